This design comes from an exercise in tuning for small area, a short achievable clock period and few clock cycles per item on the open sky130 flow, not from production work.
At most, simulation tests tie the RTL to the original design; equivalence was not proved.
Order is by start time. A run may have started before the one above it ended, and the first run may already hold edits.
Not every run is shown, and edits may drop behaviour that the tests do not exercise.
The RTL of runs 3, 4, 11 and 12 was laid out without a check of its function.
In runs 17 to 27 the design's own scripts or RTL, not TritonCTS, make the clock network.
The clock port is modelled as an ideal driver, which makes a skipped or thinned clock tree look cheaper than it is; a real chip needs a root buffer or a tree.

==> design/flow/design.v <==
module pe #(
    parameter BITWIDTH = 4,
    parameter OUTWIDTH = 2*BITWIDTH
    ) (
    input                           clk,
    input                           compute_en,
    input                           reset,
    input                           load_weights,
    input        [BITWIDTH -1:0]    in_data,     
    input        [BITWIDTH -1:0]    in_weight,   
    output logic [BITWIDTH -1:0]    out_data,    
    output logic [BITWIDTH -1:0]    out_weight,  
    output logic [OUTWIDTH -1:0]    out_result   
);
logic res_res ;
always @(posedge clk) begin
    if (reset) begin
        out_data    <= 0;
        out_weight  <= 0;
        out_result  <= 0;
        res_res     <= 0;
    end 
    else 
    begin
        if (load_weights) 
        begin
            out_data    <= 0;
            out_weight  <= 0;
            out_result  <= 0;
        end else if (compute_en) begin
            out_data    <= in_data;
            out_weight  <= in_weight;
            out_result  <= out_result + (in_data * in_weight);
        end
    end
end
endmodule
module heichips25_systolicArray #(
    parameter BITWIDTH = 4,
    parameter OUTWIDTH = 2*BITWIDTH
)(
    input                           clk,             
    input                           reset,           
    input        [BITWIDTH -1:0]    data_in,         
    input                           load_weights,    
    input                           load_inputs,     
    input                           store_outputs,     
    output logic [OUTWIDTH -1:0]    results,    
    output logic                    valid_out        
);
    reg [BITWIDTH -1:0] weights     [0:3][0:6];     
    reg [BITWIDTH -1:0] inputs      [0:3][0:6];      
    reg [BITWIDTH -1:0] pe_inputs   [0:3][0:3];   
    reg [BITWIDTH -1:0] pe_weights  [0:3][0:3];  
    reg [OUTWIDTH -1:0] accum       [0:3][0:3];       
    reg [3:0]   load_counter;           
    reg         compute_en;                   
    reg [3:0]   cp;          
    reg [3:0]   out;          
    reg [2:0]   cp2;          
    always @(posedge clk) begin
        if (reset) begin
            for (int i=0; i<4; i++) begin
                for (int j=0; j<7; j++) begin
                    weights[i][j]   <= 0;
                    inputs[i][j]    <= 0;
                end                
            end
            load_counter            <= 0;
            compute_en              <= 0;
            cp                      <= 0;
            cp2                     <= 0;
            valid_out               <= 0;
            results                 <= 0;
        end
        else begin
            valid_out               <= 0;   
            if (load_weights) begin
                case (load_counter)
                    0: weights[0][0] <= data_in;
                    1: weights[1][1] <= data_in;
                    2: weights[2][2] <= data_in;
                    3: weights[3][3] <= data_in;
                    4: weights[0][1] <= data_in;
                    5: weights[1][2] <= data_in;
                    6: weights[2][3] <= data_in;
                    7: weights[3][4] <= data_in;
                    8: weights[0][2] <= data_in;
                    9: weights[1][3] <= data_in;
                    10:weights[2][4] <= data_in;
                    11:weights[3][5] <= data_in;
                    12:weights[0][3] <= data_in;
                    13:weights[1][4] <= data_in;
                    14:weights[2][5] <= data_in;
                    15:weights[3][6] <= data_in;
                    default: weights[0][0] <= data_in;
                endcase
                load_counter <= load_counter + 1;
            end
            else if (load_inputs) begin
                case (load_counter)
                    0: inputs[0][0] <= data_in;
                    1: inputs[0][1] <= data_in;
                    2: inputs[0][2] <= data_in;
                    3: inputs[0][3] <= data_in;
                    4: inputs[1][1] <= data_in;
                    5: inputs[1][2] <= data_in;
                    6: inputs[1][3] <= data_in;
                    7: inputs[1][4] <= data_in;
                    8: inputs[2][2] <= data_in;
                    9: inputs[2][3] <= data_in;
                    10:inputs[2][4] <= data_in;
                    11:inputs[2][5] <= data_in;
                    12:inputs[3][3] <= data_in;
                    13:inputs[3][4] <= data_in;
                    14:inputs[3][5] <= data_in;
                    15:inputs[3][6] <= data_in;
                    default: inputs[0][0] <= data_in;
                endcase
                load_counter        <= load_counter + 1;
                if (load_counter == 15) begin
                    compute_en      <= 1;
                    load_counter    <= 0;
                end
            end
            else if (compute_en) begin
                if (cp == 6) begin
                    if (cp2 == 3) begin 
                        compute_en  <= 0;
                        valid_out   <= 1;
                        cp          <= 0;
                        cp2         <= 0;
                        out         <= 0;
                    end else begin
                        cp2         <= cp2 + 1 ;
                        compute_en  <= 1;
                        valid_out   <= 0;
                        cp          <= cp ;
                    end
                end
                else begin
                    cp              <= cp + 1;
                end
            end 
            else if (store_outputs) begin
                results             <= accum[out[3:2]][out[1:0]];
                out                 <= out + 1;
            end else
            begin
                load_counter        <= 0;
                out                 <= 0;
            end    
        end
    end
    genvar i, j;
    generate
        for (i=0; i<4; i++) begin : row
            for (j=0; j<4; j++) begin : col
                pe processing_element (
                    .clk            (clk),
                    .compute_en     (compute_en),
                    .load_weights   (load_weights),
                    .reset          (reset),
                    .in_data        (((j == 0)) ?   inputs[i][cp]   : pe_inputs[i][j-1] ),
                    .in_weight      ((i == 0)   ?   weights[j][cp]  : pe_weights[i-1][j]),
                    .out_data       (pe_inputs[i][j]),
                    .out_weight     (pe_weights[i][j]),
                    .out_result     (accum[i][j]) 
                );
            end
        end
    endgenerate 
endmodule
==> design/flow/run.sh <==
#!/bin/bash
# synth_recipe.tcl (not shown) runs the flow's synth.tcl, then flattens the netlist and writes it again
# the make line also repeats each setting of config.mk as NAME=value (left out here)
make -C /OpenROAD-flow-scripts/flow DESIGN_CONFIG=/design/flow/config.mk WORK_HOME=/design/flow/orfs CLKGATE_MAP_FILE= SYNTH_SCRIPT=/design/flow/synth_recipe.tcl finish
==> design/flow/config.mk <==
export PLATFORM = sky130hd
export DESIGN_NAME = heichips25_systolicArray
export DESIGN_NICKNAME = heichips25_systolicArray
export VERILOG_FILES = /design/flow/design.v
export SDC_FILE = /design/flow/constraint.sdc
export NUM_CORES = 4
export LEC_CHECK = 0
export CAP_MARGIN = 20
export CORE_MARGIN = 2
export CORE_UTILIZATION = 40
export SLEW_MARGIN = 20
==> design/flow/constraint.sdc <==
create_clock -name core_clock -period 6.5 [get_ports {clk}]
set_input_delay 1.3000 -clock core_clock [delete_from_list [all_inputs] [get_ports {clk}]]
set_output_delay 1.3000 -clock core_clock [all_outputs]
set_load 0.01 [all_outputs]
==> results of run 1 <==
[worst max-delay path by stage]
stage	cells past startpoint	to	slack, ps
floorplan	23	row[1].col[0].processing_element.out_result[7]	970
global placement	21	row[1].col[0].processing_element.out_result[7]	690
detailed placement	21	row[1].col[0].processing_element.out_result[7]	670
CTS	21	row[1].col[0].processing_element.out_result[7]	620
global route	21	row[1].col[0].processing_element.out_result[7]	160
finish	21	row[1].col[0].processing_element.out_result[7]	520
[sequential cells by signal, indices dropped and copies added, names as in the netlist]
| name | flops |
|---|---|
| compute_en | 1 |
| row.col.processing_element.out_result | 128 |
| row.col.processing_element.out_data | 48 |
| load_counter | 4 |
| weights | 64 |
| row.col.processing_element.out_weight | 48 |
| out | 4 |
| inputs | 64 |
| cp2 | 3 |
| results | 8 |
| cp | 4 |
| valid_out | 1 |
[layout make-up]
cell class                      instances  share of cell area (%)
Sequential cell                       377                    23.6
Timing Repair Buffer                   72                    1.95
Clock inverter                         25                    1.02
Multi-Input combinational cell       2477                    61.2
Tap cell                              959                    3.73
Inverter                              392                    4.57
Clock buffer                           56                    3.91
[Yosys cell counts (13+ instances only)]
cell type,n
and3_1,19
xnor2_1,35
a21oi_1,155
xor2_1,34
clkbuf_1,131
inv_1,389
nand4_1,33
mux2i_1,259
o21bai_1,32
buf_1,21
ha_1,259
a21boi_0,13
a22o_1,21
a222oi_1,66
o311ai_0,19
nand2b_1,19
o21ai_0,53
a211oi_1,38
a22oi_1,66
nand3_1,98
nor2_1,395
buf_6,13
nand2_1,204
a221oi_1,15
o211ai_1,15
a31oi_1,29
fa_1,144
dfxtp_1,373
nor3_1,31
buf_2,36
nor4_1,17
or4_1,19
and2_1,150
a21o_1,26
[metal layers]
metal | vias to the layer above | wire length [um] | GRT usage (%) | share of wire (%)
li1 | 11900 | - | - | -
met1 | 11900 | 41300 | 33.1 | 45
met3 | 187 | 5810 | 2.79 | 6.4
met5 | - | 0 | 0 | 0
met4 | 0 | 3570 | 8.55 | 3.9
met2 | 854 | 40200 | 36.9 | 44
[worst max-delay path, cell delays in order (launching register included)]
cell      delay, ps
dfxtp_1         320
inv_2           220
ha_1            230
buf_4           210
a21boi_4        210
buf_4           250
mux2i_1         230
o221ai_1        140
a222oi_1        500
o311ai_2        300
nand2_1         160
fa_1            440
fa_1            460
fa_1            490
inv_1            40
ha_1            290
nor2b_1         150
o21ai_0         210
a21boi_0        170
or4_1           510
and4_1          210
o21a_1          170
[through the flow]
stage	hold slack, ps	utilization (%)
final	459	44.0
after detailed placement	451	41.8
after CTS	460	44.0
after global routing	485	44.0
after global placement	444	41.8
after floorplan	435	-
[cells by family (layout without fill, tap and decap cells)]
group	count (synthesis)	count (layout)	synth area share, %
adders and majority gates	403	403	20.6
muxes	273	273	9.43
and+or+nand+nor	1049	1049	16.9
buffers and inverters	601	545	8.18
DFF	377	377	25.6
xor gates and xnor gates	71	71	2.15
AOI/OAI and AO/OA	681	681	17.2
==> results.sh, run 1 <==
export IMPL_cp_data_arrival_time_ps=6480
export IMPL_finalCriticalPeriod_ps=5980
export IMPL_start_util_pct=40.6
export IMPL_antenna_found_initial=0
export IMPL_max_slew_worst_pin_slew_ps=922
export IMPL_ys_warn_count=57
export IMPL_fin_nets=3777
export IMPL_async_reset_ff_share_pct=0
export IMPL_cts_tree="built"
export IMPL_fin_ws_ps=518
export IMPL_clock_sinks=377
export IMPL_synth_ff_type="dfxtp_1"
export IMPL_vias=24800
export IMPL_max_freq_ghz=0.167
export IMPL_dp_cells=4277
export IMPL_dieArea_sq_mm=0.0764
export IMPL_min_to="cp2[1]"
export IMPL_setup_violations_final=0
export IMPL_fp_dieW_um=276
export IMPL_relSlewSlack_pct=37.9
export IMPL_r2r_start="cp[2]"
export IMPL_wl_per_cell_um=20.9
export IMPL_synth_top_area_share_pct=25.2
export IMPL_num_fill_cells=7260
export IMPL_max_clock_path_buffers=3
export IMPL_core_area_sq_mm=0.0732
export IMPL_worstPathMaxFanout=14
export IMPL_detail_route_vias_per_cell=5.70
export IMPL_final_cell_mix="nor2_1, inv_1, dfxtp_1"
export IMPL_cts_hold_buffers=0
export IMPL_r2r_end="row[1].col[0].processing_element.out_result[7]"
export IMPL_antennaDiodeCount=0
export IMPL_netlist_area_sq_mm=0.0297
export IMPL_drive_above_1_share_pct=6.38
export IMPL_pre_cts_ws_ps=666
export IMPL_grt_max_degree=104
export IMPL_register_area_sq_mm=0.00759
export IMPL_drt_iter0_drc=2712
export IMPL_final_common_cell="nor2_1"
export IMPL_drt_pass1_iter_count=12
export IMPL_synth_nets=3867
export IMPL_drv_cap=0
export IMPL_clock_latency_ps=600
export IMPL_crit_required_ps=7000
export IMPL_drv_slew=0
export IMPL_min_path_type="register to register"
export IMPL_cts_resized=0
export IMPL_hp_start="cp2[1]"
export IMPL_postPlaceCellArea_sq_mm=0.0306
export IMPL_avgSynthCellArea_sq_um=8.59
export IMPL_cts_buffers=45
export IMPL_startpoint="cp[2]"
export IMPL_final_area_sq_mm=0.0322
export IMPL_status="finished clean"
export IMPL_postCtsSetupBuffers=0
export IMPL_rrSetupSlack_ps=520
export IMPL_port_buffers=17
export IMPL_multi_input_area_sq_mm=0.0197
export IMPL_synth_cell_types=96
export IMPL_cts_root_buffer="clkbuf_16"
export IMPL_post_route_period_util_pct=92.0
export IMPL_antenna_left=0
export IMPL_path_class="register to register"
export IMPL_min_path_cells=2
export IMPL_synth_edf_count=4
export IMPL_cp_end_kind="register"
export IMPL_finalSetupTns_ps=0
export IMPL_synth_seq_cells=377
export IMPL_cp_start_kind="register"
export IMPL_grt_overflow=0
export IMPL_place_congestion=0.981
export IMPL_skew_ps=30.1
export IMPL_area_delta_synth_final_pct=8.43
export IMPL_instances_no_fill=4358
export IMPL_dp_hpwl_mm=68.0
export IMPL_grt_pass1_vias=23600
export IMPL_clk_pin_slew_ps=60
export IMPL_synth_area_leaders="dfxtp_1, ha_1, fa_1"
export IMPL_hold_viol=0
export IMPL_grt_pass1_wl_mm=143
export IMPL_htree_levels=2
export IMPL_num_rows=99
export IMPL_fp_dieH_um=276
export IMPL_ys_seq_area_share_pct=25.6
export IMPL_drc=0
export IMPL_ios=18
export IMPL_synth_top_area_cell="dfxtp_1"
export IMPL_syn_inst=3455
export IMPL_drt_total_wl_mm=90.9
export IMPL_rsz0062_at_grt="false"
export IMPL_grt_usage_pct=23.5
export IMPL_r2r_cells=21
Testbench counts, summed over its fixed seeds: cycles 11,136, jobs 192.
Power of run 1 is not shown: the default activity estimate is doubtful for this run.
==> run 2: changes to the inputs <==
==> design/flow/design.v (replaced) <==
module dot4_csa (
  input  [3:0] a0, a1, a2, a3, b0, b1, b2, b3,
  output [7:0] s, c
);
  wire t1 = (a0[0] & b0[3]) ^ (a0[1] & b0[2]) ^ (a0[2] & b0[1]);
  wire t2 = ((a0[0] & b0[3]) & (a0[1] & b0[2])) | ((a0[0] & b0[3]) & (a0[2] & b0[1])) | ((a0[1] & b0[2]) & (a0[2] & b0[1]));
  wire t3 = (a0[3] & b0[0]) ^ (a1[0] & b1[3]);
  wire t4 = (a0[3] & b0[0]) & (a1[0] & b1[3]);
  wire t5 = (a0[1] & b0[3]) ^ (a0[2] & b0[2]);
  wire t6 = (a0[1] & b0[3]) & (a0[2] & b0[2]);
  wire t7 = (a0[0] & b0[2]) ^ (a0[1] & b0[1]) ^ (a0[2] & b0[0]);
  wire t8 = ((a0[0] & b0[2]) & (a0[1] & b0[1])) | ((a0[0] & b0[2]) & (a0[2] & b0[0])) | ((a0[1] & b0[1]) & (a0[2] & b0[0]));
  wire t9 = (a1[0] & b1[2]) ^ (a1[1] & b1[1]);
  wire t10 = (a1[0] & b1[2]) & (a1[1] & b1[1]);
  wire t11 = (t1) ^ (t3) ^ (a1[1] & b1[2]);
  wire t12 = ((t1) & (t3)) | ((t1) & (a1[1] & b1[2])) | ((t3) & (a1[1] & b1[2]));
  wire t13 = (a1[2] & b1[1]) ^ (a1[3] & b1[0]) ^ (a2[0] & b2[3]);
  wire t14 = ((a1[2] & b1[1]) & (a1[3] & b1[0])) | ((a1[2] & b1[1]) & (a2[0] & b2[3])) | ((a1[3] & b1[0]) & (a2[0] & b2[3]));
  wire t15 = (a2[1] & b2[2]) ^ (a2[2] & b2[1]) ^ (a2[3] & b2[0]);
  wire t16 = ((a2[1] & b2[2]) & (a2[2] & b2[1])) | ((a2[1] & b2[2]) & (a2[3] & b2[0])) | ((a2[2] & b2[1]) & (a2[3] & b2[0]));
  wire t17 = (t5) ^ (a0[3] & b0[1]) ^ (a1[1] & b1[3]);
  wire t18 = ((t5) & (a0[3] & b0[1])) | ((t5) & (a1[1] & b1[3])) | ((a0[3] & b0[1]) & (a1[1] & b1[3]));
  wire t19 = (a1[2] & b1[2]) ^ (a1[3] & b1[1]) ^ (a2[1] & b2[3]);
  wire t20 = ((a1[2] & b1[2]) & (a1[3] & b1[1])) | ((a1[2] & b1[2]) & (a2[1] & b2[3])) | ((a1[3] & b1[1]) & (a2[1] & b2[3]));
  wire t21 = (a2[2] & b2[2]) ^ (a2[3] & b2[1]) ^ (a3[1] & b3[3]);
  wire t22 = ((a2[2] & b2[2]) & (a2[3] & b2[1])) | ((a2[2] & b2[2]) & (a3[1] & b3[3])) | ((a2[3] & b2[1]) & (a3[1] & b3[3]));
  wire t23 = (a3[2] & b3[2]) ^ (a3[3] & b3[1]);
  wire t24 = (a3[2] & b3[2]) & (a3[3] & b3[1]);
  wire t25 = (a0[2] & b0[3]) ^ (a0[3] & b0[2]) ^ (a1[2] & b1[3]);
  wire t26 = ((a0[2] & b0[3]) & (a0[3] & b0[2])) | ((a0[2] & b0[3]) & (a1[2] & b1[3])) | ((a0[3] & b0[2]) & (a1[2] & b1[3]));
  wire t27 = (a1[3] & b1[2]) ^ (a2[2] & b2[3]) ^ (a2[3] & b2[2]);
  wire t28 = ((a1[3] & b1[2]) & (a2[2] & b2[3])) | ((a1[3] & b1[2]) & (a2[3] & b2[2])) | ((a2[2] & b2[3]) & (a2[3] & b2[2]));
  wire t29 = (a0[0] & b0[1]) ^ (a0[1] & b0[0]) ^ (a1[0] & b1[1]);
  wire t30 = ((a0[0] & b0[1]) & (a0[1] & b0[0])) | ((a0[0] & b0[1]) & (a1[0] & b1[1])) | ((a0[1] & b0[0]) & (a1[0] & b1[1]));
  wire t31 = (t7) ^ (t9) ^ (a1[2] & b1[0]);
  wire t32 = ((t7) & (t9)) | ((t7) & (a1[2] & b1[0])) | ((t9) & (a1[2] & b1[0]));
  wire t33 = (a2[0] & b2[2]) ^ (a2[1] & b2[1]) ^ (a2[2] & b2[0]);
  wire t34 = ((a2[0] & b2[2]) & (a2[1] & b2[1])) | ((a2[0] & b2[2]) & (a2[2] & b2[0])) | ((a2[1] & b2[1]) & (a2[2] & b2[0]));
  wire t35 = (t11) ^ (t13) ^ (t15);
  wire t36 = ((t11) & (t13)) | ((t11) & (t15)) | ((t13) & (t15));
  wire t37 = (a3[0] & b3[3]) ^ (a3[1] & b3[2]) ^ (a3[2] & b3[1]);
  wire t38 = ((a3[0] & b3[3]) & (a3[1] & b3[2])) | ((a3[0] & b3[3]) & (a3[2] & b3[1])) | ((a3[1] & b3[2]) & (a3[2] & b3[1]));
  wire t39 = (a3[3] & b3[0]) ^ (t8);
  wire t40 = (a3[3] & b3[0]) & (t8);
  wire t41 = (t17) ^ (t19) ^ (t21);
  wire t42 = ((t17) & (t19)) | ((t17) & (t21)) | ((t19) & (t21));
  wire t43 = (t23) ^ (t2) ^ (t4);
  wire t44 = ((t23) & (t2)) | ((t23) & (t4)) | ((t2) & (t4));
  wire t45 = (t12) ^ (t14) ^ (t16);
  wire t46 = ((t12) & (t14)) | ((t12) & (t16)) | ((t14) & (t16));
  wire t47 = (t25) ^ (t27) ^ (a3[2] & b3[3]);
  wire t48 = ((t25) & (t27)) | ((t25) & (a3[2] & b3[3])) | ((t27) & (a3[2] & b3[3]));
  wire t49 = (a3[3] & b3[2]) ^ (t6) ^ (t18);
  wire t50 = ((a3[3] & b3[2]) & (t6)) | ((a3[3] & b3[2]) & (t18)) | ((t6) & (t18));
  wire t51 = (t20) ^ (t22) ^ (t24);
  wire t52 = ((t20) & (t22)) | ((t20) & (t24)) | ((t22) & (t24));
  wire t53 = (a0[3] & b0[3]) ^ (a1[3] & b1[3]) ^ (a2[3] & b2[3]);
  wire t54 = ((a0[3] & b0[3]) & (a1[3] & b1[3])) | ((a0[3] & b0[3]) & (a2[3] & b2[3])) | ((a1[3] & b1[3]) & (a2[3] & b2[3]));
  wire t55 = (a3[3] & b3[3]) ^ (t26);
  wire t56 = (a3[3] & b3[3]) & (t26);
  wire t57 = (t29) ^ (a1[1] & b1[0]) ^ (a2[0] & b2[1]);
  wire t58 = ((t29) & (a1[1] & b1[0])) | ((t29) & (a2[0] & b2[1])) | ((a1[1] & b1[0]) & (a2[0] & b2[1]));
  wire t59 = (t31) ^ (t33) ^ (a3[0] & b3[2]);
  wire t60 = ((t31) & (t33)) | ((t31) & (a3[0] & b3[2])) | ((t33) & (a3[0] & b3[2]));
  wire t61 = (a3[1] & b3[1]) ^ (a3[2] & b3[0]);
  wire t62 = (a3[1] & b3[1]) & (a3[2] & b3[0]);
  wire t63 = (t35) ^ (t37) ^ (t39);
  wire t64 = ((t35) & (t37)) | ((t35) & (t39)) | ((t37) & (t39));
  wire t65 = (t10) ^ (t32) ^ (t34);
  wire t66 = ((t10) & (t32)) | ((t10) & (t34)) | ((t32) & (t34));
  wire t67 = (t41) ^ (t43) ^ (t45);
  wire t68 = ((t41) & (t43)) | ((t41) & (t45)) | ((t43) & (t45));
  wire t69 = (t36) ^ (t38) ^ (t40);
  wire t70 = ((t36) & (t38)) | ((t36) & (t40)) | ((t38) & (t40));
  wire t71 = (t47) ^ (t49) ^ (t51);
  wire t72 = ((t47) & (t49)) | ((t47) & (t51)) | ((t49) & (t51));
  wire t73 = (t42) ^ (t44) ^ (t46);
  wire t74 = ((t42) & (t44)) | ((t42) & (t46)) | ((t44) & (t46));
  wire t75 = (t53) ^ (t55) ^ (t28);
  wire t76 = ((t53) & (t55)) | ((t53) & (t28)) | ((t55) & (t28));
  wire t77 = (t48) ^ (t50) ^ (t52);
  wire t78 = ((t48) & (t50)) | ((t48) & (t52)) | ((t50) & (t52));
  wire t79 = (a0[0] & b0[0]) ^ (a1[0] & b1[0]);
  wire t80 = (a0[0] & b0[0]) & (a1[0] & b1[0]);
  wire t81 = (t57) ^ (a2[1] & b2[0]) ^ (a3[0] & b3[1]);
  wire t82 = ((t57) & (a2[1] & b2[0])) | ((t57) & (a3[0] & b3[1])) | ((a2[1] & b2[0]) & (a3[0] & b3[1]));
  wire t83 = (t59) ^ (t61) ^ (t30);
  wire t84 = ((t59) & (t61)) | ((t59) & (t30)) | ((t61) & (t30));
  wire t85 = (t63) ^ (t65) ^ (t60);
  wire t86 = ((t63) & (t65)) | ((t63) & (t60)) | ((t65) & (t60));
  wire t87 = (t67) ^ (t69) ^ (t64);
  wire t88 = ((t67) & (t69)) | ((t67) & (t64)) | ((t69) & (t64));
  wire t89 = (t71) ^ (t73) ^ (t68);
  wire t90 = ((t71) & (t73)) | ((t71) & (t68)) | ((t73) & (t68));
  wire t91 = (t75) ^ (t77) ^ (t72);
  wire t92 = ((t75) & (t77)) | ((t75) & (t72)) | ((t77) & (t72));
  wire t93 = (t54) ^ (t56) ^ (t76);
  wire t94 = ((t54) & (t56)) | ((t54) & (t76)) | ((t56) & (t76));
  wire t95 = (t79) ^ (a2[0] & b2[0]);
  wire t96 = (t79) & (a2[0] & b2[0]);
  wire t97 = (t81) ^ (a3[1] & b3[0]) ^ (t80);
  wire t98 = ((t81) & (a3[1] & b3[0])) | ((t81) & (t80)) | ((a3[1] & b3[0]) & (t80));
  wire t99 = (t83) ^ (t58) ^ (t82);
  wire t100 = ((t83) & (t58)) | ((t83) & (t82)) | ((t58) & (t82));
  wire t101 = (t85) ^ (t62) ^ (t84);
  wire t102 = ((t85) & (t62)) | ((t85) & (t84)) | ((t62) & (t84));
  wire t103 = (t87) ^ (t66) ^ (t86);
  wire t104 = ((t87) & (t66)) | ((t87) & (t86)) | ((t66) & (t86));
  wire t105 = (t89) ^ (t70) ^ (t88);
  wire t106 = ((t89) & (t70)) | ((t89) & (t88)) | ((t70) & (t88));
  wire t107 = (t91) ^ (t74) ^ (t90);
  wire t108 = ((t91) & (t74)) | ((t91) & (t90)) | ((t74) & (t90));
  wire t109 = (t93) ^ (t78) ^ (t92);
  wire t110 = ((t93) & (t78)) | ((t93) & (t92)) | ((t78) & (t92));
  assign s[0] = t95;
  assign c[0] = a3[0] & b3[0];
  assign s[1] = t97;
  assign c[1] = t96;
  assign s[2] = t99;
  assign c[2] = t98;
  assign s[3] = t101;
  assign c[3] = t100;
  assign s[4] = t103;
  assign c[4] = t102;
  assign s[5] = t105;
  assign c[5] = t104;
  assign s[6] = t107;
  assign c[6] = t106;
  assign s[7] = t109;
  assign c[7] = t108;
endmodule
module heichips25_systolicArray #(
    parameter BITWIDTH = 4,
    parameter OUTWIDTH = 2*BITWIDTH
)(
    input                           clk,
    input                           reset,
    input        [BITWIDTH -1:0]    data_in,
    input                           load_weights,
    input                           load_inputs,
    input                           store_outputs,
    output logic [OUTWIDTH -1:0]    results,
    output logic                    valid_out
);
    logic [3:0] w [0:15];
    logic [3:0] x [0:3][0:3];
    logic [3:0] icnt;        
    logic [3:0] rcn;         
    logic       st_r;        
    logic       p_is0;       
    logic [7:0] ps, pc;      
    logic [7:0] c0;          
    always @(posedge clk) begin
        if (load_weights) begin
            w[0] <= data_in;
            for (int n = 1; n < 16; n++) w[n] <= w[n-1];
        end
    end
    always @(posedge clk) begin
        for (int r = 0; r < 4; r++) begin
            if (load_inputs && icnt[3:2] == r) begin
                x[r][0] <= data_in;
                for (int k = 1; k < 4; k++) x[r][k] <= x[r][k-1];
            end
        end
    end
    always @(posedge clk) begin
        if (reset) begin
            icnt      <= 0;
            valid_out <= 0;
        end else begin
            if (load_inputs) icnt <= icnt + 1;
            valid_out <= load_inputs && icnt == 15;
        end
    end
    wire        mid = icnt[3:2] != 0;
    wire [3:0]  idx = mid ? 4'd0 : rcn;
    always @(posedge clk) begin
        rcn   <= store_outputs ? rcn + 1 : 4'd1;
        st_r  <= store_outputs;
        p_is0 <= mid;
    end
    logic [3:0] a [0:3];
    logic [3:0] b [0:3];
    always_comb begin
        for (int k = 0; k < 4; k++) begin
            a[k] = x[idx[3:2]][3-k];
            b[k] = w[15 - 4*k - idx[1:0]];
        end
    end
    wire [7:0] s, c;
    dot4_csa csa (
        .a0(a[0]), .a1(a[1]), .a2(a[2]), .a3(a[3]),
        .b0(b[0]), .b1(b[1]), .b2(b[2]), .b3(b[3]),
        .s(s), .c(c)
    );
    wire [7:0] sum = ps + pc;
    always @(posedge clk) begin
        ps <= s;
        pc <= c;
        if (p_is0) c0 <= sum;
        results <= st_r ? sum : c0;
    end
endmodule
==> results.sh, run 2 <==
export IMPL_multi_input_area_sq_mm=0.00294
export IMPL_synth_nets=668
export IMPL_synth_top_area_share_pct=50.6
export IMPL_grt_pass1_wl_mm=25.4
export IMPL_synth_ff_type="edfxtp_1"
export IMPL_post_route_period_util_pct=81.0
export IMPL_max_slew_worst_pin_slew_ps=1020
export IMPL_dp_hpwl_mm=10.8
export IMPL_clock_latency_ps=420
export IMPL_worst_path_max_delay_cell="dfxtp_1"
export IMPL_drive_above_1_share_pct=9.74
export IMPL_setup_violations_final=0
export IMPL_port_buffers=17
export IMPL_synth_area_leaders="edfxtp_1, fa_1, dfxtp_1"
export IMPL_cts_resized=0
export IMPL_synth_cell_types=56
export IMPL_cts_hold_buffers=0
export IMPL_core_area_sq_mm=0.0197
export IMPL_antenna_found_initial=0
export IMPL_postCtsSetupBuffers=0
export IMPL_async_reset_ff_share_pct=0
export IMPL_drt_pass1_iter_count=4
export IMPL_max_clock_path_buffers=2
export IMPL_ys_seq_area_share_pct=59.3
export IMPL_detail_route_vias_per_cell=5.13
export IMPL_cp_data_arrival_time_ps=5560
export IMPL_slowest_delay_ps=810
export IMPL_antennaDiodeCount=0
export IMPL_cts_tree="built"
export IMPL_min_path_cells=0
export IMPL_antenna_left=0
export IMPL_finalSetupTns_ps=0
export IMPL_num_rows=51
export IMPL_path_class="register to register"
export IMPL_drv_slew=0
export IMPL_netlist_area_sq_mm=0.00806
export IMPL_synth_edf_count=136
export IMPL_ys_warn_count=9
export IMPL_drt_iter0_drc=319
export IMPL_synth_top_area_cell="edfxtp_1"
export IMPL_synth_common_cells="edfxtp_1, nor2_1, inv_1"
export IMPL_register_area_sq_mm=0.00478
export IMPL_num_fill_cells=1792
export IMPL_cp_end_kind="register"
export IMPL_ios=18
export IMPL_drc=0
export IMPL_cts_buffers=17
export IMPL_fp_dieW_um=146
export IMPL_worstPathMaxFanout=17
export IMPL_r2r_cells=15
export IMPL_avgSynthCellArea_sq_um=13.5
export IMPL_place_congestion=0.834
export IMPL_dp_cells=860
export IMPL_vias=4570
export IMPL_max_freq_ghz=0.190
export IMPL_grt_usage_pct=15.5
export IMPL_synth_most_common_cell="edfxtp_1"
export IMPL_drt_total_wl_mm=15.6
export IMPL_fp_dieH_um=146
export IMPL_crit_required_ps=6800
export IMPL_clock_sinks=171
export IMPL_finalCriticalPeriod_ps=5270
export IMPL_skew_ps=6.35
export IMPL_hold_viol=0
export IMPL_final_common_cell="edfxtp_1"
export IMPL_cts_root_buffer="clkbuf_16"
export IMPL_area_delta_synth_final_pct=12.2
export IMPL_min_path_type="register to register"
export IMPL_fin_nets=686
export IMPL_grt_overflow=0
export IMPL_grt_max_degree=65
export IMPL_worstPathCellList="buf_4 -> mux2i_1 -> nand3_1 -> o221ai_1 -> nor2_1 -> fa_1 -> inv_1 -> fa_1 -> inv_1 -> fa_1 -> inv_1 -> fa_1 -> fa_1 -> inv_1 -> fa_1"
export IMPL_grt_pass1_vias=4770
export IMPL_relSlewSlack_pct=32.0
export IMPL_cpMostUsedCell="fa_1"
export IMPL_clk_pin_slew_ps=60
export IMPL_cp_start_kind="register"
export IMPL_reg_largest_list="w (64), x (64)"
export IMPL_instances_no_fill=891
export IMPL_dieArea_sq_mm=0.0213
export IMPL_htree_levels=4
export IMPL_wl_per_cell_um=17.5
export IMPL_final_cell_mix="edfxtp_1, nor2_1, inv_1"
export IMPL_start_util_pct=41.0
export IMPL_drv_cap=0
export IMPL_syn_inst=596
export IMPL_rsz0062_at_grt="false"
export IMPL_status="finished clean"
export IMPL_synth_seq_cells=171
-- run 2: worst max-delay path, delay by kind of cell, from the launching register on --
kind / cells / cell delay [ps]
adder cells (fa/ha/maj): 6 / 3110
flip-flops: 1 / 810
buffers and inverters: 5 / 580
AND/OR/NAND/NOR: 2 / 220
AO/OA/AOI/OAI: 1 / 220
multiplexers: 1 / 210
-- run 2: cell type report --
cell class | instances | area share, %
clock buffers | 17 | 4.70
clock inverters | 14 | 1.88
inverters | 50 | 2.13
multi-input cells | 352 | 32.5
flip-flops and latches | 171 | 52.9
well taps | 265 | 3.66
repair buffers | 22 | 2.24
-- run 2: logic make-up after synthesis --
family | share of synthesized area (%)
flops | 59.3
simple gates | 8.75
compound gates | 8.16
buf+inv | 4.17
fa+ha+maj | 14.0
mux | 4.10
xor+xnor | 1.52
-- run 2: layer usage --
metal | routed length [um] | GRT usage (%) | part of all wire [%] | vias to the layer above
met5 | 0 | 0 | 0 | -
met2 | 7760 | 25.9 | 50 | 77
met4 | 255 | 5.73 | 1.6 | 0
met1 | 6880 | 19.8 | 44 | 2321
li1 | - | - | - | 2155
met3 | 672 | 3.39 | 4.3 | 17
-- run 2: through the flow --
step	setup WS [ps]	util [%]	hold slack (ps)	area, sq um
final	1230	46.0	448	9050
after floorplan	1890	-	420	8060
after detailed placement	1180	43.0	433	8450
after global placement	1300	43.0	429	8450
after global routing	974	46.0	454	9050
after CTS	1190	46.0	448	9050
-- run 2: path summary, 6_finish.rpt --
check	startpoint	end	slack, ps
setup / recovery	rcn[2]	ps[3]	1230
setup reg to reg	rcn[2]	ps[3]	1230
hold / removal	x[10][1]	x[11][1]	450
hold reg to reg	x[10][1]	x[11][1]	450
Testbench counts for the RTL of run 2, summed over its fixed seeds: cycles 9,216, jobs 192.
Power of run 2 is not shown: the default activity estimate is doubtful for this run.
==> run 3: changes to the inputs <==
==> design/flow/design.v (replaced) <==
module dot4_csa2 (
  input  [3:0] a0, a1, a2, a3, b0, b1, b2, b3,
  output [31:0] r
);
  wire n1 = a0[0] & b0[0];
  wire n2 = a0[0] & b0[1];
  wire n3 = a0[0] & b0[2];
  wire n4 = a0[0] & b0[3];
  wire n5 = a1[0] & b1[0];
  wire n6 = a1[0] & b1[1];
  wire n7 = a1[0] & b1[2];
  wire n8 = a1[0] & b1[3];
  wire n9 = a2[0] & b2[0];
  wire n10 = a2[0] & b2[1];
  wire n11 = a2[0] & b2[2];
  wire n12 = a2[0] & b2[3];
  wire n13 = a3[0] & b3[0];
  wire n14 = a3[0] & b3[1];
  wire n15 = a3[0] & b3[2];
  wire n16 = a3[0] & b3[3];
  wire n17 = a0[1] & b0[0];
  wire n18 = a0[1] & b0[1];
  wire n19 = a0[1] & b0[2];
  wire n20 = a0[1] & b0[3];
  wire n21 = a1[1] & b1[0];
  wire n22 = a1[1] & b1[1];
  wire n23 = a1[1] & b1[2];
  wire n24 = a1[1] & b1[3];
  wire n25 = a2[1] & b2[0];
  wire n26 = a2[1] & b2[1];
  wire n27 = a2[1] & b2[2];
  wire n28 = a2[1] & b2[3];
  wire n29 = a3[1] & b3[0];
  wire n30 = a3[1] & b3[1];
  wire n31 = a3[1] & b3[2];
  wire n32 = a3[1] & b3[3];
  wire n33 = a0[2] & b0[0];
  wire n34 = a0[2] & b0[1];
  wire n35 = a0[2] & b0[2];
  wire n36 = a0[2] & b0[3];
  wire n37 = a1[2] & b1[0];
  wire n38 = a1[2] & b1[1];
  wire n39 = a1[2] & b1[2];
  wire n40 = a1[2] & b1[3];
  wire n41 = a2[2] & b2[0];
  wire n42 = a2[2] & b2[1];
  wire n43 = a2[2] & b2[2];
  wire n44 = a2[2] & b2[3];
  wire n45 = a3[2] & b3[0];
  wire n46 = a3[2] & b3[1];
  wire n47 = a3[2] & b3[2];
  wire n48 = a3[2] & b3[3];
  wire n49 = a0[3] & b0[0];
  wire n50 = a0[3] & b0[1];
  wire n51 = a0[3] & b0[2];
  wire n52 = a0[3] & b0[3];
  wire n53 = a1[3] & b1[0];
  wire n54 = a1[3] & b1[1];
  wire n55 = a1[3] & b1[2];
  wire n56 = a1[3] & b1[3];
  wire n57 = a2[3] & b2[0];
  wire n58 = a2[3] & b2[1];
  wire n59 = a2[3] & b2[2];
  wire n60 = a2[3] & b2[3];
  wire n61 = a3[3] & b3[0];
  wire n62 = a3[3] & b3[1];
  wire n63 = a3[3] & b3[2];
  wire n64 = a3[3] & b3[3];
  wire n65 = n1 ^ n5;
  wire n66 = n9 ^ n13;
  wire n67 = n65 ^ n66;
  wire n68 = ~n67 & n13;
  wire n69 = n1 & n9;
  wire n70 = n1 | n9;
  wire n71 = n5 & n70;
  wire n72 = n69 | n71;
  wire n73 = n2 ^ n6;
  wire n74 = n10 ^ n14;
  wire n75 = n73 ^ n74;
  wire n76 = n75 ^ n72;
  wire n77 = n75 ? n72 : n14;
  wire n78 = n2 & n10;
  wire n79 = n2 | n10;
  wire n80 = n6 & n79;
  wire n81 = n78 | n80;
  wire n82 = n3 ^ n7;
  wire n83 = n11 ^ n15;
  wire n84 = n82 ^ n83;
  wire n85 = n84 ^ n81;
  wire n86 = n84 ? n81 : n15;
  wire n87 = n3 & n11;
  wire n88 = n3 | n11;
  wire n89 = n7 & n88;
  wire n90 = n87 | n89;
  wire n91 = n4 ^ n8;
  wire n92 = n12 ^ n16;
  wire n93 = n91 ^ n92;
  wire n94 = n93 ^ n90;
  wire n95 = n93 ? n90 : n16;
  wire n96 = n4 & n12;
  wire n97 = n4 | n12;
  wire n98 = n8 & n97;
  wire n99 = n96 | n98;
  wire n100 = n17 ^ n21;
  wire n101 = n25 ^ n29;
  wire n102 = n100 ^ n101;
  wire n103 = ~n102 & n29;
  wire n104 = n17 & n25;
  wire n105 = n17 | n25;
  wire n106 = n21 & n105;
  wire n107 = n104 | n106;
  wire n108 = n18 ^ n22;
  wire n109 = n26 ^ n30;
  wire n110 = n108 ^ n109;
  wire n111 = n110 ^ n107;
  wire n112 = n110 ? n107 : n30;
  wire n113 = n18 & n26;
  wire n114 = n18 | n26;
  wire n115 = n22 & n114;
  wire n116 = n113 | n115;
  wire n117 = n19 ^ n23;
  wire n118 = n27 ^ n31;
  wire n119 = n117 ^ n118;
  wire n120 = n119 ^ n116;
  wire n121 = n119 ? n116 : n31;
  wire n122 = n19 & n27;
  wire n123 = n19 | n27;
  wire n124 = n23 & n123;
  wire n125 = n122 | n124;
  wire n126 = n20 ^ n24;
  wire n127 = n28 ^ n32;
  wire n128 = n126 ^ n127;
  wire n129 = n128 ^ n125;
  wire n130 = n128 ? n125 : n32;
  wire n131 = n20 & n28;
  wire n132 = n20 | n28;
  wire n133 = n24 & n132;
  wire n134 = n131 | n133;
  wire n135 = n33 ^ n37;
  wire n136 = n41 ^ n45;
  wire n137 = n135 ^ n136;
  wire n138 = ~n137 & n45;
  wire n139 = n33 & n41;
  wire n140 = n33 | n41;
  wire n141 = n37 & n140;
  wire n142 = n139 | n141;
  wire n143 = n34 ^ n38;
  wire n144 = n42 ^ n46;
  wire n145 = n143 ^ n144;
  wire n146 = n145 ^ n142;
  wire n147 = n145 ? n142 : n46;
  wire n148 = n34 & n42;
  wire n149 = n34 | n42;
  wire n150 = n38 & n149;
  wire n151 = n148 | n150;
  wire n152 = n35 ^ n39;
  wire n153 = n43 ^ n47;
  wire n154 = n152 ^ n153;
  wire n155 = n154 ^ n151;
  wire n156 = n154 ? n151 : n47;
  wire n157 = n35 & n43;
  wire n158 = n35 | n43;
  wire n159 = n39 & n158;
  wire n160 = n157 | n159;
  wire n161 = n36 ^ n40;
  wire n162 = n44 ^ n48;
  wire n163 = n161 ^ n162;
  wire n164 = n163 ^ n160;
  wire n165 = n163 ? n160 : n48;
  wire n166 = n36 & n44;
  wire n167 = n36 | n44;
  wire n168 = n40 & n167;
  wire n169 = n166 | n168;
  wire n170 = n49 ^ n53;
  wire n171 = n57 ^ n61;
  wire n172 = n170 ^ n171;
  wire n173 = ~n172 & n61;
  wire n174 = n49 & n57;
  wire n175 = n49 | n57;
  wire n176 = n53 & n175;
  wire n177 = n174 | n176;
  wire n178 = n50 ^ n54;
  wire n179 = n58 ^ n62;
  wire n180 = n178 ^ n179;
  wire n181 = n180 ^ n177;
  wire n182 = n180 ? n177 : n62;
  wire n183 = n50 & n58;
  wire n184 = n50 | n58;
  wire n185 = n54 & n184;
  wire n186 = n183 | n185;
  wire n187 = n51 ^ n55;
  wire n188 = n59 ^ n63;
  wire n189 = n187 ^ n188;
  wire n190 = n189 ^ n186;
  wire n191 = n189 ? n186 : n63;
  wire n192 = n51 & n59;
  wire n193 = n51 | n59;
  wire n194 = n55 & n193;
  wire n195 = n192 | n194;
  wire n196 = n52 ^ n56;
  wire n197 = n60 ^ n64;
  wire n198 = n196 ^ n197;
  wire n199 = n198 ^ n195;
  wire n200 = n198 ? n195 : n64;
  wire n201 = n52 & n60;
  wire n202 = n52 | n60;
  wire n203 = n56 & n202;
  wire n204 = n201 | n203;
  wire n205 = n76 ^ n68;
  wire n206 = n205 ^ n102;
  wire n207 = n76 & n102;
  wire n208 = n76 | n102;
  wire n209 = n68 & n208;
  wire n210 = n207 | n209;
  wire n211 = n85 ^ n77;
  wire n212 = n111 ^ n103;
  wire n213 = n211 ^ n212;
  wire n214 = n213 ^ n210;
  wire n215 = n213 ? n210 : n103;
  wire n216 = n85 & n111;
  wire n217 = n85 | n111;
  wire n218 = n77 & n217;
  wire n219 = n216 | n218;
  wire n220 = n94 ^ n86;
  wire n221 = n120 ^ n112;
  wire n222 = n220 ^ n221;
  wire n223 = n222 ^ n219;
  wire n224 = n222 ? n219 : n112;
  wire n225 = n94 & n120;
  wire n226 = n94 | n120;
  wire n227 = n86 & n226;
  wire n228 = n225 | n227;
  wire n229 = n99 ^ n95;
  wire n230 = n129 ^ n121;
  wire n231 = n229 ^ n230;
  wire n232 = n231 ^ n228;
  wire n233 = n231 ? n228 : n121;
  wire n234 = n99 & n129;
  wire n235 = n99 | n129;
  wire n236 = n95 & n235;
  wire n237 = n234 | n236;
  wire n238 = n134 ^ n130;
  wire n239 = n238 ^ n237;
  wire n240 = n238 ? n237 : n130;
  wire n241 = n146 ^ n138;
  wire n242 = n241 ^ n172;
  wire n243 = n146 & n172;
  wire n244 = n146 | n172;
  wire n245 = n138 & n244;
  wire n246 = n243 | n245;
  wire n247 = n155 ^ n147;
  wire n248 = n181 ^ n173;
  wire n249 = n247 ^ n248;
  wire n250 = n249 ^ n246;
  wire n251 = n249 ? n246 : n173;
  wire n252 = n155 & n181;
  wire n253 = n155 | n181;
  wire n254 = n147 & n253;
  wire n255 = n252 | n254;
  wire n256 = n164 ^ n156;
  wire n257 = n190 ^ n182;
  wire n258 = n256 ^ n257;
  wire n259 = n258 ^ n255;
  wire n260 = n258 ? n255 : n182;
  wire n261 = n164 & n190;
  wire n262 = n164 | n190;
  wire n263 = n156 & n262;
  wire n264 = n261 | n263;
  wire n265 = n169 ^ n165;
  wire n266 = n199 ^ n191;
  wire n267 = n265 ^ n266;
  wire n268 = n267 ^ n264;
  wire n269 = n267 ? n264 : n191;
  wire n270 = n169 & n199;
  wire n271 = n169 | n199;
  wire n272 = n165 & n271;
  wire n273 = n270 | n272;
  wire n274 = n204 ^ n200;
  wire n275 = n274 ^ n273;
  wire n276 = n274 ? n273 : n200;
  assign r[0] = n67;
  assign r[1] = n206;
  assign r[2] = n214;
  assign r[3] = n223;
  assign r[4] = n232;
  assign r[5] = n239;
  assign r[6] = 1'b0;
  assign r[7] = 1'b0;
  assign r[8] = 1'b0;
  assign r[9] = 1'b0;
  assign r[10] = 1'b0;
  assign r[11] = n215;
  assign r[12] = n224;
  assign r[13] = n233;
  assign r[14] = n240;
  assign r[15] = 1'b0;
  assign r[16] = 1'b0;
  assign r[17] = 1'b0;
  assign r[18] = n137;
  assign r[19] = n242;
  assign r[20] = n250;
  assign r[21] = n259;
  assign r[22] = n268;
  assign r[23] = n275;
  assign r[24] = 1'b0;
  assign r[25] = 1'b0;
  assign r[26] = 1'b0;
  assign r[27] = 1'b0;
  assign r[28] = 1'b0;
  assign r[29] = n251;
  assign r[30] = n260;
  assign r[31] = n269;
endmodule
module heichips25_systolicArray #(
    parameter BITWIDTH = 4,
    parameter OUTWIDTH = 2*BITWIDTH
)(
    input                           clk,
    input                           reset,
    input        [BITWIDTH -1:0]    data_in,
    input                           load_weights,
    input                           load_inputs,
    input                           store_outputs,
    output logic [OUTWIDTH -1:0]    results,
    output logic                    valid_out
);
    logic [3:0] w [0:15];
    logic [3:0] x [0:3][0:3];
    logic [3:0]  icnt;       
    logic [3:0]  d_r;        
    logic        lw_r;       
    logic [3:0]  li_r;       
    logic [3:0]  io, jo;     
    logic        mid_r;      
    logic        p_is0;      
    logic        st_r;       
    logic [31:0] pr;         
    logic [7:0]  c0;         
    always @(posedge clk) begin
        d_r  <= data_in;
        lw_r <= load_weights;
        for (int r = 0; r < 4; r++) li_r[r] <= load_inputs && icnt[3:2] == r;
    end
    always @(posedge clk) begin
        if (lw_r) begin
            w[0] <= d_r;
            for (int n = 1; n < 16; n++) w[n] <= w[n-1];
        end
    end
    always @(posedge clk) begin
        for (int r = 0; r < 4; r++) begin
            if (li_r[r]) begin
                x[r][0] <= d_r;
                for (int k = 1; k < 4; k++) x[r][k] <= x[r][k-1];
            end
        end
    end
    wire mid_n = icnt >= 4 && icnt <= 14;
    always @(posedge clk) begin
        icnt      <= reset ? 4'd0 : load_inputs ? icnt + 4'd1 : icnt;
        valid_out <= !reset && load_inputs && icnt == 15;
        mid_r     <= mid_n;
        if (mid_n) begin
            io <= 4'b0001;
            jo <= 4'b0001;
        end else if (store_outputs) begin
            jo <= {jo[2:0], jo[3]};
            if (jo[3]) io <= {io[2:0], io[3]};
        end else begin
            io <= 4'b0001;
            jo <= 4'b0010;
        end
        p_is0     <= mid_r;
        st_r      <= store_outputs;
    end
    logic [3:0] a [0:3];
    logic [3:0] b [0:3];
    always_comb begin
        for (int k = 0; k < 4; k++) begin
            a[k] = ({4{io[0]}} & x[0][3-k]) | ({4{io[1]}} & x[1][3-k])
                 | ({4{io[2]}} & x[2][3-k]) | ({4{io[3]}} & x[3][3-k]);
            b[k] = ({4{jo[0]}} & w[15-4*k]) | ({4{jo[1]}} & w[14-4*k])
                 | ({4{jo[2]}} & w[13-4*k]) | ({4{jo[3]}} & w[12-4*k]);
        end
    end
    wire [31:0] r4;
    dot4_csa2 csa (
        .a0(a[0]), .a1(a[1]), .a2(a[2]), .a3(a[3]),
        .b0(b[0]), .b1(b[1]), .b2(b[2]), .b3(b[3]),
        .r(r4)
    );
    logic [7:0] s2, c2;
    always_comb begin
        logic cin, p;
        logic [7:0] x1, x2, x3, x4;
        x1 = pr[7:0]; x2 = pr[15:8]; x3 = pr[23:16]; x4 = pr[31:24];
        cin = 1'b0;
        c2 = 8'd0;
        for (int col = 0; col < 8; col++) begin
            p = (x1[col] ^ x2[col]) ^ (x3[col] ^ x4[col]);
            s2[col] = p ^ cin;
            if (col < 7) c2[col+1] = p ? cin : x4[col];
            cin = (x1[col] & x3[col]) | (x2[col] & (x1[col] | x3[col]));
        end
    end
    wire [7:0] sum = s2 + c2;
    always @(posedge clk) begin
        pr <= r4;
        if (p_is0) c0 <= sum;
        results <= st_r ? sum : c0;
    end
endmodule
--- a/design/flow/config.mk
+++ b/design/flow/config.mk
@@ -5,7 +5,9 @@
 export SDC_FILE = /design/flow/constraint.sdc
 export NUM_CORES = 4
 export LEC_CHECK = 0
+export ABC_CLOCK_PERIOD_IN_PS = 2300
 export CAP_MARGIN = 20
 export CORE_MARGIN = 2
 export CORE_UTILIZATION = 40
+export SETUP_SLACK_MARGIN = 4.2
 export SLEW_MARGIN = 20
==> results.sh, run 3 <==
export IMPL_status="finished clean"
export IMPL_grt_pass1_vias=4852
export IMPL_cts_root_buffer="clkbuf_16"
export IMPL_grt_usage_pct=17.2
export IMPL_finalSetupTns_ps=0
export IMPL_grt_pass1_wl_mm=28.5
export IMPL_setup_violations_final=0
export IMPL_detail_route_vias_per_cell=5.11
export IMPL_area_delta_synth_final_pct=23.7
export IMPL_drt_pass1_iter_count=4
export IMPL_grt_max_degree=65
export IMPL_ys_warn_count=9
export IMPL_skew_ps=13.3
export IMPL_synth_most_common_cell="edfxtp_1"
export IMPL_ys_seq_area_share_pct=59.4
export IMPL_synth_seq_cells=188
export IMPL_dp_hpwl_mm=12.8
export IMPL_async_reset_ff_share_pct=0
export IMPL_max_freq_ghz=0.377
export IMPL_htree_levels=4
export IMPL_drv_slew=0
export IMPL_synth_top_area_cell="edfxtp_1"
export IMPL_drc=0
export IMPL_num_rows=53
export IMPL_netlist_area_sq_mm=0.00863
export IMPL_cp_data_arrival_time_ps=2970
export IMPL_cp_end_kind="register"
export IMPL_worstPathMaxFanout=8
export IMPL_wl_per_cell_um=19.5
export IMPL_crit_required_ps=6820
export IMPL_antennaDiodeCount=0
export IMPL_fp_dieW_um=151
export IMPL_post_route_period_util_pct=40.8
export IMPL_drive_above_1_share_pct=44.0
export IMPL_cpMostUsedCell="maj3_2"
export IMPL_rsz0062_at_grt="true"
export IMPL_fin_nets=694
export IMPL_port_buffers=17
export IMPL_reg_largest_list="w (64), x (64), pr (19)"
export IMPL_drt_total_wl_mm=18.7
export IMPL_place_congestion=0.861
export IMPL_synth_ff_type="edfxtp_1"
export IMPL_slowest_delay_ps=430
export IMPL_max_slew_worst_pin_slew_ps=1050
export IMPL_worst_path_max_delay_cell="xnor3_2"
export IMPL_max_clock_path_buffers=2
export IMPL_final_cell_mix="edfxtp_1, buf_4, xnor2_1"
export IMPL_cp_start_kind="register"
export IMPL_final_common_cell="edfxtp_1"
export IMPL_relSlewSlack_pct=29.3
export IMPL_clock_sinks=188
export IMPL_clk_pin_slew_ps=80
export IMPL_synth_edf_count=136
export IMPL_syn_inst=574
export IMPL_finalCriticalPeriod_ps=2660
export IMPL_path_buf_inv=1
export IMPL_worstPathCellList="buf_6 -> a22oi_2 -> nand2_2 -> nand2_2 -> xnor3_2 -> maj3_2 -> maj3_2 -> maj3_2"
export IMPL_drt_iter0_drc=371
export IMPL_avgSynthCellArea_sq_um=15.0
export IMPL_hold_viol=0
export IMPL_fp_dieH_um=151
export IMPL_vias=4907
export IMPL_synth_top_area_share_pct=47.3
export IMPL_synth_area_leaders="edfxtp_1, dfxtp_1, xnor2_1"
export IMPL_antenna_left=0
export IMPL_path_class="register to register"
export IMPL_cts_buffers=17
export IMPL_antenna_found_initial=0
export IMPL_start_util_pct=40.9
export IMPL_synth_common_cells="edfxtp_1, xnor2_1, dfxtp_1"
export IMPL_clock_latency_ps=440
export IMPL_min_path_type="register to register"
export IMPL_synth_cell_types=40
export IMPL_cts_tree="built"
export IMPL_core_area_sq_mm=0.0211
export IMPL_drv_cap=0
export IMPL_critPathTopFamily="adder cells"
export IMPL_synth_nets=595
export IMPL_ios=18
export IMPL_dieArea_sq_mm=0.0228
export IMPL_grt_overflow=0
-- run 3: cell count changes after synthesis, moves of 24 or more --
cell / delta
xnor2_1: +69
inv_1: -37
maj3_2: +25
nor2_1: -54
fa_1: -40
a22oi_1: +37
a21oi_1: -24
a22oi_2: +35
-- run 3: area by class of cell --
class | count | area (sq um)
clock buffers | 17 | 425
clock inverters | 15 | 176
fillers | 1806 | 10400
inverters | 12 | 45.0
multi-input cells | 355 | 3720
flip-flops and latches | 188 | 5160
well taps | 275 | 344
repair buffers | 99 | 806
-- run 3: timing repair --
action | CTS | global route
setup buffers | 37 | 44
gates cloned | 0 | 0
setup endpoints to repair | 30 | 30
pin swaps | 17 | 45
resized for setup | 73 | 57
hold buffers | 0 | 0
-- run 3: cell families (layout without fill, tap and decap cells) --
kind of cell / Yosys count / in the layout / synth area share (%)
DFF: 188 / 188 / 59.4
AOI/OAI and AO/OA: 109 / 109 / 13.7
xor gates and xnor gates: 100 / 100 / 11.2
and+or+nand+nor: 81 / 81 / 4.13
adders and majority gates: 50 / 50 / 6.94
buffers and inverters: 31 / 143 / 2.87
muxes: 15 / 15 / 1.86
-- run 3: stage by stage --
step | setup slack, ps | utilization, % | cells | hold WS, ps | area, sq um
after floorplan | 4150 | - | 574 | 310 | 8670
after global placement | 3120 | 42.6 | 848 | 317 | 8990
after detailed placement | 3080 | 42.6 | 848 | 318 | 8990
after CTS | 3890 | 48.1 | 917 | 335 | 10100
after global routing | 3770 | 50.6 | 961 | 346 | 10700
final | 3840 | 50.6 | 961 | 332 | 10700
-- run 3: worst register-to-register path: stages, from the launching register on --
cell     delay, ps
dfxtp_4        390
buf_6          130
a22oi_2        340
nand2_2        130
nand2_2         90
xnor3_2        430
maj3_2         360
maj3_2         350
maj3_2         330
-- run 3: metal layers --
layer | vias to the layer above | share of wire (%) | track usage (%)
met1 | 2452 | 44 | 22.0
met3 | 20 | 2.5 | 3.52
met2 | 71 | 52 | 29.5
met5 | - | 0 | 0
li1 | 2364 | - | -
met4 | 0 | 1.7 | 5.47
-- run 3: worst paths after layout --
kind / startpoint / end / slack (ps) / cells past startpoint
max reg2reg: io[2] / pr[14] / 3840 / 8
min reg2reg: mid_r / p_is0 / 330 / 0
min: mid_r / p_is0 / 330 / 0
max: io[2] / pr[14] / 3840 / 8
Power of run 3 is not shown: the default activity estimate is doubtful for this run.
==> run 4: changes to the inputs <==
--- a/design/flow/config.mk
+++ b/design/flow/config.mk
@@ -5,7 +5,6 @@
 export SDC_FILE = /design/flow/constraint.sdc
 export NUM_CORES = 4
 export LEC_CHECK = 0
-export ABC_CLOCK_PERIOD_IN_PS = 2300
 export CAP_MARGIN = 20
 export CORE_MARGIN = 2
 export CORE_UTILIZATION = 40
==> results.sh, run 4 <==
export IMPL_cts_hold_buffers=0
export IMPL_cts_tree="built"
export IMPL_drt_total_wl_mm=18.7
export IMPL_worst_path_max_delay_cell="xnor3_2"
export IMPL_avgSynthCellArea_sq_um=15.0
export IMPL_r2r_cells=8
export IMPL_setup_violations_final=0
export IMPL_fin_nets=694
export IMPL_r2r_end="pr[14]"
export IMPL_num_rows=53
export IMPL_cp_data_arrival_time_ps=2970
export IMPL_area_delta_synth_final_pct=23.7
export IMPL_grt_pass1_vias=4852
export IMPL_detail_route_vias_per_cell=5.11
export IMPL_worstPathCellList="buf_6 -> a22oi_2 -> nand2_2 -> nand2_2 -> xnor3_2 -> maj3_2 -> maj3_2 -> maj3_2"
export IMPL_post_route_period_util_pct=40.8
export IMPL_ys_warn_count=9
export IMPL_drv_cap=0
export IMPL_synth_top_area_cell="edfxtp_1"
export IMPL_cpMostUsedCell="maj3_2"
export IMPL_clock_sinks=188
export IMPL_synth_cell_types=40
export IMPL_synth_most_common_cell="edfxtp_1"
export IMPL_drt_pass1_iter_count=4
export IMPL_grt_util_met1_pct=22.0
export IMPL_start_util_pct=40.9
export IMPL_synth_seq_cells=188
export IMPL_reg_largest_list="w (64), x (64), pr (19)"
export IMPL_status="finished clean"
export IMPL_cp_start_kind="register"
export IMPL_wl_per_cell_um=19.5
export IMPL_cts_root_buffer="clkbuf_16"
export IMPL_port_buffers=17
export IMPL_synth_common_cells="edfxtp_1, xnor2_1, dfxtp_1"
export IMPL_worstPathMaxFanout=8
export IMPL_max_clock_path_buffers=2
export IMPL_crit_required_ps=6820
export IMPL_synth_edf_count=136
export IMPL_clock_latency_ps=440
export IMPL_grt_use_met2_pct=29.5
export IMPL_core_area_sq_mm=0.0211
export IMPL_grt_overflow=0
export IMPL_syn_inst=574
export IMPL_cts_buffers=17
export IMPL_path_class="register to register"
export IMPL_path_buf_inv=1
export IMPL_rrSetupSlack_ps=3840
export IMPL_hold_viol=0
export IMPL_fp_dieW_um=151
export IMPL_place_congestion=0.861
export IMPL_synth_ff_type="edfxtp_1"
export IMPL_grt_busiest_layer="met2"
export IMPL_grt_use_met3_pct=3.52
export IMPL_skew_ps=13.3
export IMPL_synth_area_leaders="edfxtp_1, dfxtp_1, xnor2_1"
export IMPL_dieArea_sq_mm=0.0228
export IMPL_antenna_found_initial=0
export IMPL_async_reset_ff_share_pct=0
export IMPL_grt_usage_pct=17.2
export IMPL_grt_pass1_wl_mm=28.5
export IMPL_netlist_area_sq_mm=0.00863
export IMPL_rsz0062_at_grt="true"
export IMPL_max_freq_ghz=0.377
export IMPL_clk_pin_slew_ps=80
export IMPL_drc=0
export IMPL_htree_levels=4
export IMPL_dp_hpwl_mm=12.8
export IMPL_finalSetupTns_ps=0
export IMPL_slowest_delay_ps=430
export IMPL_synth_nets=595
export IMPL_synth_top_area_share_pct=47.3
export IMPL_fp_dieH_um=151
export IMPL_critPathTopFamily="adder cells"
export IMPL_ys_seq_area_share_pct=59.4
export IMPL_drt_iter0_drc=371
export IMPL_ios=18
export IMPL_r2r_start="io[2]"
export IMPL_grt_max_degree=65
export IMPL_drv_slew=0
export IMPL_final_cell_mix="edfxtp_1, buf_4, xnor2_1"
export IMPL_relSlewSlack_pct=29.3
export IMPL_min_to="p_is0"
export IMPL_final_common_cell="edfxtp_1"
export IMPL_min_path_type="register to register"
export IMPL_drive_above_1_share_pct=44.0
export IMPL_antenna_left=0
export IMPL_min_path_cells=0
export IMPL_vias=4907
export IMPL_hp_start="mid_r"
export IMPL_finalCriticalPeriod_ps=2660
export IMPL_max_slew_worst_pin_slew_ps=1050
export IMPL_antennaDiodeCount=0
export IMPL_cp_end_kind="register"
[run 4: cell type report]
type | instances | area, sq um
well taps | 275 | 344
repair buffers | 99 | 806
fillers | 1806 | 10400
multi-input cells | 355 | 3720
flip-flops and latches | 188 | 5160
clock inverters | 15 | 176
inverters | 12 | 45.0
clock buffers | 17 | 425
[run 4: how the worst max path moves through the flow]
stage / start / slack (ps) / depth (start not counted) / to
after global placement: io[3] / 3120 / 8 / pr[21]
after CTS: jo[0] / 3890 / 9 / pr[30]
after floorplan: jo[0] / 4150 / 9 / pr[14]
after detailed placement: io[3] / 3080 / 8 / pr[21]
final: io[2] / 3840 / 8 / pr[14]
after global routing: io[2] / 3770 / 10 / pr[30]
[run 4: metal layers]
layer | vias up | share of wire [%]
li1 | 2364 | -
met1 | 2452 | 44
met2 | 71 | 52
met3 | 20 | 2.5
met4 | 0 | 1.7
met5 | - | 0
[run 4: cell families after synthesis]
kind of cell               synth area share (%)
adders and majority gates                  6.94
buffers and inverters                      2.87
and+or+nand+nor                            4.13
AOI/OAI and AO/OA                          13.7
muxes                                      1.86
DFF                                        59.4
xor gates and xnor gates                   11.2
[run 4: metrics by stage]
step                      utilization [%]  hold WS (ps)  setup slack (ps)  cell area [sq um]  std cells
after global placement               42.6           317              3120               8990        848
after CTS                            48.1           335              3890              10100        917
after floorplan                         -           310              4150               8670        574
after global routing                 50.6           346              3770              10700        961
final                                50.6           332              3840              10700        961
after detailed placement             42.6           318              3080               8990        848
[run 4: timing repair]
| action | CTS | global route |
|---|---|---|
| gates resized for setup | 73 | 57 |
| endpoints found under the hold margin | 0 | 0 |
| pin swaps | 17 | 45 |
| endpoints found under the setup margin | 30 | 30 |
| setup buffers | 37 | 44 |
[run 4: worst reg2reg max path: cells and delay by family (launching register included)]
family | cells | cell delay [ps]
compound gates | 1 | 340
xor+xnor | 1 | 430
fa+ha+maj | 3 | 1040
buf+inv | 1 | 130
flops | 1 | 390
simple gates | 2 | 220
Power of run 4 is not shown: the default activity estimate is doubtful for this run.
==> run 5: changes to the inputs <==
--- a/design/flow/design.v
+++ b/design/flow/design.v
@@ -1,6 +1,6 @@
-module dot4_csa2 (
+module dot4_l1 (
   input  [3:0] a0, a1, a2, a3, b0, b1, b2, b3,
-  output [31:0] r
+  output [63:0] r
 );
   wire n1 = a0[0] & b0[0];
   wire n2 = a0[0] & b0[1];
@@ -206,110 +206,199 @@
   wire n202 = n52 | n60;
   wire n203 = n56 & n202;
   wire n204 = n201 | n203;
-  wire n205 = n76 ^ n68;
-  wire n206 = n205 ^ n102;
-  wire n207 = n76 & n102;
-  wire n208 = n76 | n102;
-  wire n209 = n68 & n208;
-  wire n210 = n207 | n209;
-  wire n211 = n85 ^ n77;
-  wire n212 = n111 ^ n103;
-  wire n213 = n211 ^ n212;
-  wire n214 = n213 ^ n210;
-  wire n215 = n213 ? n210 : n103;
-  wire n216 = n85 & n111;
-  wire n217 = n85 | n111;
-  wire n218 = n77 & n217;
-  wire n219 = n216 | n218;
-  wire n220 = n94 ^ n86;
-  wire n221 = n120 ^ n112;
-  wire n222 = n220 ^ n221;
-  wire n223 = n222 ^ n219;
-  wire n224 = n222 ? n219 : n112;
-  wire n225 = n94 & n120;
-  wire n226 = n94 | n120;
-  wire n227 = n86 & n226;
-  wire n228 = n225 | n227;
-  wire n229 = n99 ^ n95;
-  wire n230 = n129 ^ n121;
-  wire n231 = n229 ^ n230;
-  wire n232 = n231 ^ n228;
-  wire n233 = n231 ? n228 : n121;
-  wire n234 = n99 & n129;
-  wire n235 = n99 | n129;
-  wire n236 = n95 & n235;
-  wire n237 = n234 | n236;
-  wire n238 = n134 ^ n130;
-  wire n239 = n238 ^ n237;
-  wire n240 = n238 ? n237 : n130;
-  wire n241 = n146 ^ n138;
-  wire n242 = n241 ^ n172;
-  wire n243 = n146 & n172;
-  wire n244 = n146 | n172;
-  wire n245 = n138 & n244;
-  wire n246 = n243 | n245;
-  wire n247 = n155 ^ n147;
-  wire n248 = n181 ^ n173;
-  wire n249 = n247 ^ n248;
-  wire n250 = n249 ^ n246;
-  wire n251 = n249 ? n246 : n173;
-  wire n252 = n155 & n181;
-  wire n253 = n155 | n181;
-  wire n254 = n147 & n253;
-  wire n255 = n252 | n254;
-  wire n256 = n164 ^ n156;
-  wire n257 = n190 ^ n182;
-  wire n258 = n256 ^ n257;
-  wire n259 = n258 ^ n255;
-  wire n260 = n258 ? n255 : n182;
-  wire n261 = n164 & n190;
-  wire n262 = n164 | n190;
-  wire n263 = n156 & n262;
-  wire n264 = n261 | n263;
-  wire n265 = n169 ^ n165;
-  wire n266 = n199 ^ n191;
-  wire n267 = n265 ^ n266;
-  wire n268 = n267 ^ n264;
-  wire n269 = n267 ? n264 : n191;
-  wire n270 = n169 & n199;
-  wire n271 = n169 | n199;
-  wire n272 = n165 & n271;
-  wire n273 = n270 | n272;
-  wire n274 = n204 ^ n200;
-  wire n275 = n274 ^ n273;
-  wire n276 = n274 ? n273 : n200;
   assign r[0] = n67;
-  assign r[1] = n206;
-  assign r[2] = n214;
-  assign r[3] = n223;
-  assign r[4] = n232;
-  assign r[5] = n239;
+  assign r[1] = n76;
+  assign r[2] = n85;
+  assign r[3] = n94;
+  assign r[4] = n99;
+  assign r[5] = 1'b0;
   assign r[6] = 1'b0;
   assign r[7] = 1'b0;
   assign r[8] = 1'b0;
-  assign r[9] = 1'b0;
-  assign r[10] = 1'b0;
-  assign r[11] = n215;
-  assign r[12] = n224;
-  assign r[13] = n233;
-  assign r[14] = n240;
+  assign r[9] = n68;
+  assign r[10] = n77;
+  assign r[11] = n86;
+  assign r[12] = n95;
+  assign r[13] = 1'b0;
+  assign r[14] = 1'b0;
   assign r[15] = 1'b0;
   assign r[16] = 1'b0;
-  assign r[17] = 1'b0;
-  assign r[18] = n137;
-  assign r[19] = n242;
-  assign r[20] = n250;
-  assign r[21] = n259;
-  assign r[22] = n268;
-  assign r[23] = n275;
+  assign r[17] = n102;
+  assign r[18] = n111;
+  assign r[19] = n120;
+  assign r[20] = n129;
+  assign r[21] = n134;
+  assign r[22] = 1'b0;
+  assign r[23] = 1'b0;
   assign r[24] = 1'b0;
   assign r[25] = 1'b0;
-  assign r[26] = 1'b0;
-  assign r[27] = 1'b0;
-  assign r[28] = 1'b0;
-  assign r[29] = n251;
-  assign r[30] = n260;
-  assign r[31] = n269;
+  assign r[26] = n103;
+  assign r[27] = n112;
+  assign r[28] = n121;
+  assign r[29] = n130;
+  assign r[30] = 1'b0;
+  assign r[31] = 1'b0;
+  assign r[32] = 1'b0;
+  assign r[33] = 1'b0;
+  assign r[34] = n137;
+  assign r[35] = n146;
+  assign r[36] = n155;
+  assign r[37] = n164;
+  assign r[38] = n169;
+  assign r[39] = 1'b0;
+  assign r[40] = 1'b0;
+  assign r[41] = 1'b0;
+  assign r[42] = 1'b0;
+  assign r[43] = n138;
+  assign r[44] = n147;
+  assign r[45] = n156;
+  assign r[46] = n165;
+  assign r[47] = 1'b0;
+  assign r[48] = 1'b0;
+  assign r[49] = 1'b0;
+  assign r[50] = 1'b0;
+  assign r[51] = n172;
+  assign r[52] = n181;
+  assign r[53] = n190;
+  assign r[54] = n199;
+  assign r[55] = n204;
+  assign r[56] = 1'b0;
+  assign r[57] = 1'b0;
+  assign r[58] = 1'b0;
+  assign r[59] = 1'b0;
+  assign r[60] = n173;
+  assign r[61] = n182;
+  assign r[62] = n191;
+  assign r[63] = n200;
+endmodule
+module dot4_l23 (
+  input  [63:0] r,
+  output [15:0] s
+);
+  wire n1 = r[1] ^ r[9];
+  wire n2 = n1 ^ r[17];
+  wire n3 = r[1] & r[17];
+  wire n4 = r[1] | r[17];
+  wire n5 = r[9] & n4;
+  wire n6 = n3 | n5;
+  wire n7 = r[2] ^ r[10];
+  wire n8 = r[18] ^ r[26];
+  wire n9 = n7 ^ n8;
+  wire n10 = n9 ^ n6;
+  wire n11 = n9 ? n6 : r[26];
+  wire n12 = r[2] & r[18];
+  wire n13 = r[2] | r[18];
+  wire n14 = r[10] & n13;
+  wire n15 = n12 | n14;
+  wire n16 = r[3] ^ r[11];
+  wire n17 = r[19] ^ r[27];
+  wire n18 = n16 ^ n17;
+  wire n19 = n18 ^ n15;
+  wire n20 = n18 ? n15 : r[27];
+  wire n21 = r[3] & r[19];
+  wire n22 = r[3] | r[19];
+  wire n23 = r[11] & n22;
+  wire n24 = n21 | n23;
+  wire n25 = r[4] ^ r[12];
+  wire n26 = r[20] ^ r[28];
+  wire n27 = n25 ^ n26;
+  wire n28 = n27 ^ n24;
+  wire n29 = n27 ? n24 : r[28];
+  wire n30 = r[4] & r[20];
+  wire n31 = r[4] | r[20];
+  wire n32 = r[12] & n31;
+  wire n33 = n30 | n32;
+  wire n34 = r[21] ^ r[29];
+  wire n35 = n34 ^ n33;
+  wire n36 = n34 ? n33 : r[29];
+  wire n37 = r[35] ^ r[43];
+  wire n38 = n37 ^ r[51];
+  wire n39 = r[35] & r[51];
+  wire n40 = r[35] | r[51];
+  wire n41 = r[43] & n40;
+  wire n42 = n39 | n41;
+  wire n43 = r[36] ^ r[44];
+  wire n44 = r[52] ^ r[60];
+  wire n45 = n43 ^ n44;
+  wire n46 = n45 ^ n42;
+  wire n47 = n45 ? n42 : r[60];
+  wire n48 = r[36] & r[52];
+  wire n49 = r[36] | r[52];
+  wire n50 = r[44] & n49;
+  wire n51 = n48 | n50;
+  wire n52 = r[37] ^ r[45];
+  wire n53 = r[53] ^ r[61];
+  wire n54 = n52 ^ n53;
+  wire n55 = n54 ^ n51;
+  wire n56 = n54 ? n51 : r[61];
+  wire n57 = r[37] & r[53];
+  wire n58 = r[37] | r[53];
+  wire n59 = r[45] & n58;
+  wire n60 = n57 | n59;
+  wire n61 = r[38] ^ r[46];
+  wire n62 = r[54] ^ r[62];
+  wire n63 = n61 ^ n62;
+  wire n64 = n63 ^ n60;
+  wire n65 = n63 ? n60 : r[62];
+  wire n66 = r[38] & r[54];
+  wire n67 = r[38] | r[54];
+  wire n68 = r[46] & n67;
+  wire n69 = n66 | n68;
+  wire n70 = r[55] ^ r[63];
+  wire n71 = n70 ^ n69;
+  wire n72 = n70 ? n69 : r[63];
+  wire n73 = n10 ^ r[34];
+  wire n74 = n10 & r[34];
+  wire n75 = n10 | r[34];
+  wire n76 = n19 ^ n11;
+  wire n77 = n76 ^ n38;
+  wire n78 = n77 ^ n74;
+  wire n79 = n77 & n74;
+  wire n80 = n19 & n38;
+  wire n81 = n19 | n38;
+  wire n82 = n11 & n81;
+  wire n83 = n80 | n82;
+  wire n84 = n28 ^ n20;
+  wire n85 = n84 ^ n46;
+  wire n86 = n85 ^ n83;
+  wire n87 = n85 & n83;
+  wire n88 = n28 & n46;
+  wire n89 = n28 | n46;
+  wire n90 = n20 & n89;
+  wire n91 = n88 | n90;
+  wire n92 = n35 ^ n29;
+  wire n93 = n55 ^ n47;
+  wire n94 = n92 ^ n93;
+  wire n95 = n94 ^ n91;
+  wire n96 = n94 ? n91 : n47;
+  wire n97 = n35 & n55;
+  wire n98 = n35 | n55;
+  wire n99 = n29 & n98;
+  wire n100 = n97 | n99;
+  wire n101 = n64 ^ n56;
+  wire n102 = n36 ^ n101;
+  wire n103 = n102 ^ n100;
+  wire n104 = n102 ? n100 : n56;
+  wire n105 = n36 & n64;
+  wire n106 = n71 ^ n65;
+  wire n107 = n106 ^ n105;
+  wire n108 = n106 ? n105 : n65;
+  assign s[0] = r[0];
+  assign s[1] = n2;
+  assign s[2] = n73;
+  assign s[3] = n78;
+  assign s[4] = n86;
+  assign s[5] = n95;
+  assign s[6] = n103;
+  assign s[7] = n107;
+  assign s[8] = 1'b0;
+  assign s[9] = 1'b0;
+  assign s[10] = 1'b0;
+  assign s[11] = 1'b0;
+  assign s[12] = n79;
+  assign s[13] = n87;
+  assign s[14] = n96;
+  assign s[15] = n104;
 endmodule
 module heichips25_systolicArray #(
     parameter BITWIDTH = 4,
@@ -324,54 +413,55 @@
     output logic [OUTWIDTH -1:0]    results,
     output logic                    valid_out
 );
-    logic [3:0] w [0:15];
-    logic [3:0] x [0:3][0:3];
-    logic [3:0]  icnt;       
-    logic [3:0]  d_r;        
-    logic        lw_r;       
-    logic [3:0]  li_r;       
-    logic [3:0]  io, jo;     
+    logic [3:0]  wr [0:3][0:3];    
+    logic [3:0]  x  [0:3][0:3];    
+    logic [3:0]  cnt;        
+    logic [1:0]  ph;         
+    logic [3:0]  io;         
+    logic [1:0]  jc;         
+    logic [3:0]  wp;         
     logic        mid_r;      
-    logic        p_is0;      
-    logic        st_r;       
-    logic [31:0] pr;         
-    logic [7:0]  c0;         
-    always @(posedge clk) begin
-        d_r  <= data_in;
-        lw_r <= load_weights;
-        for (int r = 0; r < 4; r++) li_r[r] <= load_inputs && icnt[3:2] == r;
-    end
+    logic [1:0]  t1, t2;     
+    logic        st1, st2;   
+    logic [63:0] r1;         
+    logic [15:0] r2;         
+    logic [7:0]  c0, c1;     
     always @(posedge clk) begin
-        if (lw_r) begin
-            w[0] <= d_r;
-            for (int n = 1; n < 16; n++) w[n] <= w[n-1];
+        for (int k = 0; k < 4; k++) begin
+            wr[k][0] <= (load_weights && cnt[3:2] == k) ? data_in : wr[k][3];
+            for (int p = 1; p < 4; p++) wr[k][p] <= wr[k][p-1];
         end
     end
     always @(posedge clk) begin
         for (int r = 0; r < 4; r++) begin
-            if (li_r[r]) begin
-                x[r][0] <= d_r;
+            if (load_inputs && cnt[3:2] == r) begin
+                x[r][0] <= data_in;
                 for (int k = 1; k < 4; k++) x[r][k] <= x[r][k-1];
             end
         end
     end
-    wire mid_n = icnt >= 4 && icnt <= 14;
+    wire       mid_n = load_inputs && cnt >= 4 && cnt <= 14;   
+    wire [1:0] ph_n  = load_weights ? cnt[1:0] : ph + 2'd1;
+    logic [1:0] jc_n;
+    always_comb begin
+        if (mid_n)              jc_n = {1'b0, cnt[0]};
+        else if (store_outputs) jc_n = jc + 2'd1;
+        else                    jc_n = 2'd2;
+    end
+    wire [1:0] wp_n = ph_n - jc_n;
     always @(posedge clk) begin
-        icnt      <= reset ? 4'd0 : load_inputs ? icnt + 4'd1 : icnt;
-        valid_out <= !reset && load_inputs && icnt == 15;
+        cnt       <= reset ? 4'd0 : (load_weights || load_inputs) ? cnt + 4'd1 : cnt;
+        valid_out <= !reset && load_inputs && cnt == 15;
+        ph        <= ph_n;
         mid_r     <= mid_n;
-        if (mid_n) begin
-            io <= 4'b0001;
-            jo <= 4'b0001;
-        end else if (store_outputs) begin
-            jo <= {jo[2:0], jo[3]};
-            if (jo[3]) io <= {io[2:0], io[3]};
-        end else begin
-            io <= 4'b0001;
-            jo <= 4'b0010;
-        end
-        p_is0     <= mid_r;
-        st_r      <= store_outputs;
+        jc        <= jc_n;
+        for (int p = 0; p < 4; p++) wp[p] <= wp_n == p;
+        if (mid_n || !store_outputs) io <= 4'b0001;
+        else if (jc == 3)            io <= {io[2:0], io[3]};
+        t1        <= {mid_r && jc[0], mid_r && !jc[0]};
+        t2        <= t1;
+        st1       <= store_outputs;
+        st2       <= st1;
     end
     logic [3:0] a [0:3];
     logic [3:0] b [0:3];
@@ -379,34 +469,24 @@
         for (int k = 0; k < 4; k++) begin
             a[k] = ({4{io[0]}} & x[0][3-k]) | ({4{io[1]}} & x[1][3-k])
                  | ({4{io[2]}} & x[2][3-k]) | ({4{io[3]}} & x[3][3-k]);
-            b[k] = ({4{jo[0]}} & w[15-4*k]) | ({4{jo[1]}} & w[14-4*k])
-                 | ({4{jo[2]}} & w[13-4*k]) | ({4{jo[3]}} & w[12-4*k]);
+            b[k] = ({4{wp[0]}} & wr[k][0]) | ({4{wp[1]}} & wr[k][1])
+                 | ({4{wp[2]}} & wr[k][2]) | ({4{wp[3]}} & wr[k][3]);
         end
     end
-    wire [31:0] r4;
-    dot4_csa2 csa (
+    wire [63:0] r1_n;
+    dot4_l1 l1 (
         .a0(a[0]), .a1(a[1]), .a2(a[2]), .a3(a[3]),
         .b0(b[0]), .b1(b[1]), .b2(b[2]), .b3(b[3]),
-        .r(r4)
+        .r(r1_n)
     );
-    logic [7:0] s2, c2;
-    always_comb begin
-        logic cin, p;
-        logic [7:0] x1, x2, x3, x4;
-        x1 = pr[7:0]; x2 = pr[15:8]; x3 = pr[23:16]; x4 = pr[31:24];
-        cin = 1'b0;
-        c2 = 8'd0;
-        for (int col = 0; col < 8; col++) begin
-            p = (x1[col] ^ x2[col]) ^ (x3[col] ^ x4[col]);
-            s2[col] = p ^ cin;
-            if (col < 7) c2[col+1] = p ? cin : x4[col];
-            cin = (x1[col] & x3[col]) | (x2[col] & (x1[col] | x3[col]));
-        end
-    end
-    wire [7:0] sum = s2 + c2;
+    wire [15:0] r2_n;
+    dot4_l23 l23 (.r(r1), .s(r2_n));
+    wire [7:0] sum = r2[7:0] + r2[15:8];
     always @(posedge clk) begin
-        pr <= r4;
-        if (p_is0) c0 <= sum;
-        results <= st_r ? sum : c0;
+        r1 <= r1_n;
+        r2 <= r2_n;
+        if (t2[0]) c0 <= sum;
+        if (t2[1]) c1 <= sum;
+        results <= !st1 ? c0 : !st2 ? c1 : sum;
     end
 endmodule
--- a/design/flow/config.mk
+++ b/design/flow/config.mk
@@ -8,5 +8,5 @@
 export CAP_MARGIN = 20
 export CORE_MARGIN = 2
 export CORE_UTILIZATION = 40
-export SETUP_SLACK_MARGIN = 4.2
+export SETUP_SLACK_MARGIN = 4.3
 export SLEW_MARGIN = 20
==> results.sh, run 5 <==
export IMPL_rsz0062_at_grt="true"
export IMPL_worstPathMaxFanout=1
export IMPL_cp_data_arrival_time_ps=950
export IMPL_vias=5026
export IMPL_synth_most_common_cell="dfxtp_1"
export IMPL_dieArea_sq_mm=0.0233
export IMPL_synth_top_area_cell="dfxtp_1"
export IMPL_worst_path_max_delay_cell="dfxtp_2"
export IMPL_cts_hold_buffers=0
export IMPL_critPathTopFamily="flip-flops"
export IMPL_grt_overflow=0
export IMPL_ys_seq_area_share_pct=59.8
export IMPL_cp_start_kind="register"
export IMPL_synth_area_leaders="dfxtp_1, edfxtp_1, xnor2_1"
export IMPL_detail_route_vias_per_cell=5.18
export IMPL_hold_viol=0
export IMPL_clock_sinks=224
export IMPL_clk_pin_slew_ps=60
export IMPL_max_clock_path_buffers=3
export IMPL_ios=18
export IMPL_max_freq_ghz=0.445
export IMPL_grt_pass1_vias=5147
export IMPL_antenna_found_initial=0
export IMPL_relSlewSlack_pct=41.4
export IMPL_grt_usage_pct=15.4
export IMPL_synth_top_area_share_pct=32.6
export IMPL_finalCriticalPeriod_ps=2250
export IMPL_area_delta_synth_final_pct=14.6
export IMPL_path_class="register to output pin"
export IMPL_start_util_pct=40.6
export IMPL_synth_seq_cells=224
export IMPL_drt_iter0_drc=254
export IMPL_fin_ws_ps=4250
export IMPL_setup_violations_final=0
export IMPL_cts_tree="built"
export IMPL_antenna_left=0
export IMPL_core_area_sq_mm=0.0218
export IMPL_cts_buffers=23
export IMPL_fp_dieH_um=153
export IMPL_ys_warn_count=9
export IMPL_status="finished clean"
export IMPL_cp_end_kind="output pin"
export IMPL_synth_cell_types=40
export IMPL_pre_cts_ws_ps=3180
export IMPL_place_congestion=0.868
export IMPL_crit_required_ps=5200
export IMPL_worstPathCellList="buf_6"
export IMPL_drv_cap=0
export IMPL_final_cell_mix="dfxtp_1, xnor2_1, edfxtp_1"
export IMPL_dp_hpwl_mm=13.1
export IMPL_cts_root_buffer="clkbuf_16"
export IMPL_min_path_type="register to register"
export IMPL_clock_latency_ps=510
export IMPL_max_slew_worst_pin_slew_ps=878
export IMPL_syn_inst=647
export IMPL_skew_ps=13.5
export IMPL_synth_nets=670
export IMPL_slowest_delay_ps=320
export IMPL_drt_total_wl_mm=17.8
export IMPL_finalSetupTns_ps=0
export IMPL_port_buffers=17
export IMPL_grt_pass1_wl_mm=28.4
export IMPL_drt_pass1_iter_count=5
export IMPL_antennaDiodeCount=0
export IMPL_drive_above_1_share_pct=23.8
export IMPL_avgSynthCellArea_sq_um=13.7
export IMPL_post_route_period_util_pct=34.6
export IMPL_fp_dieW_um=153
export IMPL_async_reset_ff_share_pct=0
export IMPL_drv_slew=0
export IMPL_synth_edf_count=80
export IMPL_synth_ff_type="dfxtp_1"
export IMPL_fin_nets=697
export IMPL_wl_per_cell_um=18.4
export IMPL_synth_common_cells="dfxtp_1, xnor2_1, edfxtp_1"
export IMPL_netlist_area_sq_mm=0.00884
export IMPL_num_rows=54
export IMPL_htree_levels=1
export IMPL_final_common_cell="dfxtp_1"
export IMPL_drc=0
export IMPL_path_buf_inv=1
export IMPL_reg_largest_list="wr (64), x (64), r1 (36)"
export IMPL_grt_max_degree=19
==> run 5: timing repair <==
| action | 4_1_cts | 5_1_grt |
|---|---|---|
| gates cloned | 0 | 0 |
| buffers inserted | 6 | 1 |
| setup endpoints to repair | 119 | 19 |
| resized for setup | 65 | 22 |
| pin swaps | 4 | 4 |
==> run 5: metal layers <==
metal	GRT usage, %	vias to the layer above	part of all wire (%)
met2	27.8	104	51
li1	-	2438	-
met4	4.10	0	2.0
met3	2.13	27	3.6
met1	19.2	2457	43
met5	0	-	0
==> run 5: per-stage QoR <==
| step | hold WS (ps) | std cells | instance area (sq um) | util, % |
|---|---|---|---|---|
| floorplan | 310 | 647 | 8880 | - |
| global placement | 317 | 922 | 9240 | 42.5 |
| detailed placement | 312 | 922 | 9240 | 42.5 |
| CTS | 327 | 969 | 10000 | 46.2 |
| global route | 343 | 970 | 10100 | 46.5 |
| finish | 326 | 970 | 10100 | 46.5 |
==> run 5: final cells by class <==
cell class | count | area [sq um]
multi-input cells | 384 | 3450
flip-flops and latches | 224 | 5300
well taps | 280 | 350
clock buffers | 33 | 696
inverters | 17 | 63.8
repair buffers | 24 | 200
fillers | 1909 | 11600
clock inverters | 8 | 61.3
==> run 5: worst paths after layout <==
path	from	to	slack (ps)	cells after the start
setup / recovery	valid_out	valid_out	4250	1
hold / removal	r1[0]	r2[0]	330	0
setup reg to reg	io[2]	r1[28]	4400	5
hold reg to reg	r1[0]	r2[0]	330	0
==> run 5: cell families after synthesis <==
logic type      count (synthesis)  share of synthesized area [%]
flops                         224                           59.8
compound gates                133                           12.5
xor+xnor                      103                           10.7
simple gates                   62                           3.33
fa+ha+maj                      56                           7.60
buf+inv                        39                           2.36
mux                            30                           3.64
Testbench counts for the RTL of run 5, summed over its fixed seeds: cycles 9,216, jobs 192.
Power of run 5 is not shown: the default activity estimate is doubtful for this run.
==> run 6: changes to the inputs <==
--- a/design/flow/config.mk
+++ b/design/flow/config.mk
@@ -7,6 +7,7 @@
 export LEC_CHECK = 0
 export CAP_MARGIN = 20
 export CORE_MARGIN = 2
-export CORE_UTILIZATION = 40
+export CORE_UTILIZATION = 60
+export CTS_BUF_LIST = sky130_fd_sc_hd__clkbuf_8 sky130_fd_sc_hd__clkbuf_4
 export SETUP_SLACK_MARGIN = 4.3
 export SLEW_MARGIN = 20
==> results.sh, run 6 <==
export IMPL_start_util_pct=61.0
export IMPL_area_delta_synth_final_pct=12.9
export IMPL_min_path_cells=0
export IMPL_cts_buffers=37
export IMPL_fin_ws_ps=4240
export IMPL_synth_cell_types=40
export IMPL_clock_sinks=224
export IMPL_cts_hold_buffers=0
export IMPL_worstSetupPathDepth=1
export IMPL_hold_viol=0
export IMPL_drv_slew=0
export IMPL_slowest_delay_ps=330
export IMPL_pre_cts_ws_ps=3080
export IMPL_worstPathMaxFanout=1
export IMPL_grt_pass1_wl_mm=28.4
export IMPL_drt_total_wl_mm=18.1
export IMPL_wl_per_cell_um=20.1
export IMPL_num_rows=44
export IMPL_htree_levels=2
export IMPL_max_slew_worst_pin_slew_ps=829
export IMPL_setup_violations_final=0
export IMPL_ys_warn_count=9
export IMPL_antenna_found_initial=0
export IMPL_dieArea_sq_mm=0.0157
export IMPL_final_common_cell="dfxtp_1"
export IMPL_antenna_left=0
export IMPL_path_buf_inv=1
export IMPL_status="finished clean"
export IMPL_synth_area_leaders="dfxtp_1, edfxtp_1, xnor2_1"
export IMPL_clock_latency_ps=530
export IMPL_relSlewSlack_pct=44.6
export IMPL_synth_most_common_cell="dfxtp_1"
export IMPL_max_freq_ghz=0.442
export IMPL_worstPathCellList="buf_6"
export IMPL_synth_xor_area_share_pct=10.7
export IMPL_synth_common_cells="dfxtp_1, xnor2_1, edfxtp_1"
export IMPL_final_area_sq_mm=0.00998
export IMPL_ios=18
export IMPL_core_area_sq_mm=0.0145
export IMPL_synth_top_family_by_area="compound AO/OA/AOI/OAI gates"
export IMPL_vias=5213
export IMPL_reg_largest_list="wr (64), x (64), r1 (36)"
export IMPL_avgSynthCellArea_sq_um=13.7
export IMPL_synth_area_mux_share_pct=3.64
export IMPL_grt_pass1_vias=5253
export IMPL_async_reset_ff_share_pct=0
export IMPL_finalCriticalPeriod_ps=2260
export IMPL_postPlaceCellArea_sq_mm=0.00912
export IMPL_drive_above_1_share_pct=25.5
export IMPL_cts_tree="built"
export IMPL_r2r_cells=5
export IMPL_synth_edf_count=80
export IMPL_ys_seq_area_share_pct=59.8
export IMPL_finalSetupTns_ps=0
export IMPL_drc=0
export IMPL_synth_compound_area_share_pct=12.5
export IMPL_antennaDiodeCount=0
export IMPL_cts_root_buffer="clkbuf_8"
export IMPL_grt_usage_pct=23.5
export IMPL_final_cell_mix="dfxtp_1, xnor2_1, edfxtp_1"
export IMPL_fp_dieW_um=125
export IMPL_synth_seq_cells=224
export IMPL_worst_path_max_delay_cell="dfxtp_2"
export IMPL_syn_inst=647
export IMPL_fin_nets=707
export IMPL_drt_iter0_drc=350
export IMPL_cp_data_arrival_time_ps=960
export IMPL_grt_overflow=0
export IMPL_synth_nets=670
export IMPL_grt_max_degree=19
export IMPL_dp_hpwl_mm=13.0
export IMPL_min_path_type="register to register"
export IMPL_skew_ps=14.7
export IMPL_fp_dieH_um=125
export IMPL_port_buffers=17
export IMPL_synthSimpleGateAreaFrac_pct=3.33
export IMPL_rsz0062_at_grt="true"
export IMPL_post_route_period_util_pct=34.8
export IMPL_cp_start_kind="register"
export IMPL_place_congestion=0.945
export IMPL_synthAdderAreaFrac_pct=7.60
export IMPL_path_class="register to output pin"
export IMPL_drv_cap=0
export IMPL_drt_pass1_iter_count=5
export IMPL_critPathTopFamily="flip-flops"
export IMPL_max_clock_path_buffers=3
export IMPL_final_core_util_pct=68.9
export IMPL_cp_end_kind="output pin"
export IMPL_synth_top_area_share_pct=32.6
export IMPL_synth_top_area_cell="dfxtp_1"
export IMPL_crit_required_ps=5200
export IMPL_synth_ff_type="dfxtp_1"
export IMPL_clk_pin_slew_ps=60
export IMPL_netlist_area_sq_mm=0.00884
export IMPL_detail_route_vias_per_cell=5.81
-- run 6: cell families (layout without fill, tap and decap cells) --
group / count (synthesis) / count (layout)
fa+ha+maj: 56 / 56
buf+inv: 39 / 105
mux: 30 / 30
simple gates: 62 / 62
flops: 224 / 224
compound gates: 133 / 133
xor+xnor: 103 / 103
-- run 6: repair_timing --
action,4_1_cts,5_1_grt
endpoints found under the setup margin,118,13
buffers inserted,2,1
gates resized for setup,67,9
pin swaps,5,3
-- run 6: layout make-up --
class | count | area (sq um)
Clock inverter | 5 | 38.8
Fill cell | 1058 | 4500
Sequential cell | 224 | 5300
Tap cell | 184 | 230
Inverter | 17 | 63.8
Clock buffer | 63 | 773
Multi-Input combinational cell | 384 | 3390
Timing Repair Buffer | 20 | 173
-- run 6: per-layer routing --
metal / routed length, um / up-vias / track usage [%]
met2: 8980 / 131 / 40.5
met5: 0 / - / 0
met1: 7880 / 2583 / 30.0
met3: 907 / 36 / 5.22
met4: 307 / 0 / 6.80
li1: - / 2463 / -
-- run 6: path summary, 6_finish.rpt --
kind | startpoint | slack, ps | endpoint
worst max-delay path | valid_out | 4240 | valid_out
worst min register to register | r1[0] | 320 | r2[0]
worst max register to register | wp[3] | 4420 | r1[45]
worst min-delay path | r1[0] | 320 | r2[0]
-- run 6: per-stage QoR --
stage	cells	hold slack, ps
after floorplan	647	310
after global placement	826	312
after detailed placement	826	312
after CTS	896	327
after global routing	897	334
final	897	321
Power of run 6 is not shown: the default activity estimate is doubtful for this run.
==> run 7: changes to the inputs <==
--- a/design/flow/config.mk
+++ b/design/flow/config.mk
@@ -8,6 +8,7 @@
 export CAP_MARGIN = 20
 export CORE_MARGIN = 2
 export CORE_UTILIZATION = 60
-export CTS_BUF_LIST = sky130_fd_sc_hd__clkbuf_8 sky130_fd_sc_hd__clkbuf_4
-export SETUP_SLACK_MARGIN = 4.3
+export CTS_CLUSTER_DIAMETER = 80
+export CTS_CLUSTER_SIZE = 32
+export SETUP_SLACK_MARGIN = 4.27
 export SLEW_MARGIN = 20
==> results.sh, run 7 <==
export IMPL_status="finished clean"
export IMPL_cp_end_kind="output pin"
export IMPL_path_buf_inv=1
export IMPL_worst_path_max_delay_cell="dfxtp_2"
export IMPL_critPathTopFamily="flip-flops"
export IMPL_crit_required_ps=5200
export IMPL_antenna_left=0
export IMPL_finalSetupTns_ps=0
export IMPL_clk_pin_slew_ps=110
export IMPL_dieArea_sq_mm=0.0157
export IMPL_grt_max_degree=34
export IMPL_r2r_start="cnt[3]"
export IMPL_vias=5014
export IMPL_startpoint="results[0]"
export IMPL_port_buffers=17
export IMPL_instances_no_fill=846
export IMPL_netlist_area_sq_mm=0.00884
export IMPL_synth_common_cells="dfxtp_1, xnor2_1, edfxtp_1"
export IMPL_setup_violations_final=0
export IMPL_synth_top_area_share_pct=32.6
export IMPL_skew_ps=13.6
export IMPL_fp_dieW_um=125
export IMPL_worstPathMaxFanout=1
export IMPL_min_path_type="register to register"
export IMPL_r2r_end="wp[0]"
export IMPL_synth_ff_type="dfxtp_1"
export IMPL_synth_top_area_cell="dfxtp_1"
export IMPL_slowest_delay_ps=350
export IMPL_r2r_cells=8
export IMPL_multi_input_area_sq_mm=0.00339
export IMPL_drt_total_wl_mm=17.5
export IMPL_grt_pass1_vias=4929
export IMPL_synth_nets=670
export IMPL_drive_above_1_share_pct=19.5
export IMPL_fp_dieH_um=125
export IMPL_antenna_found_initial=0
export IMPL_synth_cell_types=40
export IMPL_max_freq_ghz=0.449
export IMPL_drc=0
export IMPL_rrSetupSlack_ps=4370
export IMPL_drv_cap=0
export IMPL_rsz0062_at_grt="true"
export IMPL_syn_inst=647
export IMPL_final_cell_mix="dfxtp_1, xnor2_1, edfxtp_1"
export IMPL_core_area_sq_mm=0.0145
export IMPL_post_route_period_util_pct=34.2
export IMPL_cts_tree="built"
export IMPL_cts_root_buffer="clkbuf_16"
export IMPL_register_area_sq_mm=0.00530
export IMPL_detail_route_vias_per_cell=5.93
export IMPL_place_congestion=0.945
export IMPL_grt_overflow=0
export IMPL_relSlewSlack_pct=42.1
export IMPL_worstPathCellList="buf_6"
export IMPL_hold_viol=0
export IMPL_reg_largest_list="wr (64), x (64), r1 (36)"
export IMPL_synth_seq_cells=224
export IMPL_avgSynthCellArea_sq_um=13.7
export IMPL_max_clock_path_buffers=3
export IMPL_path_class="register to output pin"
export IMPL_synth_edf_count=80
export IMPL_cp_start_kind="register"
export IMPL_drv_slew=0
export IMPL_ios=18
export IMPL_dp_cells=826
export IMPL_synth_area_leaders="dfxtp_1, edfxtp_1, xnor2_1"
export IMPL_max_slew_worst_pin_slew_ps=869
export IMPL_clock_sinks=224
export IMPL_ys_warn_count=9
export IMPL_fin_nets=681
export IMPL_cp_data_arrival_time_ps=930
export IMPL_antennaDiodeCount=0
export IMPL_final_common_cell="dfxtp_1"
export IMPL_clock_latency_ps=470
export IMPL_htree_levels=1
export IMPL_finalCriticalPeriod_ps=2230
export IMPL_num_rows=44
export IMPL_start_util_pct=61.0
export IMPL_async_reset_ff_share_pct=0
export IMPL_area_delta_synth_final_pct=7.48
export IMPL_wl_per_cell_um=20.6
export IMPL_critPathCapture="results[0]"
export IMPL_dp_hpwl_mm=13.0
export IMPL_synth_most_common_cell="dfxtp_1"
export IMPL_drt_iter0_drc=367
export IMPL_ys_seq_area_share_pct=59.8
export IMPL_num_fill_cells=1116
export IMPL_grt_usage_pct=22.4
export IMPL_worstSetupPathDepth=1
export IMPL_cts_buffers=11
export IMPL_grt_pass1_wl_mm=27.3
export IMPL_drt_pass1_iter_count=5
==> run 7: cell count changes in the layout (fill, tap and decap cells not counted), sizes merged <==
cell / before / now
clkbuf: 64 / 14
clkinvlp: 3 / 1
inv: 18 / 19
==> run 7: worst min path at each step <==
stage | startpoint | endpoint | slack (ps) | depth (start not counted)
2_1_floorplan | r1[0] | r2[0] | 310 | 0
3_3_place_gp | t1[0] | t2[0] | 310 | 0
3_5_place_dp | r1[0] | r2[0] | 310 | 0
4_1_cts | r1[0] | r2[0] | 330 | 0
5_1_grt | r1[0] | r2[0] | 340 | 0
6_report | r1[0] | r2[0] | 330 | 0
==> run 7: logic make-up after synthesis <==
kind of cell,share of synthesized area [%]
DFF,59.8
AOI/OAI and AO/OA,12.5
xor gates and xnor gates,10.7
and+or+nand+nor,3.33
adders and majority gates,7.60
buffers and inverters,2.36
muxes,3.64
==> run 7: routing by layer <==
| layer | share of wire (%) | routed length (um) | GRT usage (%) |
|---|---|---|---|
| met5 | 0 | 0 | 0 |
| met4 | 0.89 | 155 | 3.53 |
| met3 | 3.9 | 679 | 2.65 |
| met1 | 44 | 7720 | 30.4 |
| met2 | 51 | 8900 | 39.8 |
==> run 7: layout make-up <==
class | count | area share, %
flip-flops and latches | 224 | 55.8
multi-input cells | 384 | 35.7
clock buffers | 13 | 2.98
well taps | 184 | 2.42
repair buffers | 20 | 1.88
inverters | 17 | 0.672
clock inverters | 4 | 0.461
==> run 7: stage by stage <==
stage	hold WS [ps]	area (sq um)	utilization, %	setup slack [ps]
floorplan	310	8880	-	4000
global placement	312	9120	63.0	3200
detailed placement	312	9120	63.0	3080
CTS	328	9480	65.5	4190
global route	336	9500	65.6	4220
finish	329	9500	65.6	4270
==> run 7: what timing repair did <==
action	4_1_cts	5_1_grt
setup endpoints to repair	118	13
hold buffers	0	0
gates resized for setup	66	11
buffers inserted	2	1
pin swaps	6	4
Power of run 7 is not shown: the default activity estimate is doubtful for this run.
==> run 8: changes to the inputs <==
--- a/design/flow/config.mk
+++ b/design/flow/config.mk
@@ -8,7 +8,7 @@
 export CAP_MARGIN = 20
 export CORE_MARGIN = 2
 export CORE_UTILIZATION = 60
-export CTS_CLUSTER_DIAMETER = 80
-export CTS_CLUSTER_SIZE = 32
+export CTS_CLUSTER_DIAMETER = 120
+export CTS_CLUSTER_SIZE = 28
 export SETUP_SLACK_MARGIN = 4.27
 export SLEW_MARGIN = 20
==> results.sh, run 8 <==
export IMPL_status="finished clean"
export IMPL_synth_most_common_cell="dfxtp_1"
export IMPL_synth_area_mux_share_pct=3.64
export IMPL_finalCriticalPeriod_ps=2230
export IMPL_grt_overflow=0
export IMPL_cts_buffers=11
export IMPL_max_clock_path_buffers=3
export IMPL_cts_hold_buffers=0
export IMPL_r2r_start="cnt[2]"
export IMPL_final_common_cell="dfxtp_1"
export IMPL_clock_latency_ps=460
export IMPL_synth_seq_cells=224
export IMPL_drt_total_wl_mm=17.4
export IMPL_post_route_period_util_pct=34.2
export IMPL_cp_end_kind="register"
export IMPL_async_reset_ff_share_pct=0
export IMPL_fp_dieW_um=125
export IMPL_synth_ff_type="dfxtp_1"
export IMPL_antenna_found_initial=0
export IMPL_worstPathCellList="buf_12 -> o211ai_1 -> inv_2 -> o31ai_4 -> ha_2 -> xor2_2 -> xor2_1 -> and2_1"
export IMPL_cp_start_kind="input port"
export IMPL_area_delta_synth_final_pct=6.95
export IMPL_drv_slew=0
export IMPL_ys_warn_count=9
export IMPL_worstPathMaxFanout=3
export IMPL_skew_ps=12.3
export IMPL_ios=18
export IMPL_dp_hpwl_mm=13.0
export IMPL_synth_top_area_share_pct=32.6
export IMPL_worst_path_max_delay_cell="ha_2"
export IMPL_clk_pin_slew_ps=100
export IMPL_hold_viol=0
export IMPL_drc=0
export IMPL_grt_pass1_vias=4948
export IMPL_instances_no_fill=846
export IMPL_min_to="t2[0]"
export IMPL_core_area_sq_mm=0.0145
export IMPL_max_slew_worst_pin_slew_ps=855
export IMPL_syn_inst=647
export IMPL_start_util_pct=61.0
export IMPL_cp_data_arrival_time_ps=2620
export IMPL_final_cell_mix="dfxtp_1, xnor2_1, edfxtp_1"
export IMPL_drive_above_1_share_pct=18.7
export IMPL_pre_cts_ws_ps=3080
export IMPL_grt_usage_pct=22.3
export IMPL_synthAdderAreaFrac_pct=7.60
export IMPL_synth_xor_area_share_pct=10.7
export IMPL_grt_max_degree=30
export IMPL_wl_per_cell_um=20.6
export IMPL_ys_seq_area_share_pct=59.8
export IMPL_max_freq_ghz=0.449
export IMPL_fp_dieH_um=125
export IMPL_dieArea_sq_mm=0.0157
export IMPL_grt_pass1_wl_mm=27.3
export IMPL_clock_sinks=224
export IMPL_rsz0062_at_grt="true"
export IMPL_synth_cell_types=40
export IMPL_min_path_type="register to register"
export IMPL_synth_top_area_cell="dfxtp_1"
export IMPL_synth_top_family_by_area="compound AO/OA/AOI/OAI gates"
export IMPL_num_fill_cells=1123
export IMPL_setup_violations_final=0
export IMPL_r2r_end="wp[0]"
export IMPL_dp_cells=826
export IMPL_hp_start="t1[0]"
export IMPL_rrSetupSlack_ps=4350
export IMPL_port_buffers=17
export IMPL_synthSimpleGateAreaFrac_pct=3.33
export IMPL_register_area_sq_mm=0.00530
export IMPL_crit_required_ps=6900
export IMPL_fin_ws_ps=4270
export IMPL_slowest_delay_ps=240
export IMPL_drt_pass1_iter_count=5
export IMPL_r2r_cells=8
export IMPL_synth_area_leaders="dfxtp_1, edfxtp_1, xnor2_1"
export IMPL_min_path_cells=0
export IMPL_path_class="input port to register"
export IMPL_vias=5007
export IMPL_cts_root_buffer="clkbuf_16"
export IMPL_fin_nets=682
export IMPL_antenna_left=0
export IMPL_finalSetupTns_ps=0
export IMPL_synth_compound_area_share_pct=12.5
export IMPL_drv_cap=0
export IMPL_cts_tree="built"
export IMPL_postPlaceCellArea_sq_mm=0.00912
export IMPL_detail_route_vias_per_cell=5.92
export IMPL_reg_largest_list="wr (64), x (64), r1 (36)"
export IMPL_netlist_area_sq_mm=0.00884
export IMPL_avgSynthCellArea_sq_um=13.7
export IMPL_htree_levels=1
export IMPL_num_rows=44
export IMPL_final_area_sq_mm=0.00945
export IMPL_relSlewSlack_pct=43.0
export IMPL_synth_edf_count=80
export IMPL_synth_nets=670
export IMPL_antennaDiodeCount=0
export IMPL_synth_common_cells="dfxtp_1, xnor2_1, edfxtp_1"
export IMPL_place_congestion=0.945
export IMPL_drt_iter0_drc=338
export IMPL_multi_input_area_sq_mm=0.00339
==> run 8: cell counts after synthesis <==
Identical to the previous run, type by type.
==> run 8: per-stage QoR <==
stage                     utilization (%)  hold slack (ps)
after CTS                            65.2              338
after global placement               63.0              312
after floorplan                         -              310
after detailed placement             63.0              312
final                                65.3              335
after global routing                 65.3              350
==> run 8: final cells by class <==
| cell class | count | share of cell area [%] |
|---|---|---|
| timing repair buffer | 21 | 1.77 |
| inverter | 17 | 0.675 |
| multi-input combinational | 384 | 35.9 |
| sequential | 224 | 56.1 |
| clock buffer | 16 | 3.11 |
| tap | 184 | 2.44 |
==> run 8: kinds of logic (layout without fill, tap and decap cells) <==
| kind of cell | Yosys count | count (layout) |
|---|---|---|
| compound gates | 133 | 133 |
| xor+xnor | 103 | 103 |
| fa+ha+maj | 56 | 56 |
| buf+inv | 39 | 54 |
| flops | 224 | 224 |
| mux | 30 | 30 |
| simple gates | 62 | 62 |
==> run 8: critical path, delay by kind of cell <==
family,cells,cell delay [ps]
and+or+nand+nor,1,140
xor gates and xnor gates,2,410
adders and majority gates,1,240
buffers and inverters,2,200
AOI/OAI and AO/OA,2,340
==> run 8: metal layers <==
metal  up-vias  global-route usage, %  part of all wire (%)
met4         0                   3.46                  0.78
met5         -                      0                     0
met2        99                   39.8                    51
li1       2384                      -                     -
met3        12                   2.44                   3.2
met1      2512                   30.2                    45
==> run 8: worst max-delay path by stage <==
stage | from | endpoint | slack (ps) | depth (start not counted)
floorplan | load_inputs | wp[0] | 4000 | 7
global placement | load_inputs | wp[0] | 3200 | 8
detailed placement | load_inputs | wp[0] | 3080 | 8
CTS | load_inputs | wp[0] | 4190 | 8
global route | load_inputs | wp[0] | 4220 | 8
finish | load_inputs | wp[0] | 4270 | 8
==> run 8: timing repair <==
item	in CTS	in global routing
setup endpoints to repair	123	6
pin swaps	4	5
resized for setup	65	7
buffers inserted	2	2
Power of run 8 is not shown: the default activity estimate is doubtful for this run.
==> run 9: changes to the inputs <==
--- a/design/flow/config.mk
+++ b/design/flow/config.mk
@@ -5,6 +5,7 @@
 export SDC_FILE = /design/flow/constraint.sdc
 export NUM_CORES = 4
 export LEC_CHECK = 0
+export ABC_AREA = 1
 export CAP_MARGIN = 20
 export CORE_MARGIN = 2
 export CORE_UTILIZATION = 60
==> results.sh, run 9 <==
export IMPL_dieArea_sq_mm=0.0175
export IMPL_num_rows=46
export IMPL_drv_slew=0
export IMPL_path_buf_inv=3
export IMPL_wl_per_cell_um=13.8
export IMPL_worstPathCellList="buf_8 -> clkinvlp_4 -> nor3_4 -> nor2_4 -> inv_2 -> o21ai_2 -> ha_2 -> xor2_2 -> or2_4 -> nand2_1 -> nor2_1"
export IMPL_cts_buffers=11
export IMPL_port_buffers=17
export IMPL_slowest_delay_ps=260
export IMPL_drv_cap=0
export IMPL_status="finished clean"
export IMPL_async_reset_ff_share_pct=0
export IMPL_path_class="input port to register"
export IMPL_synth_nets=1207
export IMPL_worst_path_max_delay_cell="or2_4"
export IMPL_rrSetupSlack_ps=4390
export IMPL_dp_hpwl_mm=14.9
export IMPL_cp_data_arrival_time_ps=2590
export IMPL_max_clock_path_buffers=3
export IMPL_dr_max_layer_used="met4"
export IMPL_cts_hold_buffers=0
export IMPL_cts_root_buffer="clkbuf_16"
export IMPL_grt_max_degree=30
export IMPL_synth_ff_type="dfxtp_1"
export IMPL_synth_top_area_share_pct=29.3
export IMPL_drt_pass1_iter_count=6
export IMPL_crit_required_ps=6870
export IMPL_antennaDiodeCount=0
export IMPL_antenna_found_initial=0
export IMPL_drt_iter0_drc=340
export IMPL_final_common_cell="nand2_1"
export IMPL_drive_above_1_share_pct=11.1
export IMPL_met1_length_mm=8.74
export IMPL_clock_latency_ps=470
export IMPL_reg_largest_list="wr (64), x (64), r1 (36)"
export IMPL_cp_end_kind="register"
export IMPL_finalSetupTns_ps=0
export IMPL_synth_cell_types=40
export IMPL_clk_pin_slew_ps=100
export IMPL_htree_levels=1
export IMPL_r2r_start="cnt[2]"
export IMPL_ys_seq_area_share_pct=53.7
export IMPL_skew_ps=15.5
export IMPL_register_area_sq_mm=0.00530
export IMPL_dp_cells=1397
export IMPL_post_route_period_util_pct=34.2
export IMPL_hp_start="t1[0]"
export IMPL_vias=7152
export IMPL_grt_pass1_vias=6698
export IMPL_wl_met3_um=655
export IMPL_ys_warn_count=9
export IMPL_cts_tree="built"
export IMPL_num_fill_cells=1382
export IMPL_instances_no_fill=1426
export IMPL_grt_overflow=0
export IMPL_syn_inst=1184
export IMPL_grt_usage_pct=22.6
export IMPL_avgSynthCellArea_sq_um=8.32
export IMPL_detail_route_vias_per_cell=5.02
export IMPL_grt_pass1_wl_mm=31.7
export IMPL_cp_start_kind="input port"
export IMPL_core_area_sq_mm=0.0159
export IMPL_synth_edf_count=80
export IMPL_fp_dieH_um=132
export IMPL_r2r_end="wp[1]"
export IMPL_hold_viol=0
export IMPL_ios=18
export IMPL_min_path_cells=0
export IMPL_max_slew_worst_pin_slew_ps=613
export IMPL_fp_dieW_um=132
export IMPL_fin_nets=1229
export IMPL_relSlewSlack_pct=59.1
export IMPL_final_cell_mix="nand2_1, inv_1, dfxtp_1"
export IMPL_drc=0
export IMPL_drt_total_wl_mm=19.7
export IMPL_multi_input_area_sq_mm=0.00383
export IMPL_area_delta_synth_final_pct=7.51
export IMPL_min_path_type="register to register"
export IMPL_netlist_area_sq_mm=0.00985
export IMPL_synth_seq_cells=224
export IMPL_rsz0062_at_grt="true"
export IMPL_min_to="t2[0]"
export IMPL_r2r_cells=11
export IMPL_worstPathMaxFanout=3
export IMPL_synth_top_area_cell="dfxtp_1"
export IMPL_fin_ws_ps=4270
export IMPL_critPathTopFamily="simple AND/OR/NAND/NOR gates"
export IMPL_setup_violations_final=0
export IMPL_synth_area_leaders="dfxtp_1, edfxtp_1, nand2_1"
export IMPL_met2_length_mm=9.77
export IMPL_start_util_pct=61.8
export IMPL_finalCriticalPeriod_ps=2230
export IMPL_synth_common_cells="nand2_1, dfxtp_1, inv_1"
export IMPL_place_congestion=0.831
export IMPL_clock_sinks=224
export IMPL_antenna_left=0
export IMPL_max_freq_ghz=0.449
export IMPL_pre_cts_ws_ps=3060
export IMPL_synth_most_common_cell="nand2_1"
[run 9: cell types whose count changed after synthesis, moves of 31 or more]
cell     previous run  this run
nand2_1             7       453
xnor2_1            87        11
maj3_2             31         0
nor2_1             32        65
a22oi_1            70         0
nand3_1             3        67
inv_1              17       143
[run 9: repair_timing]
item / CTS / global route
cloned: 0 / 0
hold endpoints to repair: 0 / 0
gates resized for setup: 59 / 19
buffers inserted: 11 / 1
endpoints found under the setup margin: 78 / 47
pin swaps: 8 / 7
[run 9: worst max-delay path by stage]
stage                startpoint  endpoint  slack, ps  cells past startpoint
floorplan           load_inputs     wp[1]       3870                     10
global placement    load_inputs   x[7][0]       3070                      3
detailed placement  load_inputs     wp[1]       3060                     11
CTS                 load_inputs     wp[1]       4230                     11
global route        load_inputs     wp[0]       4220                     11
finish              load_inputs     wp[1]       4270                     11
[run 9: logic make-up (layout without fill, tap and decap cells)]
| kind of cell | count (synthesis) | after routing | share of synthesized area [%] |
|---|---|---|---|
| and+or+nand+nor | 676 | 676 | 30.2 |
| DFF | 224 | 224 | 53.7 |
| buffers and inverters | 178 | 204 | 8.07 |
| AOI/OAI and AO/OA | 73 | 73 | 4.23 |
| xor gates and xnor gates | 18 | 18 | 1.60 |
| adders and majority gates | 14 | 14 | 2.16 |
| muxes | 1 | 1 | 0.114 |
[run 9: cell type report]
type	instances	area share, %
clock buffers	17	2.81
inverters	156	5.57
multi-input cells	782	36.2
flip-flops and latches	224	50.1
well taps	216	2.55
repair buffers	31	2.80
[run 9: metal layers]
| metal | vias up | global-route usage (%) |
|---|---|---|
| met5 | - | 0 |
| met4 | 0 | 6.28 |
| met3 | 28 | 2.58 |
| met2 | 123 | 41.0 |
| met1 | 3225 | 28.5 |
| li1 | 3776 | - |
[run 9: through the flow]
stage	instance area [sq um]	util, %	hold WS, ps
4_1_cts	10500	66.0	337
3_5_place_dp	10100	63.6	314
6_report	10600	66.4	335
3_3_place_gp	10100	63.5	310
2_1_floorplan	9880	-	310
5_1_grt	10600	66.4	348
Power of run 9 is not shown: the default activity estimate is doubtful for this run.
==> run 10: changes to the inputs <==
--- a/design/flow/config.mk
+++ b/design/flow/config.mk
@@ -5,10 +5,9 @@
 export SDC_FILE = /design/flow/constraint.sdc
 export NUM_CORES = 4
 export LEC_CHECK = 0
-export ABC_AREA = 1
 export CAP_MARGIN = 20
 export CORE_MARGIN = 2
-export CORE_UTILIZATION = 60
+export CORE_UTILIZATION = 75
 export CTS_CLUSTER_DIAMETER = 120
 export CTS_CLUSTER_SIZE = 28
 export SETUP_SLACK_MARGIN = 4.27
==> results.sh, run 10 <==
export IMPL_fin_ws_ps=4160
export IMPL_synth_most_common_cell="dfxtp_1"
export IMPL_cp_start_kind="register"
export IMPL_cp_end_kind="register"
export IMPL_synth_top_area_cell="dfxtp_1"
export IMPL_drc=0
export IMPL_num_rows=39
export IMPL_drv_slew=0
export IMPL_antenna_found_initial=0
export IMPL_drive_above_1_share_pct=18.9
export IMPL_cts_buffers=11
export IMPL_status="finished clean"
export IMPL_grt_pass1_wl_mm=26.8
export IMPL_critPathTopFamily="flip-flops"
export IMPL_vias=5083
export IMPL_min_path_type="register to register"
export IMPL_fp_dieH_um=113
export IMPL_synth_edf_count=80
export IMPL_num_fill_cells=631
export IMPL_ys_warn_count=9
export IMPL_synth_seq_cells=224
export IMPL_area_delta_synth_final_pct=6.50
export IMPL_netlist_area_sq_mm=0.00884
export IMPL_dp_cells=785
export IMPL_grt_use_met2_pct=49.5
export IMPL_antennaDiodeCount=0
export IMPL_post_route_period_util_pct=35.9
export IMPL_grt_util_met1_pct=34.6
export IMPL_drt_pass1_iter_count=6
export IMPL_skew_ps=18.1
export IMPL_clock_sinks=224
export IMPL_final_common_cell="dfxtp_1"
export IMPL_synth_nets=670
export IMPL_final_cell_mix="dfxtp_1, xnor2_1, edfxtp_1"
export IMPL_grt_usage_pct=27.4
export IMPL_drv_cap=0
export IMPL_place_congestion=0.959
export IMPL_worstPathCellList="nand4_1 -> o211ai_1 -> inv_2 -> o31ai_4 -> ha_2 -> xor2_4 -> xor2_1 -> and2_1"
export IMPL_grt_busiest_layer="met2"
export IMPL_relSlewSlack_pct=34.9
export IMPL_cp_data_arrival_time_ps=2740
export IMPL_finalCriticalPeriod_ps=2340
export IMPL_instances_no_fill=806
export IMPL_cts_root_buffer="clkbuf_16"
export IMPL_ys_seq_area_share_pct=59.8
export IMPL_max_slew_worst_pin_slew_ps=976
export IMPL_clock_latency_ps=470
export IMPL_htree_levels=1
export IMPL_path_class="register to register"
export IMPL_hold_viol=0
export IMPL_cts_hold_buffers=0
export IMPL_grt_use_met3_pct=3.78
export IMPL_clk_pin_slew_ps=100
export IMPL_port_buffers=17
export IMPL_synth_ff_type="dfxtp_1"
export IMPL_drt_iter0_drc=347
export IMPL_antenna_left=0
export IMPL_pre_cts_ws_ps=3200
export IMPL_worst_path_max_delay_cell="dfxtp_1"
export IMPL_path_buf_inv=1
export IMPL_reg_largest_list="wr (64), x (64), r1 (36)"
export IMPL_dieArea_sq_mm=0.0127
export IMPL_worstPathMaxFanout=12
export IMPL_crit_required_ps=6900
export IMPL_slowest_delay_ps=650
export IMPL_grt_max_degree=30
export IMPL_detail_route_vias_per_cell=6.31
export IMPL_cts_tree="built"
export IMPL_synth_common_cells="dfxtp_1, xnor2_1, edfxtp_1"
export IMPL_synth_top_area_share_pct=32.6
export IMPL_syn_inst=647
export IMPL_max_freq_ghz=0.428
export IMPL_core_area_sq_mm=0.0115
export IMPL_rsz0062_at_grt="true"
export IMPL_fp_dieW_um=113
export IMPL_fin_nets=683
export IMPL_drt_total_wl_mm=17.5
export IMPL_synth_cell_types=40
export IMPL_finalSetupTns_ps=0
export IMPL_avgSynthCellArea_sq_um=13.7
export IMPL_wl_per_cell_um=21.7
export IMPL_async_reset_ff_share_pct=0
export IMPL_synth_area_leaders="dfxtp_1, edfxtp_1, xnor2_1"
export IMPL_max_clock_path_buffers=3
export IMPL_grt_pass1_vias=5112
export IMPL_grt_overflow=0
export IMPL_setup_violations_final=0
export IMPL_start_util_pct=77.1
export IMPL_ios=18
export IMPL_dp_hpwl_mm=12.7
[run 10: layout make-up]
class                           count  area, sq um  share of cell area [%]
Clock buffer                       16          294                    3.12
Inverter                           17         63.8                   0.678
Multi-Input combinational cell    384         3400                    36.2
Sequential cell                   224         5300                    56.3
Tap cell                          143          179                    1.90
Timing Repair Buffer               22          170                    1.81
[run 10: path summary, 6_finish.rpt]
path              slack (ps)    from  endpoint  cells past startpoint
setup / recovery        4160  cnt[3]     wp[0]                      8
hold / removal           340   t1[0]     t2[0]                      0
setup reg to reg        4160  cnt[3]     wp[0]                      8
hold reg to reg          340   t1[0]     t2[0]                      0
[run 10: through the flow]
| stage | cell area, sq um | utilization (%) | hold WS, ps |
|---|---|---|---|
| 6_report | 9410 | 82.1 | 336 |
| 2_1_floorplan | 8880 | - | 310 |
| 4_1_cts | 9360 | 81.6 | 334 |
| 3_5_place_dp | 9070 | 79.1 | 312 |
| 5_1_grt | 9410 | 82.1 | 342 |
| 3_3_place_gp | 9070 | 79.1 | 311 |
[run 10: kinds of logic (layout without fill, tap and decap cells)]
| logic type | Yosys count | count (layout) | synth area share [%] |
|---|---|---|---|
| compound gates | 133 | 133 | 12.5 |
| xor+xnor | 103 | 103 | 10.7 |
| fa+ha+maj | 56 | 56 | 7.60 |
| buf+inv | 39 | 55 | 2.36 |
| flops | 224 | 224 | 59.8 |
| mux | 30 | 30 | 3.64 |
| simple gates | 62 | 62 | 3.33 |
[run 10: metal layers]
layer	vias to the layer above	share of wire, %
met1	2512	41
met2	145	52
met3	36	4.2
met5	-	0
met4	0	2.3
li1	2390	-
[run 10: what timing repair did]
action,in CTS,in global routing
pin swaps,6,4
endpoints found under the setup margin,124,39
gates resized for setup,57,14
setup buffers,2,3
Power of run 10 is not shown: the default activity estimate is doubtful for this run.
==> run 11: changes to the inputs <==
--- a/design/flow/design.v
+++ b/design/flow/design.v
@@ -441,21 +441,27 @@
         end
     end
     wire       mid_n = load_inputs && cnt >= 4 && cnt <= 14;   
-    wire [1:0] ph_n  = load_weights ? cnt[1:0] : ph + 2'd1;
-    logic [1:0] jc_n;
+    wire [1:0] pa = ph + 2'd1 - {1'b0, cnt[0]};   
+    wire [1:0] pb = cnt[1:0] - 2'd2;              
+    wire [1:0] pc = ph - 2'd1;                    
+    logic [3:0] wp_n;
     always_comb begin
-        if (mid_n)              jc_n = {1'b0, cnt[0]};
-        else if (store_outputs) jc_n = jc + 2'd1;
-        else                    jc_n = 2'd2;
+        for (int p = 0; p < 4; p++) begin
+            if (mid_n)              wp_n[p] = pa == p;
+            else if (store_outputs) wp_n[p] = wp[p];
+            else if (load_weights)  wp_n[p] = pb == p;
+            else                    wp_n[p] = pc == p;
+        end
     end
-    wire [1:0] wp_n = ph_n - jc_n;
     always @(posedge clk) begin
         cnt       <= reset ? 4'd0 : (load_weights || load_inputs) ? cnt + 4'd1 : cnt;
         valid_out <= !reset && load_inputs && cnt == 15;
-        ph        <= ph_n;
+        ph        <= load_weights ? cnt[1:0] : ph + 2'd1;
         mid_r     <= mid_n;
-        jc        <= jc_n;
-        for (int p = 0; p < 4; p++) wp[p] <= wp_n == p;
+        if (mid_n)              jc <= {1'b0, cnt[0]};
+        else if (store_outputs) jc <= jc + 2'd1;
+        else                    jc <= 2'd2;
+        wp        <= wp_n;
         if (mid_n || !store_outputs) io <= 4'b0001;
         else if (jc == 3)            io <= {io[2:0], io[3]};
         t1        <= {mid_r && jc[0], mid_r && !jc[0]};
--- a/design/flow/config.mk
+++ b/design/flow/config.mk
@@ -7,7 +7,7 @@
 export LEC_CHECK = 0
 export CAP_MARGIN = 20
 export CORE_MARGIN = 2
-export CORE_UTILIZATION = 75
+export CORE_UTILIZATION = 60
 export CTS_CLUSTER_DIAMETER = 120
 export CTS_CLUSTER_SIZE = 28
 export SETUP_SLACK_MARGIN = 4.27
==> results.sh, run 11 <==
export IMPL_synth_top_area_cell="dfxtp_1"
export IMPL_port_buffers=17
export IMPL_antennaDiodeCount=0
export IMPL_reg_largest_list="wr (64), x (64), r1 (36)"
export IMPL_drt_pass1_iter_count=5
export IMPL_drive_above_1_share_pct=15.0
export IMPL_hold_viol=0
export IMPL_synth_area_leaders="dfxtp_1, edfxtp_1, xnor2_1"
export IMPL_final_cell_mix="dfxtp_1, xnor2_1, edfxtp_1"
export IMPL_path_class="register to output pin"
export IMPL_cp_start_kind="register"
export IMPL_cp_end_kind="output pin"
export IMPL_post_route_period_util_pct=34.3
export IMPL_synth_most_common_cell="dfxtp_1"
export IMPL_finalSetupTns_ps=0
export IMPL_detail_route_vias_per_cell=5.90
export IMPL_grt_pass1_wl_mm=27.2
export IMPL_async_reset_ff_share_pct=0
export IMPL_ios=18
export IMPL_dp_hpwl_mm=12.5
export IMPL_antenna_left=0
export IMPL_setup_violations_final=0
export IMPL_postPlaceCellArea_sq_mm=0.00906
export IMPL_fin_ws_ps=4270
export IMPL_synth_edf_count=84
export IMPL_clk_pin_slew_ps=100
export IMPL_fp_dieH_um=125
export IMPL_start_util_pct=60.8
export IMPL_worst_path_max_delay_cell="dfxtp_2"
export IMPL_path_buf_inv=1
export IMPL_synth_top_area_share_pct=32.0
export IMPL_relSlewSlack_pct=47.4
export IMPL_critPathTopFamily="flip-flops"
export IMPL_grt_busiest_layer="met2"
export IMPL_crit_required_ps=5200
export IMPL_grt_use_met2_pct=38.1
export IMPL_drc=0
export IMPL_grt_pass1_vias=4998
export IMPL_worstPathCellList="buf_2"
export IMPL_max_freq_ghz=0.448
export IMPL_drv_cap=0
export IMPL_cts_hold_buffers=0
export IMPL_skew_ps=16.7
export IMPL_finalCriticalPeriod_ps=2230
export IMPL_dieArea_sq_mm=0.0156
export IMPL_grt_overflow=0
export IMPL_cp_data_arrival_time_ps=930
export IMPL_core_area_sq_mm=0.0144
export IMPL_drv_slew=0
export IMPL_synth_nets=673
export IMPL_antenna_found_initial=0
export IMPL_ys_warn_count=9
export IMPL_slowest_delay_ps=350
export IMPL_fp_dieW_um=125
export IMPL_drt_total_wl_mm=17.0
export IMPL_ys_seq_area_share_pct=60.7
export IMPL_cts_buffers=11
export IMPL_status="finished clean"
export IMPL_worstPathMaxFanout=1
export IMPL_wl_per_cell_um=20.0
export IMPL_max_slew_worst_pin_slew_ps=790
export IMPL_grt_usage_pct=22.0
export IMPL_grt_util_met1_pct=29.7
export IMPL_synth_common_cells="dfxtp_1, a22oi_1, xnor2_1"
export IMPL_min_path_type="register to register"
export IMPL_synth_cell_types=41
export IMPL_syn_inst=648
export IMPL_area_delta_synth_final_pct=9.20
export IMPL_num_rows=44
export IMPL_drt_iter0_drc=336
export IMPL_rsz0062_at_grt="true"
export IMPL_netlist_area_sq_mm=0.00877
export IMPL_place_congestion=0.889
export IMPL_pre_cts_ws_ps=3380
export IMPL_grt_use_met3_pct=2.71
export IMPL_clock_sinks=224
export IMPL_fin_nets=689
export IMPL_clock_latency_ps=470
export IMPL_cts_root_buffer="clkbuf_16"
export IMPL_grt_max_degree=30
export IMPL_synth_ff_type="dfxtp_1"
export IMPL_avgSynthCellArea_sq_um=13.5
export IMPL_cts_tree="built"
export IMPL_synth_seq_cells=224
export IMPL_vias=5026
export IMPL_final_common_cell="dfxtp_1"
export IMPL_max_clock_path_buffers=3
export IMPL_final_area_sq_mm=0.00958
export IMPL_htree_levels=1
## run 11: stage by stage
step | instances | hold WS (ps) | util [%]
final | 852 | 344 | 66.4
after CTS | 851 | 342 | 66.2
after floorplan | 648 | 310 | -
after detailed placement | 826 | 319 | 62.8
after global placement | 826 | 319 | 62.8
after global routing | 852 | 346 | 66.4
## run 11: final timing paths
| path | cells after the start | endpoint | slack (ps) | startpoint |
|---|---|---|---|---|
| min | 0 | r2[0] | 340 | r1[0] |
| min reg2reg | 0 | r2[0] | 340 | r1[0] |
| max reg2reg | 5 | r1[61] | 4340 | wp[3] |
| max | 1 | valid_out | 4270 | valid_out |
## run 11: final cells by class
cell class                      count  area (sq um)
Sequential cell                   224          5330
Clock buffer                       17           298
Multi-Input combinational cell    384          3380
Tap cell                          184           230
Fill cell                        1077          4850
Timing Repair Buffer               26           269
Inverter                           17          63.8
## run 11: logic make-up (layout without fill, tap and decap cells)
kind of cell / Yosys count / after routing / share of synthesized area (%)
AO/OA/AOI/OAI: 130 / 130 / 11.0
XOR/XNOR: 101 / 101 / 10.4
adder cells (fa/ha/maj): 59 / 59 / 7.87
buffers and inverters: 40 / 60 / 2.64
flip-flops: 224 / 224 / 60.7
multiplexers: 33 / 33 / 4.05
AND/OR/NAND/NOR: 61 / 61 / 3.30
## run 11: worst reg2reg max path, stage by stage, from the launching register on
cell and delay, ps:
edfxtp_1 430, buf_12 180, a22oi_1 420, a22oi_1 230, maj3_1 460, maj3_1 360
## run 11: layer usage
layer  routed length, um  vias to the layer above
met2                8500                       99
met1                7450                     2481
li1                    -                     2411
met4                 498                        0
met5                   0                        -
met3                 548                       35
## run 11: what timing repair did
item,in CTS,in global routing
gates resized for setup,62,8
endpoints found under the setup margin,132,43
buffers inserted,8,1
Power of run 11 is not shown: the default activity estimate is doubtful for this run.
==> run 12: changes to the inputs <==
==> design/flow/flow/run.sh (new file) <==
#!/bin/bash
# Layout flow: the standard flow (standard.sh), with one change to clock
# tree synthesis (pre_cts.tcl): the clock tree is built by TritonCTS as usual,
# then its middle level of buffers is removed so that the root buffer drives
# the leaf buffers directly. The tree stays balanced; it has one buffer less
# between the clock port and every register.
set -euo pipefail
work=$(pwd)
export PRE_CTS_TCL="$work/flow/pre_cts.tcl"
bash standard.sh > "$work/flow_standard.log" 2>&1 || { tail -50 "$work/flow_standard.log"; exit 1; }
tail -5 "$work/flow_standard.log"
==> design/flow/flow/pre_cts.tcl (new file) <==
# Sourced by ORFS's cts.tcl before clock tree synthesis (PRE_CTS_TCL).
# Wraps clock_tree_synthesis: after TritonCTS has built the tree, each buffer
# between the root buffer and the leaf buffers is removed and the leaf buffers
# it drove are connected to the root buffer's net. No dummy loads are added.
rename clock_tree_synthesis my_cts_orig
proc clock_tree_synthesis { args } {
  my_cts_orig {*}$args -dont_use_dummy_load
  set block [ord::get_db_block]
  set clkport [$block findBTerm clk]
  set clknet [$clkport getNet]
  # the root buffer: the one cell the clock port drives
  set roots {}
  foreach it [$clknet getITerms] {
    if {[$it isInputSignal]} { lappend roots [$it getInst] }
  }
  if {[llength $roots] != 1} { puts "pre_cts: [llength $roots] cells on the clock port, tree left as built"; return }
  set rootnet [[[lindex $roots 0] findITerm X] getNet]
  set removed 0
  foreach it [$rootnet getITerms] {
    if {![$it isInputSignal]} continue
    set inst [$it getInst]
    if {![string match *clkbuf* [[$inst getMaster] getName]]} continue
    set onet [[$inst findITerm X] getNet]
    set loads {}
    set allbuf 1
    foreach l [$onet getITerms] {
      if {[$l isInputSignal]} {
        lappend loads $l
        if {![string match *clkbuf* [[[$l getInst] getMaster] getName]]} { set allbuf 0 }
      }
    }
    if {!$allbuf || [llength $loads] == 0} continue
    foreach l $loads { $l disconnect; $l connect $rootnet }
    $it disconnect
    [$inst findITerm X] disconnect
    odb::dbInst_destroy $inst
    odb::dbNet_destroy $onet
    incr removed
  }
  puts "pre_cts: removed $removed middle clock buffers"
}
==> design/flow/standard.sh (new file) <==
#!/bin/bash
# synth_recipe.tcl (not shown) runs the flow's synth.tcl, then flattens the netlist and writes it again
# the make line also repeats each setting of config.mk as NAME=value (left out here)
make -C /OpenROAD-flow-scripts/flow DESIGN_CONFIG=/design/flow/config.mk WORK_HOME=/design/flow/orfs CLKGATE_MAP_FILE= SYNTH_SCRIPT=/design/flow/synth_recipe.tcl "${@:-finish}"
removed: design/flow/run.sh
==> results.sh, run 12 <==
export IMPL_status="finished clean"
export IMPL_hold_viol=0
export IMPL_synth_top_area_cell="dfxtp_1"
export IMPL_fin_nets=690
export IMPL_synth_edf_count=84
export IMPL_start_util_pct=60.8
export IMPL_grt_usage_pct=22.8
export IMPL_max_freq_ghz=0.456
export IMPL_min_path_type="register to register"
export IMPL_async_reset_ff_share_pct=0
export IMPL_clock_sinks=224
export IMPL_antenna_found_initial=0
export IMPL_cp_data_arrival_time_ps=2490
export IMPL_area_delta_synth_final_pct=8.57
export IMPL_synth_area_leaders="dfxtp_1, edfxtp_1, xnor2_1"
export IMPL_synth_ff_type="dfxtp_1"
export IMPL_path_class="register to register"
export IMPL_place_congestion=0.889
export IMPL_ios=18
export IMPL_cp_start_kind="register"
export IMPL_detail_route_vias_per_cell=5.93
export IMPL_relSlewSlack_pct=46.6
export IMPL_synth_cell_types=41
export IMPL_post_route_period_util_pct=33.8
export IMPL_clk_pin_slew_ps=110
export IMPL_antennaDiodeCount=0
export IMPL_setup_violations_final=0
export IMPL_avgSynthCellArea_sq_um=13.5
export IMPL_netlist_area_sq_mm=0.00877
export IMPL_drc=0
export IMPL_antenna_left=0
export IMPL_synth_top_area_share_pct=32.0
export IMPL_port_buffers=17
export IMPL_crit_required_ps=6790
export IMPL_cts_hold_buffers=0
export IMPL_drive_above_1_share_pct=16.0
export IMPL_fp_dieW_um=125
export IMPL_dp_hpwl_mm=12.5
export IMPL_worstPathMaxFanout=10
export IMPL_final_common_cell="dfxtp_1"
export IMPL_final_cell_mix="dfxtp_1, xnor2_1, edfxtp_1"
export IMPL_synth_seq_cells=224
export IMPL_synth_nets=673
export IMPL_drt_pass1_iter_count=5
export IMPL_finalSetupTns_ps=0
export IMPL_vias=5020
export IMPL_synth_common_cells="dfxtp_1, a22oi_1, xnor2_1"
export IMPL_ys_seq_area_share_pct=60.7
export IMPL_grt_overflow=0
export IMPL_drt_iter0_drc=309
export IMPL_syn_inst=648
export IMPL_grt_pass1_vias=5043
export IMPL_drv_cap=0
export IMPL_clock_latency_ps=400
export IMPL_finalCriticalPeriod_ps=2200
export IMPL_cp_end_kind="register"
export IMPL_grt_pass1_wl_mm=27.4
export IMPL_drt_total_wl_mm=17.1
export IMPL_reg_largest_list="wr (64), x (64), r1 (36)"
export IMPL_wl_per_cell_um=20.1
export IMPL_rsz0062_at_grt="true"
export IMPL_grt_max_degree=29
export IMPL_synth_most_common_cell="dfxtp_1"
export IMPL_fp_dieH_um=125
export IMPL_max_slew_worst_pin_slew_ps=801
export IMPL_skew_ps=14.2
export IMPL_core_area_sq_mm=0.0144
export IMPL_drv_slew=0
export IMPL_ys_warn_count=9
export IMPL_num_rows=44
export IMPL_dieArea_sq_mm=0.0156
export IMPL_final_core_util_pct=66.0
[run 12: cell counts after synthesis]
Identical to the previous run, type by type.
[run 12: repair_timing]
item,CTS,global route
resized for setup,62,12
setup endpoints to repair,138,20
buffers inserted,12,0
endpoints found under the hold margin,0,0
[run 12: cell families (layout without fill, tap and decap cells)]
kind of cell | Yosys count | count (layout) | share of synthesized area (%)
compound gates | 130 | 130 | 11.0
xor+xnor | 101 | 101 | 10.4
fa+ha+maj | 59 | 59 | 7.87
buf+inv | 40 | 55 | 2.64
flops | 224 | 224 | 60.7
mux | 33 | 33 | 4.05
simple gates | 61 | 61 | 3.30
[run 12: path summary, 6_finish.rpt]
check	depth (start not counted)	slack, ps	end	startpoint
worst min-delay path	0	340	r2[0]	r1[0]
worst max-delay path	5	4300	r1[61]	wp[2]
worst max register to register	5	4300	r1[61]	wp[2]
worst min register to register	0	340	r2[0]	r1[0]
[run 12: routing by layer]
| layer | vias up | GRT usage (%) | share of wire (%) |
|---|---|---|---|
| met4 | 0 | 8.17 | 2.2 |
| met3 | 21 | 3.87 | 2.7 |
| met2 | 91 | 39.1 | 51 |
| met1 | 2511 | 29.6 | 44 |
| met5 | - | 0 | 0 |
| li1 | 2397 | - | - |
[run 12: area by class of cell]
| class | count | area, sq um |
|---|---|---|
| fill | 1081 | 4900 |
| inverter | 17 | 63.8 |
| multi-input combinational | 384 | 3410 |
| sequential | 224 | 5330 |
| timing repair buffer | 29 | 262 |
| clock buffer | 9 | 225 |
| tap | 184 | 230 |
[run 12: worst max-delay path, stage by stage, from the launching register on]
cell	delay, ps
edfxtp_1	490
buf_12	190
a22oi_1	370
a22oi_1	220
maj3_1	450
maj3_1	360
[run 12: stage by stage]
| step | hold slack (ps) | setup WS, ps | std cells | area, sq um |
|---|---|---|---|---|
| floorplan | 310 | 4180 | 648 | 8850 |
| global placement | 319 | 3420 | 826 | 9060 |
| detailed placement | 319 | 3380 | 826 | 9060 |
| CTS | 344 | 4280 | 847 | 9450 |
| global route | 351 | 4250 | 847 | 9520 |
| finish | 341 | 4300 | 847 | 9520 |
Power of run 12 is not shown: the default activity estimate is doubtful for this run.
==> run 13: changes to the inputs <==
--- a/design/flow/design.v
+++ b/design/flow/design.v
@@ -444,11 +444,12 @@
     wire [1:0] pa = ph + 2'd1 - {1'b0, cnt[0]};   
     wire [1:0] pb = cnt[1:0] - 2'd2;              
     wire [1:0] pc = ph - 2'd1;                    
+    wire [1:0] pd = ph - jc;                      
     logic [3:0] wp_n;
     always_comb begin
         for (int p = 0; p < 4; p++) begin
             if (mid_n)              wp_n[p] = pa == p;
-            else if (store_outputs) wp_n[p] = wp[p];
+            else if (store_outputs) wp_n[p] = pd == p;
             else if (load_weights)  wp_n[p] = pb == p;
             else                    wp_n[p] = pc == p;
         end
==> results.sh, run 13 <==
export IMPL_final_common_cell="dfxtp_1"
export IMPL_port_buffers=17
export IMPL_clk_pin_slew_ps=100
export IMPL_netlist_area_sq_mm=0.00878
export IMPL_synth_common_cells="dfxtp_1, a22oi_1, xnor2_1"
export IMPL_status="finished clean"
export IMPL_synth_top_area_cell="dfxtp_1"
export IMPL_syn_inst=659
export IMPL_cp_start_kind="register"
export IMPL_grt_usage_pct=22.9
export IMPL_grt_overflow=0
export IMPL_synth_nets=685
export IMPL_core_area_sq_mm=0.0144
export IMPL_finalCriticalPeriod_ps=2140
export IMPL_cp_data_arrival_time_ps=840
export IMPL_fp_dieH_um=125
export IMPL_synth_top_family_by_area="compound AO/OA/AOI/OAI gates"
export IMPL_num_rows=44
export IMPL_drt_pass1_iter_count=5
export IMPL_dp_hpwl_mm=12.6
export IMPL_crit_required_ps=5200
export IMPL_grt_pass1_wl_mm=27.4
export IMPL_clock_latency_ps=390
export IMPL_synth_most_common_cell="dfxtp_1"
export IMPL_worstPathMaxFanout=1
export IMPL_grt_pass1_vias=5136
export IMPL_worst_path_max_delay_cell="dfxtp_1"
export IMPL_ys_seq_area_share_pct=60.2
export IMPL_synth_area_leaders="dfxtp_1, edfxtp_1, xnor2_1"
export IMPL_synth_xor_area_share_pct=10.7
export IMPL_drv_cap=0
export IMPL_synth_compound_area_share_pct=11.3
export IMPL_max_slew_worst_pin_slew_ps=885
export IMPL_post_route_period_util_pct=32.9
export IMPL_synth_cell_types=46
export IMPL_startpoint="valid_out"
export IMPL_dr_max_layer_used="met4"
export IMPL_met2_length_mm=8.66
export IMPL_antenna_found_initial=0
export IMPL_final_core_util_pct=64.9
export IMPL_rsz0062_at_grt="false"
export IMPL_ys_warn_count=9
export IMPL_vias=5061
export IMPL_synth_top_area_share_pct=32.8
export IMPL_relSlewSlack_pct=41.0
export IMPL_drive_above_1_share_pct=14.2
export IMPL_cts_hold_buffers=0
export IMPL_synthSimpleGateAreaFrac_pct=3.34
export IMPL_worstPathCellList="buf_2"
export IMPL_met1_length_mm=7.27
export IMPL_wl_met3_um=684
export IMPL_start_util_pct=60.9
export IMPL_async_reset_ff_share_pct=0
export IMPL_ios=18
export IMPL_reg_largest_list="wr (64), x (64), r1 (36)"
export IMPL_drv_slew=0
export IMPL_instances_no_fill=848
export IMPL_drt_total_wl_mm=17.1
export IMPL_synth_area_mux_share_pct=4.13
export IMPL_r2r_start="wp[3]"
export IMPL_slowest_delay_ps=320
export IMPL_drc=0
export IMPL_cp_end_kind="output pin"
export IMPL_antenna_left=0
export IMPL_skew_ps=16.4
export IMPL_max_freq_ghz=0.468
export IMPL_path_buf_inv=1
export IMPL_setup_violations_final=0
export IMPL_drt_iter0_drc=480
export IMPL_synth_ff_type="dfxtp_1"
export IMPL_synth_seq_cells=224
export IMPL_wl_per_cell_um=20.2
export IMPL_detail_route_vias_per_cell=5.97
export IMPL_hp_start="r1[0]"
export IMPL_area_delta_synth_final_pct=6.64
export IMPL_dieArea_sq_mm=0.0156
export IMPL_clock_sinks=224
export IMPL_place_congestion=0.899
export IMPL_fin_nets=692
export IMPL_antennaDiodeCount=0
export IMPL_hold_viol=0
export IMPL_synthAdderAreaFrac_pct=8.14
export IMPL_avgSynthCellArea_sq_um=13.3
export IMPL_fp_dieW_um=125
export IMPL_path_class="register to output pin"
export IMPL_dp_cells=835
export IMPL_finalSetupTns_ps=0
export IMPL_grt_max_degree=29
export IMPL_synth_edf_count=80
export IMPL_min_path_type="register to register"
export IMPL_critPathTopFamily="flip-flops"
export IMPL_final_cell_mix="dfxtp_1, xnor2_1, a22oi_1"
-- run 13: cell count changes after synthesis, moves of 4 or more --
cell      before  now
buf_6         10    1
buf_2          5   10
maj3_1        25   16
maj3_2        18   27
edfxtp_1      84   80
dfxtp_1      140  144
-- run 13: area by class of cell --
type                    instances  area (sq um)
flip-flops and latches        224          5300
fillers                      1125          5060
multi-input cells             393          3380
clock buffers                   9           225
inverters                      17          63.8
well taps                     184           230
repair buffers                 21           160
-- run 13: final timing paths --
| kind | endpoint | slack, ps | cells past startpoint |
|---|---|---|---|
| hold reg to reg | r2[0] | 330 | 0 |
| setup reg to reg | r1[12] | 4420 | 4 |
| hold / removal | r2[0] | 330 | 0 |
| setup / recovery | valid_out | 4360 | 1 |
-- run 13: timing repair --
action	in CTS	in global routing
endpoints found under the setup margin	129	50
pin swaps	0	0
buffers inserted	4	0
gates resized for setup	56	7
cloned	0	0
-- run 13: cell families after synthesis --
group	Yosys count
buffers and inverters	42
flip-flops	224
multiplexers	34
AND/OR/NAND/NOR	62
adder cells (fa/ha/maj)	60
XOR/XNOR	104
AO/OA/AOI/OAI	133
-- run 13: routing by layer --
layer  GRT usage [%]  vias to the layer above
met1            28.6                     2475
li1                -                     2421
met2            39.5                      128
met5               0                        -
met3            4.15                       37
met4            9.28                        0
-- run 13: stage by stage --
step	hold slack, ps	instance area (sq um)	setup WS [ps]
after floorplan	310	8830	4280
after global placement	320	9080	3290
after detailed placement	316	9080	3230
after CTS	336	9370	4250
after global routing	343	9360	4330
final	329	9360	4360
Testbench counts for the RTL of run 13, summed over its fixed seeds: cycles 9,216, jobs 192.
Power of run 13 is not shown: the default activity estimate is doubtful for this run.
==> run 14: changes to the inputs <==
--- a/design/flow/config.mk
+++ b/design/flow/config.mk
@@ -7,8 +7,8 @@
 export LEC_CHECK = 0
 export CAP_MARGIN = 20
 export CORE_MARGIN = 2
-export CORE_UTILIZATION = 60
+export CORE_UTILIZATION = 50
 export CTS_CLUSTER_DIAMETER = 120
 export CTS_CLUSTER_SIZE = 28
-export SETUP_SLACK_MARGIN = 4.27
+export SETUP_SLACK_MARGIN = 4.4
 export SLEW_MARGIN = 20
==> results.sh, run 14 <==
export IMPL_final_common_cell="dfxtp_1"
export IMPL_reg_largest_list="wr (64), x (64), r1 (36)"
export IMPL_synth_most_common_cell="dfxtp_1"
export IMPL_area_delta_synth_final_pct=8.14
export IMPL_synth_seq_cells=224
export IMPL_core_area_sq_mm=0.0172
export IMPL_slowest_delay_ps=330
export IMPL_met1_length_mm=7.50
export IMPL_detail_route_vias_per_cell=5.63
export IMPL_antennaDiodeCount=0
export IMPL_worstPathMaxFanout=1
export IMPL_path_class="register to output pin"
export IMPL_fp_dieW_um=137
export IMPL_wl_per_cell_um=19.1
export IMPL_clock_sinks=224
export IMPL_dr_max_layer_used="met4"
export IMPL_drt_iter0_drc=263
export IMPL_grt_overflow=0
export IMPL_hold_viol=0
export IMPL_setup_violations_final=0
export IMPL_dieArea_sq_mm=0.0186
export IMPL_worst_path_max_delay_cell="dfxtp_1"
export IMPL_final_cell_mix="dfxtp_1, xnor2_1, a22oi_1"
export IMPL_post_route_period_util_pct=32.9
export IMPL_antenna_left=0
export IMPL_async_reset_ff_share_pct=0
export IMPL_drt_pass1_iter_count=5
export IMPL_max_slew_worst_pin_slew_ps=710
export IMPL_grt_pass1_vias=4982
export IMPL_crit_required_ps=5200
export IMPL_netlist_area_sq_mm=0.00878
export IMPL_finalSetupTns_ps=0
export IMPL_skew_ps=14.6
export IMPL_rrSetupSlack_ps=4500
export IMPL_ys_warn_count=9
export IMPL_grt_pass1_wl_mm=27.2
export IMPL_cp_start_kind="register"
export IMPL_avgSynthCellArea_sq_um=13.3
export IMPL_synth_common_cells="dfxtp_1, a22oi_1, xnor2_1"
export IMPL_syn_inst=659
export IMPL_start_util_pct=50.9
export IMPL_drc=0
export IMPL_startpoint="valid_out"
export IMPL_antenna_found_initial=0
export IMPL_drive_above_1_share_pct=16.6
export IMPL_relSlewSlack_pct=52.6
export IMPL_synth_nets=685
export IMPL_min_to="r2[0]"
export IMPL_fp_dieH_um=137
export IMPL_r2r_end="r2[14]"
export IMPL_synth_cell_types=46
export IMPL_dp_hpwl_mm=12.4
export IMPL_r2r_cells=5
export IMPL_grt_usage_pct=19.5
export IMPL_clk_pin_slew_ps=100
export IMPL_max_freq_ghz=0.467
export IMPL_drv_slew=0
export IMPL_synth_area_leaders="dfxtp_1, edfxtp_1, xnor2_1"
export IMPL_wl_met3_um=627
export IMPL_finalCriticalPeriod_ps=2140
export IMPL_status="finished clean"
export IMPL_clock_latency_ps=400
export IMPL_r2r_start="r1[12]"
export IMPL_path_buf_inv=1
export IMPL_synth_top_area_share_pct=32.8
export IMPL_ios=18
export IMPL_grt_max_degree=29
export IMPL_critPathTopFamily="flip-flops"
export IMPL_min_path_type="register to register"
export IMPL_cp_end_kind="output pin"
export IMPL_hp_start="r1[0]"
export IMPL_drv_cap=0
export IMPL_ys_seq_area_share_pct=60.2
export IMPL_place_congestion=0.884
export IMPL_num_rows=48
export IMPL_min_path_cells=0
export IMPL_met2_length_mm=8.52
export IMPL_port_buffers=17
export IMPL_synth_edf_count=80
export IMPL_rsz0062_at_grt="true"
export IMPL_fin_nets=690
export IMPL_drt_total_wl_mm=17.0
export IMPL_cp_data_arrival_time_ps=840
export IMPL_synth_top_area_cell="dfxtp_1"
export IMPL_synth_ff_type="dfxtp_1"
export IMPL_vias=4996
export IMPL_num_fill_cells=1421
export IMPL_worstPathCellList="buf_2"
==> run 14: cell families (layout without fill, tap and decap cells) <==
family	Yosys count	in the layout	share of synthesized area, %
buf+inv	42	45	2.18
flops	224	224	60.2
xor+xnor	104	104	10.7
mux	34	34	4.13
simple gates	62	62	3.34
compound gates	133	133	11.3
fa+ha+maj	60	60	8.14
==> run 14: worst max path at each step <==
stage	endpoint	slack (ps)	cells past startpoint
final	valid_out	4360	1
after global routing	results[4]	4320	1
after CTS	valid_out	4340	1
after detailed placement	wp[2]	3210	5
after global placement	wp[2]	3250	5
after floorplan	x[4][0]	4310	2
==> run 14: area by class of cell <==
type	count	area, sq um	area share (%)
clock buffers	9	225	2.37
well taps	225	282	2.97
inverters	17	63.8	0.672
multi-input cells	393	3460	36.4
repair buffers	19	154	1.62
flip-flops and latches	224	5310	55.9
==> run 14: through the flow <==
step / area, sq um / util, % / worst slack, ps / instances / hold slack [ps]
6_report: 9490 / 55.1 / 4360 / 887 / 338
5_1_grt: 9490 / 55.1 / 4320 / 887 / 344
4_1_cts: 9420 / 54.6 / 4340 / 887 / 336
3_5_place_dp: 9140 / 53.0 / 3210 / 876 / 312
3_3_place_gp: 9140 / 53.0 / 3250 / 876 / 312
2_1_floorplan: 8850 / - / 4310 / 659 / 310
==> run 14: layer usage <==
metal	vias up	track usage, %
li1	2416	-
met1	2476	24.9
met2	84	33.3
met3	20	4.04
met4	0	6.42
met5	-	0
==> run 14: what timing repair did <==
action | 4_1_cts | 5_1_grt
pin swaps | 0 | 5
gates resized for setup | 60 | 27
hold buffers | 0 | 0
setup buffers | 2 | 0
setup endpoints to repair | 137 | 63
Power of run 14 is not shown: the default activity estimate is doubtful for this run.
==> run 15: changes to the inputs <==
--- a/design/flow/config.mk
+++ b/design/flow/config.mk
@@ -7,8 +7,8 @@
 export LEC_CHECK = 0
 export CAP_MARGIN = 20
 export CORE_MARGIN = 2
-export CORE_UTILIZATION = 50
+export CORE_UTILIZATION = 60
 export CTS_CLUSTER_DIAMETER = 120
 export CTS_CLUSTER_SIZE = 28
-export SETUP_SLACK_MARGIN = 4.4
+export SETUP_SLACK_MARGIN = 4.15
 export SLEW_MARGIN = 20
==> results.sh, run 15 <==
export IMPL_detail_route_vias_per_cell=5.95
export IMPL_synth_most_common_cell="dfxtp_1"
export IMPL_r2r_end="r1[29]"
export IMPL_drv_cap=0
export IMPL_synth_ff_type="dfxtp_1"
export IMPL_grt_pass1_wl_mm=26.9
export IMPL_avgSynthCellArea_sq_um=13.3
export IMPL_ios=18
export IMPL_min_path_type="register to register"
export IMPL_drc=0
export IMPL_grt_max_degree=29
export IMPL_synth_nets=685
export IMPL_area_delta_synth_final_pct=6.60
export IMPL_fp_dieH_um=125
export IMPL_max_freq_ghz=0.436
export IMPL_cp_end_kind="output pin"
export IMPL_synth_top_area_share_pct=32.8
export IMPL_syn_inst=659
export IMPL_final_common_cell="dfxtp_1"
export IMPL_ys_warn_count=9
export IMPL_async_reset_ff_share_pct=0
export IMPL_critPathTopFamily="flip-flops"
export IMPL_crit_required_ps=5200
export IMPL_clk_pin_slew_ps=100
export IMPL_start_util_pct=60.9
export IMPL_final_core_util_pct=64.9
export IMPL_drt_total_wl_mm=16.8
export IMPL_worstPathCellList="dlygate4sd2_1"
export IMPL_status="finished clean"
export IMPL_clock_latency_ps=390
export IMPL_dieArea_sq_mm=0.0156
export IMPL_synth_seq_cells=224
export IMPL_relSlewSlack_pct=35.6
export IMPL_multi_input_area_sq_mm=0.00336
export IMPL_antenna_left=0
export IMPL_rsz0062_at_grt="false"
export IMPL_cp_data_arrival_time_ps=990
export IMPL_wl_per_cell_um=19.8
export IMPL_finalSetupTns_ps=0
export IMPL_drt_iter0_drc=318
export IMPL_ys_seq_area_share_pct=60.2
export IMPL_grt_pass1_vias=4986
export IMPL_reg_largest_list="wr (64), x (64), r1 (36)"
export IMPL_clock_sinks=224
export IMPL_core_area_sq_mm=0.0144
export IMPL_drv_slew=0
export IMPL_worstSetupPathDepth=1
export IMPL_dp_hpwl_mm=12.5
export IMPL_skew_ps=8.13
export IMPL_r2r_cells=4
export IMPL_worst_path_max_delay_cell="dfxtp_1"
export IMPL_hp_start="r1[0]"
export IMPL_synth_top_area_cell="dfxtp_1"
export IMPL_grt_overflow=0
export IMPL_port_buffers=17
export IMPL_place_congestion=0.885
export IMPL_antenna_found_initial=0
export IMPL_setup_violations_final=0
export IMPL_rrSetupSlack_ps=4330
export IMPL_drive_above_1_share_pct=11.3
export IMPL_worstPathMaxFanout=1
export IMPL_path_class="register to output pin"
export IMPL_final_cell_mix="dfxtp_1, a22oi_1, xnor2_1"
export IMPL_fin_nets=690
export IMPL_max_slew_worst_pin_slew_ps=966
export IMPL_vias=5030
export IMPL_register_area_sq_mm=0.00530
export IMPL_slowest_delay_ps=320
export IMPL_synth_area_leaders="dfxtp_1, edfxtp_1, xnor2_1"
export IMPL_num_fill_cells=1095
export IMPL_post_route_period_util_pct=35.3
export IMPL_startpoint="valid_out"
export IMPL_cp_start_kind="register"
export IMPL_r2r_start="io[0]"
export IMPL_pre_cts_ws_ps=3260
export IMPL_synth_edf_count=80
export IMPL_netlist_area_sq_mm=0.00878
export IMPL_fp_dieW_um=125
export IMPL_fin_ws_ps=4210
export IMPL_num_rows=44
export IMPL_synth_cell_types=46
export IMPL_antennaDiodeCount=0
export IMPL_grt_usage_pct=22.6
export IMPL_finalCriticalPeriod_ps=2290
export IMPL_critPathCapture="valid_out"
export IMPL_path_buf_inv=1
export IMPL_synth_common_cells="dfxtp_1, a22oi_1, xnor2_1"
export IMPL_hold_viol=0
export IMPL_drt_pass1_iter_count=5
[run 15: cell types whose count changed in the layout (fill, tap and decap cells not counted), sizes merged]
cell           before  now
buf                12    2
clkbuf             10    9
clkdlybuf4s15       0    1
clkdlybuf4s50       5    6
dlygate4sd2         1   10
[run 15: layout make-up]
type / instances / share of cell area [%]
well taps: 184 / 2.46
clock buffers: 9 / 2.41
repair buffers: 19 / 1.98
multi-input cells: 393 / 35.9
flip-flops and latches: 224 / 56.6
inverters: 17 / 0.682
[run 15: through the flow]
stage	cell area, sq um	hold WS, ps	cells
after global placement	9070	312	835
after floorplan	8800	310	659
after CTS	9330	338	846
final	9360	334	846
after detailed placement	9070	314	835
after global routing	9360	341	846
[run 15: logic make-up after synthesis]
kind of cell / after synthesis / share of synthesized area, %
and+or+nand+nor: 62 / 3.34
xor gates and xnor gates: 104 / 10.7
DFF: 224 / 60.2
adders and majority gates: 60 / 8.14
muxes: 34 / 4.13
buffers and inverters: 42 / 2.18
AOI/OAI and AO/OA: 133 / 11.3
[run 15: how the worst min path moves through the flow]
stage | to | cells after the start | slack [ps]
4_1_cts | t2[0] | 0 | 340
6_report | r2[0] | 0 | 330
3_5_place_dp | t2[0] | 0 | 310
3_3_place_gp | t2[1] | 0 | 310
2_1_floorplan | r2[0] | 0 | 310
5_1_grt | t2[0] | 0 | 340
[run 15: repair_timing]
item	in CTS	in global routing
hold endpoints to repair	0	0
endpoints found under the setup margin	92	21
hold buffers	0	0
gates resized for setup	15	11
pin swaps	0	0
buffers inserted	2	0
[run 15: layer usage]
metal | vias to the layer above | share of wire (%) | global-route usage, %
met2 | 102 | 50 | 38.0
met4 | 0 | 3.1 | 11.0
met5 | - | 0 | 0
met3 | 32 | 2.9 | 3.04
li1 | 2413 | - | -
met1 | 2483 | 44 | 29.3
Power of run 15 is not shown: the default activity estimate is doubtful for this run.
==> run 16: changes to the inputs <==
==> design/flow/flow/run.sh (replaced) <==
#!/bin/bash
# Layout flow: the standard flow (standard.sh), with one change to clock
# tree synthesis (pre_cts.tcl): the clock tree is built by TritonCTS as usual,
# then its middle level of buffers is removed so that the root buffer drives
# the leaf buffers directly. The tree stays balanced; it has one buffer less
# between the clock port and every register. The ports are buffered with
# buf_2 rather than the slow delay buffer that buffer_ports picks by default.
set -euo pipefail
work=$(pwd)
export PRE_CTS_TCL="$work/flow/pre_cts.tcl"
export BUFFER_PORTS_ARGS="-buffer_cell sky130_fd_sc_hd__buf_2"
bash standard.sh > "$work/flow_standard.log" 2>&1 || { tail -50 "$work/flow_standard.log"; exit 1; }
tail -5 "$work/flow_standard.log"
--- a/design/flow/config.mk
+++ b/design/flow/config.mk
@@ -10,5 +10,5 @@
 export CORE_UTILIZATION = 60
 export CTS_CLUSTER_DIAMETER = 120
 export CTS_CLUSTER_SIZE = 28
-export SETUP_SLACK_MARGIN = 4.15
+export SETUP_SLACK_MARGIN = 4.27
 export SLEW_MARGIN = 20
==> results.sh, run 16 <==
export IMPL_worstPathCellList="buf_2 -> nor3b_4"
export IMPL_grt_busiest_layer="met2"
export IMPL_grt_overflow=0
export IMPL_synth_cell_types=46
export IMPL_area_delta_synth_final_pct=5.82
export IMPL_status="finished clean"
export IMPL_dieArea_sq_mm=0.0156
export IMPL_finalSetupTns_ps=0
export IMPL_syn_inst=659
export IMPL_min_path_cells=0
export IMPL_wl_per_cell_um=19.8
export IMPL_slowest_delay_ps=740
export IMPL_fp_dieW_um=125
export IMPL_num_rows=44
export IMPL_ys_seq_area_share_pct=60.2
export IMPL_relSlewSlack_pct=41.9
export IMPL_grt_max_degree=29
export IMPL_synth_nets=685
export IMPL_synth_common_cells="dfxtp_1, a22oi_1, xnor2_1"
export IMPL_synth_top_area_share_pct=32.8
export IMPL_cp_data_arrival_time_ps=2180
export IMPL_dp_hpwl_mm=12.3
export IMPL_cp_end_kind="register"
export IMPL_final_cell_mix="dfxtp_1, a22oi_1, xnor2_1"
export IMPL_num_fill_cells=1134
export IMPL_reg_largest_list="wr (64), x (64), r1 (36)"
export IMPL_fp_dieH_um=125
export IMPL_place_congestion=0.836
export IMPL_rsz0062_at_grt="false"
export IMPL_crit_required_ps=6520
export IMPL_grt_pass1_vias=4864
export IMPL_hp_start="r1[0]"
export IMPL_max_slew_worst_pin_slew_ps=871
export IMPL_drv_cap=0
export IMPL_synth_edf_count=80
export IMPL_final_common_cell="dfxtp_1"
export IMPL_drv_slew=0
export IMPL_antenna_found_initial=0
export IMPL_synth_ff_type="dfxtp_1"
export IMPL_clock_sinks=224
export IMPL_core_area_sq_mm=0.0144
export IMPL_drt_total_wl_mm=16.7
export IMPL_synth_top_area_cell="dfxtp_1"
export IMPL_start_util_pct=60.9
export IMPL_fin_nets=691
export IMPL_worstPathMaxFanout=16
export IMPL_min_path_type="register to register"
export IMPL_finalCriticalPeriod_ps=2160
export IMPL_drt_iter0_drc=444
export IMPL_port_buffers=17
export IMPL_path_class="input port to register"
export IMPL_max_freq_ghz=0.463
export IMPL_r2r_start="wp[0]"
export IMPL_hold_viol=0
export IMPL_grt_use_met3_pct=3.68
export IMPL_synth_seq_cells=224
export IMPL_synth_most_common_cell="dfxtp_1"
export IMPL_setup_violations_final=0
export IMPL_grt_use_met2_pct=37.9
export IMPL_startpoint="load_inputs"
export IMPL_worst_path_max_delay_cell="nor3b_4"
export IMPL_grt_usage_pct=22.0
export IMPL_vias=4997
export IMPL_drive_above_1_share_pct=14.0
export IMPL_async_reset_ff_share_pct=0
export IMPL_critPathTopFamily="simple AND/OR/NAND/NOR gates"
export IMPL_r2r_cells=4
export IMPL_avgSynthCellArea_sq_um=13.3
export IMPL_antennaDiodeCount=0
export IMPL_clk_pin_slew_ps=100
export IMPL_ios=18
export IMPL_post_route_period_util_pct=33.2
export IMPL_grt_pass1_wl_mm=26.3
export IMPL_drc=0
export IMPL_path_buf_inv=1
export IMPL_drt_pass1_iter_count=6
export IMPL_clock_latency_ps=390
export IMPL_detail_route_vias_per_cell=5.90
export IMPL_antenna_left=0
export IMPL_cp_start_kind="input port"
export IMPL_synth_area_leaders="dfxtp_1, edfxtp_1, xnor2_1"
export IMPL_grt_util_met1_pct=28.4
export IMPL_worstSetupPathDepth=2
export IMPL_ys_warn_count=9
export IMPL_netlist_area_sq_mm=0.00878
export IMPL_skew_ps=10.3
run 16: cell counts after synthesis:
No cell type changed its count.
run 16: kinds of logic (layout without fill, tap and decap cells):
group / count (synthesis) / in the layout / share of synthesized area (%)
buffers and inverters: 42 / 46 / 2.18
and+or+nand+nor: 62 / 62 / 3.34
muxes: 34 / 34 / 4.13
adders and majority gates: 60 / 60 / 8.14
xor gates and xnor gates: 104 / 104 / 10.7
DFF: 224 / 224 / 60.2
AOI/OAI and AO/OA: 133 / 133 / 11.3
run 16: cell type report:
class,instances,area (sq um),share of cell area (%)
Tap cell,184,230,2.48
Multi-Input combinational cell,393,3370,36.2
Sequential cell,224,5300,57.0
Timing Repair Buffer,20,108,1.16
Inverter,17,63.8,0.687
Clock buffer,9,225,2.42
run 16: repair_timing:
item,in CTS,in global routing
hold buffers,0,0
endpoints found under the setup margin,25,50
resized for setup,8,6
buffers inserted,0,3
run 16: worst paths after layout:
path,to,slack (ps)
worst max-delay path,x[3][3],4340
worst min-delay path,r2[0],340
worst max register to register,r1[12],4370
worst min register to register,r2[0],340
run 16: routing by layer:
layer | vias up | share of wire, % | wire (um)
met5 | - | 0 | 0
met4 | 0 | 2.4 | 408
met3 | 33 | 3.7 | 619
met2 | 127 | 50 | 8360
met1 | 2427 | 44 | 7350
li1 | 2410 | - | -
run 16: per-stage QoR:
| step | utilization [%] | hold slack, ps | std cells | cell area, sq um | setup slack [ps] |
|---|---|---|---|---|---|
| after floorplan | - | 310 | 659 | 8830 | 4280 |
| after global placement | 62.4 | 316 | 835 | 8990 | 3750 |
| after detailed placement | 62.4 | 314 | 835 | 8990 | 3690 |
| after CTS | 64.1 | 338 | 844 | 9240 | 4280 |
| after global routing | 64.4 | 346 | 847 | 9290 | 4290 |
| final | 64.4 | 338 | 847 | 9290 | 4340 |
Power of run 16 is not shown: the default activity estimate is doubtful for this run.
==> run 17: changes to the inputs <==
==> design/flow/flow/run.sh (replaced) <==
#!/bin/bash
# Layout flow: the standard flow (standard.sh), with one change to clock
# tree synthesis (pre_cts.tcl): the clock tree is built by TritonCTS as usual,
# then its middle level of buffers is removed so that the root buffer drives
# the leaf buffers directly. The tree stays balanced; it has one buffer less
# between the clock port and every register. Its buffers are then made
# inverters of the same drive (two inversions between the port and every
# register).
set -euo pipefail
work=$(pwd)
export PRE_CTS_TCL="$work/flow/pre_cts.tcl"
bash standard.sh > "$work/flow_standard.log" 2>&1 || { tail -50 "$work/flow_standard.log"; exit 1; }
tail -5 "$work/flow_standard.log"
--- a/design/flow/flow/pre_cts.tcl
+++ b/design/flow/flow/pre_cts.tcl
@@ -1,7 +1,11 @@
 # Sourced by ORFS's cts.tcl before clock tree synthesis (PRE_CTS_TCL).
-# Wraps clock_tree_synthesis: after TritonCTS has built the tree, each buffer
-# between the root buffer and the leaf buffers is removed and the leaf buffers
-# it drove are connected to the root buffer's net. No dummy loads are added.
+# Wraps clock_tree_synthesis: after TritonCTS has built the tree (without
+# dummy loads), each buffer between the root buffer and the leaf buffers is
+# removed and the leaf buffers it drove are connected to the root buffer's
+# net. Then every buffer of the tree (the root and the leaves) is replaced by
+# an inverter of the same drive at the same place: the registers see the clock
+# through two inversions, so its edges are unchanged, and every register is
+# still reached through the same number of stages.
 rename clock_tree_synthesis my_cts_orig
 proc clock_tree_synthesis { args } {
   my_cts_orig {*}$args -dont_use_dummy_load
@@ -14,7 +18,8 @@
     if {[$it isInputSignal]} { lappend roots [$it getInst] }
   }
   if {[llength $roots] != 1} { puts "pre_cts: [llength $roots] cells on the clock port, tree left as built"; return }
-  set rootnet [[[lindex $roots 0] findITerm X] getNet]
+  set root [lindex $roots 0]
+  set rootnet [[$root findITerm X] getNet]
   set removed 0
   foreach it [$rootnet getITerms] {
     if {![$it isInputSignal]} continue
@@ -38,4 +43,26 @@
     incr removed
   }
   puts "pre_cts: removed $removed middle clock buffers"
+  # root and leaves: buffers -> inverters
+  set inv [[ord::get_db] findMaster sky130_fd_sc_hd__clkinv_16]
+  set tree [list $root]
+  foreach it [$rootnet getITerms] {
+    if {[$it isInputSignal]} { lappend tree [$it getInst] }
+  }
+  set swapped 0
+  foreach inst $tree {
+    if {![string match *clkbuf* [[$inst getMaster] getName]]} continue
+    set in [[$inst findITerm A] getNet]
+    set out [[$inst findITerm X] getNet]
+    set loc [$inst getLocation]
+    set name [$inst getName]
+    odb::dbInst_destroy $inst
+    set ni [odb::dbInst_create $block $inv ${name}_inv]
+    $ni setLocation [lindex $loc 0] [lindex $loc 1]
+    $ni setPlacementStatus PLACED
+    [$ni findITerm A] connect $in
+    [$ni findITerm Y] connect $out
+    incr swapped
+  }
+  puts "pre_cts: $swapped clock buffers made inverters"
 }
==> results.sh, run 17 <==
export IMPL_dp_hpwl_mm=12.6
export IMPL_fp_dieH_um=125
export IMPL_post_route_period_util_pct=33.6
export IMPL_min_path_type="register to register"
export IMPL_finalSetupTns_ps=0
export IMPL_async_reset_ff_share_pct=0
export IMPL_drt_iter0_drc=435
export IMPL_finalCriticalPeriod_ps=2180
export IMPL_antenna_left=0
export IMPL_final_area_sq_mm=0.00945
export IMPL_drv_slew=0
export IMPL_cp_start_kind="register"
export IMPL_netlist_area_sq_mm=0.00878
export IMPL_dieArea_sq_mm=0.0156
export IMPL_grt_overflow=0
export IMPL_fin_nets=692
export IMPL_grt_pass1_wl_mm=27.4
export IMPL_place_congestion=0.899
export IMPL_grt_max_degree=29
export IMPL_antenna_found_initial=0
export IMPL_synth_seq_cells=224
export IMPL_start_util_pct=60.9
export IMPL_final_cell_mix="dfxtp_1, xnor2_1, a22oi_1"
export IMPL_crit_required_ps=5200
export IMPL_detail_route_vias_per_cell=5.99
export IMPL_max_freq_ghz=0.458
export IMPL_synth_top_area_cell="dfxtp_1"
export IMPL_fp_dieW_um=125
export IMPL_antennaDiodeCount=0
export IMPL_hold_viol=0
export IMPL_core_area_sq_mm=0.0144
export IMPL_drt_total_wl_mm=17.1
export IMPL_drive_above_1_share_pct=13.0
export IMPL_rsz0062_at_grt="false"
export IMPL_slowest_delay_ps=300
export IMPL_ys_warn_count=9
export IMPL_synth_ff_type="dfxtp_1"
export IMPL_avgSynthCellArea_sq_um=13.3
export IMPL_clock_latency_ps=310
export IMPL_path_buf_inv=1
export IMPL_synth_most_common_cell="dfxtp_1"
export IMPL_grt_usage_pct=22.9
export IMPL_synth_cell_types=46
export IMPL_postPlaceCellArea_sq_mm=0.00908
export IMPL_cp_end_kind="output pin"
export IMPL_path_class="register to output pin"
export IMPL_ios=18
export IMPL_port_buffers=17
export IMPL_num_rows=44
export IMPL_cp_data_arrival_time_ps=880
export IMPL_grt_pass1_vias=5107
export IMPL_syn_inst=659
export IMPL_synth_common_cells="dfxtp_1, a22oi_1, xnor2_1"
export IMPL_rrSetupSlack_ps=4430
export IMPL_reg_largest_list="wr (64), x (64), r1 (36)"
export IMPL_relSlewSlack_pct=42.3
export IMPL_drc=0
export IMPL_wl_per_cell_um=20.1
export IMPL_drv_cap=0
export IMPL_clk_pin_slew_ps=80
export IMPL_ys_seq_area_share_pct=60.2
export IMPL_synth_area_leaders="dfxtp_1, edfxtp_1, xnor2_1"
export IMPL_worstPathCellList="dlygate4sd2_1"
export IMPL_synth_top_area_share_pct=32.8
export IMPL_drt_pass1_iter_count=5
export IMPL_setup_violations_final=0
export IMPL_vias=5081
export IMPL_area_delta_synth_final_pct=7.70
export IMPL_synth_nets=685
export IMPL_synth_edf_count=80
export IMPL_num_fill_cells=1105
export IMPL_worst_path_max_delay_cell="dfxtp_1"
export IMPL_worstPathMaxFanout=1
export IMPL_critPathTopFamily="flip-flops"
export IMPL_final_common_cell="dfxtp_1"
export IMPL_clock_sinks=224
export IMPL_skew_ps=9.10
export IMPL_max_slew_worst_pin_slew_ps=865
export IMPL_status="finished clean"
[run 17: cell types whose count changed in the layout (fill, tap and decap cells not counted), moves of 2 or more]
| cell | previous run | this run |
|---|---|---|
| clkbuf_16 | 9 | 0 |
| dlygate4sd2_1 | 0 | 4 |
| a22oi_1 | 90 | 88 |
| buf_2 | 17 | 1 |
| clkdlybuf4s50_1 | 0 | 5 |
| clkdlybuf4s15_1 | 0 | 6 |
| clkinv_16 | 0 | 9 |
| a22oi_2 | 0 | 2 |
[run 17: logic make-up after synthesis]
family                     synth area share (%)
and+or+nand+nor                            3.34
muxes                                      4.13
AOI/OAI and AO/OA                          11.3
DFF                                        60.2
adders and majority gates                  8.14
buffers and inverters                      2.18
xor gates and xnor gates                   10.7
[run 17: worst register-to-register path: cells and delay by family (launching register included)]
family                     cells  cell delay, ps
AOI/OAI and AO/OA              2             760
adders and majority gates      2             740
DFF                            1             450
[run 17: worst paths after layout]
check	startpoint	to	cells past startpoint
max	results[6]	results[6]	1
min	r1[0]	r2[0]	0
max reg2reg	wp[3]	r1[12]	4
min reg2reg	r1[0]	r2[0]	0
[run 17: per-stage QoR]
stage	utilization [%]	worst slack (ps)	hold slack [ps]	instances
after floorplan	-	4280	310	659
after global placement	62.9	3290	320	835
after detailed placement	62.9	3230	316	835
after CTS	65.5	4270	334	848
after global routing	65.5	4270	343	848
final	65.5	4320	331	848
[run 17: layout make-up]
| type | instances | area, sq um | area share, % |
|---|---|---|---|
| inverter | 26 | 334 | 3.53 |
| timing repair buffer | 21 | 198 | 2.09 |
| tap | 184 | 230 | 2.44 |
| multi-input combinational | 393 | 3400 | 35.9 |
| sequential | 224 | 5300 | 56.0 |
[run 17: layer usage]
layer	up-vias	wire length, um	track usage, %
met5	-	0	0
met4	0	474	8.37
met3	32	637	4.19
met2	136	8630	39.5
met1	2494	7340	29.1
li1	2419	-	-
[run 17: repair_timing]
action	4_1_cts	5_1_grt
endpoints found under the setup margin	130	51
pin swaps	0	0
gates resized for setup	34	12
cloned	0	0
hold buffers	0	0
buffers inserted	4	0
Power of run 17 is not shown: the default activity estimate is doubtful for this run.
==> run 18: changes to the inputs <==
--- a/design/flow/flow/run.sh
+++ b/design/flow/flow/run.sh
@@ -5,9 +5,11 @@
 # the leaf buffers directly. The tree stays balanced; it has one buffer less
 # between the clock port and every register. Its buffers are then made
 # inverters of the same drive (two inversions between the port and every
-# register).
+# register). The ports are buffered with buf_2 rather than the slow delay
+# buffer that buffer_ports picks by default.
 set -euo pipefail
 work=$(pwd)
 export PRE_CTS_TCL="$work/flow/pre_cts.tcl"
+export BUFFER_PORTS_ARGS="-buffer_cell sky130_fd_sc_hd__buf_2"
 bash standard.sh > "$work/flow_standard.log" 2>&1 || { tail -50 "$work/flow_standard.log"; exit 1; }
 tail -5 "$work/flow_standard.log"
--- a/design/flow/config.mk
+++ b/design/flow/config.mk
@@ -10,5 +10,5 @@
 export CORE_UTILIZATION = 60
 export CTS_CLUSTER_DIAMETER = 120
 export CTS_CLUSTER_SIZE = 28
-export SETUP_SLACK_MARGIN = 4.27
+export SETUP_SLACK_MARGIN = 4.4
 export SLEW_MARGIN = 20
==> results.sh, run 18 <==
export IMPL_antenna_found_initial=0
export IMPL_grt_usage_pct=22.2
export IMPL_drt_iter0_drc=353
export IMPL_max_slew_worst_pin_slew_ps=817
export IMPL_skew_ps=11.0
export IMPL_fp_dieH_um=125
export IMPL_start_util_pct=60.9
export IMPL_worstPathCellList="buf_2 -> nor3b_2 -> mux2_2"
export IMPL_wl_per_cell_um=19.9
export IMPL_drt_total_wl_mm=16.9
export IMPL_postPlaceCellArea_sq_mm=0.00900
export IMPL_synth_area_leaders="dfxtp_1, edfxtp_1, xnor2_1"
export IMPL_path_buf_inv=1
export IMPL_synth_cell_types=46
export IMPL_final_cell_mix="dfxtp_1, a22oi_1, xnor2_1"
export IMPL_status="finished clean"
export IMPL_syn_inst=659
export IMPL_finalSetupTns_ps=0
export IMPL_num_rows=44
export IMPL_synth_top_area_share_pct=32.8
export IMPL_detail_route_vias_per_cell=5.94
export IMPL_area_delta_synth_final_pct=7.38
export IMPL_clk_pin_slew_ps=90
export IMPL_fp_dieW_um=125
export IMPL_synth_edf_count=80
export IMPL_worst_path_max_delay_cell="nor3b_2"
export IMPL_drt_pass1_iter_count=5
export IMPL_synth_most_common_cell="dfxtp_1"
export IMPL_num_fill_cells=1092
export IMPL_synth_common_cells="dfxtp_1, a22oi_1, xnor2_1"
export IMPL_path_class="input port to register"
export IMPL_pre_cts_ws_ps=3690
export IMPL_hold_ws_ps=337
export IMPL_async_reset_ff_share_pct=0
export IMPL_min_path_type="register to register"
export IMPL_synth_top_area_cell="dfxtp_1"
export IMPL_clock_sinks=224
export IMPL_setup_violations_final=0
export IMPL_drv_slew=0
export IMPL_dieArea_sq_mm=0.0156
export IMPL_drive_above_1_share_pct=16.0
export IMPL_drv_cap=0
export IMPL_netlist_area_sq_mm=0.00878
export IMPL_reg_largest_list="wr (64), x (64), r1 (36)"
export IMPL_clock_latency_ps=320
export IMPL_final_common_cell="dfxtp_1"
export IMPL_ios=18
export IMPL_antenna_left=0
export IMPL_ys_warn_count=9
export IMPL_fin_ws_ps=4430
export IMPL_place_congestion=0.850
export IMPL_crit_required_ps=6710
export IMPL_vias=5028
export IMPL_register_area_sq_mm=0.00530
export IMPL_cp_start_kind="input port"
export IMPL_grt_pass1_vias=4994
export IMPL_antennaDiodeCount=0
export IMPL_port_buffers=17
export IMPL_ys_seq_area_share_pct=60.2
export IMPL_avgSynthCellArea_sq_um=13.3
export IMPL_critPathTopFamily="simple AND/OR/NAND/NOR gates"
export IMPL_hold_viol=0
export IMPL_synth_nets=685
export IMPL_drc=0
export IMPL_slowest_delay_ps=390
export IMPL_cts_hold_buffers=0
export IMPL_grt_overflow=0
export IMPL_grt_max_degree=29
export IMPL_grt_pass1_wl_mm=26.6
export IMPL_multi_input_area_sq_mm=0.00342
export IMPL_finalCriticalPeriod_ps=2070
export IMPL_cp_data_arrival_time_ps=2280
export IMPL_synth_ff_type="dfxtp_1"
export IMPL_fin_nets=691
export IMPL_max_freq_ghz=0.484
export IMPL_cp_end_kind="register"
export IMPL_post_route_period_util_pct=31.8
export IMPL_dp_hpwl_mm=12.3
export IMPL_final_area_sq_mm=0.00943
export IMPL_relSlewSlack_pct=45.6
export IMPL_worstPathMaxFanout=8
export IMPL_rsz0062_at_grt="true"
export IMPL_core_area_sq_mm=0.0144
export IMPL_synth_seq_cells=224
[run 18: final cells by class]
type,instances,area share [%]
sequential,224,56.2
timing repair buffer,20,1.51
tap,184,2.44
multi-input combinational,393,36.3
inverter,26,3.54
[run 18: final timing paths]
path	start	end	slack, ps	depth (start not counted)
setup reg to reg	wp[0]	r1[12]	4450	4
hold reg to reg	t1[1]	t2[1]	340	0
setup / recovery	load_weights	wr[0][0]	4430	3
hold / removal	t1[1]	t2[1]	340	0
[run 18: timing repair]
item | in CTS | in global routing
endpoints found under the setup margin | 73 | 14
gates resized for setup | 16 | 15
buffers inserted | 3 | 0
cloned | 0 | 0
pin swaps | 0 | 2
[run 18: kinds of logic (layout without fill, tap and decap cells)]
| kind of cell | count (synthesis) | in the layout | synth area share (%) |
|---|---|---|---|
| and+or+nand+nor | 62 | 62 | 3.34 |
| AOI/OAI and AO/OA | 133 | 133 | 11.3 |
| buffers and inverters | 42 | 46 | 2.18 |
| muxes | 34 | 34 | 4.13 |
| xor gates and xnor gates | 104 | 104 | 10.7 |
| DFF | 224 | 224 | 60.2 |
| adders and majority gates | 60 | 60 | 8.14 |
[run 18: metal layers]
layer | global-route usage (%) | vias to the layer above | share of wire [%]
met5 | 0 | - | 0
met4 | 6.54 | 0 | 1.9
met3 | 4.07 | 21 | 3.2
met2 | 37.7 | 106 | 50
met1 | 29.3 | 2494 | 44
li1 | - | 2407 | -
[run 18: stage by stage]
stage               instances  utilization [%]
CTS                       847             65.0
finish                    847             65.4
global placement          835             62.4
global route              847             65.4
detailed placement        835             62.4
floorplan                 659                -
Power of run 18 is not shown: the default activity estimate is doubtful for this run.
==> run 19: changes to the inputs <==
--- a/design/flow/config.mk
+++ b/design/flow/config.mk
@@ -10,5 +10,5 @@
 export CORE_UTILIZATION = 60
 export CTS_CLUSTER_DIAMETER = 120
 export CTS_CLUSTER_SIZE = 28
-export SETUP_SLACK_MARGIN = 4.4
+export SETUP_SLACK_MARGIN = 4.55
 export SLEW_MARGIN = 20
==> results.sh, run 19 <==
export IMPL_fin_nets=698
export IMPL_worstPathCellList="buf_6"
export IMPL_synth_nets=685
export IMPL_synth_top_area_cell="dfxtp_1"
export IMPL_place_congestion=0.824
export IMPL_ios=18
export IMPL_synth_cell_types=46
export IMPL_synth_most_common_cell="dfxtp_1"
export IMPL_path_class="register to output pin"
export IMPL_drv_cap=0
export IMPL_finalSetupTns_ps=0
export IMPL_worstPathMaxFanout=1
export IMPL_grt_usage_pct=21.8
export IMPL_antenna_found_initial=0
export IMPL_port_buffers=17
export IMPL_cp_data_arrival_time_ps=760
export IMPL_status="finished clean"
export IMPL_synth_ff_type="dfxtp_1"
export IMPL_antennaDiodeCount=0
export IMPL_drc=0
export IMPL_vias=4971
export IMPL_clock_sinks=224
export IMPL_max_slew_worst_pin_slew_ps=682
export IMPL_max_freq_ghz=0.485
export IMPL_setup_violations_final=0
export IMPL_final_common_cell="dfxtp_1"
export IMPL_hold_viol=0
export IMPL_clock_latency_ps=320
export IMPL_netlist_area_sq_mm=0.00878
export IMPL_skew_ps=12.8
export IMPL_cp_start_kind="register"
export IMPL_grt_pass1_vias=4991
export IMPL_crit_required_ps=5200
export IMPL_synth_common_cells="dfxtp_1, a22oi_1, xnor2_1"
export IMPL_min_path_type="register to register"
export IMPL_drt_pass1_iter_count=5
export IMPL_detail_route_vias_per_cell=5.82
export IMPL_synth_edf_count=80
export IMPL_async_reset_ff_share_pct=0
export IMPL_cts_hold_buffers=0
export IMPL_instances_no_fill=854
export IMPL_dp_hpwl_mm=12.1
export IMPL_worst_path_max_delay_cell="dfxtp_2"
export IMPL_synth_area_leaders="dfxtp_1, edfxtp_1, xnor2_1"
export IMPL_core_area_sq_mm=0.0144
export IMPL_ys_warn_count=9
export IMPL_rsz0062_at_grt="true"
export IMPL_critPathTopFamily="flip-flops"
export IMPL_reg_largest_list="wr (64), x (64), r1 (36)"
export IMPL_relSlewSlack_pct=54.5
export IMPL_synth_top_area_share_pct=32.8
export IMPL_path_buf_inv=1
export IMPL_syn_inst=659
export IMPL_num_rows=44
export IMPL_drt_iter0_drc=279
export IMPL_dp_cells=835
export IMPL_drive_above_1_share_pct=25.2
export IMPL_fp_dieH_um=125
export IMPL_grt_pass1_wl_mm=26.4
export IMPL_start_util_pct=60.9
export IMPL_avgSynthCellArea_sq_um=13.3
export IMPL_dieArea_sq_mm=0.0156
export IMPL_grt_overflow=0
export IMPL_wl_per_cell_um=19.3
export IMPL_post_route_period_util_pct=31.7
export IMPL_grt_max_degree=29
export IMPL_area_delta_synth_final_pct=12.1
export IMPL_fp_dieW_um=125
export IMPL_drv_slew=0
export IMPL_ys_seq_area_share_pct=60.2
export IMPL_synth_seq_cells=224
export IMPL_clk_pin_slew_ps=90
export IMPL_finalCriticalPeriod_ps=2060
export IMPL_cp_end_kind="output pin"
export IMPL_slowest_delay_ps=330
export IMPL_final_cell_mix="dfxtp_1, xnor2_1, edfxtp_1"
export IMPL_antenna_left=0
export IMPL_drt_total_wl_mm=16.5
[run 19: metal layers]
layer	wire (um)	global-route usage (%)
met3	457	4.58
met1	7380	28.5
met5	0	0
met2	8440	37.7
met4	230	5.42
[run 19: logic make-up (layout without fill, tap and decap cells)]
logic type	Yosys count	count (layout)	synth area share, %
flip-flops	224	224	60.2
AO/OA/AOI/OAI	133	133	11.3
XOR/XNOR	104	104	10.7
adder cells (fa/ha/maj)	60	60	8.14
multiplexers	34	34	4.13
AND/OR/NAND/NOR	62	62	3.34
buffers and inverters	42	53	2.18
[run 19: final cells by class]
type                            instances  area (sq um)
Timing Repair Buffer                   27           215
Fill cell                            1031          4580
Tap cell                              184           230
Multi-Input combinational cell        393          3740
Sequential cell                       224          5320
Inverter                               26           334
[run 19: what timing repair did]
item | CTS | global route
endpoints found under the hold margin | 0 | 0
setup endpoints to repair | 105 | 51
resized for setup | 50 | 49
buffers inserted | 8 | 2
pin swaps | 9 | 13
[run 19: path summary, 6_finish.rpt]
check | start | end | slack, ps | cells past startpoint
min | t1[0] | t2[0] | 330 | 0
min reg2reg | t1[0] | t2[0] | 330 | 0
max reg2reg | r1[12] | r2[14] | 4480 | 6
max | valid_out | valid_out | 4440 | 1
[run 19: worst reg2reg max path, cell delays in order (launching register included)]
cell	delay, ps
dfxtp_2	350
xor3_1	450
buf_4	150
maj3_2	330
xnor2_2	160
xnor2_2	170
maj3_2	310
[run 19: metrics by stage]
| step | util, % | area [sq um] | setup slack, ps | hold slack [ps] |
|---|---|---|---|---|
| 2_1_floorplan | - | 8890 | 4310 | 310 |
| 3_3_place_gp | 62.7 | 9040 | 3750 | 312 |
| 3_5_place_dp | 62.7 | 9040 | 3680 | 312 |
| 4_1_cts | 66.5 | 9590 | 4420 | 333 |
| 5_1_grt | 68.2 | 9840 | 4400 | 341 |
| 6_report | 68.2 | 9840 | 4440 | 333 |
Power of run 19 is not shown: the default activity estimate is doubtful for this run.
==> run 20: changes to the inputs <==
--- a/design/flow/config.mk
+++ b/design/flow/config.mk
@@ -7,8 +7,8 @@
 export LEC_CHECK = 0
 export CAP_MARGIN = 20
 export CORE_MARGIN = 2
-export CORE_UTILIZATION = 60
+export CORE_UTILIZATION = 66
 export CTS_CLUSTER_DIAMETER = 120
 export CTS_CLUSTER_SIZE = 28
-export SETUP_SLACK_MARGIN = 4.55
+export SETUP_SLACK_MARGIN = 4.4
 export SLEW_MARGIN = 20
==> results.sh, run 20 <==
export IMPL_status="finished clean"
export IMPL_synth_nets=685
export IMPL_path_class="input port to register"
export IMPL_syn_inst=659
export IMPL_grt_pass1_wl_mm=25.9
export IMPL_dp_hpwl_mm=12.0
export IMPL_netlist_area_sq_mm=0.00878
export IMPL_finalCriticalPeriod_ps=2070
export IMPL_start_util_pct=66.8
export IMPL_drt_iter0_drc=372
export IMPL_cp_data_arrival_time_ps=2280
export IMPL_synth_top_area_share_pct=32.8
export IMPL_drt_pass1_iter_count=5
export IMPL_drc=0
export IMPL_grt_pass1_vias=4890
export IMPL_drive_above_1_share_pct=16.1
export IMPL_finalSetupTns_ps=0
export IMPL_place_congestion=0.861
export IMPL_final_cell_mix="dfxtp_1, xnor2_1, a22oi_1"
export IMPL_max_freq_ghz=0.482
export IMPL_vias=4999
export IMPL_instances_no_fill=839
export IMPL_slowest_delay_ps=390
export IMPL_core_area_sq_mm=0.0131
export IMPL_drv_cap=0
export IMPL_worstPathCellList="buf_2 -> o21ai_1 -> a41oi_4 -> mux2_2 -> o211a_1"
export IMPL_synth_seq_cells=224
export IMPL_ys_seq_area_share_pct=60.2
export IMPL_async_reset_ff_share_pct=0
export IMPL_synth_cell_types=46
export IMPL_detail_route_vias_per_cell=5.96
export IMPL_max_slew_worst_pin_slew_ps=736
export IMPL_rsz0062_at_grt="true"
export IMPL_area_delta_synth_final_pct=7.10
export IMPL_final_common_cell="dfxtp_1"
export IMPL_ys_warn_count=9
export IMPL_wl_per_cell_um=19.7
export IMPL_clk_pin_slew_ps=90
export IMPL_antenna_left=0
export IMPL_port_buffers=17
export IMPL_grt_overflow=0
export IMPL_grt_max_degree=29
export IMPL_worstPathMaxFanout=6
export IMPL_avgSynthCellArea_sq_um=13.3
export IMPL_crit_required_ps=6710
export IMPL_ios=18
export IMPL_relSlewSlack_pct=51.0
export IMPL_cp_start_kind="input port"
export IMPL_antenna_found_initial=0
export IMPL_drv_slew=0
export IMPL_synth_edf_count=80
export IMPL_skew_ps=9.64
export IMPL_fp_dieW_um=119
export IMPL_path_buf_inv=1
export IMPL_synth_common_cells="dfxtp_1, a22oi_1, xnor2_1"
export IMPL_synth_ff_type="dfxtp_1"
export IMPL_synth_area_leaders="dfxtp_1, edfxtp_1, xnor2_1"
export IMPL_dp_cells=827
export IMPL_clock_sinks=224
export IMPL_min_path_type="register to register"
export IMPL_cts_hold_buffers=0
export IMPL_post_route_period_util_pct=31.9
export IMPL_fin_nets=691
export IMPL_drt_total_wl_mm=16.5
export IMPL_antennaDiodeCount=0
export IMPL_worst_path_max_delay_cell="mux2_2"
export IMPL_cp_end_kind="register"
export IMPL_num_fill_cells=920
export IMPL_setup_violations_final=0
export IMPL_dieArea_sq_mm=0.0142
export IMPL_num_rows=42
export IMPL_grt_usage_pct=24.1
export IMPL_reg_largest_list="wr (64), x (64), r1 (36)"
export IMPL_fp_dieH_um=119
export IMPL_synth_most_common_cell="dfxtp_1"
export IMPL_critPathTopFamily="compound AO/OA/AOI/OAI gates"
export IMPL_hold_viol=0
export IMPL_clock_latency_ps=320
export IMPL_synth_top_area_cell="dfxtp_1"
[run 20: layer usage]
layer	GRT usage [%]	part of all wire, %
met2	42.0	51
met1	31.2	43
met4	7.43	1.7
met3	3.93	4.1
met5	0	0
[run 20: kinds of logic after synthesis]
kind of cell | Yosys count | share of synthesized area, %
AOI/OAI and AO/OA | 133 | 11.3
xor gates and xnor gates | 104 | 10.7
adders and majority gates | 60 | 8.14
buffers and inverters | 42 | 2.18
DFF | 224 | 60.2
muxes | 34 | 4.13
and+or+nand+nor | 62 | 3.34
[run 20: final cells by class]
class | instances | area (sq um) | share of cell area [%]
inverter | 26 | 334 | 3.55
multi-input combinational | 393 | 3420 | 36.4
sequential | 224 | 5300 | 56.4
tap | 176 | 220 | 2.34
timing repair buffer | 20 | 124 | 1.32
[run 20: worst paths after layout]
check / endpoint / slack, ps / from / cells after the start
max: wp[2] / 4430 / load_inputs / 5
min: t2[0] / 340 / t1[0] / 0
max reg2reg: r1[28] / 4450 / wp[0] / 4
min reg2reg: t2[0] / 340 / t1[0] / 0
[run 20: what timing repair did]
item | 4_1_cts | 5_1_grt
pin swaps | 0 | 9
hold endpoints to repair | 0 | 0
setup buffers | 2 | 1
setup endpoints to repair | 73 | 21
gates resized for setup | 16 | 13
[run 20: through the flow]
stage	util (%)	setup WS, ps	hold slack [ps]	instance area [sq um]
global route	71.6	4390	346	9400
finish	71.6	4430	338	9400
CTS	71.2	4410	338	9350
detailed placement	68.4	3680	313	8990
global placement	68.4	3760	312	8990
floorplan	-	4310	310	8850
Power of run 20 is not shown: the default activity estimate is doubtful for this run.
==> run 21: changes to the inputs <==
--- a/design/flow/config.mk
+++ b/design/flow/config.mk
@@ -7,8 +7,8 @@
 export LEC_CHECK = 0
 export CAP_MARGIN = 20
 export CORE_MARGIN = 2
-export CORE_UTILIZATION = 66
+export CORE_UTILIZATION = 60
 export CTS_CLUSTER_DIAMETER = 120
 export CTS_CLUSTER_SIZE = 28
-export SETUP_SLACK_MARGIN = 4.4
+export SETUP_SLACK_MARGIN = 4.46
 export SLEW_MARGIN = 20
==> results.sh, run 21 <==
export IMPL_place_congestion=0.915
export IMPL_fin_nets=694
export IMPL_syn_inst=659
export IMPL_cts_hold_buffers=0
export IMPL_hp_start="r1[0]"
export IMPL_final_common_cell="dfxtp_1"
export IMPL_clk_pin_slew_ps=90
export IMPL_path_class="register to output pin"
export IMPL_finalSetupTns_ps=0
export IMPL_num_rows=44
export IMPL_synth_seq_cells=224
export IMPL_r2r_end="r2[4]"
export IMPL_path_buf_inv=1
export IMPL_antennaDiodeCount=0
export IMPL_status="finished clean"
export IMPL_clock_latency_ps=310
export IMPL_drt_iter0_drc=337
export IMPL_cp_start_kind="register"
export IMPL_drc=0
export IMPL_vias=5007
export IMPL_clock_sinks=224
export IMPL_port_buffers=17
export IMPL_start_util_pct=60.9
export IMPL_ys_seq_area_share_pct=60.2
export IMPL_synth_area_leaders="dfxtp_1, edfxtp_1, xnor2_1"
export IMPL_finalCriticalPeriod_ps=2050
export IMPL_grt_pass1_wl_mm=27.0
export IMPL_worstPathCellList="buf_2"
export IMPL_max_freq_ghz=0.487
export IMPL_post_route_period_util_pct=31.6
export IMPL_synth_top_area_cell="dfxtp_1"
export IMPL_grt_pass1_vias=5095
export IMPL_drt_pass1_iter_count=5
export IMPL_dieArea_sq_mm=0.0156
export IMPL_detail_route_vias_per_cell=5.89
export IMPL_synth_top_area_share_pct=32.8
export IMPL_grt_overflow=0
export IMPL_rrSetupSlack_ps=4480
export IMPL_cp_data_arrival_time_ps=750
export IMPL_fp_dieW_um=125
export IMPL_grt_usage_pct=22.2
export IMPL_crit_required_ps=5200
export IMPL_reg_largest_list="wr (64), x (64), r1 (36)"
export IMPL_setup_violations_final=0
export IMPL_final_cell_mix="dfxtp_1, xnor2_1, edfxtp_1"
export IMPL_synth_cell_types=46
export IMPL_hold_viol=0
export IMPL_fp_dieH_um=125
export IMPL_drv_cap=0
export IMPL_min_path_type="register to register"
export IMPL_async_reset_ff_share_pct=0
export IMPL_wl_per_cell_um=19.4
export IMPL_antenna_found_initial=0
export IMPL_ys_warn_count=9
export IMPL_drv_slew=0
export IMPL_avgSynthCellArea_sq_um=13.3
export IMPL_antenna_left=0
export IMPL_worstPathMaxFanout=1
export IMPL_dp_hpwl_mm=12.1
export IMPL_relSlewSlack_pct=53.4
export IMPL_min_to="r2[0]"
export IMPL_multi_input_area_sq_mm=0.00357
export IMPL_ios=18
export IMPL_skew_ps=8.59
export IMPL_critPathTopFamily="flip-flops"
export IMPL_synth_nets=685
export IMPL_num_fill_cells=1085
export IMPL_rsz0062_at_grt="true"
export IMPL_synth_common_cells="dfxtp_1, a22oi_1, xnor2_1"
export IMPL_core_area_sq_mm=0.0144
export IMPL_register_area_sq_mm=0.00532
export IMPL_r2r_start="r1[12]"
export IMPL_slowest_delay_ps=320
export IMPL_drt_total_wl_mm=16.5
export IMPL_cp_end_kind="output pin"
export IMPL_netlist_area_sq_mm=0.00878
export IMPL_synth_edf_count=80
export IMPL_synth_most_common_cell="dfxtp_1"
export IMPL_min_path_cells=0
export IMPL_r2r_cells=5
export IMPL_grt_max_degree=29
export IMPL_area_delta_synth_final_pct=9.51
export IMPL_max_slew_worst_pin_slew_ps=699
export IMPL_drive_above_1_share_pct=19.8
export IMPL_synth_ff_type="dfxtp_1"
export IMPL_worst_path_max_delay_cell="dfxtp_1"
run 21: repair_timing:
item | CTS | global route
gates resized for setup | 20 | 41
pin swaps | 7 | 4
endpoints found under the setup margin | 80 | 62
setup buffers | 4 | 2
run 21: worst max path at each step:
| stage | start | to | slack, ps | cells past startpoint |
|---|---|---|---|---|
| floorplan | load_inputs | x[4][0] | 4310 | 2 |
| global placement | load_inputs | wp[2] | 3950 | 5 |
| detailed placement | load_inputs | x[3][2] | 3900 | 2 |
| CTS | valid_out | valid_out | 4420 | 1 |
| global route | results[6] | results[6] | 4400 | 1 |
| finish | valid_out | valid_out | 4450 | 1 |
run 21: per-layer routing:
metal / vias to the layer above / global-route usage [%] / wire length [um]
met1: 2468 / 29.2 / 7340
li1: 2412 / - / -
met5: - / 0 / 0
met3: 31 / 3.38 / 461
met2: 96 / 37.4 / 8290
met4: 0 / 8.43 / 395
run 21: cells by family after synthesis:
| group | after synthesis | synth area share [%] |
|---|---|---|
| AO/OA/AOI/OAI | 133 | 11.3 |
| XOR/XNOR | 104 | 10.7 |
| adder cells (fa/ha/maj) | 60 | 8.14 |
| buffers and inverters | 42 | 2.18 |
| flip-flops | 224 | 60.2 |
| multiplexers | 34 | 4.13 |
| AND/OR/NAND/NOR | 62 | 3.34 |
run 21: layout make-up:
class	instances	area share, %
inverter	26	3.48
multi-input combinational	393	37.2
sequential	224	55.3
tap	184	2.39
timing repair buffer	23	1.65
run 21: stage by stage:
stage          setup WS [ps]  std cells  util [%]  hold WS, ps  instance area, sq um
3_5_place_dp            3900        835      62.8          319                  9050
3_3_place_gp            3950        835      62.8          316                  9050
4_1_cts                 4420        848      65.4          340                  9430
5_1_grt                 4400        850      66.6          348                  9610
6_report                4450        850      66.6          338                  9610
2_1_floorplan           4310        659         -          310                  8910
Power of run 21 is not shown: the default activity estimate is doubtful for this run.
==> run 22: changes to the inputs <==
--- a/design/flow/design.v
+++ b/design/flow/design.v
@@ -421,11 +421,11 @@
     logic [1:0]  jc;         
     logic [3:0]  wp;         
     logic        mid_r;      
-    logic [1:0]  t1, t2;     
+    logic        m2, m3;     
     logic        st1, st2;   
     logic [63:0] r1;         
     logic [15:0] r2;         
-    logic [7:0]  c0, c1;     
+    logic [7:0]  ca, cb;     
     always @(posedge clk) begin
         for (int k = 0; k < 4; k++) begin
             wr[k][0] <= (load_weights && cnt[3:2] == k) ? data_in : wr[k][3];
@@ -441,7 +441,8 @@
         end
     end
     wire       mid_n = load_inputs && cnt >= 4 && cnt <= 14;   
-    wire [1:0] pa = ph + 2'd1 - {1'b0, cnt[0]};   
+    wire [1:0] ph1 = ph + 2'd1;
+    wire [1:0] pa = ph1 - {1'b0, ph1[0]};         
     wire [1:0] pb = cnt[1:0] - 2'd2;              
     wire [1:0] pc = ph - 2'd1;                    
     wire [1:0] pd = ph - jc;                      
@@ -459,14 +460,14 @@
         valid_out <= !reset && load_inputs && cnt == 15;
         ph        <= load_weights ? cnt[1:0] : ph + 2'd1;
         mid_r     <= mid_n;
-        if (mid_n)              jc <= {1'b0, cnt[0]};
+        if (mid_n)              jc <= {1'b0, ph1[0]};
         else if (store_outputs) jc <= jc + 2'd1;
         else                    jc <= 2'd2;
         wp        <= wp_n;
         if (mid_n || !store_outputs) io <= 4'b0001;
         else if (jc == 3)            io <= {io[2:0], io[3]};
-        t1        <= {mid_r && jc[0], mid_r && !jc[0]};
-        t2        <= t1;
+        m2        <= mid_r;
+        m3        <= m2;
         st1       <= store_outputs;
         st2       <= st1;
     end
@@ -492,8 +493,8 @@
     always @(posedge clk) begin
         r1 <= r1_n;
         r2 <= r2_n;
-        if (t2[0]) c0 <= sum;
-        if (t2[1]) c1 <= sum;
-        results <= !st1 ? c0 : !st2 ? c1 : sum;
+        ca <= m3 ? sum : cb;
+        cb <= ca;
+        results <= (!st1 || !st2) ? ((ph[0] ^ st1) ? ca : cb) : sum;
     end
 endmodule
--- a/design/flow/config.mk
+++ b/design/flow/config.mk
@@ -10,5 +10,5 @@
 export CORE_UTILIZATION = 60
 export CTS_CLUSTER_DIAMETER = 120
 export CTS_CLUSTER_SIZE = 28
-export SETUP_SLACK_MARGIN = 4.46
+export SETUP_SLACK_MARGIN = 4.4
 export SLEW_MARGIN = 20
==> results.sh, run 22 <==
export IMPL_clock_sinks=222
export IMPL_path_class="register to register"
export IMPL_max_freq_ghz=0.482
export IMPL_place_congestion=0.915
export IMPL_start_util_pct=60.6
export IMPL_drv_slew=0
export IMPL_worstPathMaxFanout=16
export IMPL_finalSetupTns_ps=0
export IMPL_min_path_type="register to register"
export IMPL_drt_pass1_iter_count=5
export IMPL_hold_viol=0
export IMPL_synth_cell_types=45
export IMPL_cp_data_arrival_time_ps=2290
export IMPL_area_delta_synth_final_pct=7.57
export IMPL_clk_pin_slew_ps=90
export IMPL_async_reset_ff_share_pct=0
export IMPL_synth_seq_cells=222
export IMPL_fp_dieW_um=125
export IMPL_drt_total_wl_mm=16.7
export IMPL_synth_top_area_share_pct=36.3
export IMPL_antenna_left=0
export IMPL_skew_ps=13.4
export IMPL_status="finished clean"
export IMPL_finalCriticalPeriod_ps=2070
export IMPL_detail_route_vias_per_cell=5.87
export IMPL_relSlewSlack_pct=53.1
export IMPL_num_fill_cells=1088
export IMPL_grt_max_degree=29
export IMPL_ys_seq_area_share_pct=58.4
export IMPL_ys_warn_count=9
export IMPL_rsz0062_at_grt="true"
export IMPL_fp_dieH_um=125
export IMPL_netlist_area_sq_mm=0.00871
export IMPL_drive_above_1_share_pct=18.6
export IMPL_cts_hold_buffers=0
export IMPL_drv_cap=0
export IMPL_final_cell_mix="dfxtp_1, xnor2_1, a22oi_1"
export IMPL_synth_common_cells="dfxtp_1, xnor2_1, a22oi_1"
export IMPL_clock_latency_ps=320
export IMPL_dieArea_sq_mm=0.0155
export IMPL_synth_most_common_cell="dfxtp_1"
export IMPL_synth_ff_type="dfxtp_1"
export IMPL_grt_overflow=0
export IMPL_drc=0
export IMPL_synth_edf_count=64
export IMPL_grt_usage_pct=22.4
export IMPL_cp_start_kind="register"
export IMPL_grt_pass1_vias=4974
export IMPL_ios=18
export IMPL_avgSynthCellArea_sq_um=12.9
export IMPL_synth_area_leaders="dfxtp_1, edfxtp_1, xnor2_1"
export IMPL_reg_largest_list="wr (64), x (64), r1 (36)"
export IMPL_syn_inst=675
export IMPL_wl_per_cell_um=19.3
export IMPL_final_common_cell="dfxtp_1"
export IMPL_core_area_sq_mm=0.0144
export IMPL_synth_top_area_cell="dfxtp_1"
export IMPL_num_rows=44
export IMPL_crit_required_ps=6710
export IMPL_antennaDiodeCount=0
export IMPL_setup_violations_final=0
export IMPL_fin_nets=706
export IMPL_cp_end_kind="register"
export IMPL_drt_iter0_drc=315
export IMPL_dp_hpwl_mm=12.3
export IMPL_antenna_found_initial=0
export IMPL_max_slew_worst_pin_slew_ps=703
export IMPL_grt_pass1_wl_mm=26.8
export IMPL_vias=5069
export IMPL_port_buffers=17
export IMPL_post_route_period_util_pct=31.9
export IMPL_synth_nets=700
[run 22: through the flow]
step,hold WS [ps],area [sq um],worst slack [ps],util [%],cells
detailed placement,314,8940,3960,62.2,851
CTS,336,9280,4410,64.6,863
floorplan,310,8790,4310,-,675
finish,333,9370,4430,65.2,863
global placement,316,8940,4010,62.2,851
global route,361,9370,4370,65.2,863
[run 22: worst paths after layout]
path                               end  slack (ps)  depth (start not counted)  startpoint
worst max-delay path            r1[61]        4430                          4       wp[0]
worst min-delay path             r2[0]         330                          0       r1[0]
worst max register to register  r1[61]        4430                          4       wp[0]
worst min register to register   r2[0]         330                          0       r1[0]
[run 22: cell type report]
type	instances	area, sq um	area share [%]
sequential	222	5110	54.5
timing repair buffer	20	133	1.42
inverter	25	330	3.52
tap	184	230	2.46
multi-input combinational	412	3570	38.1
[run 22: routing by layer]
| layer | vias to the layer above | part of all wire (%) | GRT usage (%) | routed length [um] |
|---|---|---|---|---|
| li1 | 2462 | - | - | - |
| met1 | 2485 | 45 | 29.5 | 7470 |
| met2 | 100 | 50 | 37.5 | 8330 |
| met3 | 22 | 3.4 | 3.82 | 564 |
| met4 | 0 | 1.9 | 7.93 | 312 |
| met5 | - | 0 | 0 | 0 |
[run 22: cells by family after synthesis]
| family | share of synthesized area (%) |
|---|---|
| buffers and inverters | 2.30 |
| DFF | 58.4 |
| xor gates and xnor gates | 10.7 |
| and+or+nand+nor | 4.21 |
| AOI/OAI and AO/OA | 12.4 |
| adders and majority gates | 8.06 |
| muxes | 4.01 |
[run 22: worst max-delay path, stage by stage, from the launching register on]
cell and delay (ps):
dfxtp_2 460, a22oi_1 510, a22oi_1 230, maj3_1 400
maj3_1 360
[run 22: what timing repair did]
action | 4_1_cts | 5_1_grt
endpoints found under the setup margin | 51 | 24
pin swaps | 3 | 3
gates resized for setup | 14 | 20
buffers inserted | 3 | 0
cloned | 0 | 0
Testbench counts for the RTL of run 22, summed over its fixed seeds: cycles 9,216, jobs 192.
Power of run 22 is not shown: the default activity estimate is doubtful for this run.
==> run 23: changes to the inputs <==
--- a/design/flow/config.mk
+++ b/design/flow/config.mk
@@ -7,8 +7,8 @@
 export LEC_CHECK = 0
 export CAP_MARGIN = 20
 export CORE_MARGIN = 2
-export CORE_UTILIZATION = 60
+export CORE_UTILIZATION = 66
 export CTS_CLUSTER_DIAMETER = 120
 export CTS_CLUSTER_SIZE = 28
-export SETUP_SLACK_MARGIN = 4.4
+export SETUP_SLACK_MARGIN = 4.42
 export SLEW_MARGIN = 20
==> results.sh, run 23 <==
export IMPL_status="finished clean"
export IMPL_ios=18
export IMPL_fp_dieH_um=119
export IMPL_rsz0062_at_grt="true"
export IMPL_synth_cell_types=45
export IMPL_drt_pass1_iter_count=5
export IMPL_clock_latency_ps=320
export IMPL_instances_no_fill=850
export IMPL_dp_cells=839
export IMPL_avgSynthCellArea_sq_um=12.9
export IMPL_port_buffers=17
export IMPL_dp_hpwl_mm=12.8
export IMPL_final_common_cell="dfxtp_1"
export IMPL_clk_pin_slew_ps=90
export IMPL_ys_warn_count=9
export IMPL_synth_ff_type="dfxtp_1"
export IMPL_grt_pass1_wl_mm=27.4
export IMPL_reg_largest_list="wr (64), x (64), r1 (36)"
export IMPL_area_delta_synth_final_pct=7.60
export IMPL_drt_total_wl_mm=17.2
export IMPL_final_core_util_pct=73.4
export IMPL_async_reset_ff_share_pct=0
export IMPL_crit_required_ps=5200
export IMPL_synth_top_area_share_pct=36.3
export IMPL_core_area_sq_mm=0.0128
export IMPL_finalSetupTns_ps=0
export IMPL_num_rows=41
export IMPL_worst_path_max_delay_cell="dfxtp_2"
export IMPL_vias=5190
export IMPL_fp_dieW_um=119
export IMPL_netlist_area_sq_mm=0.00871
export IMPL_antenna_found_initial=0
export IMPL_slowest_delay_ps=330
export IMPL_wl_per_cell_um=20.2
export IMPL_max_slew_worst_pin_slew_ps=695
export IMPL_cp_data_arrival_time_ps=760
export IMPL_grt_pass1_vias=5224
export IMPL_critPathTopFamily="flip-flops"
export IMPL_place_congestion=0.833
export IMPL_drt_iter0_drc=433
export IMPL_finalCriticalPeriod_ps=2060
export IMPL_cts_hold_buffers=0
export IMPL_worstPathCellList="buf_6"
export IMPL_drive_above_1_share_pct=19.0
export IMPL_grt_max_degree=29
export IMPL_synth_nets=700
export IMPL_drv_slew=0
export IMPL_fin_nets=705
export IMPL_worstPathMaxFanout=1
export IMPL_synth_area_leaders="dfxtp_1, edfxtp_1, xnor2_1"
export IMPL_ys_seq_area_share_pct=58.4
export IMPL_drc=0
export IMPL_antennaDiodeCount=0
export IMPL_clock_sinks=222
export IMPL_antenna_left=0
export IMPL_synth_top_area_cell="dfxtp_1"
export IMPL_drv_cap=0
export IMPL_grt_overflow=0
export IMPL_final_cell_mix="dfxtp_1, xnor2_1, a22oi_1"
export IMPL_synth_edf_count=64
export IMPL_skew_ps=8.66
export IMPL_min_path_type="register to register"
export IMPL_relSlewSlack_pct=53.7
export IMPL_synth_seq_cells=222
export IMPL_post_route_period_util_pct=31.7
export IMPL_dieArea_sq_mm=0.0141
export IMPL_detail_route_vias_per_cell=6.11
export IMPL_max_freq_ghz=0.486
export IMPL_synth_most_common_cell="dfxtp_1"
export IMPL_synth_common_cells="dfxtp_1, xnor2_1, a22oi_1"
export IMPL_path_class="register to output pin"
export IMPL_syn_inst=675
export IMPL_cp_start_kind="register"
export IMPL_start_util_pct=68.2
export IMPL_path_buf_inv=1
export IMPL_setup_violations_final=0
export IMPL_grt_usage_pct=25.4
export IMPL_cp_end_kind="output pin"
export IMPL_hold_viol=0
==> run 23: kinds of logic after synthesis <==
kind of cell	count (synthesis)	share of synthesized area, %
compound gates	138	12.4
flops	222	58.4
xor+xnor	103	10.7
buf+inv	41	2.30
fa+ha+maj	59	8.06
simple gates	80	4.21
mux	32	4.01
==> run 23: stage by stage <==
step	setup WS [ps]	cell area, sq um	hold slack [ps]
3_5_place_dp	3980	8920	318
6_report	4440	9380	336
5_1_grt	4400	9380	345
3_3_place_gp	4030	8920	317
2_1_floorplan	4310	8790	310
4_1_cts	4380	9270	339
==> run 23: path summary, 6_finish.rpt <==
path	from	to	slack [ps]	cells past startpoint
hold reg to reg	r1[0]	r2[0]	340	0
setup / recovery	valid_out	valid_out	4440	1
hold / removal	r1[0]	r2[0]	340	0
setup reg to reg	io[0]	r1[61]	4440	4
==> run 23: layout make-up <==
| cell class | count | area, sq um |
|---|---|---|
| Inverter | 25 | 330 |
| Timing Repair Buffer | 19 | 131 |
| Sequential cell | 222 | 5110 |
| Tap cell | 172 | 215 |
| Fill cell | 837 | 3400 |
| Multi-Input combinational cell | 412 | 3590 |
==> run 23: what timing repair did <==
| item | CTS | global route |
|---|---|---|
| pin swaps | 2 | 5 |
| buffers inserted | 2 | 0 |
| endpoints found under the hold margin | 0 | 0 |
| endpoints found under the setup margin | 54 | 30 |
| resized for setup | 15 | 25 |
==> run 23: per-layer routing <==
layer  global-route usage (%)  vias up  part of all wire [%]
li1                         -     2454                     -
met1                     32.8     2590                    43
met2                     43.3      120                    51
met3                     3.54       26                   3.5
met4                     10.3        0                   2.6
met5                        0        -                     0
Power of run 23 is not shown: the default activity estimate is doubtful for this run.
==> run 24: changes to the inputs <==
--- a/design/flow/design.v
+++ b/design/flow/design.v
@@ -347,58 +347,56 @@
   wire n70 = r[55] ^ r[63];
   wire n71 = n70 ^ n69;
   wire n72 = n70 ? n69 : r[63];
-  wire n73 = n10 ^ r[34];
-  wire n74 = n10 & r[34];
-  wire n75 = n10 | r[34];
-  wire n76 = n19 ^ n11;
-  wire n77 = n76 ^ n38;
-  wire n78 = n77 ^ n74;
-  wire n79 = n77 & n74;
-  wire n80 = n19 & n38;
-  wire n81 = n19 | n38;
-  wire n82 = n11 & n81;
-  wire n83 = n80 | n82;
-  wire n84 = n28 ^ n20;
-  wire n85 = n84 ^ n46;
-  wire n86 = n85 ^ n83;
-  wire n87 = n85 & n83;
-  wire n88 = n28 & n46;
-  wire n89 = n28 | n46;
-  wire n90 = n20 & n89;
-  wire n91 = n88 | n90;
-  wire n92 = n35 ^ n29;
-  wire n93 = n55 ^ n47;
-  wire n94 = n92 ^ n93;
-  wire n95 = n94 ^ n91;
-  wire n96 = n94 ? n91 : n47;
-  wire n97 = n35 & n55;
-  wire n98 = n35 | n55;
-  wire n99 = n29 & n98;
-  wire n100 = n97 | n99;
-  wire n101 = n64 ^ n56;
-  wire n102 = n36 ^ n101;
-  wire n103 = n102 ^ n100;
-  wire n104 = n102 ? n100 : n56;
-  wire n105 = n36 & n64;
-  wire n106 = n71 ^ n65;
-  wire n107 = n106 ^ n105;
-  wire n108 = n106 ? n105 : n65;
+  wire n73 = n19 ^ n11;
+  wire n74 = n73 ^ n38;
+  wire n75 = n19 & n38;
+  wire n76 = n19 | n38;
+  wire n77 = n11 & n76;
+  wire n78 = n75 | n77;
+  wire n79 = n28 ^ n20;
+  wire n80 = n46 ^ n78;
+  wire n81 = n79 ^ n80;
+  wire n82 = n46 ? (n78 & ~n79) : (n78 & n79);
+  wire n83 = n28 & n46;
+  wire n84 = n28 | n46;
+  wire n85 = n20 & n84;
+  wire n86 = n83 | n85;
+  wire n87 = n35 ^ n29;
+  wire n88 = n55 ^ n47;
+  wire n89 = n87 ^ n88;
+  wire n90 = n89 ^ n86;
+  wire n91 = n89 ? n86 : n47;
+  wire n92 = n35 & n55;
+  wire n93 = n35 | n55;
+  wire n94 = n29 & n93;
+  wire n95 = n92 | n94;
+  wire n96 = n36 ^ n64;
+  wire n97 = n56 ^ n95;
+  wire n98 = n96 ^ n97;
+  wire n99 = n56 ? (n95 & ~n96) : (n95 & n96);
+  wire n100 = n36 & n56;
+  wire n101 = n36 | n56;
+  wire n102 = n64 & n101;
+  wire n103 = n100 | n102;
+  wire n104 = n71 ^ n65;
+  wire n105 = n104 ^ n103;
+  wire n106 = n104 ? n103 : n65;
   assign s[0] = r[0];
   assign s[1] = n2;
-  assign s[2] = n73;
-  assign s[3] = n78;
-  assign s[4] = n86;
-  assign s[5] = n95;
-  assign s[6] = n103;
-  assign s[7] = n107;
+  assign s[2] = n10;
+  assign s[3] = n74;
+  assign s[4] = n81;
+  assign s[5] = n90;
+  assign s[6] = n98;
+  assign s[7] = n105;
   assign s[8] = 1'b0;
   assign s[9] = 1'b0;
-  assign s[10] = 1'b0;
+  assign s[10] = r[34];
   assign s[11] = 1'b0;
-  assign s[12] = n79;
-  assign s[13] = n87;
-  assign s[14] = n96;
-  assign s[15] = n104;
+  assign s[12] = 1'b0;
+  assign s[13] = n82;
+  assign s[14] = n91;
+  assign s[15] = n99;
 endmodule
 module heichips25_systolicArray #(
     parameter BITWIDTH = 4,
--- a/design/flow/config.mk
+++ b/design/flow/config.mk
@@ -10,5 +10,5 @@
 export CORE_UTILIZATION = 66
 export CTS_CLUSTER_DIAMETER = 120
 export CTS_CLUSTER_SIZE = 28
-export SETUP_SLACK_MARGIN = 4.42
+export SETUP_SLACK_MARGIN = 4.5
 export SLEW_MARGIN = 20
==> results.sh, run 24 <==
export IMPL_syn_inst=681
export IMPL_dieArea_sq_mm=0.0143
export IMPL_grt_usage_pct=25.6
export IMPL_synth_edf_count=64
export IMPL_critPathTopFamily="flip-flops"
export IMPL_worstPathMaxFanout=1
export IMPL_start_util_pct=67.1
export IMPL_finalSetupTns_ps=0
export IMPL_path_class="register to output pin"
export IMPL_ys_warn_count=9
export IMPL_max_slew_worst_pin_slew_ps=657
export IMPL_finalCriticalPeriod_ps=2060
export IMPL_clk_pin_slew_ps=90
export IMPL_synth_ff_type="dfxtp_1"
export IMPL_detail_route_vias_per_cell=6.03
export IMPL_drv_cap=0
export IMPL_synth_top_area_share_pct=35.9
export IMPL_place_congestion=0.937
export IMPL_slowest_delay_ps=320
export IMPL_antenna_found_initial=0
export IMPL_min_path_type="register to register"
export IMPL_synth_area_leaders="dfxtp_1, edfxtp_1, xnor2_1"
export IMPL_startpoint="results[0]"
export IMPL_clock_latency_ps=320
export IMPL_post_route_period_util_pct=31.7
export IMPL_synth_top_area_cell="dfxtp_1"
export IMPL_clock_sinks=222
export IMPL_vias=5207
export IMPL_relSlewSlack_pct=56.2
export IMPL_worstPathCellList="buf_2"
export IMPL_wl_per_cell_um=20.2
export IMPL_synth_nets=704
export IMPL_synth_most_common_cell="dfxtp_1"
export IMPL_ios=18
export IMPL_synth_common_cells="dfxtp_1, xnor2_1, a22oi_1"
export IMPL_hp_start="mid_r"
export IMPL_grt_pass1_wl_mm=27.5
export IMPL_synth_cell_types=50
export IMPL_crit_required_ps=5200
export IMPL_fin_nets=713
export IMPL_max_freq_ghz=0.485
export IMPL_r2r_start="r1[53]"
export IMPL_drive_above_1_share_pct=21.7
export IMPL_fp_dieH_um=120
export IMPL_worst_path_max_delay_cell="dfxtp_1"
export IMPL_drt_total_wl_mm=17.5
export IMPL_path_buf_inv=1
export IMPL_area_delta_synth_final_pct=9.01
export IMPL_rsz0062_at_grt="true"
export IMPL_cp_end_kind="output pin"
export IMPL_antenna_left=0
export IMPL_ys_seq_area_share_pct=57.7
export IMPL_fp_dieW_um=120
export IMPL_synth_seq_cells=222
export IMPL_grt_max_degree=29
export IMPL_grt_pass1_vias=5181
export IMPL_setup_violations_final=0
export IMPL_port_buffers=17
export IMPL_async_reset_ff_share_pct=0
export IMPL_cp_data_arrival_time_ps=760
export IMPL_drc=0
export IMPL_cts_hold_buffers=0
export IMPL_drv_slew=0
export IMPL_reg_largest_list="wr (64), x (64), r1 (36)"
export IMPL_avgSynthCellArea_sq_um=12.9
export IMPL_final_cell_mix="dfxtp_1, xnor2_1, edfxtp_1"
export IMPL_netlist_area_sq_mm=0.00882
export IMPL_status="finished clean"
export IMPL_cp_start_kind="register"
export IMPL_drt_iter0_drc=443
export IMPL_antennaDiodeCount=0
export IMPL_skew_ps=10.7
export IMPL_core_area_sq_mm=0.0131
export IMPL_final_common_cell="dfxtp_1"
export IMPL_dp_hpwl_mm=12.7
export IMPL_grt_overflow=0
export IMPL_num_rows=42
export IMPL_hold_viol=0
export IMPL_drt_pass1_iter_count=5
[run 24: cell count changes after synthesis, sizes merged, moves of 3 or more]
| cell | delta |
|---|---|
| a31oi | +3 |
| inv | -4 |
| maj3 | -5 |
| xnor2 | -3 |
| nand2 | -4 |
| and2 | +3 |
| o21ai | +4 |
| nor2 | +4 |
| a21oi | +4 |
[run 24: worst paths after layout]
check	to	slack, ps	cells after the start
hold / removal	m2	330	0
setup / recovery	results[0]	4440	1
hold reg to reg	m2	330	0
setup reg to reg	r2[14]	4540	6
[run 24: timing repair]
action | 4_1_cts | 5_1_grt
endpoints found under the setup margin | 64 | 46
gates resized for setup | 22 | 40
pin swaps | 0 | 8
endpoints found under the hold margin | 0 | 0
buffers inserted | 2 | 5
cloned | 0 | 0
[run 24: final cells by class]
type,instances,area (sq um)
Tap cell,176,220
Sequential cell,222,5120
Inverter,21,315
Fill cell,890,3520
Multi-Input combinational cell,421,3780
Timing Repair Buffer,24,175
[run 24: cells by family (layout without fill, tap and decap cells)]
kind of cell | after synthesis | after routing | share of synthesized area (%)
AO/OA/AOI/OAI | 152 | 152 | 14.1
XOR/XNOR | 104 | 104 | 11.0
adder cells (fa/ha/maj) | 52 | 52 | 6.92
buffers and inverters | 38 | 45 | 2.33
flip-flops | 222 | 222 | 57.7
multiplexers | 28 | 28 | 3.48
AND/OR/NAND/NOR | 85 | 85 | 4.54
[run 24: routing by layer]
layer	vias to the layer above	global-route usage [%]	routed length, um
met2	119	44.1	8900
met4	0	8.82	386
met3	31	4.56	627
li1	2499	-	-
met1	2558	32.6	7570
met5	-	0	0
[run 24: through the flow]
stage | setup slack (ps) | util (%) | instances | area, sq um | hold slack [ps]
after floorplan | 4310 | - | 681 | 8920 | 310
after global placement | 4050 | 68.8 | 848 | 9040 | 314
after detailed placement | 4020 | 68.8 | 848 | 9040 | 312
after CTS | 4430 | 71.6 | 859 | 9400 | 334
after global routing | 4400 | 73.2 | 864 | 9610 | 349
final | 4440 | 73.2 | 864 | 9610 | 331
Testbench counts for the RTL of run 24, summed over its fixed seeds: cycles 9,216, jobs 192.
Power of run 24 is not shown: the default activity estimate is doubtful for this run.
==> run 25: changes to the inputs <==
--- a/design/flow/flow/run.sh
+++ b/design/flow/flow/run.sh
@@ -5,7 +5,8 @@
 # the leaf buffers directly. The tree stays balanced; it has one buffer less
 # between the clock port and every register. Its buffers are then made
 # inverters of the same drive (two inversions between the port and every
-# register). The ports are buffered with buf_2 rather than the slow delay
+# register). The clock port drives two root inverters, each half the leaves.
+# The ports are buffered with buf_2 rather than the slow delay
 # buffer that buffer_ports picks by default.
 set -euo pipefail
 work=$(pwd)
--- a/design/flow/flow/pre_cts.tcl
+++ b/design/flow/flow/pre_cts.tcl
@@ -2,7 +2,8 @@
 # Wraps clock_tree_synthesis: after TritonCTS has built the tree (without
 # dummy loads), each buffer between the root buffer and the leaf buffers is
 # removed and the leaf buffers it drove are connected to the root buffer's
-# net. Then every buffer of the tree (the root and the leaves) is replaced by
+# net, and a second root buffer, also on the clock port, takes over half of
+# the leaf buffers. Then every buffer of the tree (roots and leaves) is replaced by
 # an inverter of the same drive at the same place: the registers see the clock
 # through two inversions, so its edges are unchanged, and every register is
 # still reached through the same number of stages.
@@ -43,11 +44,44 @@
     incr removed
   }
   puts "pre_cts: removed $removed middle clock buffers"
-  # root and leaves: buffers -> inverters
+  # split the root: a second root buffer next to the first takes the leaf
+  # buffers on the far half (by x), so each root drives half the leaves
+  set leaves {}
+  foreach it [$rootnet getITerms] {
+    if {[$it isInputSignal]} { lappend leaves $it }
+  }
+  set n [llength $leaves]
+  if {$n >= 4} {
+    set xs {}
+    foreach it $leaves { lappend xs [list [lindex [[$it getInst] getLocation] 0] $it] }
+    set xs [lsort -integer -index 0 $xs]
+    set master [$root getMaster]
+    set loc [$root getLocation]
+    set root2 [odb::dbInst_create $block $master [$root getName]_b]
+    $root2 setLocation [lindex $loc 0] [lindex $loc 1]
+    $root2 setPlacementStatus PLACED
+    set net2 [odb::dbNet_create $block [$rootnet getName]_b]
+    $net2 setSigType CLOCK
+    [$root2 findITerm A] connect $clknet
+    [$root2 findITerm X] connect $net2
+    foreach pair [lrange $xs [expr {$n / 2}] end] {
+      set it [lindex $pair 1]
+      $it disconnect
+      $it connect $net2
+    }
+    puts "pre_cts: second root buffer drives [expr {$n - $n / 2}] of $n leaf buffers"
+  }
+  # roots and leaves: buffers -> inverters
   set inv [[ord::get_db] findMaster sky130_fd_sc_hd__clkinv_16]
-  set tree [list $root]
-  foreach it [$rootnet getITerms] {
-    if {[$it isInputSignal]} { lappend tree [$it getInst] }
+  set tree {}
+  foreach it [$clknet getITerms] {
+    if {[$it isInputSignal]} {
+      set r [$it getInst]
+      lappend tree $r
+      foreach it2 [[[$r findITerm X] getNet] getITerms] {
+        if {[$it2 isInputSignal]} { lappend tree [$it2 getInst] }
+      }
+    }
   }
   set swapped 0
   foreach inst $tree {
--- a/design/flow/config.mk
+++ b/design/flow/config.mk
@@ -10,5 +10,5 @@
 export CORE_UTILIZATION = 66
 export CTS_CLUSTER_DIAMETER = 120
 export CTS_CLUSTER_SIZE = 28
-export SETUP_SLACK_MARGIN = 4.5
+export SETUP_SLACK_MARGIN = 4.55
 export SLEW_MARGIN = 20
==> results.sh, run 25 <==
export IMPL_reg_largest_list="wr (64), x (64), r1 (36)"
export IMPL_cp_end_kind="register"
export IMPL_critPathTopFamily="simple AND/OR/NAND/NOR gates"
export IMPL_slowest_delay_ps=230
export IMPL_r2r_start="r1[45]"
export IMPL_area_delta_synth_final_pct=10.5
export IMPL_post_route_period_util_pct=30.7
export IMPL_worstPathMaxFanout=8
export IMPL_cp_data_arrival_time_ps=2090
export IMPL_r2r_cells=7
export IMPL_ys_warn_count=9
export IMPL_ios=18
export IMPL_hold_ws_ps=331
export IMPL_hold_viol=0
export IMPL_final_cell_mix="dfxtp_1, xnor2_1, edfxtp_1"
export IMPL_async_reset_ff_share_pct=0
export IMPL_fp_dieW_um=120
export IMPL_worst_path_max_delay_cell="mux2i_4"
export IMPL_num_rows=42
export IMPL_drv_cap=0
export IMPL_synth_edf_count=64
export IMPL_drt_pass1_iter_count=5
export IMPL_synth_seq_cells=222
export IMPL_min_path_cells=0
export IMPL_r2r_end="r2[7]"
export IMPL_rsz0062_at_grt="true"
export IMPL_met1_length_mm=7.78
export IMPL_path_class="input port to register"
export IMPL_finalSetupTns_ps=0
export IMPL_path_buf_inv=1
export IMPL_antenna_left=0
export IMPL_grt_pass1_vias=5206
export IMPL_synth_top_area_cell="dfxtp_1"
export IMPL_max_slew_worst_pin_slew_ps=664
export IMPL_drv_slew=0
export IMPL_dp_hpwl_mm=12.8
export IMPL_port_buffers=17
export IMPL_avgSynthCellArea_sq_um=12.9
export IMPL_synth_cell_types=50
export IMPL_synth_area_leaders="dfxtp_1, edfxtp_1, xnor2_1"
export IMPL_fin_nets=714
export IMPL_core_area_sq_mm=0.0131
export IMPL_start_util_pct=67.1
export IMPL_min_to="m2"
export IMPL_cts_hold_buffers=0
export IMPL_detail_route_vias_per_cell=6.11
export IMPL_clock_sinks=222
export IMPL_synth_common_cells="dfxtp_1, xnor2_1, a22oi_1"
export IMPL_status="finished clean"
export IMPL_wl_met3_um=524
export IMPL_wl_per_cell_um=20.5
export IMPL_final_common_cell="dfxtp_1"
export IMPL_max_freq_ghz=0.501
export IMPL_hp_start="mid_r"
export IMPL_rrSetupSlack_ps=4560
export IMPL_drt_iter0_drc=371
export IMPL_finalCriticalPeriod_ps=2000
export IMPL_setup_violations_final=0
export IMPL_synth_top_area_share_pct=35.9
export IMPL_grt_usage_pct=25.1
export IMPL_num_fill_cells=877
export IMPL_worstSetupPathDepth=5
export IMPL_synth_most_common_cell="dfxtp_1"
export IMPL_clock_latency_ps=210
export IMPL_grt_pass1_wl_mm=27.6
export IMPL_netlist_area_sq_mm=0.00882
export IMPL_worstPathCellList="buf_12 -> mux2i_4 -> nor2b_2 -> o21ai_2 -> and3_1"
export IMPL_grt_overflow=0
export IMPL_dr_max_layer_used="met4"
export IMPL_drc=0
export IMPL_dieArea_sq_mm=0.0143
export IMPL_place_congestion=0.932
export IMPL_relSlewSlack_pct=55.7
export IMPL_drt_total_wl_mm=17.8
export IMPL_clk_pin_slew_ps=70
export IMPL_syn_inst=681
export IMPL_antenna_found_initial=0
export IMPL_synth_nets=704
export IMPL_min_path_type="register to register"
export IMPL_antennaDiodeCount=0
export IMPL_crit_required_ps=6600
export IMPL_synth_ff_type="dfxtp_1"
export IMPL_met2_length_mm=9.11
export IMPL_vias=5283
export IMPL_cp_start_kind="input port"
export IMPL_drive_above_1_share_pct=23.8
export IMPL_ys_seq_area_share_pct=57.7
export IMPL_skew_ps=8.36
export IMPL_grt_max_degree=29
export IMPL_fp_dieH_um=120
[run 25: cell counts after synthesis]
Identical to the previous run, type by type.
[run 25: logic make-up after synthesis]
logic type | after synthesis | synth area share (%)
mux | 28 | 3.48
buf+inv | 38 | 2.33
fa+ha+maj | 52 | 6.92
xor+xnor | 104 | 11.0
compound gates | 152 | 14.1
flops | 222 | 57.7
simple gates | 85 | 4.54
[run 25: final cells by class]
cell class	count	area (sq um)	area share, %
inverters	22	345	3.54
multi-input cells	421	3880	39.8
flip-flops and latches	222	5120	52.5
well taps	176	220	2.26
repair buffers	24	185	1.90
[run 25: worst max-delay path by stage]
stage                      start       to  slack [ps]
floorplan           load_weights   cnt[3]        4310
global placement     load_inputs  x[0][2]        4050
detailed placement   load_inputs  x[1][3]        4020
CTS                       r1[35]   r2[13]        4510
global route              r1[45]    r2[7]        4470
finish              load_weights    wp[2]        4500
[run 25: routing by layer]
| metal | vias up | GRT usage, % |
|---|---|---|
| met5 | - | 0 |
| met4 | 0 | 7.43 |
| met3 | 34 | 3.56 |
| met2 | 100 | 42.6 |
| met1 | 2656 | 33.7 |
| li1 | 2493 | - |
[run 25: worst reg2reg max path, stage by stage (launching register included)]
cell and delay [ps]:
dfxtp_1 340, xnor3_2 450, nor2_1 120, o21ai_1 130, fa_2 390, xnor2_2 150, xnor2_1 130, xnor2_1 120
[run 25: what timing repair did]
action                     CTS  global route
gates resized for setup     52            33
buffers inserted             4             3
pin swaps                    2            12
hold endpoints to repair     0             0
setup endpoints to repair  124            60
[run 25: per-stage QoR]
step	utilization [%]	instance area, sq um	setup slack [ps]	instances
3_5_place_dp	68.8	9040	4020	848
4_1_cts	72.8	9560	4510	862
6_report	74.2	9740	4500	865
3_3_place_gp	68.8	9040	4050	848
5_1_grt	74.2	9740	4470	865
2_1_floorplan	-	8920	4310	681
Power of run 25 is not shown: the default activity estimate is doubtful for this run.
==> run 26: changes to the inputs <==
--- a/design/flow/flow/run.sh
+++ b/design/flow/flow/run.sh
@@ -5,8 +5,7 @@
 # the leaf buffers directly. The tree stays balanced; it has one buffer less
 # between the clock port and every register. Its buffers are then made
 # inverters of the same drive (two inversions between the port and every
-# register). The clock port drives two root inverters, each half the leaves.
-# The ports are buffered with buf_2 rather than the slow delay
+# register). The ports are buffered with buf_2 rather than the slow delay
 # buffer that buffer_ports picks by default.
 set -euo pipefail
 work=$(pwd)
==> design/flow/flow/pre_cts.tcl: back to that of run 17 <==
--- a/design/flow/config.mk
+++ b/design/flow/config.mk
@@ -10,5 +10,5 @@
 export CORE_UTILIZATION = 66
 export CTS_CLUSTER_DIAMETER = 120
 export CTS_CLUSTER_SIZE = 28
-export SETUP_SLACK_MARGIN = 4.55
+export SETUP_SLACK_MARGIN = 4.42
 export SLEW_MARGIN = 20
==> results.sh, run 26 <==
export IMPL_netlist_area_sq_mm=0.00882
export IMPL_detail_route_vias_per_cell=6.03
export IMPL_fin_nets=707
export IMPL_finalCriticalPeriod_ps=2050
export IMPL_max_freq_ghz=0.487
export IMPL_avgSynthCellArea_sq_um=12.9
export IMPL_dp_hpwl_mm=12.7
export IMPL_fp_dieW_um=120
export IMPL_slowest_delay_ps=330
export IMPL_setup_violations_final=0
export IMPL_grt_pass1_vias=5198
export IMPL_cp_start_kind="register"
export IMPL_max_slew_worst_pin_slew_ps=679
export IMPL_grt_busiest_layer="met2"
export IMPL_hold_viol=0
export IMPL_synth_top_area_cell="dfxtp_1"
export IMPL_instances_no_fill=858
export IMPL_worstPathMaxFanout=1
export IMPL_grt_usage_pct=25.4
export IMPL_antennaDiodeCount=0
export IMPL_wl_per_cell_um=20.1
export IMPL_critPathTopFamily="flip-flops"
export IMPL_place_congestion=0.935
export IMPL_clk_pin_slew_ps=90
export IMPL_grt_max_degree=29
export IMPL_path_buf_inv=1
export IMPL_worst_path_max_delay_cell="dfxtp_2"
export IMPL_clock_latency_ps=320
export IMPL_drv_cap=0
export IMPL_cp_data_arrival_time_ps=750
export IMPL_clock_sinks=222
export IMPL_area_delta_synth_final_pct=7.04
export IMPL_worstPathCellList="buf_6"
export IMPL_drt_iter0_drc=422
export IMPL_synth_top_area_share_pct=35.9
export IMPL_grt_use_met2_pct=42.8
export IMPL_skew_ps=12.6
export IMPL_drc=0
export IMPL_port_buffers=17
export IMPL_synth_most_common_cell="dfxtp_1"
export IMPL_vias=5170
export IMPL_crit_required_ps=5200
export IMPL_finalSetupTns_ps=0
export IMPL_synth_edf_count=64
export IMPL_drv_slew=0
export IMPL_r2r_start="r1[35]"
export IMPL_rsz0062_at_grt="true"
export IMPL_synth_common_cells="dfxtp_1, xnor2_1, a22oi_1"
export IMPL_r2r_cells=5
export IMPL_drive_above_1_share_pct=18.2
export IMPL_synth_seq_cells=222
export IMPL_final_area_sq_mm=0.00944
export IMPL_final_cell_mix="dfxtp_1, xnor2_1, edfxtp_1"
export IMPL_fp_dieH_um=120
export IMPL_ios=18
export IMPL_dieArea_sq_mm=0.0143
export IMPL_core_area_sq_mm=0.0131
export IMPL_dp_cells=848
export IMPL_grt_use_met3_pct=4.09
export IMPL_num_fill_cells=911
export IMPL_cts_hold_buffers=0
export IMPL_min_path_type="register to register"
export IMPL_rrSetupSlack_ps=4470
export IMPL_async_reset_ff_share_pct=0
export IMPL_critPathCapture="results[0]"
export IMPL_r2r_end="r2[13]"
export IMPL_antenna_left=0
export IMPL_status="finished clean"
export IMPL_drt_total_wl_mm=17.3
export IMPL_startpoint="results[0]"
export IMPL_ys_seq_area_share_pct=57.7
export IMPL_relSlewSlack_pct=54.7
export IMPL_post_route_period_util_pct=31.6
export IMPL_postPlaceCellArea_sq_mm=0.00901
export IMPL_path_class="register to output pin"
export IMPL_synth_nets=704
export IMPL_grt_overflow=0
export IMPL_cp_end_kind="output pin"
export IMPL_ys_warn_count=9
export IMPL_grt_pass1_wl_mm=27.6
export IMPL_reg_largest_list="wr (64), x (64), r1 (36)"
export IMPL_worstSetupPathDepth=1
export IMPL_drt_pass1_iter_count=5
export IMPL_synth_cell_types=50
export IMPL_grt_util_met1_pct=33.4
export IMPL_num_rows=42
export IMPL_start_util_pct=67.1
export IMPL_final_common_cell="dfxtp_1"
export IMPL_syn_inst=681
export IMPL_antenna_found_initial=0
export IMPL_synth_area_leaders="dfxtp_1, edfxtp_1, xnor2_1"
export IMPL_synth_ff_type="dfxtp_1"
-- run 26: cell counts after synthesis --
No cell type changed its count.
-- run 26: worst min path at each step --
stage	end	depth (start not counted)	from	slack (ps)
2_1_floorplan	m2	0	mid_r	310
3_3_place_gp	m2	0	mid_r	310
3_5_place_dp	r2[0]	0	r1[0]	310
4_1_cts	r2[0]	0	r1[0]	330
5_1_grt	r2[0]	0	r1[0]	340
6_report	r2[0]	0	r1[0]	330
-- run 26: final cells by class --
cell class / count / area (sq um) / area share, %
multi-input cells: 421 / 3670 / 38.9
flip-flops and latches: 222 / 5110 / 54.2
inverters: 21 / 315 / 3.34
well taps: 176 / 220 / 2.33
repair buffers: 18 / 118 / 1.25
-- run 26: cell families after synthesis --
logic type,after synthesis,synth area share [%]
DFF,222,57.7
AOI/OAI and AO/OA,152,14.1
xor gates and xnor gates,104,11.0
and+or+nand+nor,85,4.54
adders and majority gates,52,6.92
buffers and inverters,38,2.33
muxes,28,3.48
-- run 26: per-layer routing --
layer,share of wire [%],wire [um]
met4,2.1,355
met3,2.8,478
met5,0,0
met1,45,7720
met2,50,8720
-- run 26: what timing repair did --
action | in CTS | in global routing
pin swaps | 0 | 1
resized for setup | 12 | 27
setup buffers | 1 | 0
endpoints found under the setup margin | 48 | 29
-- run 26: per-stage QoR --
stage,hold slack (ps),worst slack [ps],util [%]
final,331,4450,71.8
after global routing,342,4360,71.8
after CTS,333,4420,71.0
after detailed placement,312,3970,68.6
after global placement,314,4040,68.6
after floorplan,310,4310,-
Power of run 26 is not shown: the default activity estimate is doubtful for this run.
==> run 27: changes to the inputs <==
--- a/design/flow/flow/run.sh
+++ b/design/flow/flow/run.sh
@@ -5,7 +5,8 @@
 # the leaf buffers directly. The tree stays balanced; it has one buffer less
 # between the clock port and every register. Its buffers are then made
 # inverters of the same drive (two inversions between the port and every
-# register). The ports are buffered with buf_2 rather than the slow delay
+# register). The clock port drives two root inverters, each half the leaves.
+# The ports are buffered with buf_2 rather than the slow delay
 # buffer that buffer_ports picks by default.
 set -euo pipefail
 work=$(pwd)
==> design/flow/flow/pre_cts.tcl: back to that of run 25 <==
--- a/design/flow/config.mk
+++ b/design/flow/config.mk
@@ -10,5 +10,5 @@
 export CORE_UTILIZATION = 66
 export CTS_CLUSTER_DIAMETER = 120
 export CTS_CLUSTER_SIZE = 28
-export SETUP_SLACK_MARGIN = 4.42
+export SETUP_SLACK_MARGIN = 4.48
 export SLEW_MARGIN = 20
==> results.sh, run 27 <==
export IMPL_async_reset_ff_share_pct=0
export IMPL_post_route_period_util_pct=30.5
export IMPL_dieArea_sq_mm=0.0143
export IMPL_skew_ps=9.69
export IMPL_path_class="input port to register"
export IMPL_min_to="m2"
export IMPL_hp_start="mid_r"
export IMPL_setup_violations_final=0
export IMPL_r2r_cells=5
export IMPL_synth_compound_area_share_pct=14.1
export IMPL_synth_xor_area_share_pct=11.0
export IMPL_drc=0
export IMPL_drt_pass1_iter_count=5
export IMPL_cp_start_kind="input port"
export IMPL_synth_seq_cells=222
export IMPL_vias=5226
export IMPL_wl_per_cell_um=20.1
export IMPL_fin_nets=712
export IMPL_synth_common_cells="dfxtp_1, xnor2_1, a22oi_1"
export IMPL_synth_area_leaders="dfxtp_1, edfxtp_1, xnor2_1"
export IMPL_grt_pass1_vias=5219
export IMPL_grt_pass1_wl_mm=27.7
export IMPL_synth_top_area_share_pct=35.9
export IMPL_r2r_end="r2[13]"
export IMPL_drv_cap=0
export IMPL_synth_cell_types=50
export IMPL_core_area_sq_mm=0.0131
export IMPL_r2r_start="r1[35]"
export IMPL_final_cell_mix="dfxtp_1, xnor2_1, edfxtp_1"
export IMPL_place_congestion=0.937
export IMPL_port_buffers=17
export IMPL_synth_edf_count=64
export IMPL_syn_inst=681
export IMPL_max_slew_worst_pin_slew_ps=697
export IMPL_detail_route_vias_per_cell=6.06
export IMPL_grt_overflow=0
export IMPL_status="finished clean"
export IMPL_final_core_util_pct=72.7
export IMPL_final_common_cell="dfxtp_1"
export IMPL_cp_end_kind="register"
export IMPL_clk_pin_slew_ps=70
export IMPL_start_util_pct=67.1
export IMPL_finalSetupTns_ps=0
export IMPL_clock_latency_ps=210
export IMPL_hold_viol=0
export IMPL_grt_max_degree=29
export IMPL_area_delta_synth_final_pct=8.30
export IMPL_max_freq_ghz=0.504
export IMPL_fp_dieW_um=120
export IMPL_dp_hpwl_mm=12.7
export IMPL_drive_above_1_share_pct=19.2
export IMPL_cp_data_arrival_time_ps=2080
export IMPL_fp_dieH_um=120
export IMPL_reg_largest_list="wr (64), x (64), r1 (36)"
export IMPL_netlist_area_sq_mm=0.00882
export IMPL_rsz0062_at_grt="true"
export IMPL_antenna_found_initial=0
export IMPL_min_path_type="register to register"
export IMPL_grt_usage_pct=25.2
export IMPL_drv_slew=0
export IMPL_synth_ff_type="dfxtp_1"
export IMPL_worstPathMaxFanout=8
export IMPL_synthSimpleGateAreaFrac_pct=4.54
export IMPL_crit_required_ps=6600
export IMPL_finalCriticalPeriod_ps=1980
export IMPL_synthAdderAreaFrac_pct=6.92
export IMPL_drt_total_wl_mm=17.4
export IMPL_synth_top_family_by_area="compound AO/OA/AOI/OAI gates"
export IMPL_ys_seq_area_share_pct=57.7
export IMPL_drt_iter0_drc=407
export IMPL_num_rows=42
export IMPL_antennaDiodeCount=0
export IMPL_relSlewSlack_pct=53.6
export IMPL_avgSynthCellArea_sq_um=12.9
export IMPL_ys_warn_count=9
export IMPL_synth_top_area_cell="dfxtp_1"
export IMPL_rrSetupSlack_ps=4520
export IMPL_synth_area_mux_share_pct=3.48
export IMPL_ios=18
export IMPL_synth_nets=704
export IMPL_min_path_cells=0
export IMPL_clock_sinks=222
export IMPL_synth_most_common_cell="dfxtp_1"
export IMPL_antenna_left=0
==> run 27: cell count changes in the layout (fill, tap and decap cells not counted), sizes merged <==
cell,delta
buf,+4
clkinv,+1
==> run 27: worst max-delay path by stage <==
stage / start / endpoint / slack, ps / cells past startpoint
detailed placement: load_inputs / x[0][2] / 4020 / 2
floorplan: load_weights / cnt[3] / 4310 / 6
finish: load_weights / wr[0][0] / 4520 / 4
CTS: io[2] / r1[10] / 4470 / 5
global route: io[0] / r1[12] / 4460 / 4
global placement: load_inputs / x[0][2] / 4050 / 2
==> run 27: cell type report <==
class                      instances  area [sq um]
sequential                       222          5120
multi-input combinational        421          3720
fill                             903          3590
inverter                          22           345
tap                              176           220
timing repair buffer              22           151
==> run 27: cells by family after synthesis <==
kind of cell | after synthesis
flip-flops | 222
AO/OA/AOI/OAI | 152
XOR/XNOR | 104
AND/OR/NAND/NOR | 85
adder cells (fa/ha/maj) | 52
buffers and inverters | 38
multiplexers | 28
==> run 27: worst max-delay path, cell delays in order <==
cell,delay [ps]
buf_6,120
nor3b_4,170
buf_4,180
mux2_4,300
==> run 27: metal layers <==
metal | GRT usage (%) | vias to the layer above | share of wire (%)
met5 | 0 | - | 0
met4 | 7.35 | 0 | 1.9
met3 | 3.47 | 29 | 3.1
met2 | 44.0 | 100 | 51
met1 | 33.0 | 2600 | 44
li1 | - | 2497 | -
==> run 27: timing repair <==
item / CTS / global route
resized for setup: 22 / 27
hold buffers: 0 / 0
pin swaps: 2 / 7
buffers inserted: 3 / 2
setup endpoints to repair: 97 / 51
==> run 27: metrics by stage <==
step | hold slack [ps] | setup slack (ps) | area (sq um) | instances
after CTS | 329 | 4470 | 9440 | 861
after global routing | 345 | 4460 | 9550 | 863
final | 327 | 4520 | 9550 | 863
after floorplan | 310 | 4310 | 8920 | 681
after global placement | 314 | 4050 | 9040 | 848
after detailed placement | 312 | 4020 | 9040 | 848
Power of run 27 is not shown: the default activity estimate is doubtful for this run.

## re-timing with driven ports
No port has a modelled driver above. Below, the same layouts with a new extraction and two added sets of constraints.
Step 1 (the two cells are an assumption about what drives the block):
set clk [get_ports {clk}]
set_driving_cell -lib_cell sky130_fd_sc_hd__clkbuf_16 $clk
set_driving_cell -lib_cell sky130_fd_sc_hd__buf_2 [delete_from_list [all_inputs] $clk]
Step 2 times the ports against the registers' clock, not the clock port: input delays grow and output delays shrink by t, the midpoint of the rising clock arrivals with the driver on.
a / b / c = ideal ports / drivers / drivers and shift; a / b = the first two.
run | shift t [ns] | slack for setup (ns) | clock arrival spread, ns | slew at the worst register clock pin (ns) | cell pins on the clock port's net
run 1 | 0.652 | 0.518 / 0.518 / 0.518 | 0.030 / 0.030 | 0.07 / 0.07 | 1
run 2 | 0.467 | 1.235 / 1.235 / 1.235 | 0.007 / 0.007 | 0.06 / 0.06 | 1
run 3 | 0.475 | 3.845 / 3.845 / 3.845 | 0.013 / 0.014 | 0.08 / 0.08 | 1
run 4 | 0.475 | 3.845 / 3.845 / 3.845 | 0.013 / 0.014 | 0.08 / 0.08 | 1
run 5 | 0.548 | 4.254 / 4.210 / 3.780 | 0.013 / 0.013 | 0.06 / 0.06 | 1
run 6 | 0.559 | 4.238 / 4.199 / 3.744 | 0.015 / 0.015 | 0.06 / 0.06 | 1
run 7 | 0.502 | 4.275 / 4.232 / 3.773 | 0.015 / 0.015 | 0.11 / 0.11 | 1
run 8 | 0.492 | 4.275 / 4.251 / 3.779 | 0.013 / 0.014 | 0.11 / 0.11 | 1
run 9 | 0.501 | 4.274 / 4.245 / 3.761 | 0.016 / 0.016 | 0.11 / 0.11 | 1
run 10 | 0.502 | 4.164 / 4.164 / 3.670 | 0.019 / 0.019 | 0.11 / 0.11 | 1
run 11 | 0.502 | 4.268 / 4.225 / 3.806 | 0.017 / 0.017 | 0.11 / 0.11 | 1
run 12 | 0.433 | 4.305 / 4.298 / 3.903 | 0.015 / 0.014 | 0.11 / 0.11 | 1
run 13 | 0.426 | 4.363 / 4.323 / 4.033 | 0.017 / 0.017 | 0.11 / 0.11 | 1
run 14 | 0.436 | 4.360 / 4.317 / 4.050 | 0.015 / 0.015 | 0.11 / 0.11 | 1
run 15 | 0.431 | 4.207 / 4.164 / 3.839 | 0.009 / 0.009 | 0.10 / 0.10 | 1
run 16 | 0.425 | 4.339 / 4.309 / 3.935 | 0.011 / 0.011 | 0.10 / 0.10 | 1
run 17 | 0.382 | 4.318 / 4.245 / 4.056 | 0.010 / 0.010 | 0.09 / 0.09 | 1
run 18 | 0.391 | 4.434 / 4.366 / 4.098 | 0.011 / 0.011 | 0.09 / 0.09 | 1
run 19 | 0.388 | 4.438 / 4.365 / 4.181 | 0.013 / 0.013 | 0.09 / 0.09 | 1
run 20 | 0.387 | 4.426 / 4.367 / 4.084 | 0.010 / 0.010 | 0.09 / 0.09 | 1
run 21 | 0.386 | 4.445 / 4.370 / 4.098 | 0.010 / 0.009 | 0.09 / 0.09 | 1
run 22 | 0.395 | 4.427 / 4.367 / 4.135 | 0.014 / 0.013 | 0.09 / 0.09 | 1
run 23 | 0.387 | 4.443 / 4.368 / 4.123 | 0.010 / 0.010 | 0.09 / 0.09 | 1
run 24 | 0.397 | 4.440 / 4.361 / 4.212 | 0.013 / 0.013 | 0.09 / 0.09 | 1
run 25 | 0.322 | 4.504 / 4.443 / 4.240 | 0.009 / 0.009 | 0.07 / 0.07 | 2
run 26 | 0.390 | 4.449 / 4.371 / 4.145 | 0.014 / 0.015 | 0.09 / 0.09 | 1
run 27 | 0.327 | 4.517 / 4.423 / 4.276 | 0.010 / 0.010 | 0.07 / 0.07 | 2
After both steps every run listed still meets setup and hold. The setup slack of run 9, which loses most, moves by -0.029 ns with the drivers and by -0.513 ns with both steps.
